What follows belongs to an exercise in optimizing a design on an open flow for a short achievable clock period and few clock cycles; a production flow would make more cautious choices.
At most, simulation tests tie the RTL to the original design; equivalence was not proved.
Runs are listed by start time; runs that overlapped did not see each other's results, and the first one shown may already differ from the original design.
Not every run is shown, and edits may drop behaviour that the tests do not exercise.
The RTL of run 2 was laid out without a check of its function.

**design.v**
```verilog
module ALU(
    input  [31:0] a,
    input  [31:0] b,
    input         cin,
    input         slt,
    output [31:0] result
    );
    wire [32:0] sum = {1'b0, a} + {1'b0, b} + {32'b0, cin};
    assign result = slt ? {31'b0, ~sum[32]} : sum[31:0];
endmodule
module CSA_Level #(parameter N = 3, parameter M = 2)(
    input  [32*N-1:0] in,
    output [32*M-1:0] out
    );
    localparam G = N / 3;
    genvar g;
    generate
        for (g = 0; g < G; g = g + 1) begin : grp
            wire [31:0] x = in[32*(3*g)   +: 32];
            wire [31:0] y = in[32*(3*g+1) +: 32];
            wire [31:0] z = in[32*(3*g+2) +: 32];
            wire [31:0] mj = (x & y) | (x & z) | (y & z);
            assign out[32*(2*g)   +: 32] = x ^ y ^ z;
            assign out[32*(2*g+1) +: 32] = {mj[30:0], 1'b0};
        end
        if (N % 3 != 0) begin : rest
            assign out[32*M-1 : 32*(2*G)] = in[32*N-1 : 32*(3*G)];
        end
    endgenerate
endmodule
module Mul_CSA(
    input  [31:0] a,
    input  [31:0] b,
    output [31:0] s,
    output [31:0] c
    );
    function integer nxt(input integer n);
        nxt = 2 * (n / 3) + (n % 3);
    endfunction
    localparam L0 = 32;
    localparam L1 = nxt(L0);
    localparam L2 = nxt(L1);
    localparam L3 = nxt(L2);
    localparam L4 = nxt(L3);
    localparam L5 = nxt(L4);
    localparam L6 = nxt(L5);
    localparam L7 = nxt(L6);
    localparam L8 = nxt(L7);
    wire [32*L0-1:0] r0;
    genvar i;
    generate
        for (i = 0; i < 32; i = i + 1) begin : pp
            wire [31:0] sh = a << i;
            assign r0[32*i +: 32] = b[i] ? sh : 32'b0;
        end
    endgenerate
    wire [32*L1-1:0] r1;
    wire [32*L2-1:0] r2;
    wire [32*L3-1:0] r3;
    wire [32*L4-1:0] r4;
    wire [32*L5-1:0] r5;
    wire [32*L6-1:0] r6;
    wire [32*L7-1:0] r7;
    wire [32*L8-1:0] r8;
    CSA_Level #(L0, L1) c1(r0, r1);
    CSA_Level #(L1, L2) c2(r1, r2);
    CSA_Level #(L2, L3) c3(r2, r3);
    CSA_Level #(L3, L4) c4(r3, r4);
    CSA_Level #(L4, L5) c5(r4, r5);
    CSA_Level #(L5, L6) c6(r5, r6);
    CSA_Level #(L6, L7) c7(r6, r7);
    CSA_Level #(L7, L8) c8(r7, r8);
    assign s = r8[31:0];
    assign c = r8[63:32];
endmodule
`timescale 1ns / 1ps
module Adder(
    input [31:0] A,
    input [31:0] B,
    output [31:0] C
    );
    assign C = A + B;
endmodule
module Control_Unit(
    input  [5:0] Opcode,
    output       is_r,
    output       is_addi,
    output       is_lw,
    output       is_sw,
    output       is_beq,
    output       is_j
    );
    assign is_r    = (Opcode == 6'h00);
    assign is_addi = (Opcode == 6'h08);
    assign is_lw   = (Opcode == 6'h23);
    assign is_sw   = (Opcode == 6'h2B);
    assign is_beq  = (Opcode == 6'h04);
    assign is_j    = (Opcode == 6'h02);
endmodule
module Data_Memory(
    input          clk,
    input          reset,
    input  [99:0]  sel,
    input          WE,
    input  [31:0]  WD,
    output [31:0]  RD,
    output [15:0]  test_value
    );
    reg [31:0] mem [0:99];
    wire [31:0] masked [0:99];
    genvar i;
    generate
        for (i = 0; i < 100; i = i + 1) begin : words
            always @(posedge clk, negedge reset) begin
                if (!reset)
                    mem[i] <= 32'b0;
                else if (WE && sel[i])
                    mem[i] <= WD;
            end
            assign masked[i] = sel[i] ? mem[i] : 32'b0;
        end
    endgenerate
    reg [31:0] rd_or;
    integer k;
    always @(*) begin
        rd_or = 32'b0;
        for (k = 0; k < 100; k = k + 1)
            rd_or = rd_or | masked[k];
    end
    assign RD = rd_or;
    assign test_value = mem[0][15:0];
endmodule
`timescale 1ns / 1ps
module Mux
    #(parameter bits_num = 32)(
    input [bits_num-1:0] in1,
    input [bits_num-1:0] in2,
    input sel,
    output [bits_num-1:0] out
    );
    assign out = (sel)?(in1):(in2);
endmodule
`timescale 1ns / 1ps
module Program_Counter(
    input clk,
    input reset,
    input [31:0] PC_in,
    output reg [31:0] PC_out
    );
    always @(posedge clk,negedge reset) begin
        if(!reset)
            PC_out <= 'b0;
        else
            PC_out <= PC_in;
    end
endmodule
module Reg_File(
    input         clk,
    input         reset,
    input  [4:0]  A1,
    input  [4:0]  A2,
    input         WEA,
    input  [4:0]  AA,
    input  [31:0] WDA,
    input         WEB,
    input  [4:0]  AB,
    input  [31:0] WDB,
    output [31:0] RD1,
    output [31:0] RD2
    );
    reg [31:0] r [0:31];
    genvar i;
    generate
        for (i = 0; i < 32; i = i + 1) begin : regs
            always @(posedge clk, negedge reset) begin
                if (!reset)
                    r[i] <= 32'b0;
                else if (WEA && AA == i)
                    r[i] <= WDA;
                else if (WEB && AB == i)
                    r[i] <= WDB;
            end
        end
    endgenerate
    assign RD1 = r[A1];
    assign RD2 = r[A2];
endmodule
`timescale 1ns / 1ps
module Shift_Left_Twice
    #(parameter bits_num = 32)(
    input [bits_num-1:0] in,
    output [bits_num-1:0] out
    );
    assign out = in<<2;
endmodule
`timescale 1ns / 1ps
module Sign_Extend(
    input [15:0] Instr,
    output [31:0] SignImm
    );
    assign SignImm = {{16{Instr[15]}},Instr[15:0]};
endmodule
module Datapath(
    input         clk,
    input         reset,
    input  [31:0] instr,
    output [31:0] pc,
    output        dmem_we,
    output [31:0] dmem_addr,
    output [31:0] dmem_wdata,
    output [15:0] test_value
    );
    reg  [31:2] pc_r;
    wire [31:2] pc4 = pc_r + 30'd1;
    wire f_r, f_addi, f_lw, f_sw, f_beq, f_j;
    Control_Unit cu(
        .Opcode(instr[31:26]),
        .is_r(f_r), .is_addi(f_addi), .is_lw(f_lw), .is_sw(f_sw),
        .is_beq(f_beq), .is_j(f_j)
    );
    wire [31:2] f_jt = {pc4[31:28], instr[25:0]};
    reg  [31:0] d_ir;
    reg  [31:2] d_pc4;
    reg         d_r, d_addi, d_lw, d_sw, d_beq;
    wire [4:0]  rs = d_ir[25:21];
    wire [4:0]  rt = d_ir[20:16];
    wire [4:0]  rd = d_ir[15:11];
    wire [5:0]  fn = d_ir[5:0];
    wire [31:0] imm;
    Sign_Extend se(.Instr(d_ir[15:0]), .SignImm(imm));
    wire d_mul = d_r & (fn == 6'h1C);
    wire d_sub = d_r & (fn == 6'h22);
    wire d_slt = d_r & (fn == 6'h2A);
    wire use_a = d_r | d_addi | d_lw | d_sw | d_beq;
    wire use_b = d_r | d_sw | d_beq;
    wire d_wr  = d_r | d_addi | d_lw;
    wire d_ldst = d_lw | d_sw;
    wire [4:0] d_dst = d_r ? rd : rt;
    reg         x_wa;       
    reg         x_mul;      
    reg  [4:0]  x_rd;
    reg  [31:0] x_a, x_b;
    reg         x_cin, x_slt, x_ld, x_st;
    reg  [99:0] x_sel;
    reg  [31:0] x_addr, x_wdata;
    reg         m_v;
    reg  [4:0]  m_rd;
    reg  [31:0] m_s, m_c;
    wire [31:0] m_res = m_s + m_c;
    wire [31:0] alu_res, ld_data;
    ALU alu(.a(x_a), .b(x_b), .cin(x_cin), .slt(x_slt), .result(alu_res));
    wire [31:0] x_res = x_ld ? ld_data : alu_res;
    wire [31:0] mul_s, mul_c;
    Mul_CSA mul(.a(x_a), .b(x_b), .s(mul_s), .c(mul_c));
    Data_Memory dm(
        .clk(clk), .reset(reset),
        .sel(x_sel), .WE(x_st), .WD(x_wdata),
        .RD(ld_data), .test_value(test_value)
    );
    wire [31:0] rf_a, rf_b;
    Reg_File rf(
        .clk(clk), .reset(reset),
        .A1(rs), .A2(rt),
        .WEA(x_wa), .AA(x_rd), .WDA(x_res),
        .WEB(m_v), .AB(m_rd), .WDB(m_res),
        .RD1(rf_a), .RD2(rf_b)
    );
    wire xa_hit = x_wa  & (x_rd == rs);
    wire xa_mul = x_mul & (x_rd == rs);
    wire ma_hit = m_v   & (m_rd == rs);
    wire xb_hit = x_wa  & (x_rd == rt);
    wire xb_mul = x_mul & (x_rd == rt);
    wire mb_hit = m_v   & (m_rd == rt);
    wire [31:0] a_val = xa_hit ? x_res : ma_hit ? m_res : rf_a;
    wire [31:0] b_val = xb_hit ? x_res : mb_hit ? m_res : rf_b;
    wire stall = (use_a & xa_mul) | (use_b & xb_mul) |
                 (d_ldst & (xa_hit | xa_mul | ma_hit));
    wire go = ~stall;
    wire [31:0] addr = rf_a + imm;
    wire        hi_zero = (addr[31:7] == 25'b0);
    wire [99:0] sel;
    genvar i;
    generate
        for (i = 0; i < 100; i = i + 1) begin : dec
            assign sel[i] = hi_zero & (addr[6:0] == i);
        end
    endgenerate
    wire        taken = d_beq & go & (a_val == b_val);
    wire [31:2] btgt = d_pc4 + imm[29:0];
    always @(posedge clk, negedge reset) begin
        if (!reset) begin
            pc_r  <= 30'b0;
            d_ir  <= 32'b0;
            d_pc4 <= 30'b0;
            d_r <= 1'b0; d_addi <= 1'b0; d_lw <= 1'b0; d_sw <= 1'b0; d_beq <= 1'b0;
        end else if (taken) begin
            pc_r <= btgt;
            d_r <= 1'b0; d_addi <= 1'b0; d_lw <= 1'b0; d_sw <= 1'b0; d_beq <= 1'b0;
        end else if (go) begin
            pc_r  <= f_j ? f_jt : pc4;
            d_ir  <= instr;
            d_pc4 <= pc4;
            d_r <= f_r; d_addi <= f_addi; d_lw <= f_lw; d_sw <= f_sw; d_beq <= f_beq;
        end
    end
    always @(posedge clk, negedge reset) begin
        if (!reset) begin
            x_wa <= 1'b0; x_mul <= 1'b0; x_rd <= 5'b0;
            x_a <= 32'b0; x_b <= 32'b0;
            x_cin <= 1'b0; x_slt <= 1'b0; x_ld <= 1'b0; x_st <= 1'b0;
            x_sel <= 100'b0; x_addr <= 32'b0; x_wdata <= 32'b0;
            m_v <= 1'b0; m_rd <= 5'b0; m_s <= 32'b0; m_c <= 32'b0;
        end else begin
            x_wa   <= go & d_wr & ~d_mul;
            x_mul  <= go & d_mul;
            x_st   <= go & d_sw;
            x_rd   <= d_dst;
            x_a    <= a_val;
            x_b    <= d_addi ? imm : (d_sub | d_slt) ? ~b_val : b_val;
            x_cin  <= d_sub | d_slt;
            x_slt  <= d_slt;
            x_ld   <= d_lw;
            x_sel  <= sel;
            x_addr <= addr;
            x_wdata <= b_val;
            m_v  <= x_mul;
            m_rd <= x_rd;
            m_s  <= mul_s;
            m_c  <= mul_c;
        end
    end
    assign pc         = {pc_r, 2'b00};
    assign dmem_we    = x_st;
    assign dmem_addr  = x_addr;
    assign dmem_wdata = x_wdata;
endmodule
module MIPS_Top(
    input clk,
    input reset,
    input [31:0] instr,
    output [31:0] pc,
    output dmem_we,
    output [31:0] dmem_addr,
    output [31:0] dmem_wdata,
    output [15:0] test_value
    );
    Datapath dp(
        .clk(clk),
        .reset(reset),
        .instr(instr),
        .pc(pc),
        .dmem_we(dmem_we),
        .dmem_addr(dmem_addr),
        .dmem_wdata(dmem_wdata),
        .test_value(test_value)
    );
endmodule
```
**run.sh**
```bash
#!/bin/bash
# synth_recipe.tcl (not shown) runs the flow's synth.tcl, then flattens the netlist and writes it again
# the make line also repeats each setting of config.mk as NAME=value (left out here)
make -C /OpenROAD-flow-scripts/flow DESIGN_CONFIG=/design/flow/config.mk WORK_HOME=/design/flow/orfs CLKGATE_MAP_FILE= SYNTH_SCRIPT=/design/flow/synth_recipe.tcl finish
```
**constraint.sdc**
```tcl
create_clock -name core_clock -period 21.0 [get_ports {clk}]
set_input_delay 4.2000 -clock core_clock [delete_from_list [all_inputs] [get_ports {clk}]]
set_output_delay 4.2000 -clock core_clock [all_outputs]
set_load 0.01 [all_outputs]
```
**config.mk**
```make
export PLATFORM = sky130hd
export DESIGN_NAME = MIPS_Top
export DESIGN_NICKNAME = MIPS_Top
export VERILOG_FILES = /design/flow/design.v
export SDC_FILE = /design/flow/constraint.sdc
export NUM_CORES = 8
export LEC_CHECK = 0
export CAP_MARGIN = 20
export CORE_MARGIN = 2
export CORE_UTILIZATION = 30
export PLACE_DENSITY = 0.45
export SLEW_MARGIN = 20
```
==> flow_summary.ini, run 1 <==
[detailed_routing]
via_per_inst = 6.45
wl_um = 1410000
dr_wl_met3_um = 175000
wl_met2_um = 568000
wl_met1_um = 565000
vias = 198810
drcViolationCount = 0
ant_nets = 0
avgRoutedWirePerCell_um = 45.7
first_iter_violations = 33221
top_layer = met5
dr.pass1.iters = 12

[logic_synthesis]
synth_top_family_by_area = multiplexers
syn_area_um2 = 233000
ys_seq_elements = 4615
synthCells = 20545
muxShareOfSynthArea = 0.181
synth.most_common_cell = dfrtp_1
yosysUniqueCellTypes = 107
synth_compound_area_frac = 0.143
yosys-top-cells-area = dfrtp_1 (50%), mux2_2 (16%), a22oi_1 (4.2%)
synth_xor_area_frac = 0.00975
synthTopCellsByCount = dfrtp_1 (4615), mux2_2 (3398), nand2_1 (1626)
yosys.area_share.simple = 0.0819
yosysTopAreaCell = dfrtp_1
ys.flop_type = dfrtp_1
async_flop_share = 1.00
synth_adder_area_share = 0.0473
avgSynthCellArea_um2 = 11.3
synth_top_area_share = 0.496
yosysWarnings = 5
synth_edf_count = 0
ys_seq_area_frac = 0.496

[setup_path]
arrival_ns = 11.14
cp-start-kind = flop
rr_endpoint = dp.x_sel[74]
reg2reg_slack_ns = 10.82
crit_fanout = 84
rr_worst_depth = 25
criticalPathCategory = reg -> reg
r2r_start = dp.d_ir[22]
crit_path_end_kind = flop
worstPathRequired_ns = 21.97

[timing]
setup_tns_ns = 0
min_period_over_period = 0.485
fin_skew_ns = 0.124
slew_violations = 0
min_period_ns = 10.18
rsz0062_at_grt = false
report.final.setup_viol = 0
worstMarginPinSlew_ns = 1.33
max-slew-margin-rel = 0.110
hold_viol = 0
fmax_ghz = 0.0982

[cts]
clk_pin_slew_ns = 0.06
post_cts_resized = 0
post_cts_buffers = 0
cts_tree = built
cts_made_buffers = 550
clock_path_buffers = 4
htreeDepth = 6
postCtsHoldBufs = 0
cts_root_buf = clkbuf_16
clock_latency_ns = 1.20
cts.sinks = 4615

[floorplanning]
pin_count = 147
dieArea_um2 = 782000
die_h_um = 885
coreArea_um2 = 773000
rows = 323
fp.dieW_um = 885
initial_core_util = 0.301

[grt]
grt_pass1_wl_um = 1830000
grt_pass1_vias = 184467
antenna_found_initial = 199
globalRoute.totalOverflow = 0
grt_usage = 0.346
grt_max_degree = 179

[finish]
drive_gt1_frac = 0.274
area_delta_synth_final_pct = 14.8
fin_nets = 20695

[hold_path]
min_path_cells = 0
hold_class = reg -> reg
min_to = dp.m_v
min_from = dp.x_mul

[outcome]
status = no timing/DRC/antenna violations

[job]
drv_cap = 0

[placed_design]
portBuffers = 144
gp_routability_congestion = 1.02
hpwl_um = 881000
==> routing by layer <==
layer | global-route usage | vias up
li1 | - | 73890
met1 | 0.466 | 105831
met2 | 0.485 | 15023
met3 | 0.117 | 3986
met4 | 0.190 | 80
met5 | 0.00279 | -
==> layout make-up <==
class	instances	area, um2
diodes	101	253
clock buffers	818	16100
clock inverters	163	2260
fillers	76756	506000
inverters	455	1710
multi-input cells	13495	110000
flip-flops and latches	4615	116000
well taps	10237	12800
repair buffers	916	7590
==> placed cells by master (no fill, tap or decap), drive strengths merged, types with 82 or more instances in the layout <==
cell type         n
o21ai          1000
buf             772
ha              210
mux2i           304
nand2          1627
clkdlybuf4s50   143
clkinv          103
a22o            550
fa              418
dfrtp          4615
diode           101
xor2             82
clkbuf          819
mux2           3450
nor3            122
inv             490
nor2            907
a221oi          559
xnor2           177
nand4           317
and2            382
a21oi           763
a22oi          1300
nor4            206
a211oi          222
nand3           197
==> kinds of logic (layout without fill, tap and decap cells) <==
group / count (synthesis) / after routing
AOI/OAI and AO/OA: 4772 / 4772
DFF: 4615 / 4615
and+or+nand+nor: 4079 / 4079
muxes: 3755 / 3755
buffers and inverters: 2436 / 2352
adders and majority gates: 628 / 628
xor gates and xnor gates: 259 / 259
other: 1 / 103
==> worst max-delay path by stage <==
stage / cells after the start / startpoint / end
finish: 25 / dp.d_ir[22] / dp.x_sel[74]
global placement: 25 / dp.d_ir[22] / dp.x_sel[74]
global route: 25 / dp.d_ir[22] / dp.x_sel[35]
detailed placement: 25 / dp.d_ir[22] / dp.x_sel[93]
floorplan: 29 / dp.d_ir[25] / dp.x_sel[0]
CTS: 25 / dp.d_ir[22] / dp.x_sel[14]
==> state kept, by name (all words and copies together) (netlist names), 5 cells and up <==
register / count
dp.dm.mem: 3200
dp.rf.r: 1024
dp.x_sel: 100
dp.m_s: 32
dp.x_a: 32
dp.x_addr: 32
dp.x_b: 32
dp.x_wdata: 32
dp.d_pc4: 30
dp.pc_r: 30
dp.d_ir: 26
dp.m_c: 23
dp.m_rd: 5
dp.x_rd: 5
==> critical path, stage by stage (launching register included) <==
cell       delay [ns]
dfrtp_2          1.01
nand2b_1         0.78
nor2_4           0.85
buf_4            0.71
a22oi_1          0.25
nand4_1          0.13
nor3_1           0.07
a21oi_1          0.25
ha_1             0.26
fa_1             0.27
a21o_1           0.20
a21oi_1          0.14
o21bai_1         0.19
a211oi_1         0.15
nor3_1           0.60
o2111ai_1        0.28
a31oi_1          0.42
or4b_2           0.20
o311ai_0         0.18
nor3_1           0.25
nand4b_1         0.20
or4b_1           0.54
or4_1            0.42
or4_4            0.64
buf_4            0.48
nor4_1           0.38
==> metrics by stage <==
step                std cells  worst slack, ns  utilization  hold WS, ns  instance area [um2]
floorplan               20546            14.48            -        0.352               233000
global placement        29706            11.25        0.321        0.423               248000
detailed placement      29714            11.26        0.321        0.433               248000
CTS                     30695            11.21        0.345        0.444               267000
global route            30722            10.80        0.345        0.469               267000
finish                  30800            10.82        0.345        0.449               267000
Testbench counts, summed over its fixed seeds: cycles 63,852.
Power of run 1 is not shown: the default activity estimate is doubtful for this run.
==> run 2: changes to the inputs <==
--- a/design.v
+++ b/design.v
@@ -100,24 +100,23 @@
 module Data_Memory(
     input          clk,
     input          reset,
-    input  [99:0]  sel,
+    input  [99:0]  wsel,
     input          WE,
     input  [31:0]  WD,
+    input  [99:0]  rsel,
     output [31:0]  RD,
     output [15:0]  test_value
     );
     reg [31:0] mem [0:99];
-    wire [31:0] masked [0:99];
     genvar i;
     generate
         for (i = 0; i < 100; i = i + 1) begin : words
             always @(posedge clk, negedge reset) begin
                 if (!reset)
                     mem[i] <= 32'b0;
-                else if (WE && sel[i])
+                else if (WE && wsel[i])
                     mem[i] <= WD;
             end
-            assign masked[i] = sel[i] ? mem[i] : 32'b0;
         end
     endgenerate
     reg [31:0] rd_or;
@@ -125,7 +124,7 @@
     always @(*) begin
         rd_or = 32'b0;
         for (k = 0; k < 100; k = k + 1)
-            rd_or = rd_or | masked[k];
+            rd_or = rd_or | ({32{rsel[k]}} & mem[k]);
     end
     assign RD = rd_or;
     assign test_value = mem[0][15:0];
@@ -157,8 +156,8 @@
 module Reg_File(
     input         clk,
     input         reset,
-    input  [4:0]  A1,
-    input  [4:0]  A2,
+    input  [31:0] S1,
+    input  [31:0] S2,
     input         WEA,
     input  [4:0]  AA,
     input  [31:0] WDA,
@@ -182,8 +181,18 @@
             end
         end
     endgenerate
-    assign RD1 = r[A1];
-    assign RD2 = r[A2];
+    reg [31:0] rd1, rd2;
+    integer k;
+    always @(*) begin
+        rd1 = 32'b0;
+        rd2 = 32'b0;
+        for (k = 0; k < 32; k = k + 1) begin
+            rd1 = rd1 | ({32{S1[k]}} & r[k]);
+            rd2 = rd2 | ({32{S2[k]}} & r[k]);
+        end
+    end
+    assign RD1 = rd1;
+    assign RD2 = rd2;
 endmodule
 `timescale 1ns / 1ps
 module Shift_Left_Twice
@@ -212,55 +221,70 @@
     );
     reg  [31:2] pc_r;
     wire [31:2] pc4 = pc_r + 30'd1;
-    wire f_r, f_addi, f_lw, f_sw, f_beq, f_j;
+    wire [4:0]  rs = instr[25:21];
+    wire [4:0]  rt = instr[20:16];
+    wire [4:0]  rd = instr[15:11];
+    wire [5:0]  fn = instr[5:0];
+    wire [31:0] imm;
+    Sign_Extend se(.Instr(instr[15:0]), .SignImm(imm));
+    wire is_r, is_addi, is_lw, is_sw, is_beq, is_j;
     Control_Unit cu(
         .Opcode(instr[31:26]),
-        .is_r(f_r), .is_addi(f_addi), .is_lw(f_lw), .is_sw(f_sw),
-        .is_beq(f_beq), .is_j(f_j)
+        .is_r(is_r), .is_addi(is_addi), .is_lw(is_lw), .is_sw(is_sw),
+        .is_beq(is_beq), .is_j(is_j)
     );
-    wire [31:2] f_jt = {pc4[31:28], instr[25:0]};
-    reg  [31:0] d_ir;
-    reg  [31:2] d_pc4;
-    reg         d_r, d_addi, d_lw, d_sw, d_beq;
-    wire [4:0]  rs = d_ir[25:21];
-    wire [4:0]  rt = d_ir[20:16];
-    wire [4:0]  rd = d_ir[15:11];
-    wire [5:0]  fn = d_ir[5:0];
-    wire [31:0] imm;
-    Sign_Extend se(.Instr(d_ir[15:0]), .SignImm(imm));
-    wire d_mul = d_r & (fn == 6'h1C);
-    wire d_sub = d_r & (fn == 6'h22);
-    wire d_slt = d_r & (fn == 6'h2A);
-    wire use_a = d_r | d_addi | d_lw | d_sw | d_beq;
-    wire use_b = d_r | d_sw | d_beq;
-    wire d_wr  = d_r | d_addi | d_lw;
-    wire d_ldst = d_lw | d_sw;
-    wire [4:0] d_dst = d_r ? rd : rt;
+    wire is_mul = is_r & (fn == 6'h1C);
+    wire is_sub = is_r & (fn == 6'h22);
+    wire is_slt = is_r & (fn == 6'h2A);
+    wire use_a  = is_r | is_addi | is_lw | is_sw | is_beq;
+    wire use_b  = is_r | is_sw | is_beq;
+    wire wr     = is_r | is_addi | is_lw;
+    wire [4:0] dst = is_r ? rd : rt;
     reg         x_wa;       
     reg         x_mul;      
+    reg         x_ld, x_st, x_slt, x_cin;
     reg  [4:0]  x_rd;
-    reg  [31:0] x_a, x_b;
-    reg         x_cin, x_slt, x_ld, x_st;
-    reg  [99:0] x_sel;
-    reg  [31:0] x_addr, x_wdata;
+    reg  [31:0] x_a, x_b, x_wd;
+    reg         w_st;       
+    reg  [31:0] w_addr;     
+    reg  [31:0] w_wdata;    
+    reg         w_sv;       
+    reg  [6:0]  w_lo;       
+    reg  [99:0] w_wen;      
+    reg  [31:0] w_mwd;      
     reg         m_v;
     reg  [4:0]  m_rd;
     reg  [31:0] m_s, m_c;
     wire [31:0] m_res = m_s + m_c;
-    wire [31:0] alu_res, ld_data;
+    wire [31:0] alu_res;
     ALU alu(.a(x_a), .b(x_b), .cin(x_cin), .slt(x_slt), .result(alu_res));
-    wire [31:0] x_res = x_ld ? ld_data : alu_res;
-    wire [31:0] mul_s, mul_c;
-    Mul_CSA mul(.a(x_a), .b(x_b), .s(mul_s), .c(mul_c));
+    wire [7:0]  lo = {1'b0, x_a[6:0]} + {1'b0, x_b[6:0]};
+    wire [31:7] hx = x_a[31:7] ^ x_b[31:7];
+    wire [31:7] hc = {x_a[30:7] | x_b[30:7], lo[7]};
+    wire        hz = (hx == hc);
+    wire [99:0] sel;
+    genvar i;
+    generate
+        for (i = 0; i < 100; i = i + 1) begin : dec
+            assign sel[i] = hz & (lo[6:0] == i);
+        end
+    endgenerate
+    wire [31:0] mem_rd;
     Data_Memory dm(
         .clk(clk), .reset(reset),
-        .sel(x_sel), .WE(x_st), .WD(x_wdata),
-        .RD(ld_data), .test_value(test_value)
+        .wsel(w_wen), .WE(1'b1), .WD(w_mwd),
+        .rsel(sel), .RD(mem_rd),
+        .test_value(test_value)
     );
+    wire byp = w_sv & hz & (w_lo == lo[6:0]);
+    wire [31:0] ld_data = byp ? w_mwd : mem_rd;
+    wire [31:0] x_res = x_ld ? ld_data : alu_res;
+    wire [31:0] mul_s, mul_c;
+    Mul_CSA mul(.a(x_a), .b(x_b), .s(mul_s), .c(mul_c));
     wire [31:0] rf_a, rf_b;
     Reg_File rf(
         .clk(clk), .reset(reset),
-        .A1(rs), .A2(rt),
+        .S1(32'b1 << rs), .S2(32'b1 << rt),
         .WEA(x_wa), .AA(x_rd), .WDA(x_res),
         .WEB(m_v), .AB(m_rd), .WDB(m_res),
         .RD1(rf_a), .RD2(rf_b)
@@ -273,56 +297,82 @@
     wire mb_hit = m_v   & (m_rd == rt);
     wire [31:0] a_val = xa_hit ? x_res : ma_hit ? m_res : rf_a;
     wire [31:0] b_val = xb_hit ? x_res : mb_hit ? m_res : rf_b;
-    wire stall = (use_a & xa_mul) | (use_b & xb_mul) |
-                 (d_ldst & (xa_hit | xa_mul | ma_hit));
-    wire go = ~stall;
-    wire [31:0] addr = rf_a + imm;
-    wire        hi_zero = (addr[31:7] == 25'b0);
-    wire [99:0] sel;
-    genvar i;
-    generate
-        for (i = 0; i < 100; i = i + 1) begin : dec
-            assign sel[i] = hi_zero & (addr[6:0] == i);
-        end
-    endgenerate
-    wire        taken = d_beq & go & (a_val == b_val);
-    wire [31:2] btgt = d_pc4 + imm[29:0];
+    wire stall = (use_a & xa_mul) | (use_b & xb_mul);
+    wire        taken = is_beq & (a_val == b_val);
+    wire [31:2] btgt  = pc4 + imm[29:0];
+    wire [31:2] jt    = {pc4[31:28], instr[25:0]};
+    localparam NF = 2;
+    reg  [NF-1:0] fv;
+    reg  [31:2]   fkey [0:NF-1];
+    reg  [31:2]   ftgt [0:NF-1];
+    reg           fptr;
+    reg  [31:2]   prev_pc;     
+    reg           prev_seq;    
+    reg  [31:2]   fold_tgt;
+    reg           fold_hit;
+    integer fk;
+    always @(*) begin
+        fold_hit = 1'b0;
+        fold_tgt = 30'b0;
+        for (fk = 0; fk < NF; fk = fk + 1)
+            if (fv[fk] && fkey[fk] == pc_r) begin
+                fold_hit = 1'b1;
+                fold_tgt = fold_tgt | ftgt[fk];
+            end
+    end
+    wire learn = ~stall & is_j & prev_seq;
+    integer fr;
     always @(posedge clk, negedge reset) begin
         if (!reset) begin
-            pc_r  <= 30'b0;
-            d_ir  <= 32'b0;
-            d_pc4 <= 30'b0;
-            d_r <= 1'b0; d_addi <= 1'b0; d_lw <= 1'b0; d_sw <= 1'b0; d_beq <= 1'b0;
-        end else if (taken) begin
-            pc_r <= btgt;
-            d_r <= 1'b0; d_addi <= 1'b0; d_lw <= 1'b0; d_sw <= 1'b0; d_beq <= 1'b0;
-        end else if (go) begin
-            pc_r  <= f_j ? f_jt : pc4;
-            d_ir  <= instr;
-            d_pc4 <= pc4;
-            d_r <= f_r; d_addi <= f_addi; d_lw <= f_lw; d_sw <= f_sw; d_beq <= f_beq;
+            pc_r     <= 30'b0;
+            prev_pc  <= 30'b0;
+            prev_seq <= 1'b0;
+            fv       <= {NF{1'b0}};
+            fptr     <= 1'b0;
+            for (fr = 0; fr < NF; fr = fr + 1) begin
+                fkey[fr] <= 30'b0;
+                ftgt[fr] <= 30'b0;
+            end
+        end else if (!stall) begin
+            pc_r     <= taken ? btgt : is_j ? jt : fold_hit ? fold_tgt : pc4;
+            prev_pc  <= pc_r;
+            prev_seq <= ~taken & ~is_j & ~fold_hit;
+            if (learn) begin
+                fv[fptr]   <= 1'b1;
+                fkey[fptr] <= prev_pc;
+                ftgt[fptr] <= jt;
+                fptr       <= ~fptr;
+            end
         end
     end
     always @(posedge clk, negedge reset) begin
         if (!reset) begin
-            x_wa <= 1'b0; x_mul <= 1'b0; x_rd <= 5'b0;
-            x_a <= 32'b0; x_b <= 32'b0;
-            x_cin <= 1'b0; x_slt <= 1'b0; x_ld <= 1'b0; x_st <= 1'b0;
-            x_sel <= 100'b0; x_addr <= 32'b0; x_wdata <= 32'b0;
+            x_wa <= 1'b0; x_mul <= 1'b0; x_ld <= 1'b0; x_st <= 1'b0;
+            x_slt <= 1'b0; x_cin <= 1'b0; x_rd <= 5'b0;
+            x_a <= 32'b0; x_b <= 32'b0; x_wd <= 32'b0;
+            w_st <= 1'b0; w_addr <= 32'b0; w_wdata <= 32'b0;
+            w_sv <= 1'b0; w_lo <= 7'b0; w_wen <= 100'b0; w_mwd <= 32'b0;
             m_v <= 1'b0; m_rd <= 5'b0; m_s <= 32'b0; m_c <= 32'b0;
         end else begin
-            x_wa   <= go & d_wr & ~d_mul;
-            x_mul  <= go & d_mul;
-            x_st   <= go & d_sw;
-            x_rd   <= d_dst;
-            x_a    <= a_val;
-            x_b    <= d_addi ? imm : (d_sub | d_slt) ? ~b_val : b_val;
-            x_cin  <= d_sub | d_slt;
-            x_slt  <= d_slt;
-            x_ld   <= d_lw;
-            x_sel  <= sel;
-            x_addr <= addr;
-            x_wdata <= b_val;
+            x_wa  <= ~stall & wr & ~is_mul;
+            x_mul <= ~stall & is_mul;
+            x_st  <= ~stall & is_sw;
+            x_ld  <= is_lw;
+            x_slt <= is_slt;
+            x_cin <= is_sub | is_slt;
+            x_rd  <= dst;
+            x_a   <= a_val;
+            x_b   <= (is_addi | is_lw | is_sw) ? imm :
+                     (is_sub | is_slt) ? ~b_val : b_val;
+            x_wd  <= b_val;
+            w_st    <= x_st;
+            w_addr  <= alu_res;
+            w_wdata <= x_wd;
+            w_sv    <= x_st & hz & (lo[6:0] < 7'd100);
+            w_lo    <= lo[6:0];
+            w_wen   <= {100{x_st}} & sel;
+            if (x_st)
+                w_mwd <= x_wd;
             m_v  <= x_mul;
             m_rd <= x_rd;
             m_s  <= mul_s;
@@ -330,9 +380,9 @@
         end
     end
     assign pc         = {pc_r, 2'b00};
-    assign dmem_we    = x_st;
-    assign dmem_addr  = x_addr;
-    assign dmem_wdata = x_wdata;
+    assign dmem_we    = w_st;
+    assign dmem_addr  = w_addr;
+    assign dmem_wdata = w_wdata;
 endmodule
 module MIPS_Top(
     input clk,
==> flow/run.sh (new file) <==
#!/bin/bash
# The standard layout (standard.sh, unchanged synthesis), with the
# timing repair steps asked to leave a setup margin, so that they keep
# working on the paths after the design's period is met.
set -euo pipefail
bash standard.sh SETUP_SLACK_MARGIN=15.5 finish > standard.log 2>&1
==> standard.sh (new file) <==
#!/bin/bash
# synth_recipe.tcl (not shown) runs the flow's synth.tcl, then flattens the netlist and writes it again
# the make line also repeats each setting of config.mk as NAME=value (left out here)
make -C /OpenROAD-flow-scripts/flow DESIGN_CONFIG=/design/flow/config.mk WORK_HOME=/design/flow/orfs CLKGATE_MAP_FILE= SYNTH_SCRIPT=/design/flow/synth_recipe.tcl "${@:-finish}"
--- a/config.mk
+++ b/config.mk
@@ -7,6 +7,6 @@
 export LEC_CHECK = 0
 export CAP_MARGIN = 20
 export CORE_MARGIN = 2
-export CORE_UTILIZATION = 30
-export PLACE_DENSITY = 0.45
+export CORE_UTILIZATION = 55
+export PLACE_DENSITY = 0.65
 export SLEW_MARGIN = 20
removed: run.sh
==> flow_summary.ini, run 2 <==
[cts]
clock_path_buffers = 4
cts_made_buffers = 530
postCtsHoldBufs = 0
cts.sinks = 4781
cts_root_buf = clkbuf_16
htreeDepth = 6

[logic_synthesis]
yosysTopAreaCell = dfrtp_1
ys.flop_type = dfrtp_1
avgSynthCellArea_um2 = 10.9
synth.most_common_cell = dfrtp_1
ys_seq_elements = 4781
syn_area_um2 = 247000
synth_edf_count = 0
synthCells = 22611
ys_seq_area_frac = 0.485
yosysWarnings = 7
async_flop_share = 1.00
yosys-top-cells-area = dfrtp_1 (49%), mux2_2 (16%), a22oi_1 (4.3%)
synth_top_area_share = 0.485
synthTopCellsByCount = dfrtp_1 (4781), mux2_2 (3537), nand2_1 (1699)
yosysUniqueCellTypes = 117

[grt]
grt_usage = 0.742
globalRoute.totalOverflow = 44
grt_pass1_vias = 234582
grt_pass1_wl_um = 2260000
grt_max_degree = 168

[outcome]
firstError = [ERROR GRT-0116] Global routing finished with congestion. Check the congestion regions in the DRC Viewer.
stop_stage = global routing
status = stopped before the end

[placed_design]
hpwl_um = 958000
gp_routability_congestion = 1.14
portBuffers = 144

[floorplanning]
fp.dieW_um = 673
rows = 245
pin_count = 147
initial_core_util = 0.553
die_h_um = 673
## run 2: cell count changes after synthesis, sizes merged, moves of 103 or more
cell    delta
nor2     +559
a21oi    +347
a221oi   -330
clkbuf   +306
a22o     -236
nand3    +172
dfrtp    +166
nor3     +131
a22oi    +119
a32oi    +103
## run 2: what timing repair did
action	CTS
setup buffers	1064
resized for setup	3312
pin swaps	443
cloned	169
setup endpoints to repair	3655
## run 2: worst max-delay path by stage
stage | slack (ns) | cells past startpoint | start | to
floorplan | 12.65 | 21 | instr[22] | dp.pc_r[11]
global placement | 7.84 | 23 | instr[25] | dp.pc_r[31]
CTS | 12.34 | 25 | instr[22] | dp.pc_r[13]
detailed placement | 7.74 | 23 | instr[25] | dp.pc_r[31]
## run 2: cells by family after synthesis
kind of cell	after synthesis	synth area share
and+or+nand+nor	4939	0.0921
xor gates and xnor gates	345	0.0126
muxes	3894	0.176
adders and majority gates	621	0.0443
buffers and inverters	2801	0.0447
DFF	4781	0.485
other	1	0.0000152
AOI/OAI and AO/OA	5229	0.145
## run 2: metal layers
metal	overflow	GRT usage
met1	0	0.786
met2	19	0.876
met3	5	0.594
met4	20	0.679
met5	0	0.315
## run 2: stage by stage
stage	setup WS [ns]	cells	cell area, um2
4_1_cts	12.34	29570	301000
3_3_place_gp	7.84	27371	258000
2_1_floorplan	12.65	22612	249000
3_5_place_dp	7.74	27383	258000
==> run 3: changes to the inputs <==
--- a/design.v
+++ b/design.v
@@ -5,8 +5,8 @@
     input         slt,
     output [31:0] result
     );
-    wire [32:0] sum = {1'b0, a} + {1'b0, b} + {32'b0, cin};
-    assign result = slt ? {31'b0, ~sum[32]} : sum[31:0];
+    wire [33:0] sum = {1'b0, a, 1'b1} + {1'b0, b, cin};
+    assign result = slt ? {31'b0, ~sum[33]} : sum[32:1];
 endmodule
 module CSA_Level #(parameter N = 3, parameter M = 2)(
     input  [32*N-1:0] in,
@@ -73,6 +73,43 @@
     assign s = r8[31:0];
     assign c = r8[63:32];
 endmodule
+module Sum_Eq(
+    input  [31:0] a,
+    input  [31:0] b,
+    input         cin,
+    input  [31:0] k,
+    output        eq
+    );
+    wire [31:0] h = a ^ b;
+    wire [31:0] g = (a & b) | (h & ~k);
+    assign eq = ((h ^ k) == {g[30:0], cin});
+endmodule
+module Branch_Cmp(
+    input  [31:0] pa,
+    input  [31:0] pb,
+    input  [31:0] xa,
+    input  [31:0] xb,
+    input         xcin,
+    input         xslt,
+    input         xld,
+    input         slt_bit,
+    input  [31:0] ld,
+    input         fa,
+    input         fb,
+    output        eq
+    );
+    wire add_a, add_b;
+    Sum_Eq sa(.a(xa), .b(xb), .cin(xcin), .k(pa), .eq(add_a));
+    Sum_Eq sb(.a(xa), .b(xb), .cin(xcin), .k(pb), .eq(add_b));
+    wire slt_a = (pa[31:1] == 31'b0) & (pa[0] == slt_bit);
+    wire slt_b = (pb[31:1] == 31'b0) & (pb[0] == slt_bit);
+    wire ld_a  = (ld == pa);
+    wire ld_b  = (ld == pb);
+    wire x_a = xld ? ld_a : xslt ? slt_a : add_a;
+    wire x_b = xld ? ld_b : xslt ? slt_b : add_b;
+    wire ab  = (pa == pb);
+    assign eq = fa ? (fb | x_b) : (fb ? x_a : ab);
+endmodule
 `timescale 1ns / 1ps
 module Adder(
     input [31:0] A,
@@ -221,70 +258,77 @@
     );
     reg  [31:2] pc_r;
     wire [31:2] pc4 = pc_r + 30'd1;
-    wire [4:0]  rs = instr[25:21];
-    wire [4:0]  rt = instr[20:16];
-    wire [4:0]  rd = instr[15:11];
-    wire [5:0]  fn = instr[5:0];
-    wire [31:0] imm;
-    Sign_Extend se(.Instr(instr[15:0]), .SignImm(imm));
-    wire is_r, is_addi, is_lw, is_sw, is_beq, is_j;
+    wire f_r, f_addi, f_lw, f_sw, f_beq, f_j;
     Control_Unit cu(
         .Opcode(instr[31:26]),
-        .is_r(is_r), .is_addi(is_addi), .is_lw(is_lw), .is_sw(is_sw),
-        .is_beq(is_beq), .is_j(is_j)
+        .is_r(f_r), .is_addi(f_addi), .is_lw(f_lw), .is_sw(f_sw),
+        .is_beq(f_beq), .is_j(f_j)
     );
-    wire is_mul = is_r & (fn == 6'h1C);
-    wire is_sub = is_r & (fn == 6'h22);
-    wire is_slt = is_r & (fn == 6'h2A);
-    wire use_a  = is_r | is_addi | is_lw | is_sw | is_beq;
-    wire use_b  = is_r | is_sw | is_beq;
-    wire wr     = is_r | is_addi | is_lw;
-    wire [4:0] dst = is_r ? rd : rt;
+    wire [31:2] f_jt = {pc4[31:28], instr[25:0]};
+    localparam NF = 2;
+    reg  [NF-1:0] fv;
+    reg  [31:2]   fkey [0:NF-1];
+    reg  [31:2]   ftgt [0:NF-1];
+    reg           fptr;
+    reg  [31:2]   prev_pc;     
+    reg           prev_seq;    
+    reg  [31:2]   fold_tgt;
+    reg           fold_hit;
+    integer fk;
+    always @(*) begin
+        fold_hit = 1'b0;
+        fold_tgt = 30'b0;
+        for (fk = 0; fk < NF; fk = fk + 1)
+            if (fv[fk] && fkey[fk] == pc_r) begin
+                fold_hit = 1'b1;
+                fold_tgt = fold_tgt | ftgt[fk];
+            end
+    end
+    reg  [31:0] d_ir;
+    reg  [31:2] d_pc4;
+    reg  [31:0] d_rs_oh, d_rt_oh;    
+    reg         d_r, d_addi, d_lw, d_sw, d_beq;
+    wire [4:0]  rs = d_ir[25:21];
+    wire [4:0]  rt = d_ir[20:16];
+    wire [4:0]  rd = d_ir[15:11];
+    wire [5:0]  fn = d_ir[5:0];
+    wire [31:0] imm;
+    Sign_Extend se(.Instr(d_ir[15:0]), .SignImm(imm));
+    wire d_mul = d_r & (fn == 6'h1C);
+    wire d_sub = d_r & (fn == 6'h22);
+    wire d_slt = d_r & (fn == 6'h2A);
+    wire use_a = d_r | d_addi | d_lw | d_sw | d_beq;
+    wire use_b = d_r | d_sw | d_beq;
+    wire d_wr  = d_r | d_addi | d_lw;
+    wire d_ldst = d_lw | d_sw;
+    wire [4:0] d_dst = d_r ? rd : rt;
     reg         x_wa;       
     reg         x_mul;      
-    reg         x_ld, x_st, x_slt, x_cin;
     reg  [4:0]  x_rd;
-    reg  [31:0] x_a, x_b, x_wd;
-    reg         w_st;       
-    reg  [31:0] w_addr;     
-    reg  [31:0] w_wdata;    
-    reg         w_sv;       
-    reg  [6:0]  w_lo;       
-    reg  [99:0] w_wen;      
-    reg  [31:0] w_mwd;      
+    reg  [31:0] x_a, x_b;
+    reg         x_cin, x_slt, x_ld, x_st;
+    reg  [99:0] x_sel;      
+    reg  [31:0] x_addr, x_wdata;    
+    reg  [99:0] x_wen;      
+    reg  [31:0] x_mwd;      
     reg         m_v;
     reg  [4:0]  m_rd;
     reg  [31:0] m_s, m_c;
     wire [31:0] m_res = m_s + m_c;
-    wire [31:0] alu_res;
+    wire [31:0] alu_res, ld_data;
     ALU alu(.a(x_a), .b(x_b), .cin(x_cin), .slt(x_slt), .result(alu_res));
-    wire [7:0]  lo = {1'b0, x_a[6:0]} + {1'b0, x_b[6:0]};
-    wire [31:7] hx = x_a[31:7] ^ x_b[31:7];
-    wire [31:7] hc = {x_a[30:7] | x_b[30:7], lo[7]};
-    wire        hz = (hx == hc);
-    wire [99:0] sel;
-    genvar i;
-    generate
-        for (i = 0; i < 100; i = i + 1) begin : dec
-            assign sel[i] = hz & (lo[6:0] == i);
-        end
-    endgenerate
-    wire [31:0] mem_rd;
-    Data_Memory dm(
-        .clk(clk), .reset(reset),
-        .wsel(w_wen), .WE(1'b1), .WD(w_mwd),
-        .rsel(sel), .RD(mem_rd),
-        .test_value(test_value)
-    );
-    wire byp = w_sv & hz & (w_lo == lo[6:0]);
-    wire [31:0] ld_data = byp ? w_mwd : mem_rd;
     wire [31:0] x_res = x_ld ? ld_data : alu_res;
     wire [31:0] mul_s, mul_c;
     Mul_CSA mul(.a(x_a), .b(x_b), .s(mul_s), .c(mul_c));
+    Data_Memory dm(
+        .clk(clk), .reset(reset),
+        .wsel(x_wen), .WE(1'b1), .WD(x_mwd),
+        .rsel(x_sel), .RD(ld_data), .test_value(test_value)
+    );
     wire [31:0] rf_a, rf_b;
     Reg_File rf(
         .clk(clk), .reset(reset),
-        .S1(32'b1 << rs), .S2(32'b1 << rt),
+        .S1(d_rs_oh), .S2(d_rt_oh),
         .WEA(x_wa), .AA(x_rd), .WDA(x_res),
         .WEB(m_v), .AB(m_rd), .WDB(m_res),
         .RD1(rf_a), .RD2(rf_b)
@@ -295,84 +339,108 @@
     wire xb_hit = x_wa  & (x_rd == rt);
     wire xb_mul = x_mul & (x_rd == rt);
     wire mb_hit = m_v   & (m_rd == rt);
-    wire [31:0] a_val = xa_hit ? x_res : ma_hit ? m_res : rf_a;
-    wire [31:0] b_val = xb_hit ? x_res : mb_hit ? m_res : rf_b;
-    wire stall = (use_a & xa_mul) | (use_b & xb_mul);
-    wire        taken = is_beq & (a_val == b_val);
-    wire [31:2] btgt  = pc4 + imm[29:0];
-    wire [31:2] jt    = {pc4[31:28], instr[25:0]};
-    localparam NF = 2;
-    reg  [NF-1:0] fv;
-    reg  [31:2]   fkey [0:NF-1];
-    reg  [31:2]   ftgt [0:NF-1];
-    reg           fptr;
-    reg  [31:2]   prev_pc;     
-    reg           prev_seq;    
-    reg  [31:2]   fold_tgt;
-    reg           fold_hit;
-    integer fk;
-    always @(*) begin
-        fold_hit = 1'b0;
-        fold_tgt = 30'b0;
-        for (fk = 0; fk < NF; fk = fk + 1)
-            if (fv[fk] && fkey[fk] == pc_r) begin
-                fold_hit = 1'b1;
-                fold_tgt = fold_tgt | ftgt[fk];
-            end
+    wire [31:0] pa = ma_hit ? m_res : rf_a;
+    wire [31:0] pb = mb_hit ? m_res : rf_b;
+    wire [31:0] a_val = xa_hit ? x_res : pa;
+    wire [31:0] b_val = xb_hit ? x_res : pb;
+    wire stall = (use_a & xa_mul) | (use_b & xb_mul) |
+                 (d_ldst & (xa_hit | xa_mul | ma_hit));
+    wire go = ~stall;
+    wire [31:0] addr = rf_a + imm;
+    wire [7:0]  lo = {1'b0, rf_a[6:0]} + {1'b0, imm[6:0]};
+    wire [31:7] hx = rf_a[31:7] ^ imm[31:7];
+    wire [31:7] hc = {rf_a[30:7] | imm[30:7], lo[7]};
+    wire        hi_zero = (hx == hc);
+    wire [99:0] sel;
+    genvar i;
+    generate
+        for (i = 0; i < 100; i = i + 1) begin : dec
+            assign sel[i] = hi_zero & (lo[6:0] == i);
+        end
+    endgenerate
+    wire eq;
+    Branch_Cmp bc(
+        .pa(pa), .pb(pb),
+        .xa(x_a), .xb(x_b), .xcin(x_cin), .xslt(x_slt), .xld(x_ld),
+        .slt_bit(alu_res[0]), .ld(ld_data),
+        .fa(xa_hit), .fb(xb_hit), .eq(eq)
+    );
+    wire        taken = d_beq & go & eq;
+    wire [31:2] btgt = d_pc4 + imm[29:0];
+    always @(posedge clk, negedge reset) begin
+        if (!reset)
+            pc_r <= 30'b0;
+        else
+            pc_r <= taken ? btgt : go ? (f_j ? f_jt : fold_hit ? fold_tgt : pc4) : pc_r;
+    end
+    always @(posedge clk, negedge reset) begin
+        if (!reset) begin
+            d_r <= 1'b0; d_addi <= 1'b0; d_lw <= 1'b0; d_sw <= 1'b0; d_beq <= 1'b0;
+        end else if (taken) begin
+            d_r <= 1'b0; d_addi <= 1'b0; d_lw <= 1'b0; d_sw <= 1'b0; d_beq <= 1'b0;
+        end else if (go) begin
+            d_r <= f_r; d_addi <= f_addi; d_lw <= f_lw; d_sw <= f_sw; d_beq <= f_beq;
+        end
     end
-    wire learn = ~stall & is_j & prev_seq;
     integer fr;
     always @(posedge clk, negedge reset) begin
         if (!reset) begin
-            pc_r     <= 30'b0;
-            prev_pc  <= 30'b0;
-            prev_seq <= 1'b0;
-            fv       <= {NF{1'b0}};
-            fptr     <= 1'b0;
+            d_ir  <= 32'b0;
+            d_pc4 <= 30'b0;
+            d_rs_oh <= 32'b0; d_rt_oh <= 32'b0;
+            fv <= {NF{1'b0}};
+            fptr <= 0;
+            prev_pc <= 30'b0;
             for (fr = 0; fr < NF; fr = fr + 1) begin
                 fkey[fr] <= 30'b0;
                 ftgt[fr] <= 30'b0;
             end
-        end else if (!stall) begin
-            pc_r     <= taken ? btgt : is_j ? jt : fold_hit ? fold_tgt : pc4;
-            prev_pc  <= pc_r;
-            prev_seq <= ~taken & ~is_j & ~fold_hit;
-            if (learn) begin
+        end else if (go) begin
+            d_ir  <= instr;
+            d_pc4 <= pc4;
+            d_rs_oh <= 32'b1 << instr[25:21];
+            d_rt_oh <= 32'b1 << instr[20:16];
+            prev_pc <= pc_r;
+            if (f_j && prev_seq) begin
                 fv[fptr]   <= 1'b1;
                 fkey[fptr] <= prev_pc;
-                ftgt[fptr] <= jt;
-                fptr       <= ~fptr;
+                ftgt[fptr] <= f_jt;
+                fptr <= ~fptr;
             end
         end
     end
     always @(posedge clk, negedge reset) begin
+        if (!reset)
+            prev_seq <= 1'b0;
+        else if (taken)
+            prev_seq <= 1'b0;
+        else if (go)
+            prev_seq <= ~f_j & ~fold_hit;
+    end
+    always @(posedge clk, negedge reset) begin
         if (!reset) begin
-            x_wa <= 1'b0; x_mul <= 1'b0; x_ld <= 1'b0; x_st <= 1'b0;
-            x_slt <= 1'b0; x_cin <= 1'b0; x_rd <= 5'b0;
-            x_a <= 32'b0; x_b <= 32'b0; x_wd <= 32'b0;
-            w_st <= 1'b0; w_addr <= 32'b0; w_wdata <= 32'b0;
-            w_sv <= 1'b0; w_lo <= 7'b0; w_wen <= 100'b0; w_mwd <= 32'b0;
+            x_wa <= 1'b0; x_mul <= 1'b0; x_rd <= 5'b0;
+            x_a <= 32'b0; x_b <= 32'b0;
+            x_cin <= 1'b0; x_slt <= 1'b0; x_ld <= 1'b0; x_st <= 1'b0;
+            x_sel <= 100'b0; x_addr <= 32'b0; x_wdata <= 32'b0;
+            x_wen <= 100'b0; x_mwd <= 32'b0;
             m_v <= 1'b0; m_rd <= 5'b0; m_s <= 32'b0; m_c <= 32'b0;
         end else begin
-            x_wa  <= ~stall & wr & ~is_mul;
-            x_mul <= ~stall & is_mul;
-            x_st  <= ~stall & is_sw;
-            x_ld  <= is_lw;
-            x_slt <= is_slt;
-            x_cin <= is_sub | is_slt;
-            x_rd  <= dst;
-            x_a   <= a_val;
-            x_b   <= (is_addi | is_lw | is_sw) ? imm :
-                     (is_sub | is_slt) ? ~b_val : b_val;
-            x_wd  <= b_val;
-            w_st    <= x_st;
-            w_addr  <= alu_res;
-            w_wdata <= x_wd;
-            w_sv    <= x_st & hz & (lo[6:0] < 7'd100);
-            w_lo    <= lo[6:0];
-            w_wen   <= {100{x_st}} & sel;
-            if (x_st)
-                w_mwd <= x_wd;
+            x_wa   <= go & d_wr & ~d_mul;
+            x_mul  <= go & d_mul;
+            x_st   <= go & d_sw;
+            x_rd   <= d_dst;
+            x_a    <= a_val;
+            x_b    <= d_addi ? imm : (d_sub | d_slt) ? ~b_val : b_val;
+            x_cin  <= d_sub | d_slt;
+            x_slt  <= d_slt;
+            x_ld   <= d_lw;
+            x_sel  <= sel;
+            x_addr <= addr;
+            x_wdata <= b_val;
+            x_wen  <= {100{go & d_sw}} & sel;
+            if (go & d_sw)
+                x_mwd <= b_val;
             m_v  <= x_mul;
             m_rd <= x_rd;
             m_s  <= mul_s;
@@ -380,9 +448,9 @@
         end
     end
     assign pc         = {pc_r, 2'b00};
-    assign dmem_we    = w_st;
-    assign dmem_addr  = w_addr;
-    assign dmem_wdata = w_wdata;
+    assign dmem_we    = x_st;
+    assign dmem_addr  = x_addr;
+    assign dmem_wdata = x_wdata;
 endmodule
 module MIPS_Top(
     input clk,
--- a/config.mk
+++ b/config.mk
@@ -7,6 +7,6 @@
 export LEC_CHECK = 0
 export CAP_MARGIN = 20
 export CORE_MARGIN = 2
-export CORE_UTILIZATION = 55
-export PLACE_DENSITY = 0.65
+export CORE_UTILIZATION = 45
+export PLACE_DENSITY = 0.55
 export SLEW_MARGIN = 20
==> flow_summary.ini, run 3 <==
[logic_synthesis]
synth.most_common_cell = dfrtp_1
syn_area_um2 = 246000
synth_edf_count = 0
async_flop_share = 1.00
yosysUniqueCellTypes = 90
yosys-top-cells-area = dfrtp_1 (51%), mux2_2 (15%), a22oi_1 (4.2%)
yosysWarnings = 7
synth_top_area_share = 0.505
synthTopCellsByCount = dfrtp_1 (4965), mux2_2 (3378), clkbuf_1 (1720)
synthCells = 21525
ys_seq_elements = 4965
avgSynthCellArea_um2 = 11.4
yosysTopAreaCell = dfrtp_1
ys.flop_type = dfrtp_1
ys_seq_area_frac = 0.505

[timing]
report.final.setup_viol = 0
min_period_over_period = 0.310
fmax_ghz = 0.154
fin_skew_ns = 0.127
max-slew-margin-rel = 0.0542
worstMarginPinSlew_ns = 1.42
rsz0062_at_grt = true
hold_viol = 0
min_period_ns = 6.51
slew_violations = 0
setup_tns_ns = 0

[floorplanning]
dieArea_um2 = 552000
pin_count = 147
rows = 271
coreArea_um2 = 545000
fp.dieW_um = 743
initial_core_util = 0.451
die_h_um = 743

[finish]
stdcell_area_um2 = 281000
layout_commonest_cell = dfrtp_1
area_delta_synth_final_pct = 14.4
largest_register_ffs = 3200
fin_nets = 21925
regMostFlops = dp.dm.mem
drive_gt1_frac = 0.289
layout_common_cells = dfrtp_1 (4588), mux2_2 (3293), nor2_1 (1426)
top_regs = dp.dm.mem: 3200 flops, dp.rf.r: 1024 flops

[cts]
cts.sinks = 4965
htreeDepth = 6
postCtsHoldBufs = 0
clock_path_buffers = 4
clock_latency_ns = 1.20
clk_pin_slew_ns = 0.07
cts_made_buffers = 565
cts_tree = built
cts_root_buf = clkbuf_16

[outcome]
status = no timing/DRC/antenna violations

[placed_design]
gp_routability_congestion = 1.03
portBuffers = 144
hpwl_um = 805000
dpl_cell_area_um2 = 256000

[detailed_routing]
vias = 214668
drcViolationCount = 0
dr.pass1.iters = 14
ant_nets = 0
avgRoutedWirePerCell_um = 47.0
wl_um = 1370000
via_per_inst = 7.40
first_iter_violations = 40242

[grt]
globalRoute.totalOverflow = 0
antenna_found_initial = 174
grt_usage = 0.482
grt_pass1_wl_um = 1800000
grt_max_degree = 178
grt_pass1_vias = 195517

[setup_path]
criticalPathCategory = reg -> reg
worstPathRequired_ns = 22.05
rr_endpoint = dp.pc_r[24]
crit_fanout = 16
critPathCapture = dp.pc_r[24]
r2r_start = dp.x_sel[21]
rr_worst_depth = 19
reg2reg_slack_ns = 14.49
arrival_ns = 7.56
cp-start-kind = flop
crit_path_end_kind = flop
cp-startpoint = dp.x_sel[21]

[hold_path]
hold_class = reg -> reg

[job]
drv_cap = 0
==> run 3: changes by cell type after synthesis, moves of 159 or more <==
cell      previous run  this run
mux2_2            3537      3378
a221oi_1           227       636
nor3_1             237        78
a21oi_1           1102       845
and2_1             291        20
nand3_1            366       160
dfrtp_1           4781      4965
nand2_1           1699      1364
a22o_1             314       638
==> run 3: cells by family (layout without fill, tap and decap cells) <==
family / Yosys count / after routing / synth area share
compound gates: 4924 / 4925 / 0.140
other cells: 1 / 184 / 0.0000153
simple gates: 3910 / 3913 / 0.0708
mux: 3845 / 3845 / 0.174
flops: 4965 / 4965 / 0.505
xor+xnor: 484 / 484 / 0.0172
fa+ha+maj: 713 / 713 / 0.0509
buf+inv: 2683 / 2761 / 0.0416
==> run 3: metrics by stage <==
stage | utilization | cells | worst slack (ns) | hold WS [ns]
2_1_floorplan | - | 21526 | 15.37 | 0.352
3_3_place_gp | 0.471 | 27512 | 12.38 | 0.470
3_5_place_dp | 0.471 | 27515 | 12.40 | 0.476
4_1_cts | 0.512 | 28719 | 14.84 | 0.489
5_1_grt | 0.516 | 28858 | 14.65 | 0.504
6_report | 0.517 | 29024 | 14.49 | 0.487
==> run 3: what timing repair did <==
item / 4_1_cts / 5_1_grt
pin swaps: 58 / 83
setup endpoints to repair: 2714 / 1348
gates resized for setup: 986 / 286
buffers inserted: 188 / 113
gates cloned: 19 / 6
==> run 3: worst max-delay path, stage by stage, from the launching register on <==
cell	delay, ns
dfrtp_4	0.61
buf_4	0.33
buf_4	0.37
a221oi_1	0.87
nand4_1	0.28
or4_1	0.63
nor4_4	0.37
buf_12	0.21
xor2_1	0.17
nand4_1	0.10
nor4_1	0.47
o2111ai_1	0.20
nor4_1	0.42
nand4_1	0.21
a31oi_4	0.22
buf_12	0.22
buf_12	0.13
buf_16	0.12
nor3_2	0.05
a221o_1	0.30
==> run 3: how the worst min path moves through the flow <==
stage / end / cells after the start / slack [ns] / startpoint
after detailed placement: dp.m_v / 0 / 0.48 / dp.x_mul
after floorplan: dp.m_rd[0] / 0 / 0.35 / dp.x_rd[0]
after global placement: dp.m_v / 0 / 0.47 / dp.x_mul
after CTS: dp.m_v / 0 / 0.49 / dp.x_mul
final: dp.m_v / 0 / 0.49 / dp.x_mul
after global routing: dp.m_v / 0 / 0.50 / dp.x_mul
==> run 3: layer usage <==
| layer | global-route usage | part of all wire | routed length [um] | vias up |
|---|---|---|---|---|
| met5 | 0.0169 | 0.0010 | 1420 | - |
| met3 | 0.227 | 0.15 | 210000 | 7062 |
| li1 | - | - | - | 77287 |
| met2 | 0.649 | 0.40 | 541000 | 21083 |
| met4 | 0.393 | 0.10 | 142000 | 90 |
| met1 | 0.582 | 0.34 | 471000 | 109146 |
==> run 3: layout make-up <==
class                   instances  area, um2
diodes                        182        455
clock buffers                 848      16700
clock inverters               149       1900
fillers                     48111     263000
inverters                     552       2270
multi-input cells           13882     114000
flip-flops and latches       4965     125000
well taps                    7234       9050
repair buffers               1212      11500
Testbench counts for the RTL of run 3, summed over its fixed seeds: cycles 60,988.
Power of run 3 is not shown: the default activity estimate is doubtful for this run.
==> run 4: changes to the inputs <==
--- a/design.v
+++ b/design.v
@@ -91,9 +91,7 @@
     input  [31:0] xb,
     input         xcin,
     input         xslt,
-    input         xld,
     input         slt_bit,
-    input  [31:0] ld,
     input         fa,
     input         fb,
     output        eq
@@ -103,10 +101,8 @@
     Sum_Eq sb(.a(xa), .b(xb), .cin(xcin), .k(pb), .eq(add_b));
     wire slt_a = (pa[31:1] == 31'b0) & (pa[0] == slt_bit);
     wire slt_b = (pb[31:1] == 31'b0) & (pb[0] == slt_bit);
-    wire ld_a  = (ld == pa);
-    wire ld_b  = (ld == pb);
-    wire x_a = xld ? ld_a : xslt ? slt_a : add_a;
-    wire x_b = xld ? ld_b : xslt ? slt_b : add_b;
+    wire x_a = xslt ? slt_a : add_a;
+    wire x_b = xslt ? slt_b : add_b;
     wire ab  = (pa == pb);
     assign eq = fa ? (fb | x_b) : (fb ? x_a : ab);
 endmodule
@@ -118,6 +114,18 @@
     );
     assign C = A + B;
 endmodule
+module Branch_Target(
+    input  [31:2] pc4,
+    input  [15:0] imm,
+    output [31:2] tgt
+    );
+    wire [16:0] lo = {1'b0, pc4[17:2]} + {1'b0, imm};
+    wire [31:18] hi    = pc4[31:18];
+    wire [31:18] hi_p1 = pc4[31:18] + 14'd1;
+    wire [31:18] hi_m1 = pc4[31:18] - 14'd1;
+    assign tgt[17:2]  = lo[15:0];
+    assign tgt[31:18] = imm[15] ? (lo[16] ? hi : hi_m1) : (lo[16] ? hi_p1 : hi);
+endmodule
 module Control_Unit(
     input  [5:0] Opcode,
     output       is_r,
@@ -141,8 +149,8 @@
     input          WE,
     input  [31:0]  WD,
     input  [99:0]  rsel,
-    output [31:0]  RD,
-    output [15:0]  test_value
+    input  [99:0]  rseln,
+    output [31:0]  RD
     );
     reg [31:0] mem [0:99];
     genvar i;
@@ -161,10 +169,9 @@
     always @(*) begin
         rd_or = 32'b0;
         for (k = 0; k < 100; k = k + 1)
-            rd_or = rd_or | ({32{rsel[k]}} & mem[k]);
+            rd_or = rd_or | ({{16{~rseln[k]}}, {16{rsel[k]}}} & mem[k]);
     end
     assign RD = rd_or;
-    assign test_value = mem[0][15:0];
 endmodule
 `timescale 1ns / 1ps
 module Mux
@@ -195,6 +202,8 @@
     input         reset,
     input  [31:0] S1,
     input  [31:0] S2,
+    input  [31:0] N1,
+    input  [31:0] N2,
     input         WEA,
     input  [4:0]  AA,
     input  [31:0] WDA,
@@ -224,8 +233,8 @@
         rd1 = 32'b0;
         rd2 = 32'b0;
         for (k = 0; k < 32; k = k + 1) begin
-            rd1 = rd1 | ({32{S1[k]}} & r[k]);
-            rd2 = rd2 | ({32{S2[k]}} & r[k]);
+            rd1 = rd1 | ({{16{~N1[k]}}, {16{S1[k]}}} & r[k]);
+            rd2 = rd2 | ({{16{~N2[k]}}, {16{S2[k]}}} & r[k]);
         end
     end
     assign RD1 = rd1;
@@ -265,6 +274,11 @@
         .is_beq(f_beq), .is_j(f_j)
     );
     wire [31:2] f_jt = {pc4[31:28], instr[25:0]};
+    wire        f_same = f_beq & (instr[25:21] == instr[20:16]);
+    wire [31:2] f_bt;
+    Branch_Target ft(.pc4(pc4), .imm(instr[15:0]), .tgt(f_bt));
+    wire        f_jmp  = f_j | f_same;
+    wire [31:2] f_tgt  = f_j ? f_jt : f_bt;
     localparam NF = 2;
     reg  [NF-1:0] fv;
     reg  [31:2]   fkey [0:NF-1];
@@ -287,6 +301,7 @@
     reg  [31:0] d_ir;
     reg  [31:2] d_pc4;
     reg  [31:0] d_rs_oh, d_rt_oh;    
+    reg  [31:0] d_rs_on, d_rt_on;    
     reg         d_r, d_addi, d_lw, d_sw, d_beq;
     wire [4:0]  rs = d_ir[25:21];
     wire [4:0]  rt = d_ir[20:16];
@@ -306,9 +321,14 @@
     reg         x_mul;      
     reg  [4:0]  x_rd;
     reg  [31:0] x_a, x_b;
+    reg  [31:0] x_ma, x_mb;     
     reg         x_cin, x_slt, x_ld, x_st;
     reg  [99:0] x_sel;      
+    reg  [99:0] x_seln;     
     reg  [31:0] x_addr, x_wdata;    
+    reg         w_st;
+    reg  [31:0] w_addr, w_wdata;
+    reg  [15:0] x_tv, tv;
     reg  [99:0] x_wen;      
     reg  [31:0] x_mwd;      
     reg         m_v;
@@ -319,16 +339,16 @@
     ALU alu(.a(x_a), .b(x_b), .cin(x_cin), .slt(x_slt), .result(alu_res));
     wire [31:0] x_res = x_ld ? ld_data : alu_res;
     wire [31:0] mul_s, mul_c;
-    Mul_CSA mul(.a(x_a), .b(x_b), .s(mul_s), .c(mul_c));
+    Mul_CSA mul(.a(x_ma), .b(x_mb), .s(mul_s), .c(mul_c));
     Data_Memory dm(
         .clk(clk), .reset(reset),
         .wsel(x_wen), .WE(1'b1), .WD(x_mwd),
-        .rsel(x_sel), .RD(ld_data), .test_value(test_value)
+        .rsel(x_sel), .rseln(x_seln), .RD(ld_data)
     );
     wire [31:0] rf_a, rf_b;
     Reg_File rf(
         .clk(clk), .reset(reset),
-        .S1(d_rs_oh), .S2(d_rt_oh),
+        .S1(d_rs_oh), .S2(d_rt_oh), .N1(d_rs_on), .N2(d_rt_on),
         .WEA(x_wa), .AA(x_rd), .WDA(x_res),
         .WEB(m_v), .AB(m_rd), .WDB(m_res),
         .RD1(rf_a), .RD2(rf_b)
@@ -344,7 +364,9 @@
     wire [31:0] a_val = xa_hit ? x_res : pa;
     wire [31:0] b_val = xb_hit ? x_res : pb;
     wire stall = (use_a & xa_mul) | (use_b & xb_mul) |
-                 (d_ldst & (xa_hit | xa_mul | ma_hit));
+                 (d_ldst & (xa_hit | xa_mul | ma_hit)) |
+                 (d_beq & ((ma_hit & ~xa_hit) | (mb_hit & ~xb_hit))) |
+                 (d_beq & x_ld & (xa_hit | xb_hit));
     wire go = ~stall;
     wire [31:0] addr = rf_a + imm;
     wire [7:0]  lo = {1'b0, rf_a[6:0]} + {1'b0, imm[6:0]};
@@ -360,18 +382,21 @@
     endgenerate
     wire eq;
     Branch_Cmp bc(
-        .pa(pa), .pb(pb),
-        .xa(x_a), .xb(x_b), .xcin(x_cin), .xslt(x_slt), .xld(x_ld),
-        .slt_bit(alu_res[0]), .ld(ld_data),
+        .pa(rf_a), .pb(rf_b),
+        .xa(x_a), .xb(x_b), .xcin(x_cin), .xslt(x_slt),
+        .slt_bit(alu_res[0]),
         .fa(xa_hit), .fb(xb_hit), .eq(eq)
     );
     wire        taken = d_beq & go & eq;
     wire [31:2] btgt = d_pc4 + imm[29:0];
+    wire [31:2] pc_seq = go ? (f_jmp ? f_tgt : fold_hit ? fold_tgt : pc4) : pc_r;
+    wire [31:2] pc_next;
+    Mux #(.bits_num(30)) pc_mux(.in1(btgt), .in2(pc_seq), .sel(taken), .out(pc_next));
     always @(posedge clk, negedge reset) begin
         if (!reset)
             pc_r <= 30'b0;
         else
-            pc_r <= taken ? btgt : go ? (f_j ? f_jt : fold_hit ? fold_tgt : pc4) : pc_r;
+            pc_r <= pc_next;
     end
     always @(posedge clk, negedge reset) begin
         if (!reset) begin
@@ -379,32 +404,50 @@
         end else if (taken) begin
             d_r <= 1'b0; d_addi <= 1'b0; d_lw <= 1'b0; d_sw <= 1'b0; d_beq <= 1'b0;
         end else if (go) begin
-            d_r <= f_r; d_addi <= f_addi; d_lw <= f_lw; d_sw <= f_sw; d_beq <= f_beq;
+            d_r <= f_r; d_addi <= f_addi; d_lw <= f_lw; d_sw <= f_sw; d_beq <= f_beq & ~f_same;
         end
     end
+    reg         learn;
+    reg         d_j;
+    reg  [31:2] pp_pc;
+    wire [31:2] d_jt = {d_pc4[31:28], d_ir[25:0]};
     integer fr;
     always @(posedge clk, negedge reset) begin
         if (!reset) begin
             d_ir  <= 32'b0;
             d_pc4 <= 30'b0;
             d_rs_oh <= 32'b0; d_rt_oh <= 32'b0;
-            fv <= {NF{1'b0}};
-            fptr <= 0;
+            d_rs_on <= 32'b0; d_rt_on <= 32'b0;
+            d_j <= 1'b0;
             prev_pc <= 30'b0;
-            for (fr = 0; fr < NF; fr = fr + 1) begin
-                fkey[fr] <= 30'b0;
-                ftgt[fr] <= 30'b0;
-            end
+            pp_pc <= 30'b0;
         end else if (go) begin
             d_ir  <= instr;
             d_pc4 <= pc4;
             d_rs_oh <= 32'b1 << instr[25:21];
             d_rt_oh <= 32'b1 << instr[20:16];
+            d_rs_on <= ~(32'b1 << instr[25:21]);
+            d_rt_on <= ~(32'b1 << instr[20:16]);
+            d_j <= f_j;
             prev_pc <= pc_r;
-            if (f_j && prev_seq) begin
+            pp_pc <= prev_pc;
+        end
+    end
+    always @(posedge clk, negedge reset) begin
+        if (!reset) begin
+            learn <= 1'b0;
+            fv <= {NF{1'b0}};
+            fptr <= 0;
+            for (fr = 0; fr < NF; fr = fr + 1) begin
+                fkey[fr] <= 30'b0;
+                ftgt[fr] <= 30'b0;
+            end
+        end else begin
+            learn <= go & f_jmp & prev_seq;
+            if (learn) begin
                 fv[fptr]   <= 1'b1;
-                fkey[fptr] <= prev_pc;
-                ftgt[fptr] <= f_jt;
+                fkey[fptr] <= pp_pc;
+                ftgt[fptr] <= d_j ? d_jt : btgt;
                 fptr <= ~fptr;
             end
         end
@@ -415,14 +458,16 @@
         else if (taken)
             prev_seq <= 1'b0;
         else if (go)
-            prev_seq <= ~f_j & ~fold_hit;
+            prev_seq <= ~f_jmp & ~fold_hit;
     end
     always @(posedge clk, negedge reset) begin
         if (!reset) begin
             x_wa <= 1'b0; x_mul <= 1'b0; x_rd <= 5'b0;
             x_a <= 32'b0; x_b <= 32'b0;
+            x_ma <= 32'b0; x_mb <= 32'b0;
             x_cin <= 1'b0; x_slt <= 1'b0; x_ld <= 1'b0; x_st <= 1'b0;
-            x_sel <= 100'b0; x_addr <= 32'b0; x_wdata <= 32'b0;
+            x_sel <= 100'b0; x_seln <= {100{1'b1}};
+            x_addr <= 32'b0; x_wdata <= 32'b0;
             x_wen <= 100'b0; x_mwd <= 32'b0;
             m_v <= 1'b0; m_rd <= 5'b0; m_s <= 32'b0; m_c <= 32'b0;
         end else begin
@@ -431,11 +476,16 @@
             x_st   <= go & d_sw;
             x_rd   <= d_dst;
             x_a    <= a_val;
+            if (go & d_mul) begin
+                x_ma <= a_val;
+                x_mb <= b_val;
+            end
             x_b    <= d_addi ? imm : (d_sub | d_slt) ? ~b_val : b_val;
             x_cin  <= d_sub | d_slt;
             x_slt  <= d_slt;
             x_ld   <= d_lw;
             x_sel  <= sel;
+            x_seln <= ~sel;
             x_addr <= addr;
             x_wdata <= b_val;
             x_wen  <= {100{go & d_sw}} & sel;
@@ -448,9 +498,23 @@
         end
     end
     assign pc         = {pc_r, 2'b00};
-    assign dmem_we    = x_st;
-    assign dmem_addr  = x_addr;
-    assign dmem_wdata = x_wdata;
+    always @(posedge clk, negedge reset) begin
+        if (!reset) begin
+            w_st <= 1'b0; w_addr <= 32'b0; w_wdata <= 32'b0;
+            x_tv <= 16'b0; tv <= 16'b0;
+        end else begin
+            w_st    <= x_st;
+            if (x_wen[0])
+                x_tv <= x_mwd[15:0];
+            tv      <= x_tv;
+            w_addr  <= x_addr;
+            w_wdata <= x_wdata;
+        end
+    end
+    assign dmem_we    = w_st;
+    assign dmem_addr  = w_addr;
+    assign dmem_wdata = w_wdata;
+    assign test_value = tv;
 endmodule
 module MIPS_Top(
     input clk,
--- a/config.mk
+++ b/config.mk
@@ -10,3 +10,4 @@
 export CORE_UTILIZATION = 45
 export PLACE_DENSITY = 0.55
 export SLEW_MARGIN = 20
+export SYNTH_HIERARCHICAL = 1
==> flow_summary.ini, run 4 <==
[setup_path]
reg2reg_slack_ns = 15.07
path_cells = buf_6
criticalPathCategory = reg -> out
crit_fanout = 2
slowest_stage = dfrtp_4
crit_path_end_kind = primary output
arrival_ns = 1.81
path_buf_inv = 1
cp-start-kind = flop
worstPathRequired_ns = 16.80
max_stage_delay_ns = 0.53
cpLargestDelayFamily = flip-flops

[timing]
slew_violations = 0
max-slew-margin-rel = 0.107
hold_viol = 0
min_period_ns = 6.01
fin_skew_ns = 0.0749
worstMarginPinSlew_ns = 1.34
report.final.setup_viol = 0
rsz0062_at_grt = true
min_period_over_period = 0.286
fmax_ghz = 0.166
fin_hold_ws_ns = 0.344
setup_tns_ns = 0

[finish]
seq_area_um2 = 134000
layout_common_cells = dfrtp_1 (5080), mux2_2 (3307), nand2_1 (2890)
top_regs = dp.dm.mem: 3200 flops, dp.rf.r: 1024 flops
largest_register_ffs = 3200
final_util = 0.511
fillCellCount = 54477
regMostFlops = dp.dm.mem
fin_nets = 26020
layout_commonest_cell = dfrtp_1
drive_gt1_frac = 0.249
area_delta_synth_final_pct = 13.2
multiInputGateArea_um2 = 132000

[grt]
grt_max_degree = 159
grt_use_met3 = 0.190
grt_pass1_vias = 214287
grt_usage = 0.434
globalRoute.totalOverflow = 0
use_met2 = 0.581
grt_pass1_wl_um = 1850000
busiest_layer = met2
antenna_found_initial = 195
use_met1 = 0.575

[logic_synthesis]
synth.most_common_cell = dfrtp_1
avgSynthCellArea_um2 = 11.0
yosysTopAreaCell = dfrtp_1
synth_compound_area_frac = 0.117
syn_area_um2 = 275000
ys.flop_type = dfrtp_1
muxShareOfSynthArea = 0.140
async_flop_share = 1.00
synth_top_family_by_area = multiplexers
synth_top_area_share = 0.475
synthCells = 24930
ys_seq_elements = 5331
yosysWarnings = 13
synthTopCellsByCount = dfrtp_1 (5231), mux2_2 (3313), nand2_1 (3056)
synth_adder_area_share = 0.0800
ys_seq_area_frac = 0.485
yosys.area_share.simple = 0.112
yosys-top-cells-area = dfrtp_1 (48%), mux2_2 (14%), fa_1 (7.2%)
yosysUniqueCellTypes = 117
synth_xor_area_frac = 0.0146
synth_edf_count = 0

[placed_design]
gp_routability_congestion = 0.997
hpwl_um = 852000
portBuffers = 144

[cts]
cts_tree = built
htreeDepth = 6
cts_root_buf = clkbuf_16
cts.sinks = 5331
cts_made_buffers = 593
clock_latency_ns = 1.20
clock_path_buffers = 4
postCtsHoldBufs = 0
clk_pin_slew_ns = 0.06

[outcome]
status = no timing/DRC/antenna violations

[floorplanning]
fp.dieW_um = 786
die_h_um = 786
coreArea_um2 = 610000
initial_core_util = 0.451
pin_count = 147
rows = 287
dieArea_um2 = 618000

[detailed_routing]
avgRoutedWirePerCell_um = 40.9
vias = 228994
drcViolationCount = 0
wl_um = 1370000
ant_nets = 0
first_iter_violations = 37223
dr.pass1.iters = 22
via_per_inst = 6.83

[job]
drv_cap = 0

[hold_path]
hold_class = reg -> reg
run 4: cell types whose count changed after synthesis, moves of 504 or more:
cell and delta:
nand2_1 +1692, a31oi_1 +1035, a21oi_1 -587, o21ai_0 -554, fa_1 +518, and2_1 +504
run 4: path summary, 6_finish.rpt:
| check | start | depth (start not counted) | endpoint |
|---|---|---|---|
| setup / recovery | dp.pc_r[2] | 1 | pc[2] |
| hold / removal | dp.x_wdata[26] | 0 | dp.w_wdata[26] |
| setup reg to reg | dp.x_sel[33] | 8 | dp.x_ma[2] |
| hold reg to reg | dp.x_wdata[26] | 0 | dp.w_wdata[26] |
| max in group asynchronous | reset | 6 | dp.rf.r[26][16] |
| min in group asynchronous | reset | 1 | dp.dm.mem[68][26] |
run 4: kinds of logic (layout without fill, tap and decap cells):
family	after synthesis	in the layout
and+or+nand+nor	6680	6683
DFF	5331	5331
AOI/OAI and AO/OA	4531	4531
muxes	3412	3412
buffers and inverters	3394	3229
adders and majority gates	1163	1163
xor gates and xnor gates	408	408
other	11	680
run 4: Yosys stat by module (local to each module, per instance), excerpt:
module         cells  flip-flops and latches  copies in the design
Data_Memory     9779                    3200                     1
Mul_CSA          607                       0                     1
ALU              352                       0                     1
Sum_Eq           107                       0                     2
Branch_Target    180                       0                     1
Sign_Extend       32                       0                     1
Branch_Cmp        76                       0                     1
Control_Unit      10                       0                     1
Datapath        4429                    1107                     1
Reg_File        7964                    1024                     1
run 4: area by class of cell:
type,instances,share of cell area
Sequential cell,5331,0.430
Multi-Input combinational cell,16726,0.425
Clock buffer,889,0.0559
Timing Repair Buffer,1254,0.0374
Tap cell,8092,0.0325
Inverter,917,0.0111
Clock inverter,169,0.00709
Antenna cell,151,0.00121
run 4: timing repair:
| action | CTS | global route |
|---|---|---|
| buffers inserted | 111 | 177 |
| endpoints found under the setup margin | 4424 | 2288 |
| pin swaps | 69 | 43 |
| gates cloned | 18 | 6 |
| gates resized for setup | 975 | 260 |
run 4: per-layer routing:
metal | wire [um] | share of wire
met1 | 518000 | 0.38
met2 | 537000 | 0.39
met3 | 204000 | 0.15
met4 | 110000 | 0.080
met5 | 1670 | 0.0012
run 4: stage by stage:
stage               instance area, um2  worst slack [ns]  std cells
detailed placement              286000             12.16      31999
CTS                             308000             14.97      33186
floorplan                       277000             14.38      25448
finish                          312000             14.99      33529
global route                    311000             14.98      33405
global placement                286000             12.19      31994
Testbench counts for the RTL of run 4, summed over its fixed seeds: cycles 60,689.
Power of run 4 is not shown: the default activity estimate is doubtful for this run.
==> run 5: changes to the inputs <==
--- a/design.v
+++ b/design.v
@@ -142,6 +142,17 @@
     assign is_beq  = (Opcode == 6'h04);
     assign is_j    = (Opcode == 6'h02);
 endmodule
+module Early_Beq(
+    input  beq,
+    input  za,
+    input  zb,
+    input  da,
+    input  db,
+    input  dz,
+    output taken
+    );
+    assign taken = beq & ((za & zb) | (dz & ((da & zb) | (db & za))));
+endmodule
 module Data_Memory(
     input          clk,
     input          reset,
@@ -211,22 +222,31 @@
     input  [4:0]  AB,
     input  [31:0] WDB,
     output [31:0] RD1,
-    output [31:0] RD2
+    output [31:0] RD2,
+    output [31:0] NZ
     );
     reg [31:0] r [0:31];
+    reg [31:0] nz;
+    wire nza = |WDA;
+    wire nzb = |WDB;
     genvar i;
     generate
         for (i = 0; i < 32; i = i + 1) begin : regs
             always @(posedge clk, negedge reset) begin
-                if (!reset)
-                    r[i] <= 32'b0;
-                else if (WEA && AA == i)
-                    r[i] <= WDA;
-                else if (WEB && AB == i)
-                    r[i] <= WDB;
+                if (!reset) begin
+                    r[i]  <= 32'b0;
+                    nz[i] <= 1'b0;
+                end else if (WEA && AA == i) begin
+                    r[i]  <= WDA;
+                    nz[i] <= nza;
+                end else if (WEB && AB == i) begin
+                    r[i]  <= WDB;
+                    nz[i] <= nzb;
+                end
             end
         end
     endgenerate
+    assign NZ = nz;
     reg [31:0] rd1, rd2;
     integer k;
     always @(*) begin
@@ -277,7 +297,6 @@
     wire        f_same = f_beq & (instr[25:21] == instr[20:16]);
     wire [31:2] f_bt;
     Branch_Target ft(.pc4(pc4), .imm(instr[15:0]), .tgt(f_bt));
-    wire        f_jmp  = f_j | f_same;
     wire [31:2] f_tgt  = f_j ? f_jt : f_bt;
     localparam NF = 2;
     reg  [NF-1:0] fv;
@@ -345,13 +364,13 @@
         .wsel(x_wen), .WE(1'b1), .WD(x_mwd),
         .rsel(x_sel), .rseln(x_seln), .RD(ld_data)
     );
-    wire [31:0] rf_a, rf_b;
+    wire [31:0] rf_a, rf_b, nz;
     Reg_File rf(
         .clk(clk), .reset(reset),
         .S1(d_rs_oh), .S2(d_rt_oh), .N1(d_rs_on), .N2(d_rt_on),
         .WEA(x_wa), .AA(x_rd), .WDA(x_res),
         .WEB(m_v), .AB(m_rd), .WDB(m_res),
-        .RD1(rf_a), .RD2(rf_b)
+        .RD1(rf_a), .RD2(rf_b), .NZ(nz)
     );
     wire xa_hit = x_wa  & (x_rd == rs);
     wire xa_mul = x_mul & (x_rd == rs);
@@ -389,9 +408,25 @@
     );
     wire        taken = d_beq & go & eq;
     wire [31:2] btgt = d_pc4 + imm[29:0];
-    wire [31:2] pc_seq = go ? (f_jmp ? f_tgt : fold_hit ? fold_tgt : pc4) : pc_r;
-    wire [31:2] pc_next;
-    Mux #(.bits_num(30)) pc_mux(.in1(btgt), .in2(pc_seq), .sel(taken), .out(pc_next));
+    wire [4:0] frs = instr[25:21];
+    wire [4:0] frt = instr[20:16];
+    wire d_known = (d_addi | (d_r & ~d_mul)) & ~xa_hit & ~ma_hit &
+                   ~(d_r & (xb_hit | mb_hit));
+    wire z_add;
+    Sum_Eq zsum(.a(rf_a), .b(d_addi ? imm : rf_b), .cin(1'b0), .k(32'b0), .eq(z_add));
+    wire d_zero  = d_sub ? (rf_a == rf_b) : d_slt ? ~(rf_a < rf_b) : z_add;
+    wire dz      = d_known & d_zero;
+    wire [31:0] d_wv  = {32{d_wr}} & (32'b1 << d_dst);
+    wire [31:0] xm_wv = ({32{x_wa | x_mul}} & (32'b1 << x_rd)) | ({32{m_v}} & (32'b1 << m_rd));
+    wire [31:0] z0    = ~d_wv & ~xm_wv & ~nz;
+    wire f_early;
+    Early_Beq eb(.beq(f_beq), .za(z0[frs]), .zb(z0[frt]), .da(d_wv[frs]), .db(d_wv[frt]),
+                 .dz(dz), .taken(f_early));
+    wire f_jmp   = f_j | f_same | f_early;
+    wire [31:2] pc_a = go ? (f_j ? f_jt : fold_hit ? fold_tgt : pc4) : pc_r;
+    wire [31:2] pc_b, pc_next;
+    Mux #(.bits_num(30)) pc_mux_e(.in1(f_bt), .in2(pc_a), .sel(go & (f_same | f_early)), .out(pc_b));
+    Mux #(.bits_num(30)) pc_mux(.in1(btgt), .in2(pc_b), .sel(taken), .out(pc_next));
     always @(posedge clk, negedge reset) begin
         if (!reset)
             pc_r <= 30'b0;
@@ -404,7 +439,7 @@
         end else if (taken) begin
             d_r <= 1'b0; d_addi <= 1'b0; d_lw <= 1'b0; d_sw <= 1'b0; d_beq <= 1'b0;
         end else if (go) begin
-            d_r <= f_r; d_addi <= f_addi; d_lw <= f_lw; d_sw <= f_sw; d_beq <= f_beq & ~f_same;
+            d_r <= f_r; d_addi <= f_addi; d_lw <= f_lw; d_sw <= f_sw; d_beq <= f_beq & ~f_same & ~f_early;
         end
     end
     reg         learn;
@@ -443,7 +478,7 @@
                 ftgt[fr] <= 30'b0;
             end
         end else begin
-            learn <= go & f_jmp & prev_seq;
+            learn <= go & (f_j | f_same) & prev_seq;
             if (learn) begin
                 fv[fptr]   <= 1'b1;
                 fkey[fptr] <= pp_pc;
==> flow_summary.ini, run 5 <==
[outcome]
status = no timing/DRC/antenna violations

[floorplanning]
initial_core_util = 0.451
pin_count = 147
die_h_um = 797
dieArea_um2 = 635000
coreArea_um2 = 627000
rows = 291
fp.dieW_um = 797

[placed_design]
portBuffers = 144
gp_routability_congestion = 0.968
hpwl_um = 830000

[cts]
cts.sinks = 5363
postCtsHoldBufs = 0
clock_latency_ns = 1.22
cts_root_buf = clkbuf_16
htreeDepth = 6
clk_pin_slew_ns = 0.06
clock_path_buffers = 4
cts_made_buffers = 599
cts_tree = built

[logic_synthesis]
yosysUniqueCellTypes = 116
async_flop_share = 1.00
yosys-top-cells-area = dfrtp_1 (47%), mux2_2 (13%), fa_1 (7.3%)
yosysWarnings = 13
ys_seq_area_frac = 0.475
synthCells = 24634
ys.flop_type = dfrtp_1
synthTopCellsByCount = dfrtp_1 (5263), mux2_2 (3356), clkbuf_1 (1566)
ys_seq_elements = 5363
avgSynthCellArea_um2 = 11.5
synth_top_area_share = 0.466
synth.most_common_cell = dfrtp_1
yosysTopAreaCell = dfrtp_1
synth_edf_count = 0
syn_area_um2 = 283000

[setup_path]
path_cells = buf_4 -> a22oi_1 -> nand3_1 -> or4_4 -> inv_1 -> o21ai_0 -> fa_1 -> xnor2_1 -> nor4_1 -> nand4_1 -> nor4_2 -> o211ai_1 -> a211oi_4 -> buf_12 -> a21oi_2 -> o21ai_2 -> o21a_4 -> buf_12 -> buf_16 -> mux2_4 -> mux2_4
cp-startpoint = dp.d_rt_oh[10]
path_buf_inv = 5
crit_fanout = 9
worstPathRequired_ns = 22.02
max_stage_delay_ns = 0.72
r2r_start = dp.d_rt_oh[10]
cpLargestDelayFamily = simple AND/OR/NAND/NOR gates
rr_endpoint = dp.pc_r[15]
crit_path_end_kind = flop
cp-start-kind = flop
critical_path_depth = 21
rr_worst_depth = 21
critPathCapture = dp.pc_r[15]
slowest_stage = dfrtp_1
reg2reg_slack_ns = 14.90
arrival_ns = 7.13
criticalPathCategory = reg -> reg

[job]
drv_cap = 0

[finish]
drive_gt1_frac = 0.250
regMostFlops = dp.dm.mem
area_delta_synth_final_pct = 12.5
fin_nets = 25670
largest_register_ffs = 3200
final_util = 0.508
layout_common_cells = dfrtp_1 (5148), mux2_2 (3350), nand2_1 (1335)
top_regs = dp.dm.mem: 3200 flops, dp.rf.r: 1024 flops
fillCellCount = 55866
layout_commonest_cell = dfrtp_1

[timing]
rsz0062_at_grt = true
max-slew-margin-rel = 0.0998
worstMarginPinSlew_ns = 1.35
fin_skew_ns = 0.107
report.final.setup_viol = 0
setup_tns_ns = 0
fmax_ghz = 0.164
min_period_over_period = 0.291
min_period_ns = 6.10
hold_viol = 0
slew_violations = 0

[detailed_routing]
vias = 222459
wl_um = 1340000
ant_nets = 0
dr.pass1.iters = 9
drcViolationCount = 0
first_iter_violations = 33697
via_per_inst = 6.67
avgRoutedWirePerCell_um = 40.1

[grt]
globalRoute.totalOverflow = 0
grt_max_degree = 176
grt_pass1_wl_um = 1820000
grt_usage = 0.412
antenna_found_initial = 129
grt_pass1_vias = 212841

[hold_path]
hold_class = reg -> reg
min_path_cells = 0
==> run 5: per-layer routing <==
metal	global-route usage	share of wire
met5	0.00287	0.00047
met4	0.244	0.075
met3	0.152	0.13
met2	0.566	0.40
met1	0.555	0.39
==> run 5: worst min path at each step <==
| stage | from | end | slack [ns] |
|---|---|---|---|
| 6_report | dp.x_wdata[0] | dp.w_wdata[0] | 0.34 |
| 5_1_grt | dp.x_wdata[0] | dp.w_wdata[0] | 0.35 |
| 4_1_cts | dp.x_addr[26] | dp.w_addr[26] | 0.34 |
| 3_5_place_dp | dp.x_wdata[12] | dp.w_wdata[12] | 0.33 |
| 3_3_place_gp | dp.x_wdata[28] | dp.w_wdata[28] | 0.33 |
| 2_1_floorplan | dp.x_addr[0] | dp.w_addr[0] | 0.33 |
==> run 5: cell families after synthesis <==
family          share of synthesized area
simple gates                       0.0862
compound gates                      0.120
buf+inv                            0.0495
fa+ha+maj                          0.0815
xor+xnor                           0.0157
other cells                      0.000146
flops                               0.475
mux                                 0.172
==> run 5: worst register-to-register path, stage by stage (launching register included) <==
cell and delay (ns):
dfrtp_1 0.72, buf_4 0.40, a22oi_1 0.23, nand3_1 0.10
or4_4 0.67, inv_1 0.14, o21ai_0 0.13, fa_1 0.51
xnor2_1 0.18, nor4_1 0.33, nand4_1 0.21, nor4_2 0.33
o211ai_1 0.19, a211oi_4 0.29, buf_12 0.19, a21oi_2 0.07
o21ai_2 0.20, o21a_4 0.23, buf_12 0.15, buf_16 0.16
mux2_4 0.31, mux2_4 0.26
==> run 5: area by class of cell <==
type,instances,area (um2),share of cell area
multi-input cells,16516,139000,0.438
repair buffers,1123,10400,0.0328
inverters,807,3060,0.00960
clock buffers,895,17700,0.0557
diodes,90,225,0.000708
flip-flops and latches,5363,135000,0.423
well taps,8350,10400,0.0328
clock inverters,187,2460,0.00772
==> run 5: through the flow <==
| step | hold WS (ns) | cell area (um2) | setup WS [ns] | cells |
|---|---|---|---|---|
| after floorplan | 0.331 | 285000 | 14.19 | 25185 |
| after global placement | 0.334 | 294000 | 12.20 | 31993 |
| after detailed placement | 0.335 | 294000 | 12.22 | 32001 |
| after CTS | 0.341 | 317000 | 14.95 | 33198 |
| after global routing | 0.349 | 318000 | 14.97 | 33257 |
| final | 0.344 | 318000 | 14.90 | 33331 |
==> run 5: timing repair <==
| action | 4_1_cts | 5_1_grt |
|---|---|---|
| pin swaps | 41 | 40 |
| endpoints found under the hold margin | 0 | 0 |
| setup endpoints to repair | 3452 | 1805 |
| gates resized for setup | 896 | 159 |
| gates cloned | 25 | 5 |
| setup buffers | 90 | 34 |
==> run 5: Yosys stat by module, one instance, submodules excluded, a selection <==
module         cells inside  copies in the design
Mul_CSA                 607                     1
Data_Memory            9779                     1
ALU                     352                     1
Branch_Cmp               76                     1
Sum_Eq                  107                     3
Control_Unit             10                     1
Datapath               4677                     1
Branch_Target           180                     1
Reg_File               7276                     1
Sign_Extend              32                     1
Testbench counts for the RTL of run 5, summed over its fixed seeds: cycles 58,670.
Power of run 5 is not shown: the default activity estimate is doubtful for this run.
==> run 6: changes to the inputs <==
--- a/design.v
+++ b/design.v
@@ -223,30 +223,37 @@
     input  [31:0] WDB,
     output [31:0] RD1,
     output [31:0] RD2,
-    output [31:0] NZ
+    output [31:0] NZ,
+    output [31:0] ONE
     );
     reg [31:0] r [0:31];
-    reg [31:0] nz;
+    reg [31:0] nz, one;
     wire nza = |WDA;
     wire nzb = |WDB;
+    wire ona = (WDA == 32'd1);
+    wire onb = (WDB == 32'd1);
     genvar i;
     generate
         for (i = 0; i < 32; i = i + 1) begin : regs
             always @(posedge clk, negedge reset) begin
                 if (!reset) begin
-                    r[i]  <= 32'b0;
-                    nz[i] <= 1'b0;
+                    r[i]   <= 32'b0;
+                    nz[i]  <= 1'b0;
+                    one[i] <= 1'b0;
                 end else if (WEA && AA == i) begin
-                    r[i]  <= WDA;
-                    nz[i] <= nza;
+                    r[i]   <= WDA;
+                    nz[i]  <= nza;
+                    one[i] <= ona;
                 end else if (WEB && AB == i) begin
-                    r[i]  <= WDB;
-                    nz[i] <= nzb;
+                    r[i]   <= WDB;
+                    nz[i]  <= nzb;
+                    one[i] <= onb;
                 end
             end
         end
     endgenerate
     assign NZ = nz;
+    assign ONE = one;
     reg [31:0] rd1, rd2;
     integer k;
     always @(*) begin
@@ -364,13 +371,13 @@
         .wsel(x_wen), .WE(1'b1), .WD(x_mwd),
         .rsel(x_sel), .rseln(x_seln), .RD(ld_data)
     );
-    wire [31:0] rf_a, rf_b, nz;
+    wire [31:0] rf_a, rf_b, nz, one;
     Reg_File rf(
         .clk(clk), .reset(reset),
         .S1(d_rs_oh), .S2(d_rt_oh), .N1(d_rs_on), .N2(d_rt_on),
         .WEA(x_wa), .AA(x_rd), .WDA(x_res),
         .WEB(m_v), .AB(m_rd), .WDB(m_res),
-        .RD1(rf_a), .RD2(rf_b), .NZ(nz)
+        .RD1(rf_a), .RD2(rf_b), .NZ(nz), .ONE(one)
     );
     wire xa_hit = x_wa  & (x_rd == rs);
     wire xa_mul = x_mul & (x_rd == rs);
@@ -410,12 +417,17 @@
     wire [31:2] btgt = d_pc4 + imm[29:0];
     wire [4:0] frs = instr[25:21];
     wire [4:0] frt = instr[20:16];
-    wire d_known = (d_addi | (d_r & ~d_mul)) & ~xa_hit & ~ma_hit &
-                   ~(d_r & (xb_hit | mb_hit));
-    wire z_add;
-    Sum_Eq zsum(.a(rf_a), .b(d_addi ? imm : rf_b), .cin(1'b0), .k(32'b0), .eq(z_add));
-    wire d_zero  = d_sub ? (rf_a == rf_b) : d_slt ? ~(rf_a < rf_b) : z_add;
-    wire dz      = d_known & d_zero;
+    wire d_clean = ~xa_hit & ~ma_hit & ~(d_r & (xb_hit | mb_hit));
+    wire a_zero  = |(d_rs_oh & ~nz);
+    wire a_one   = |(d_rs_oh & one);
+    wire b_zero  = |(d_rt_oh & ~nz);
+    wire imm_m1  = (d_ir[15:0] == 16'hFFFF);
+    wire imm_0   = (d_ir[15:0] == 16'h0000);
+    wire d_same  = (rs == rt);
+    wire dz = d_clean & (
+              (d_addi & ((imm_m1 & a_one) | (imm_0 & a_zero))) |
+              (d_r & ~d_mul & (d_sub | d_slt) & d_same) |
+              (d_r & ~d_mul & ~d_sub & ~d_slt & a_zero & b_zero));
     wire [31:0] d_wv  = {32{d_wr}} & (32'b1 << d_dst);
     wire [31:0] xm_wv = ({32{x_wa | x_mul}} & (32'b1 << x_rd)) | ({32{m_v}} & (32'b1 << m_rd));
     wire [31:0] z0    = ~d_wv & ~xm_wv & ~nz;
==> flow_summary.ini, run 6 <==
[detailed_routing]
drcViolationCount = 0
vias = 231510
dr.pass1.iters = 16
avgRoutedWirePerCell_um = 41.4
first_iter_violations = 37238
wl_um = 1410000
ant_nets = 0
via_per_inst = 6.81

[timing]
slew_violations = 0
max-slew-margin-rel = 0.102
setup_tns_ns = 0
worstMarginPinSlew_ns = 1.35
fmax_ghz = 0.164
min_period_over_period = 0.291
min_period_ns = 6.10
fin_hold_ws_ns = 0.338
fin_skew_ns = 0.103
report.final.setup_viol = 0
rsz0062_at_grt = true
hold_viol = 0

[floorplanning]
fp.dieW_um = 798
pin_count = 147
rows = 291
die_h_um = 798
coreArea_um2 = 628000
dieArea_um2 = 637000
initial_core_util = 0.452

[cts]
clock_latency_ns = 1.23
clk_pin_slew_ns = 0.06
htreeDepth = 6
cts_tree = built
postCtsHoldBufs = 0
cts_root_buf = clkbuf_16
clock_path_buffers = 4
cts_made_buffers = 610
cts.sinks = 5395

[finish]
top_regs = dp.dm.mem: 3200 flops, dp.rf.r: 1024 flops
regMostFlops = dp.dm.mem
area_delta_synth_final_pct = 12.3
layout_common_cells = dfrtp_1 (5140), mux2_2 (3292), nand2_1 (2413)
layout_commonest_cell = dfrtp_1
fin_nets = 26190
largest_register_ffs = 3200
fillCellCount = 56021
drive_gt1_frac = 0.243

[outcome]
status = no timing/DRC/antenna violations

[grt]
grt_usage = 0.432
grt_pass1_vias = 217602
use_met1 = 0.575
use_met2 = 0.577
grt_pass1_wl_um = 1890000
globalRoute.totalOverflow = 0
grt_max_degree = 198
grt_use_met3 = 0.192
antenna_found_initial = 197
busiest_layer = met2

[setup_path]
rr_endpoint = dp.pc_r[4]
max_stage_delay_ns = 0.71
crit_fanout = 30
arrival_ns = 7.15
r2r_start = dp.d_rt_on[20]
cp-startpoint = dp.d_rt_on[20]
critPathCapture = dp.pc_r[4]
path_cells = buf_4 -> inv_1 -> a2111oi_0 -> nand4_1 -> buf_4 -> inv_1 -> fa_1 -> xnor2_1 -> nor4_2 -> nand3_1 -> nor4_2 -> a22oi_1 -> o21ai_0 -> a31oi_1 -> o211ai_1 -> buf_4 -> nand2_1 -> nor2_4 -> clkbuf_8 -> mux2_4
path_common_cell = buf_4
cp-start-kind = flop
reg2reg_slack_ns = 14.90
worstPathRequired_ns = 22.05
criticalPathCategory = reg -> reg
rr_worst_depth = 20
slowest_stage = a2111oi_0
crit_path_end_kind = flop

[logic_synthesis]
ys_seq_elements = 5395
yosysTopAreaCell = dfrtp_1
ys.flop_type = dfrtp_1
ys_seq_area_frac = 0.476
async_flop_share = 1.00
yosysWarnings = 13
synth_edf_count = 0
avgSynthCellArea_um2 = 11.2
synth_top_area_share = 0.467
yosys-top-cells-area = dfrtp_1 (47%), mux2_2 (13%), fa_1 (7.0%)
syn_area_um2 = 284000
yosysUniqueCellTypes = 128
synth.most_common_cell = dfrtp_1
synthTopCellsByCount = dfrtp_1 (5295), mux2_2 (3295), nand2_1 (2567)
synthCells = 25346

[placed_design]
gp_routability_congestion = 1.01
portBuffers = 144
hpwl_um = 889000

[hold_path]
hold_class = reg -> reg

[job]
drv_cap = 0
[run 6: per-stage QoR]
stage	utilization	cell area, um2	setup slack, ns	instances
after CTS	0.505	317000	14.95	33812
after global routing	0.507	318000	14.90	33894
after detailed placement	0.469	295000	12.48	32623
after global placement	0.469	295000	12.54	32619
after floorplan	-	286000	14.08	25864
final	0.507	319000	14.90	33997
[run 6: critical path, delay by kind of cell, from the launching register on]
| kind | cells | cell delay, ns |
|---|---|---|
| AO/OA/AOI/OAI | 5 | 1.21 |
| XOR/XNOR | 1 | 0.26 |
| adder cells (fa/ha/maj) | 1 | 0.42 |
| buffers and inverters | 6 | 1.90 |
| flip-flops | 1 | 0.35 |
| multiplexers | 1 | 0.34 |
| AND/OR/NAND/NOR | 6 | 1.41 |
[run 6: cell type report]
cell class | instances | area [um2] | share of cell area
antenna | 165 | 413 | 0.00130
clock buffer | 922 | 18200 | 0.0572
clock inverter | 179 | 2300 | 0.00722
inverter | 807 | 3080 | 0.00966
multi-input combinational | 17099 | 139000 | 0.436
sequential | 5395 | 135000 | 0.425
tap | 8350 | 10400 | 0.0328
timing repair buffer | 1080 | 9840 | 0.0309
[run 6: cells by family after synthesis]
group | synth area share
mux | 0.156
buf+inv | 0.0510
compound gates | 0.121
other cells | 0.000145
flops | 0.476
xor+xnor | 0.0147
fa+ha+maj | 0.0776
simple gates | 0.103
[run 6: worst min path at each step]
| stage | from | to | slack [ns] | cells after the start |
|---|---|---|---|---|
| 4_1_cts | dp.x_wdata[6] | dp.w_wdata[6] | 0.34 | 0 |
| 5_1_grt | dp.x_addr[16] | dp.w_addr[16] | 0.35 | 0 |
| 2_1_floorplan | dp.x_addr[0] | dp.w_addr[0] | 0.33 | 0 |
| 6_report | dp.x_addr[16] | dp.w_addr[16] | 0.34 | 0 |
| 3_5_place_dp | dp.x_addr[0] | dp.w_addr[0] | 0.33 | 0 |
| 3_3_place_gp | dp.x_addr[7] | dp.w_addr[7] | 0.33 | 0 |
[run 6: repair_timing]
item / 4_1_cts / 5_1_grt
cloned: 22 / 4
setup endpoints to repair: 4147 / 2496
setup buffers: 66 / 10
pin swaps: 34 / 21
resized for setup: 868 / 132
[run 6: layer usage]
layer	up-vias	wire length, um
li1	88449	-
met1	120320	542000
met2	17699	551000
met3	4898	209000
met4	144	104000
met5	-	1850
[run 6: modules after synthesis (local to each module, per instance), excerpt]
module	cell area (um2)	flops+latches	cells inside	copies in the design
Reg_File	63800	1088	7918	1
Datapath	49500	1107	4854	1
Early_Beq	20.0	0	4	1
Branch_Target	1280	0	180	1
Control_Unit	71.3	0	10	1
Sign_Extend	240	0	32	1
ALU	2280	0	352	1
Sum_Eq	1110	0	107	2
Data_Memory	138000	3200	9779	1
Mul_CSA	3710	0	607	1
Branch_Cmp	549	0	76	1
Testbench counts for the RTL of run 6, summed over its fixed seeds: cycles 58,767.
Power of run 6 is not shown: the default activity estimate is doubtful for this run.
==> run 7: changes to the inputs <==
==> flow/run.sh (replaced) <==
#!/bin/bash
# The standard layout (standard.sh, unchanged synthesis), with the
# timing repair steps asked to leave a setup margin, so that they keep
# working on the paths after the design's period is met.
set -euo pipefail
bash standard.sh SETUP_SLACK_MARGIN=16 finish > standard.log 2>&1
==> flow_summary.ini, run 7 <==
[outcome]
status = failed layout checks
so_faults = max-capacitance violations, max-slew violations

[placed_design]
hpwl_um = 877000
dpl_cell_area_um2 = 295000
place_ws_ns = 12.26
dp.cells = 32638
portBuffers = 144
gp_routability_congestion = 1.00

[logic_synthesis]
ys.flop_type = dfrtp_1
synthTopCellsByCount = dfrtp_1 (5295), mux2_2 (3295), nand2_1 (2567)
yosysUniqueCellTypes = 128
syn_area_um2 = 284000
synth_edf_count = 0
synth.most_common_cell = dfrtp_1
synth_top_area_share = 0.467
avgSynthCellArea_um2 = 11.2
async_flop_share = 1.00
ys_seq_area_frac = 0.476
yosysTopAreaCell = dfrtp_1
yosys-top-cells-area = dfrtp_1 (47%), mux2_2 (13%), fa_1 (7.0%)
synthCells = 25346
ys_seq_elements = 5395
yosysWarnings = 13

[detailed_routing]
first_iter_violations = 37387
dr.pass1.iters = 16
ant_nets = 0
avgRoutedWirePerCell_um = 41.7
drcViolationCount = 0
vias = 234752
wl_um = 1430000
via_per_inst = 6.86

[cts]
clock_latency_ns = 1.22
cts_tree = built
cts_root_buf = clkbuf_16
clock_path_buffers = 4
htreeDepth = 6
cts.sinks = 5395
clk_pin_slew_ns = 0.06
postCtsHoldBufs = 0
cts_made_buffers = 616

[floorplanning]
initial_core_util = 0.452
coreArea_um2 = 628000
pin_count = 147
dieArea_um2 = 637000
rows = 291
die_h_um = 798
fp.dieW_um = 798

[finish]
layout_common_cells = dfrtp_1 (5133), mux2_2 (3291), nand2_1 (2408)
layout_commonest_cell = dfrtp_1
drive_gt1_frac = 0.262
area_delta_synth_final_pct = 14.2
stdcell_area_um2 = 324000
fin_nets = 26411
largest_register_ffs = 3200
regMostFlops = dp.dm.mem
final_cells = 34225
fillCellCount = 55407
top_regs = dp.dm.mem: 3200 flops, dp.rf.r: 1024 flops

[timing]
setup_tns_ns = 0
slew_violations = 4
max-slew-margin-rel = -0.0108
report.final.setup_viol = 0
fin_skew_ns = 0.0756
worstMarginPinSlew_ns = 1.52
min_period_ns = 6.18
fmax_ghz = 0.162
worst_slack_ns = 14.82
min_period_over_period = 0.294
rsz0062_at_grt = true
hold_viol = 0

[setup_path]
crit_fanout = 8
worstPathRequired_ns = 22.06
crit_path_end_kind = flop
criticalPathCategory = in -> reg
arrival_ns = 7.24
reg2reg_slack_ns = 15.27
cp-start-kind = primary input

[grt]
grt_max_degree = 165
antenna_found_initial = 167
globalRoute.totalOverflow = 0
grt_pass1_wl_um = 1920000
grt_usage = 0.438
grt_pass1_vias = 221859

[job]
drv_cap = 1

[hold_path]
hold_class = reg -> reg
[run 7: cell counts after synthesis]
Identical to the previous run, type by type.
[run 7: path summary, 6_finish.rpt]
check | from | depth (start not counted) | to
worst max-delay path | instr[16] | 13 | dp.pc_r[12]
worst min-delay path | dp.x_wdata[14] | 0 | dp.w_wdata[14]
worst max register to register | dp.d_rt_on[13] | 20 | dp.pc_r[12]
worst min register to register | dp.x_wdata[14] | 0 | dp.w_wdata[14]
max in group asynchronous | reset | 6 | dp.w_addr[15]
min in group asynchronous | reset | 1 | dp.dm.mem[84][27]
[run 7: critical path, stage by stage]
cell	delay [ns]
buf_12	0.11
buf_12	0.15
mux4_2	0.51
mux4_2	0.51
mux2i_2	0.22
nand2_1	0.14
o21ai_4	0.22
inv_2	0.08
a21oi_4	0.19
buf_6	0.18
buf_12	0.16
mux2_4	0.30
mux2_4	0.26
[run 7: routing by layer]
layer	vias to the layer above	GRT usage	wire length [um]
met5	-	0.0263	2570
met2	18630	0.585	558000
met3	5508	0.179	201000
met4	118	0.285	121000
met1	121605	0.579	544000
li1	88891	-	-
[run 7: cells by family after synthesis]
logic type | Yosys count | synth area share
other | 11 | 0.000145
xor gates and xnor gates | 423 | 0.0147
AOI/OAI and AO/OA | 4973 | 0.121
buffers and inverters | 3371 | 0.0510
adders and majority gates | 1163 | 0.0776
muxes | 3934 | 0.156
DFF | 5395 | 0.476
and+or+nand+nor | 6076 | 0.103
[run 7: per-stage QoR]
stage | util | hold WS, ns
floorplan | - | 0.331
global placement | 0.469 | 0.333
detailed placement | 0.469 | 0.335
CTS | 0.511 | 0.344
global route | 0.516 | 0.351
finish | 0.516 | 0.346
[run 7: repair_timing]
action,4_1_cts,5_1_grt
resized for setup,1391,303
setup buffers,170,69
pin swaps,416,113
cloned,42,20
endpoints found under the setup margin,5028,2730
[run 7: layout make-up]
class / count / area [um2] / share of cell area
Tap cell: 8350 / 10400 / 0.0322
Clock buffer: 955 / 18500 / 0.0572
Sequential cell: 5395 / 136000 / 0.418
Clock inverter: 162 / 1930 / 0.00595
Inverter: 807 / 3120 / 0.00963
Antenna cell: 162 / 405 / 0.00125
Multi-Input combinational cell: 17101 / 140000 / 0.433
Timing Repair Buffer: 1293 / 13600 / 0.0420
[run 7: Yosys stat by module (local to each module, per instance), a selection]
module	copies in the design	cells	area, um2
ALU	1	352	2280
Branch_Cmp	1	76	549
Branch_Target	1	180	1280
Control_Unit	1	10	71.3
Data_Memory	1	9779	138000
Datapath	1	4854	49500
Early_Beq	1	4	20.0
Mul_CSA	1	607	3710
Reg_File	1	7918	63800
Sign_Extend	1	32	240
Sum_Eq	2	107	1110
Power of run 7 is not shown: the default activity estimate is doubtful for this run.
==> run 8: changes to the inputs <==
--- a/design.v
+++ b/design.v
@@ -153,6 +153,13 @@
     );
     assign taken = beq & ((za & zb) | (dz & ((da & zb) | (db & za))));
 endmodule
+module Bit_Sel(
+    input  [31:0] v,
+    input  [4:0]  s,
+    output        y
+    );
+    assign y = |(v & (32'b1 << s));
+endmodule
 module Data_Memory(
     input          clk,
     input          reset,
@@ -393,7 +400,10 @@
                  (d_ldst & (xa_hit | xa_mul | ma_hit)) |
                  (d_beq & ((ma_hit & ~xa_hit) | (mb_hit & ~xb_hit))) |
                  (d_beq & x_ld & (xa_hit | xb_hit));
+    reg         kill;
+    reg  [31:2] kill_tgt;
     wire go = ~stall;
+    wire dgo = go & ~kill;      
     wire [31:0] addr = rf_a + imm;
     wire [7:0]  lo = {1'b0, rf_a[6:0]} + {1'b0, imm[6:0]};
     wire [31:7] hx = rf_a[31:7] ^ imm[31:7];
@@ -413,7 +423,7 @@
         .slt_bit(alu_res[0]),
         .fa(xa_hit), .fb(xb_hit), .eq(eq)
     );
-    wire        taken = d_beq & go & eq;
+    wire        taken = d_beq & dgo & eq;
     wire [31:2] btgt = d_pc4 + imm[29:0];
     wire [4:0] frs = instr[25:21];
     wire [4:0] frt = instr[20:16];
@@ -432,13 +442,26 @@
     wire [31:0] xm_wv = ({32{x_wa | x_mul}} & (32'b1 << x_rd)) | ({32{m_v}} & (32'b1 << m_rd));
     wire [31:0] z0    = ~d_wv & ~xm_wv & ~nz;
     wire f_early;
-    Early_Beq eb(.beq(f_beq), .za(z0[frs]), .zb(z0[frt]), .da(d_wv[frs]), .db(d_wv[frt]),
+    wire za, zb;
+    Bit_Sel sza(.v(z0), .s(frs), .y(za));
+    Bit_Sel szb(.v(z0), .s(frt), .y(zb));
+    Early_Beq eb(.beq(f_beq), .za(za), .zb(zb),
+                 .da(d_wr & (d_dst == frs)), .db(d_wr & (d_dst == frt)),
                  .dz(dz), .taken(f_early));
     wire f_jmp   = f_j | f_same | f_early;
     wire [31:2] pc_a = go ? (f_j ? f_jt : fold_hit ? fold_tgt : pc4) : pc_r;
     wire [31:2] pc_b, pc_next;
     Mux #(.bits_num(30)) pc_mux_e(.in1(f_bt), .in2(pc_a), .sel(go & (f_same | f_early)), .out(pc_b));
-    Mux #(.bits_num(30)) pc_mux(.in1(btgt), .in2(pc_b), .sel(taken), .out(pc_next));
+    Mux #(.bits_num(30)) pc_mux(.in1(kill_tgt), .in2(pc_b), .sel(kill), .out(pc_next));
+    always @(posedge clk, negedge reset) begin
+        if (!reset) begin
+            kill <= 1'b0;
+            kill_tgt <= 30'b0;
+        end else begin
+            kill <= taken;
+            kill_tgt <= btgt;
+        end
+    end
     always @(posedge clk, negedge reset) begin
         if (!reset)
             pc_r <= 30'b0;
@@ -448,7 +471,7 @@
     always @(posedge clk, negedge reset) begin
         if (!reset) begin
             d_r <= 1'b0; d_addi <= 1'b0; d_lw <= 1'b0; d_sw <= 1'b0; d_beq <= 1'b0;
-        end else if (taken) begin
+        end else if (kill) begin
             d_r <= 1'b0; d_addi <= 1'b0; d_lw <= 1'b0; d_sw <= 1'b0; d_beq <= 1'b0;
         end else if (go) begin
             d_r <= f_r; d_addi <= f_addi; d_lw <= f_lw; d_sw <= f_sw; d_beq <= f_beq & ~f_same & ~f_early;
@@ -502,7 +525,7 @@
     always @(posedge clk, negedge reset) begin
         if (!reset)
             prev_seq <= 1'b0;
-        else if (taken)
+        else if (kill)
             prev_seq <= 1'b0;
         else if (go)
             prev_seq <= ~f_jmp & ~fold_hit;
@@ -518,12 +541,12 @@
             x_wen <= 100'b0; x_mwd <= 32'b0;
             m_v <= 1'b0; m_rd <= 5'b0; m_s <= 32'b0; m_c <= 32'b0;
         end else begin
-            x_wa   <= go & d_wr & ~d_mul;
-            x_mul  <= go & d_mul;
-            x_st   <= go & d_sw;
+            x_wa   <= dgo & d_wr & ~d_mul;
+            x_mul  <= dgo & d_mul;
+            x_st   <= dgo & d_sw;
             x_rd   <= d_dst;
             x_a    <= a_val;
-            if (go & d_mul) begin
+            if (dgo & d_mul) begin
                 x_ma <= a_val;
                 x_mb <= b_val;
             end
@@ -535,8 +558,8 @@
             x_seln <= ~sel;
             x_addr <= addr;
             x_wdata <= b_val;
-            x_wen  <= {100{go & d_sw}} & sel;
-            if (go & d_sw)
+            x_wen  <= {100{dgo & d_sw}} & sel;
+            if (dgo & d_sw)
                 x_mwd <= b_val;
             m_v  <= x_mul;
             m_rd <= x_rd;
==> flow/run.sh (replaced) <==
#!/bin/bash
# The standard layout (standard.sh, unchanged synthesis), with the
# timing repair steps asked to leave a setup margin, so that they keep
# working on the paths after the design's period is met.
set -euo pipefail
bash standard.sh SETUP_SLACK_MARGIN=15.5 finish > standard.log 2>&1
==> flow_summary.ini, run 8 <==
[detailed_routing]
ant_nets = 0
wl_um = 1410000
first_iter_violations = 34988
vias = 232423
avgRoutedWirePerCell_um = 41.3
drcViolationCount = 0
dr.pass1.iters = 13
via_per_inst = 6.78

[setup_path]
crit_path_end_kind = primary output
max_stage_delay_ns = 0.58
slowest_stage = dfrtp_2
path_cells = buf_6
criticalPathCategory = reg -> out
crit_fanout = 1
path_buf_inv = 1
arrival_ns = 1.87
cpLargestDelayFamily = flip-flops
reg2reg_slack_ns = 15.13
worstPathRequired_ns = 16.80
cp-start-kind = flop

[cts]
cts_tree = built
cts.sinks = 5426
clock_latency_ns = 1.22
htreeDepth = 6
cts_made_buffers = 613
clock_path_buffers = 4
clk_pin_slew_ns = 0.06
cts_root_buf = clkbuf_16

[grt]
globalRoute.totalOverflow = 0
grt_pass1_vias = 222741
grt_pass1_wl_um = 1910000
grt_usage = 0.433
grt_max_degree = 166
antenna_found_initial = 137

[floorplanning]
pin_count = 147
fp.dieW_um = 799
dieArea_um2 = 639000
coreArea_um2 = 631000
initial_core_util = 0.451
rows = 292
die_h_um = 799

[outcome]
status = no timing/DRC/antenna violations

[finish]
drive_gt1_frac = 0.240
fillCellCount = 56403
layout_common_cells = dfrtp_1 (5197), mux2_2 (3280), nand2_1 (2487)
top_regs = dp.dm.mem: 3200 flops, dp.rf.r: 1024 flops
fin_nets = 26496
layout_commonest_cell = dfrtp_1
largest_register_ffs = 3200
stdcell_area_um2 = 320000
regMostFlops = dp.dm.mem
area_delta_synth_final_pct = 12.3

[placed_design]
portBuffers = 144
hpwl_um = 898000
gp_routability_congestion = 1.01
dpl_cell_area_um2 = 296000

[logic_synthesis]
yosysUniqueCellTypes = 120
synthCells = 25592
ys.flop_type = dfrtp_1
yosys-top-cells-area = dfrtp_1 (47%), mux2_2 (13%), fa_1 (7.0%)
ys_seq_area_frac = 0.477
synth_edf_count = 0
ys_seq_elements = 5426
avgSynthCellArea_um2 = 11.1
synthTopCellsByCount = dfrtp_1 (5326), mux2_2 (3280), nand2_1 (2633)
synth.most_common_cell = dfrtp_1
yosysWarnings = 13
synth_top_area_share = 0.468
async_flop_share = 1.00
syn_area_um2 = 285000
yosysTopAreaCell = dfrtp_1

[timing]
slew_violations = 0
fmax_ghz = 0.165
rsz0062_at_grt = true
min_period_over_period = 0.289
report.final.setup_viol = 0
hold_viol = 0
max-slew-margin-rel = 0.0944
setup_tns_ns = 0
min_period_ns = 6.07
worstMarginPinSlew_ns = 1.35
fin_skew_ns = 0.130

[hold_path]
hold_class = reg -> reg

[job]
drv_cap = 0
==> run 8: modules after synthesis, one instance, submodules excluded, excerpt <==
module	flops+latches	cells inside	area, um2	times used
Data_Memory	3200	9779	138000	1
Mul_CSA	0	607	3710	1
ALU	0	352	2280	1
Reg_File	1088	7918	63800	1
Bit_Sel	0	57	382	2
Control_Unit	0	10	71.3	1
Sign_Extend	0	32	240	1
Datapath	1138	4986	49600	1
Sum_Eq	0	107	1110	2
Early_Beq	0	4	20.0	1
Branch_Cmp	0	76	549	1
==> run 8: cells by family (layout without fill, tap and decap cells) <==
kind of cell	Yosys count	after routing	synth area share
XOR/XNOR	407	407	0.0141
AND/OR/NAND/NOR	6259	6262	0.106
flip-flops	5426	5426	0.477
adder cells (fa/ha/maj)	1163	1163	0.0774
buffers and inverters	3426	3100	0.0515
multiplexers	3882	3882	0.152
AO/OA/AOI/OAI	5018	5018	0.122
other	11	626	0.000145
==> run 8: per-layer routing <==
layer	vias to the layer above	GRT usage	wire, um
met3	5591	0.148	180000
met4	56	0.321	137000
met1	119739	0.542	510000
li1	89230	-	-
met2	17807	0.619	588000
met5	-	0.00202	564
==> run 8: timing repair <==
item / CTS / global route
resized for setup: 1068 / 144
setup endpoints to repair: 3487 / 2001
pin swaps: 36 / 47
buffers inserted: 55 / 38
hold buffers: 0 / 0
cloned: 22 / 6
==> run 8: path summary, 6_finish.rpt <==
check / from / to / cells past startpoint
worst max-delay path: dp.w_wdata[30] / dmem_wdata[30] / 1
worst min-delay path: dp.x_tv[2] / dp.tv[2] / 0
worst max register to register: dp.d_r / dp.pc_r[4] / 18
worst min register to register: dp.x_tv[2] / dp.tv[2] / 0
max in group asynchronous: reset / dp.m_rd[1] / 4
min in group asynchronous: reset / dp.dm.mem[14][21] / 1
==> run 8: cell type report <==
class | instances | area, um2 | share of cell area
diodes | 97 | 243 | 0.000759
clock buffers | 955 | 18200 | 0.0568
clock inverters | 148 | 1840 | 0.00575
inverters | 849 | 3240 | 0.0101
multi-input cells | 17261 | 139000 | 0.435
flip-flops and latches | 5426 | 136000 | 0.426
well taps | 8379 | 10500 | 0.0328
repair buffers | 1148 | 10500 | 0.0330
==> run 8: stage by stage <==
step           worst slack (ns)  hold WS [ns]  instances  utilization
2_1_floorplan             14.41         0.331      26110            -
6_report                  14.93         0.306      34263        0.507
4_1_cts                   14.92         0.316      34119        0.505
3_5_place_dp              12.60         0.335      32939        0.468
3_3_place_gp              12.62         0.334      32934        0.468
5_1_grt                   14.94         0.341      34176        0.506
Testbench counts for the RTL of run 8, summed over its fixed seeds: cycles 58,910.
Power of run 8 is not shown: the default activity estimate is doubtful for this run.
==> run 9: changes to the inputs <==
--- a/design.v
+++ b/design.v
@@ -400,10 +400,7 @@
                  (d_ldst & (xa_hit | xa_mul | ma_hit)) |
                  (d_beq & ((ma_hit & ~xa_hit) | (mb_hit & ~xb_hit))) |
                  (d_beq & x_ld & (xa_hit | xb_hit));
-    reg         kill;
-    reg  [31:2] kill_tgt;
     wire go = ~stall;
-    wire dgo = go & ~kill;      
     wire [31:0] addr = rf_a + imm;
     wire [7:0]  lo = {1'b0, rf_a[6:0]} + {1'b0, imm[6:0]};
     wire [31:7] hx = rf_a[31:7] ^ imm[31:7];
@@ -423,7 +420,7 @@
         .slt_bit(alu_res[0]),
         .fa(xa_hit), .fb(xb_hit), .eq(eq)
     );
-    wire        taken = d_beq & dgo & eq;
+    wire        taken = d_beq & go & eq;
     wire [31:2] btgt = d_pc4 + imm[29:0];
     wire [4:0] frs = instr[25:21];
     wire [4:0] frt = instr[20:16];
@@ -452,16 +449,7 @@
     wire [31:2] pc_a = go ? (f_j ? f_jt : fold_hit ? fold_tgt : pc4) : pc_r;
     wire [31:2] pc_b, pc_next;
     Mux #(.bits_num(30)) pc_mux_e(.in1(f_bt), .in2(pc_a), .sel(go & (f_same | f_early)), .out(pc_b));
-    Mux #(.bits_num(30)) pc_mux(.in1(kill_tgt), .in2(pc_b), .sel(kill), .out(pc_next));
-    always @(posedge clk, negedge reset) begin
-        if (!reset) begin
-            kill <= 1'b0;
-            kill_tgt <= 30'b0;
-        end else begin
-            kill <= taken;
-            kill_tgt <= btgt;
-        end
-    end
+    Mux #(.bits_num(30)) pc_mux(.in1(btgt), .in2(pc_b), .sel(taken), .out(pc_next));
     always @(posedge clk, negedge reset) begin
         if (!reset)
             pc_r <= 30'b0;
@@ -471,7 +459,7 @@
     always @(posedge clk, negedge reset) begin
         if (!reset) begin
             d_r <= 1'b0; d_addi <= 1'b0; d_lw <= 1'b0; d_sw <= 1'b0; d_beq <= 1'b0;
-        end else if (kill) begin
+        end else if (taken) begin
             d_r <= 1'b0; d_addi <= 1'b0; d_lw <= 1'b0; d_sw <= 1'b0; d_beq <= 1'b0;
         end else if (go) begin
             d_r <= f_r; d_addi <= f_addi; d_lw <= f_lw; d_sw <= f_sw; d_beq <= f_beq & ~f_same & ~f_early;
@@ -525,7 +513,7 @@
     always @(posedge clk, negedge reset) begin
         if (!reset)
             prev_seq <= 1'b0;
-        else if (kill)
+        else if (taken)
             prev_seq <= 1'b0;
         else if (go)
             prev_seq <= ~f_jmp & ~fold_hit;
@@ -541,12 +529,12 @@
             x_wen <= 100'b0; x_mwd <= 32'b0;
             m_v <= 1'b0; m_rd <= 5'b0; m_s <= 32'b0; m_c <= 32'b0;
         end else begin
-            x_wa   <= dgo & d_wr & ~d_mul;
-            x_mul  <= dgo & d_mul;
-            x_st   <= dgo & d_sw;
+            x_wa   <= go & d_wr & ~d_mul;
+            x_mul  <= go & d_mul;
+            x_st   <= go & d_sw;
             x_rd   <= d_dst;
             x_a    <= a_val;
-            if (dgo & d_mul) begin
+            if (go & d_mul) begin
                 x_ma <= a_val;
                 x_mb <= b_val;
             end
@@ -558,8 +546,8 @@
             x_seln <= ~sel;
             x_addr <= addr;
             x_wdata <= b_val;
-            x_wen  <= {100{dgo & d_sw}} & sel;
-            if (dgo & d_sw)
+            x_wen  <= {100{go & d_sw}} & sel;
+            if (go & d_sw)
                 x_mwd <= b_val;
             m_v  <= x_mul;
             m_rd <= x_rd;
==> flow_summary.ini, run 9 <==
[outcome]
status = no timing/DRC/antenna violations

[finish]
regMostFlops = dp.dm.mem
layout_commonest_cell = dfrtp_1
layout_common_cells = dfrtp_1 (5147), mux2_2 (3327), nand2_1 (2200)
stdcell_area_um2 = 319000
largest_register_ffs = 3200
area_delta_synth_final_pct = 12.4
drive_gt1_frac = 0.245
top_regs = dp.dm.mem: 3200 flops, dp.rf.r: 1024 flops
fin_nets = 26170

[grt]
globalRoute.totalOverflow = 0
grt_pass1_wl_um = 1900000
grt_max_degree = 142
grt_usage = 0.434
grt_pass1_vias = 220489
antenna_found_initial = 184

[hold_path]
hold_class = reg -> reg

[setup_path]
slowest_stage = dfrtp_1
crit_fanout = 30
arrival_ns = 7.41
crit_path_end_kind = flop
path_buf_inv = 3
path_common_cell = nand4_1
cp-start-kind = flop
criticalPathCategory = reg -> reg
max_stage_delay_ns = 0.81
cpLargestDelayFamily = simple AND/OR/NAND/NOR gates
worstPathRequired_ns = 22.05
path_cells = buf_4 -> o22ai_1 -> nor3_1 -> nand4_1 -> inv_1 -> fa_1 -> xor2_1 -> nand4_1 -> nor4_2 -> a22oi_1 -> o21ai_0 -> a31oi_1 -> o211ai_1 -> nand2_1 -> nor2_4 -> clkbuf_8 -> mux2_4

[detailed_routing]
via_per_inst = 6.87
drcViolationCount = 0
first_iter_violations = 35252
dr.pass1.iters = 13
avgRoutedWirePerCell_um = 41.7
vias = 233152
wl_um = 1420000
ant_nets = 0

[timing]
rsz0062_at_grt = true
hold_viol = 0
setup_tns_ns = 0
worstMarginPinSlew_ns = 1.42
slew_violations = 0
report.final.setup_viol = 0
worst_slack_ns = 14.64
min_period_ns = 6.36
fin_skew_ns = 0.100
max-slew-margin-rel = 0.0542
fmax_ghz = 0.157
min_period_over_period = 0.303

[floorplanning]
die_h_um = 798
dieArea_um2 = 637000
initial_core_util = 0.452
pin_count = 147
fp.dieW_um = 798
coreArea_um2 = 628000
rows = 291

[cts]
htreeDepth = 6
clk_pin_slew_ns = 0.06
cts.sinks = 5395
cts_tree = built
cts_root_buf = clkbuf_16
clock_path_buffers = 4
cts_made_buffers = 606
clock_latency_ns = 1.23

[logic_synthesis]
synth.most_common_cell = dfrtp_1
yosysWarnings = 13
syn_area_um2 = 284000
avgSynthCellArea_um2 = 11.2
yosysTopAreaCell = dfrtp_1
ys_seq_elements = 5395
ys.flop_type = dfrtp_1
yosysUniqueCellTypes = 128
synthCells = 25299
synth_top_area_share = 0.467
async_flop_share = 1.00
synthTopCellsByCount = dfrtp_1 (5295), mux2_2 (3329), nand2_1 (2345)
yosys-top-cells-area = dfrtp_1 (47%), mux2_2 (13%), fa_1 (7.0%)
ys_seq_area_frac = 0.476
synth_edf_count = 0

[placed_design]
portBuffers = 144
gp_routability_congestion = 1.01
dpl_cell_area_um2 = 295000
hpwl_um = 882000
place_ws_ns = 12.49

[job]
drv_cap = 0
## run 9: cell types whose count changed after synthesis, moves of 24 or more
cell	previous run	this run
buf_2	243	267
mux2_1	5	57
mux2i_1	537	576
dfrtp_1	5326	5295
xnor2_1	243	289
xor2_1	134	105
mux2_2	3280	3329
a21oi_1	664	635
inv_1	829	766
nand2_1	2633	2345
## run 9: metrics by stage
| stage | util | hold WS (ns) | instances |
|---|---|---|---|
| 3_5_place_dp | 0.469 | 0.335 | 32581 |
| 2_1_floorplan | - | 0.331 | 25817 |
| 6_report | 0.508 | 0.326 | 33960 |
| 4_1_cts | 0.506 | 0.313 | 33778 |
| 3_3_place_gp | 0.469 | 0.333 | 32575 |
| 5_1_grt | 0.507 | 0.336 | 33832 |
## run 9: layout make-up
class                      instances  area, um2
antenna                          148        370
clock buffer                     911      18100
clock inverter                   186       2570
fill                           56301     309000
inverter                         786       3000
multi-input combinational      17063     139000
sequential                      5395     135000
tap                             8350      10400
timing repair buffer            1121      10300
## run 9: timing repair
item | CTS | global route
pin swaps | 33 | 37
resized for setup | 908 | 133
endpoints found under the setup margin | 3294 | 1631
buffers inserted | 80 | 24
hold buffers | 0 | 0
gates cloned | 20 | 1
## run 9: path summary, 6_finish.rpt
| check | startpoint | endpoint | slack, ns | cells after the start |
|---|---|---|---|---|
| worst max-delay path | dp.d_rt_on[17] | dp.pc_r[12] | 14.64 | 17 |
| min in group asynchronous | reset | dp.dm.mem[80][26] | 3.01 | 1 |
| worst min register to register | dp.x_addr[20] | dp.w_addr[20] | 0.33 | 0 |
| worst max register to register | dp.d_rt_on[17] | dp.pc_r[12] | 14.64 | 17 |
| worst min-delay path | dp.x_addr[20] | dp.w_addr[20] | 0.33 | 0 |
| max in group asynchronous | reset | dp.d_rt_oh[24] | 15.61 | 5 |
## run 9: per-layer routing
layer  part of all wire  global-route usage
met5            0.00089             0.00660
met4              0.075               0.252
met3               0.15               0.194
met2               0.39               0.579
met1               0.39               0.579
## run 9: cells by family after synthesis
kind of cell,synth area share
DFF,0.476
and+or+nand+nor,0.102
other,0.000145
xor gates and xnor gates,0.0147
buffers and inverters,0.0509
muxes,0.158
AOI/OAI and AO/OA,0.121
adders and majority gates,0.0776
## run 9: per-module statistics from Yosys, one instance, submodules excluded, a selection
module,times used,area (um2),flip-flops and latches,cells inside
ALU,1,2280,0,352
Branch_Cmp,1,549,0,76
Branch_Target,1,1280,0,180
Data_Memory,1,138000,3200,9779
Datapath,1,48900,1107,4693
Early_Beq,1,20.0,0,4
Mul_CSA,1,3710,0,607
Sign_Extend,1,240,0,32
Sum_Eq,2,1110,0,107
Testbench counts for the RTL of run 9, summed over its fixed seeds: cycles 58,767.
Power of run 9 is not shown: the default activity estimate is doubtful for this run.
==> run 10: changes to the inputs <==
==> design.v: back to that of run 8 <==
==> flow/run.sh (replaced) <==
#!/bin/bash
# The standard layout (standard.sh, unchanged synthesis), with the
# timing repair steps asked to leave a setup margin, so that they keep
# working on the paths after the design's period is met. After placement,
# the flip-flops that only drive an output port's buffer are moved next to
# that buffer (flow/reloc.tcl), then the standard layout goes on.
set -euo pipefail
odb=orfs/results/${FLOW_PLATFORM}/MIPS_Top/base/3_place.odb
bash standard.sh SETUP_SLACK_MARGIN=15.5 place > standard_place.log 2>&1
ODB=$odb OUT=$odb.reloc openroad -exit flow/reloc.tcl > reloc.log 2>&1
mv $odb.reloc $odb
bash standard.sh SETUP_SLACK_MARGIN=15.5 finish > standard.log 2>&1
==> flow/reloc.tcl (new file) <==
# Put each flip-flop that drives an output port only through the port's
# buffer next to that buffer, then legalize.
read_db $::env(ODB)
set block [ord::get_db_block]
set moved 0
foreach bterm [$block getBTerms] {
  if {[$bterm getIoType] ne "OUTPUT"} continue
  set net [$bterm getNet]
  set buf ""
  foreach it [$net getITerms] { if {[$it isOutputSignal]} { set buf [$it getInst] } }
  if {$buf eq ""} continue
  set in ""
  foreach it [$buf getITerms] { if {[$it isInputSignal] && [$it getNet] ne "NULL"} { set in [$it getNet] } }
  if {$in eq ""} continue
  set drv ""; set nload 0
  foreach it [$in getITerms] {
    if {[$it isOutputSignal]} { set drv [$it getInst] } elseif {[$it isInputSignal]} { incr nload }
  }
  if {$drv eq "" || $nload != 1} continue
  if {![string match "*df*" [[$drv getMaster] getName]]} continue
  set loc [$buf getLocation]
  $drv setLocation [lindex $loc 0] [lindex $loc 1]
  incr moved
}
puts "RELOC moved $moved flops"
detailed_placement
check_placement
write_db $::env(OUT)
--- a/config.mk
+++ b/config.mk
@@ -7,7 +7,7 @@
 export LEC_CHECK = 0
 export CAP_MARGIN = 20
 export CORE_MARGIN = 2
-export CORE_UTILIZATION = 45
-export PLACE_DENSITY = 0.55
+export CORE_UTILIZATION = 52
+export PLACE_DENSITY = 0.62
 export SLEW_MARGIN = 20
 export SYNTH_HIERARCHICAL = 1
==> flow_summary.ini, run 10 <==
[outcome]
status = no timing/DRC/antenna violations

[grt]
grt_pass1_wl_um = 1860000
globalRoute.totalOverflow = 0
antenna_found_initial = 156
grt_usage = 0.487
grt_max_degree = 141
grt_pass1_vias = 223907

[setup_path]
path_cells = buf_4 -> clkinv_1 -> buf_4 -> o2bb2ai_1 -> nor4_1 -> nand4_1 -> inv_1 -> fa_1 -> xor2_1 -> nand4_1 -> nor4_2 -> a22oi_1 -> o21ai_0 -> a31oi_1 -> o211ai_1 -> clkbuf_4 -> nand2_1 -> nor3_1
slowest_stage = nand4_1
rr_endpoint = dp.kill
path_buf_inv = 5
crit_fanout = 9
worstPathRequired_ns = 21.99
critical_path_depth = 18
critPathCapture = dp.kill
cp-startpoint = dp.d_rt_on[13]
arrival_ns = 7.05
crit_path_end_kind = flop
cp-start-kind = flop
r2r_start = dp.d_rt_on[13]
cpLargestDelayFamily = simple AND/OR/NAND/NOR gates
max_stage_delay_ns = 0.86
reg2reg_slack_ns = 14.93
rr_worst_depth = 18
criticalPathCategory = reg -> reg

[timing]
min_period_over_period = 0.289
min_period_ns = 6.07
fin_skew_ns = 0.103
rsz0062_at_grt = true
hold_viol = 0
max-slew-margin-rel = 0.0837
worstMarginPinSlew_ns = 1.34
fmax_ghz = 0.165
report.final.setup_viol = 0
slew_violations = 0
setup_tns_ns = 0

[floorplanning]
pin_count = 147
coreArea_um2 = 545000
fp.dieW_um = 744
rows = 271
initial_core_util = 0.523
die_h_um = 744
dieArea_um2 = 553000

[cts]
cts.sinks = 5426
clock_path_buffers = 4
clk_pin_slew_ns = 0.07
cts_tree = built
cts_root_buf = clkbuf_16
cts_made_buffers = 595
htreeDepth = 6
clock_latency_ns = 1.19

[detailed_routing]
wl_met2_um = 552000
ant_nets = 0
drcViolationCount = 0
vias = 235511
top_layer = met5
wl_met1_um = 478000
first_iter_violations = 36578
via_per_inst = 7.11
dr.pass1.iters = 13
avgRoutedWirePerCell_um = 41.4
wl_um = 1370000
dr_wl_met3_um = 197000

[finish]
layout_common_cells = dfrtp_1 (5174), mux2_2 (3279), nand2_1 (2487)
area_delta_synth_final_pct = 11.6
layout_commonest_cell = dfrtp_1
regMostFlops = dp.dm.mem
largest_register_ffs = 3200
top_regs = dp.dm.mem: 3200 flops, dp.rf.r: 1024 flops
drive_gt1_frac = 0.238
fin_nets = 26425
final_cells = 33105

[placed_design]
dp.cells = 31728
gp_routability_congestion = 1.02
hpwl_um = 855000
portBuffers = 144

[hold_path]
hold_class = reg -> reg
min_from = dp.x_tv[0]

[logic_synthesis]
yosys.area_share.simple = 0.106
synth_edf_count = 0
ys_seq_elements = 5426
muxShareOfSynthArea = 0.152
ys_seq_area_frac = 0.477
ys.flop_type = dfrtp_1
synth_top_family_by_area = multiplexers
synth_adder_area_share = 0.0774
yosys-top-cells-area = dfrtp_1 (47%), mux2_2 (13%), fa_1 (7.0%)
synth_top_area_share = 0.468
yosysTopAreaCell = dfrtp_1
synth_compound_area_frac = 0.122
yosysWarnings = 13
synth.most_common_cell = dfrtp_1
synthTopCellsByCount = dfrtp_1 (5326), mux2_2 (3280), nand2_1 (2633)
avgSynthCellArea_um2 = 11.1
async_flop_share = 1.00
synth_xor_area_frac = 0.0141
syn_area_um2 = 285000
yosysUniqueCellTypes = 120
synthCells = 25592

[job]
drv_cap = 0
run 10: cell types whose count changed in the layout (fill, tap and decap cells not counted), moves of 30 or more:
| cell | previous run | this run |
|---|---|---|
| a21oi_1 | 618 | 652 |
| xor2_1 | 96 | 126 |
| xnor2_1 | 270 | 229 |
| mux2_2 | 3327 | 3279 |
| mux2_1 | 57 | 5 |
| mux2i_1 | 569 | 525 |
| nand2_1 | 2200 | 2487 |
| inv_1 | 745 | 812 |
run 10: repair_timing:
action | in CTS | in global routing
gates resized for setup | 983 | 200
gates cloned | 23 | 4
setup endpoints to repair | 3922 | 2392
pin swaps | 35 | 40
hold buffers | 0 | 0
setup buffers | 76 | 28
run 10: final cells by class:
type | count | area [um2]
timing repair inverter | 1 | 5.00
tap | 7234 | 9050
clock inverter | 173 | 2240
clock buffer | 901 | 17700
fill | 45292 | 227000
inverter | 849 | 3250
antenna | 166 | 415
multi-input combinational | 17260 | 139000
sequential | 5426 | 136000
timing repair buffer | 1095 | 10200
run 10: cell families after synthesis:
kind of cell,count (synthesis)
flip-flops,5426
other,11
XOR/XNOR,407
AND/OR/NAND/NOR,6259
AO/OA/AOI/OAI,5018
adder cells (fa/ha/maj),1163
multiplexers,3882
buffers and inverters,3426
run 10: how the worst min path moves through the flow:
| stage | endpoint | slack [ns] | depth (start not counted) |
|---|---|---|---|
| 6_report | dp.tv[0] | 0.32 | 0 |
| 5_1_grt | dp.w_addr[31] | 0.35 | 0 |
| 4_1_cts | dp.w_st | 0.35 | 0 |
| 3_5_place_dp | dp.w_st | 0.33 | 0 |
| 3_3_place_gp | dp.w_wdata[29] | 0.33 | 0 |
| 2_1_floorplan | dp.w_addr[0] | 0.33 | 0 |
run 10: through the flow:
step	instance area (um2)	hold WS, ns	utilization	worst slack (ns)
after global placement	294000	0.332	0.539	12.60
after floorplan	287000	0.331	-	14.41
after global routing	318000	0.353	0.583	14.97
after detailed placement	294000	0.335	0.539	12.58
final	318000	0.323	0.583	14.93
after CTS	316000	0.349	0.580	14.97
run 10: Yosys stat by module (local to each module, per instance), excerpt:
module / times used / cell area (um2) / flip-flops and latches / cells inside
Reg_File: 1 / 63800 / 1088 / 7918
Datapath: 1 / 49600 / 1138 / 4986
Mul_CSA: 1 / 3710 / 0 / 607
ALU: 1 / 2280 / 0 / 352
Branch_Target: 1 / 1280 / 0 / 180
Sum_Eq: 2 / 1110 / 0 / 107
Bit_Sel: 2 / 382 / 0 / 57
Sign_Extend: 1 / 240 / 0 / 32
Control_Unit: 1 / 71.3 / 0 / 10
run 10: per-layer routing:
layer | vias to the layer above | track usage
met4 | 112 | 0.397
li1 | 89235 | -
met3 | 6588 | 0.208
met1 | 119831 | 0.595
met5 | - | 0.00710
met2 | 19745 | 0.668
run 10: worst register-to-register path, cell delays in order (launching register included):
cell and delay (ns):
dfrtp_1 0.40, buf_4 0.40, clkinv_1 0.34, buf_4 0.34, o2bb2ai_1 0.19, nor4_1 0.43, nand4_1 0.86, inv_1 0.35
fa_1 0.47, xor2_1 0.20, nand4_1 0.12, nor4_2 0.33, a22oi_1 0.13, o21ai_0 0.19, a31oi_1 0.07, o211ai_1 0.40
clkbuf_4 0.41, nand2_1 0.07, nor3_1 0.23
Testbench counts for the RTL of run 10, summed over its fixed seeds: cycles 58,910.
Power of run 10 is not shown: the default activity estimate is doubtful for this run.
==> run 11: changes to the inputs <==
--- a/design.v
+++ b/design.v
@@ -160,6 +160,19 @@
     );
     assign y = |(v & (32'b1 << s));
 endmodule
+module Fetch_Sel(
+    input  en,
+    input  same,
+    input  beq,
+    input  za,
+    input  zb,
+    input  da,
+    input  db,
+    input  dz,
+    output sel
+    );
+    assign sel = en & (same | (beq & ((za & zb) | (dz & ((da & zb) | (db & za))))));
+endmodule
 module Data_Memory(
     input          clk,
     input          reset,
@@ -450,9 +463,18 @@
                  .dz(dz), .taken(f_early));
     wire f_jmp   = f_j | f_same | f_early;
     wire [31:2] pc_a = go ? (f_j ? f_jt : fold_hit ? fold_tgt : pc4) : pc_r;
-    wire [31:2] pc_b, pc_next;
-    Mux #(.bits_num(30)) pc_mux_e(.in1(f_bt), .in2(pc_a), .sel(go & (f_same | f_early)), .out(pc_b));
-    Mux #(.bits_num(30)) pc_mux(.in1(kill_tgt), .in2(pc_b), .sel(kill), .out(pc_next));
+    wire [31:2] pc_k, pc_next;
+    Mux #(.bits_num(30)) pc_mux(.in1(kill_tgt), .in2(pc_a), .sel(kill), .out(pc_k));
+    wire fen = go & ~kill;
+    wire da = d_wr & (d_dst == frs);
+    wire db = d_wr & (d_dst == frt);
+    wire sel_lo, sel_hi;
+    Fetch_Sel fs_lo(.en(fen), .same(f_same), .beq(f_beq), .za(za), .zb(zb), .da(da), .db(db),
+                    .dz(dz), .sel(sel_lo));
+    Fetch_Sel fs_hi(.en(fen), .same(f_same), .beq(f_beq), .za(za), .zb(zb), .da(da), .db(db),
+                    .dz(dz), .sel(sel_hi));
+    Mux #(.bits_num(15)) pc_mux_lo(.in1(f_bt[16:2]), .in2(pc_k[16:2]), .sel(sel_lo), .out(pc_next[16:2]));
+    Mux #(.bits_num(15)) pc_mux_hi(.in1(f_bt[31:17]), .in2(pc_k[31:17]), .sel(sel_hi), .out(pc_next[31:17]));
     always @(posedge clk, negedge reset) begin
         if (!reset) begin
             kill <= 1'b0;
==> flow/run.sh (replaced) <==
#!/bin/bash
# The standard layout (standard.sh, unchanged synthesis), with the
# timing repair steps asked to leave a setup margin, so that they keep
# working on the paths after the design's period is met.
set -euo pipefail
bash standard.sh SETUP_SLACK_MARGIN=15.5 finish > standard.log 2>&1
--- a/config.mk
+++ b/config.mk
@@ -7,7 +7,7 @@
 export LEC_CHECK = 0
 export CAP_MARGIN = 20
 export CORE_MARGIN = 2
-export CORE_UTILIZATION = 52
-export PLACE_DENSITY = 0.62
+export CORE_UTILIZATION = 45
+export PLACE_DENSITY = 0.55
 export SLEW_MARGIN = 20
 export SYNTH_HIERARCHICAL = 1
removed: flow/reloc.tcl
==> flow_summary.ini, run 11 <==
[detailed_routing]
vias = 232424
first_iter_violations = 38456
drcViolationCount = 0
via_per_inst = 6.83
dr.pass1.iters = 10
wl_um = 1390000
ant_nets = 0
avgRoutedWirePerCell_um = 40.8

[finish]
layout_commonest_cell = dfrtp_1
drive_gt1_frac = 0.242
seq_area_um2 = 136000
top_regs = dp.dm.mem: 3200 flops, dp.rf.r: 1024 flops
fin_nets = 26212
fillCellCount = 56207
largest_register_ffs = 3200
area_delta_synth_final_pct = 12.3
multiInputGateArea_um2 = 138000
layout_common_cells = dfrtp_1 (5138), mux2_2 (3299), nand2_1 (2320)
regMostFlops = dp.dm.mem

[timing]
slew_violations = 0
setup_tns_ns = 0
worstMarginPinSlew_ns = 1.39
min_period_ns = 6.01
report.final.setup_viol = 0
fin_skew_ns = 0.119
fmax_ghz = 0.167
hold_viol = 0
min_period_over_period = 0.286
max-slew-margin-rel = 0.0725
rsz0062_at_grt = true

[setup_path]
slowest_stage = dfrtp_2
max_stage_delay_ns = 0.49
reg2reg_slack_ns = 15.22
cpLargestDelayFamily = flip-flops
r2r_start = dp.x_sel[51]
cp-start-kind = flop
cp-startpoint = dp.w_wdata[3]
criticalPathCategory = reg -> out
path_cells = buf_6
arrival_ns = 1.81
rr_endpoint = dp.rf.nz[17]
rr_worst_depth = 13
path_buf_inv = 1
crit_path_end_kind = primary output
worstPathRequired_ns = 16.80
crit_fanout = 1

[logic_synthesis]
synth_edf_count = 0
synth_compound_area_frac = 0.122
synthCells = 25353
async_flop_share = 1.00
muxShareOfSynthArea = 0.156
yosysUniqueCellTypes = 122
syn_area_um2 = 284000
yosys-top-cells-area = dfrtp_1 (47%), mux2_2 (13%), fa_1 (7.0%)
yosys.area_share.simple = 0.101
ys_seq_area_frac = 0.478
synth.most_common_cell = dfrtp_1
yosysWarnings = 13
synthTopCellsByCount = dfrtp_1 (5326), mux2_2 (3313), nand2_1 (2457)
synth_xor_area_frac = 0.0145
synth_top_family_by_area = multiplexers
synth_top_area_share = 0.469
ys_seq_elements = 5426
ys.flop_type = dfrtp_1
yosysTopAreaCell = dfrtp_1
avgSynthCellArea_um2 = 11.2
synth_adder_area_share = 0.0775

[hold_path]
hold_class = reg -> reg
min_from = dp.x_wdata[15]
min_to = dp.w_wdata[15]
min_path_cells = 0

[grt]
grt_pass1_wl_um = 1870000
grt_max_degree = 169
grt_pass1_vias = 218479
globalRoute.totalOverflow = 0
antenna_found_initial = 172
grt_usage = 0.424

[placed_design]
gp_routability_congestion = 1.00
hpwl_um = 861000
portBuffers = 144

[floorplanning]
die_h_um = 799
fp.dieW_um = 799
pin_count = 147
rows = 291
dieArea_um2 = 638000
coreArea_um2 = 629000
initial_core_util = 0.452

[cts]
cts_made_buffers = 610
clk_pin_slew_ns = 0.06
cts_root_buf = clkbuf_16
cts_tree = built
clock_path_buffers = 4
clock_latency_ns = 1.23
htreeDepth = 6
cts.sinks = 5426
postCtsHoldBufs = 0

[job]
drv_cap = 0

[outcome]
status = no timing/DRC/antenna violations
-- run 11: cell count changes in the layout (fill, tap and decap cells not counted), sizes merged, moves of 23 or more --
cell    previous run  this run
nor3             264       185
clkbuf           911       936
inv              849       903
mux2            3345      3403
a31oi            474       445
nor2            1011       986
mux2i            537       560
nand2           2641      2465
a21oi            664       637
o22ai            369       407
-- run 11: final cells by class --
type | count | share of cell area
Sequential cell | 5426 | 0.427
Timing Repair Buffer | 1082 | 0.0314
Inverter | 898 | 0.0107
Clock inverter | 171 | 0.00741
Clock buffer | 933 | 0.0566
Tap cell | 8350 | 0.0327
Multi-Input combinational cell | 16997 | 0.433
Antenna cell | 165 | 0.00129
-- run 11: kinds of logic after synthesis --
group           after synthesis
xor+xnor                    418
fa+ha+maj                  1163
mux                        3963
other cells                  11
compound gates             5011
simple gates               5912
flops                      5426
buf+inv                    3449
-- run 11: metrics by stage --
stage	hold WS, ns	util	setup slack [ns]	instances	cell area, um2
floorplan	0.331	-	14.68	25871	286000
global placement	0.332	0.469	12.37	32625	295000
detailed placement	0.335	0.469	12.34	32630	295000
CTS	0.327	0.505	14.95	33816	318000
global route	0.327	0.507	14.98	33877	319000
finish	0.337	0.508	14.99	34022	319000
-- run 11: how the worst max path moves through the flow --
stage / slack, ns / cells after the start / to
2_1_floorplan: 14.68 / 11 / dp.pc_r[10]
3_3_place_gp: 12.37 / 6 / dp.dm.mem[99][23]
3_5_place_dp: 12.34 / 6 / dp.dm.mem[13][23]
4_1_cts: 14.95 / 1 / pc[18]
5_1_grt: 14.98 / 1 / pc[18]
6_report: 14.99 / 1 / dmem_wdata[3]
-- run 11: repair_timing --
| action | in CTS | in global routing |
|---|---|---|
| endpoints found under the setup margin | 3947 | 2504 |
| endpoints found under the hold margin | 0 | 0 |
| pin swaps | 27 | 34 |
| buffers inserted | 60 | 36 |
| cloned | 22 | 1 |
| resized for setup | 914 | 196 |
-- run 11: modules after synthesis (local to each module, per instance), excerpt --
module         times used  flip-flops and latches  cells inside  area [um2]
Branch_Target           1                       0           180        1280
Sign_Extend             1                       0            32         240
Fetch_Sel               2                       0             5        28.8
Early_Beq               1                       0             4        20.0
Datapath                1                    1138          4736       49200
Sum_Eq                  2                       0           107        1110
Branch_Cmp              1                       0            76         549
Bit_Sel                 2                       0            57         382
-- run 11: metal layers --
layer,share of wire,vias to the layer above,GRT usage
met5,0.0013,-,0.0155
met4,0.070,100,0.234
met3,0.15,4678,0.176
met2,0.39,18268,0.571
met1,0.39,120933,0.575
li1,-,88445,-
Testbench counts for the RTL of run 11, summed over its fixed seeds: cycles 58,910.
Power of run 11 is not shown: the default activity estimate is doubtful for this run.
==> run 12: changes to the inputs <==
--- a/design.v
+++ b/design.v
@@ -228,6 +228,19 @@
             PC_out <= PC_in;
     end
 endmodule
+module PC_Reg(
+    input             clk,
+    input             reset,
+    input      [31:2] d,
+    output reg [31:2] q
+    );
+    always @(posedge clk, negedge reset) begin
+        if (!reset)
+            q <= 30'b0;
+        else
+            q <= d;
+    end
+endmodule
 module Reg_File(
     input         clk,
     input         reset,
@@ -589,7 +602,9 @@
             m_c  <= mul_c;
         end
     end
-    assign pc         = {pc_r, 2'b00};
+    wire [31:2] pc_o;
+    PC_Reg pc_port(.clk(clk), .reset(reset), .d(pc_next), .q(pc_o));
+    assign pc         = {pc_o, 2'b00};
     always @(posedge clk, negedge reset) begin
         if (!reset) begin
             w_st <= 1'b0; w_addr <= 32'b0; w_wdata <= 32'b0;
==> flow/run.sh (replaced) <==
#!/bin/bash
# The standard layout (standard.sh, unchanged synthesis), with the
# timing repair steps asked to leave a setup margin, so that they keep
# working on the paths after the design's period is met. After placement,
# the flip-flops that only drive an output port's buffer are moved next to
# that buffer (flow/reloc.tcl), then the standard layout goes on.
set -euo pipefail
odb=orfs/results/${FLOW_PLATFORM}/MIPS_Top/base/3_place.odb
bash standard.sh SETUP_SLACK_MARGIN=15.5 place > standard_place.log 2>&1
ODB=$odb OUT=$odb.reloc openroad -exit flow/reloc.tcl > reloc.log 2>&1
mv $odb.reloc $odb
bash standard.sh SETUP_SLACK_MARGIN=15.5 finish > standard.log 2>&1
==> flow/reloc.tcl (new file) <==
# Put each flip-flop that drives an output port only through the port's
# buffer next to that buffer, then legalize.
read_db $::env(ODB)
set block [ord::get_db_block]
set moved 0
foreach bterm [$block getBTerms] {
  if {[$bterm getIoType] ne "OUTPUT"} continue
  set net [$bterm getNet]
  set buf ""
  foreach it [$net getITerms] { if {[$it isOutputSignal]} { set buf [$it getInst] } }
  if {$buf eq ""} continue
  set in ""
  foreach it [$buf getITerms] { if {[$it isInputSignal] && [$it getNet] ne "NULL"} { set in [$it getNet] } }
  if {$in eq ""} continue
  set drv ""; set nload 0
  foreach it [$in getITerms] {
    if {[$it isOutputSignal]} { set drv [$it getInst] } elseif {[$it isInputSignal]} { incr nload }
  }
  if {$drv eq "" || $nload != 1} continue
  if {![string match "*df*" [[$drv getMaster] getName]]} continue
  set loc [$buf getLocation]
  $drv setLocation [lindex $loc 0] [lindex $loc 1]
  incr moved
}
puts "RELOC moved $moved flops"
detailed_placement
check_placement
write_db $::env(OUT)
==> flow_summary.ini, run 12 <==
[outcome]
status = no timing/DRC/antenna violations

[detailed_routing]
first_iter_violations = 37860
avgRoutedWirePerCell_um = 40.8
wl_um = 1390000
drcViolationCount = 0
dr.pass1.iters = 13
vias = 231400
via_per_inst = 6.79
ant_nets = 0

[logic_synthesis]
yosysUniqueCellTypes = 122
synthTopCellsByCount = dfrtp_1 (5356), mux2_2 (3313), nand2_1 (2457)
synth_top_area_share = 0.470
ys_seq_area_frac = 0.479
synthCells = 25383
yosysTopAreaCell = dfrtp_1
avgSynthCellArea_um2 = 11.2
async_flop_share = 1.00
ys.flop_type = dfrtp_1
synth.most_common_cell = dfrtp_1
synth_edf_count = 0
yosys-top-cells-area = dfrtp_1 (47%), mux2_2 (13%), fa_1 (7.0%)
syn_area_um2 = 285000
yosysWarnings = 14
ys_seq_elements = 5456

[grt]
grt_pass1_wl_um = 1870000
globalRoute.totalOverflow = 0
antenna_found_initial = 182
grt_pass1_vias = 217947
grt_max_degree = 190
grt_usage = 0.424

[floorplanning]
fp.dieW_um = 800
initial_core_util = 0.451
dieArea_um2 = 640000
pin_count = 147
rows = 292
die_h_um = 800
coreArea_um2 = 632000

[setup_path]
cp-start-kind = flop
cp-startpoint = dp.tv[15]
path_cells = buf_2
rr_endpoint = dp.rf.nz[18]
arrival_ns = 1.64
r2r_start = dp.x_sel[14]
reg2reg_slack_ns = 15.28
max_stage_delay_ns = 0.36
cpLargestDelayFamily = flip-flops
path_buf_inv = 1
crit_fanout = 1
criticalPathCategory = reg -> out
rr_worst_depth = 15
worstPathRequired_ns = 16.80
slowest_stage = dfrtp_1
crit_path_end_kind = primary output
critPathCapture = test_value[15]
critical_path_depth = 1

[cts]
postCtsHoldBufs = 0
cts_root_buf = clkbuf_16
htreeDepth = 6
clock_latency_ns = 1.17
cts_made_buffers = 615
clock_path_buffers = 4
clk_pin_slew_ns = 0.06
cts_tree = built
cts.sinks = 5456

[timing]
fmax_ghz = 0.171
hold_viol = 0
worstMarginPinSlew_ns = 1.36
fin_skew_ns = 0.116
rsz0062_at_grt = true
min_period_over_period = 0.278
fin_hold_ws_ns = 0.358
max-slew-margin-rel = 0.0941
min_period_ns = 5.84
slew_violations = 0
report.final.setup_viol = 0
setup_tns_ns = 0

[finish]
largest_register_ffs = 3200
stdcell_area_um2 = 320000
regMostFlops = dp.dm.mem
fin_nets = 26235
final_cells = 34087
drive_gt1_frac = 0.241
layout_common_cells = dfrtp_1 (5209), mux2_2 (3298), nand2_1 (2318)
layout_commonest_cell = dfrtp_1
top_regs = dp.dm.mem: 3200 flops, dp.rf.r: 1024 flops
area_delta_synth_final_pct = 12.1

[job]
drv_cap = 0

[hold_path]
min_path_cells = 0
hold_class = reg -> reg

[placed_design]
dp.cells = 32684
portBuffers = 144
hpwl_um = 867000
dpl_cell_area_um2 = 296000
gp_routability_congestion = 1.01
## run 12: cell count changes in the layout (fill, tap and decap cells not counted), moves of 7 or more
cell	delta
dfrtp_2	-33
buf_4	-35
diode_2	+28
bufinv_16	-7
buf_6	-10
a21oi_1	-7
clkbuf_2	+7
dfrtp_1	+71
buf_12	+8
buf_2	+24
dfrtp_4	-8
clkbuf_16	+9
clkbuf_8	-7
## run 12: area by class of cell
| cell class | instances | area (um2) |
|---|---|---|
| inverter | 898 | 3420 |
| clock inverter | 168 | 2110 |
| tap | 8379 | 10500 |
| timing repair buffer | 1068 | 9810 |
| sequential | 5456 | 137000 |
| fill | 56140 | 312000 |
| multi-input combinational | 16999 | 138000 |
| clock buffer | 926 | 18000 |
| antenna | 193 | 483 |
## run 12: stage by stage
step	worst slack (ns)	util
2_1_floorplan	14.66	-
3_3_place_gp	12.59	0.468
3_5_place_dp	12.61	0.468
4_1_cts	15.10	0.503
5_1_grt	15.13	0.505
6_report	15.16	0.506
## run 12: how the worst min path moves through the flow
stage	start	to
2_1_floorplan	dp.x_addr[0]	dp.w_addr[0]
3_3_place_gp	dp.x_wdata[17]	dp.w_wdata[17]
3_5_place_dp	dp.x_addr[12]	dp.w_addr[12]
4_1_cts	dp.x_wdata[23]	dp.w_wdata[23]
5_1_grt	dp.x_wdata[23]	dp.w_wdata[23]
6_report	dp.x_wdata[3]	dp.w_wdata[3]
## run 12: cells by family after synthesis
logic type	Yosys count	synth area share
adder cells (fa/ha/maj)	1163	0.0773
flip-flops	5456	0.479
multiplexers	3963	0.155
XOR/XNOR	418	0.0144
AND/OR/NAND/NOR	5912	0.100
other	11	0.000145
AO/OA/AOI/OAI	5011	0.121
buffers and inverters	3449	0.0519
## run 12: what timing repair did
item,4_1_cts,5_1_grt
cloned,21,7
endpoints found under the setup margin,3207,2029
gates resized for setup,844,224
pin swaps,36,65
setup buffers,43,39
## run 12: Yosys stat by module, one instance, submodules excluded, a selection
module         times used  cell area (um2)
Datapath                1            49200
Mul_CSA                 1             3710
Branch_Target           1             1280
Sum_Eq                  2             1110
PC_Reg                  1              751
Reg_File                1            63800
Early_Beq               1             20.0
ALU                     1             2280
Bit_Sel                 2              382
Control_Unit            1             71.3
Fetch_Sel               2             28.8
Data_Memory             1           138000
## run 12: routing by layer
layer	GRT usage	part of all wire	wire length [um]
met1	0.568	0.39	538000
met2	0.570	0.39	548000
met3	0.179	0.14	201000
met4	0.244	0.073	101000
met5	0.0169	0.0019	2680
Testbench counts for the RTL of run 12, summed over its fixed seeds: cycles 58,910.
Power of run 12 is not shown: the default activity estimate is doubtful for this run.

-- re-timing with driven ports --
The results above use ideal ports. As a check the final layouts listed here were re-extracted and re-timed, cells and wires unchanged. Step 1: set_driving_cell puts a clkbuf_16 on clk and a buf_2 on each other input, an assumption about the parent block. Step 2 adds t to the input delays and takes it off the output delays; t is the mean of the earliest and latest rising clock arrival at the registers after step 1. Input paths then give back, and output paths get back, about the clock's delay inside the block. Slacks: no drivers / after step 1 / after step 2; pairs: no drivers / after step 1.
| run | t (ns) | setup WS [ns] | worst slew at a driven data input, ns |
|---|---|---|---|
| run 1 | 1.278 | 10.822 / 10.822 / 10.822 | 0.08 |
| run 3 | 1.268 | 14.494 / 14.494 / 14.220 | 0.25 |
| run 4 | 1.317 | 14.993 / 14.837 / 13.950 | 0.22 |
| run 5 | 1.302 | 14.896 / 14.860 / 13.680 | 0.27 |
| run 6 | 1.308 | 14.899 / 14.779 / 13.472 | 0.40 |
| run 7 | 1.308 | 14.824 / 14.817 / 13.563 | 0.71 |
| run 8 | 1.304 | 14.930 / 14.778 / 13.788 | 0.36 |
| run 9 | 1.294 | 14.642 / 14.642 / 13.396 | 0.27 |
| run 10 | 1.277 | 14.934 / 14.842 / 13.743 | 0.26 |
| run 11 | 1.318 | 14.994 / 14.848 / 14.171 | 0.24 |
| run 12 | 1.257 | 15.163 / 15.013 / 14.153 | 0.33 |
For run 6, which loses most, drivers alone change the setup slack by -0.120 ns; drivers and shift together by -1.427 ns. The worst setup slack also covers recovery checks on asynchronous resets.
